This design comes from an exercise in tuning for small area, a short achievable clock period and few clock cycles on the open sky130 flow, not from production work. At most, simulation tests tie the RTL to the original design; equivalence was not proved. Order is by start time. A run may have started before the one above it ended, and the first run may already hold edits. Not every run is shown, and edits may drop behaviour that the tests do not exercise. For runs 2 to 5, only the layout was checked, not whether the RTL still works.

## design/flow/config.mk

```make
export PLATFORM = sky130hd
export DESIGN_NAME = LASER
export DESIGN_NICKNAME = LASER
export VERILOG_FILES = /design/flow/design.v
export SDC_FILE = /design/flow/constraint.sdc
export NUM_CORES = 4
export LEC_CHECK = 0
export CAP_MARGIN = 20
export CORE_MARGIN = 2
export CORE_UTILIZATION = 40
export SLEW_MARGIN = 20
```

## design/flow/constraint.sdc

```tcl
create_clock -name core_clock -period 6.5 [get_ports {CLK}]
set_input_delay 1.3000 -clock core_clock [delete_from_list [all_inputs] [get_ports {CLK}]]
set_output_delay 1.3000 -clock core_clock [all_outputs]
set_load 0.01 [all_outputs]
```

## design/flow/design.v

```verilog
module LASER (
    input CLK,
    input RST,
    input [3:0] X,
    input [3:0] Y,
    output reg [3:0] C1X,
    output reg [3:0] C1Y,
    output reg [3:0] C2X,
    output reg [3:0] C2Y,
    output reg DONE);
  parameter DATA_WIDTH      = 4;
  parameter VALID_POINT_NUM = 40;
  parameter VALID_POINT_NUM_BY_FOUR = 10;
  parameter ITER_NUM        = 4;
  parameter VALID_PTS_WIDTH       = 6;
  parameter RADIUS = 4;
  integer idx,depth;
  reg[6:0] currentState, nextState;
  localparam IDLE         = 7'b0000001;
  localparam RD_DATA      = 7'b0000010;
  localparam FIRST_TRY_C1 = 7'b0000100;
  localparam FIND_C2      = 7'b0001000;
  localparam FIND_C1      = 7'b0010000;
  localparam EVAL         = 7'b0100000;
  localparam FINISH         = 7'b1000000;
  wire state_IDLE         = currentState[0];
  wire state_RD_DATA      = currentState[1];
  wire state_FIRST_TRY_C1 = currentState[2];
  wire state_FIND_C2      = currentState[3];
  wire state_FIND_C1      = currentState[4];
  wire state_EVAL         = currentState[5];
  wire state_DONE         = currentState[6];
  reg[5:0] valid_pts_cnt;
  reg[DATA_WIDTH-1:0] row_ptr,col_ptr;
  reg[2:0] iters_cnt ;
  wire[1:0] rd_data_in_switch = valid_pts_cnt[1:0];
  reg[VALID_PTS_WIDTH-1:0] curr_valid_Num_acc_ff;
  reg[VALID_PTS_WIDTH-1:0] best_Num_ff;
  reg[DATA_WIDTH-1:0] bestC1X_ff,bestC1Y_ff,bestC2X_ff,bestC2Y_ff;
  reg[DATA_WIDTH-1:0] valid_pts_X_cir_buf[0:VALID_POINT_NUM_BY_FOUR-1][0:3];
  reg[DATA_WIDTH-1:0] valid_pts_Y_cir_buf[0:VALID_POINT_NUM_BY_FOUR-1][0:3];
  reg [VALID_PTS_WIDTH-1:0] det_inside_C1;
  reg [VALID_PTS_WIDTH-1:0] det_inside_C2;
  reg [VALID_PTS_WIDTH-1:0] curr_valid_Num_acc_wr;
  wire[3:0] pt_is_in;
  wire[DATA_WIDTH-1:0] current_validX1 = valid_pts_X_cir_buf[VALID_POINT_NUM_BY_FOUR-1][0];
  wire[DATA_WIDTH-1:0] current_validY1 = valid_pts_Y_cir_buf[VALID_POINT_NUM_BY_FOUR-1][0];
  wire[DATA_WIDTH-1:0] current_validX2 = valid_pts_X_cir_buf[VALID_POINT_NUM_BY_FOUR-1][1];
  wire[DATA_WIDTH-1:0] current_validY2 = valid_pts_Y_cir_buf[VALID_POINT_NUM_BY_FOUR-1][1];
  wire[DATA_WIDTH-1:0] current_validX3 = valid_pts_X_cir_buf[VALID_POINT_NUM_BY_FOUR-1][2];
  wire[DATA_WIDTH-1:0] current_validY3 = valid_pts_Y_cir_buf[VALID_POINT_NUM_BY_FOUR-1][2];
  wire[DATA_WIDTH-1:0] current_validX4 = valid_pts_X_cir_buf[VALID_POINT_NUM_BY_FOUR-1][3];
  wire[DATA_WIDTH-1:0] current_validY4 = valid_pts_Y_cir_buf[VALID_POINT_NUM_BY_FOUR-1][3];
  wire rd_data_done_f        = valid_pts_cnt == (VALID_POINT_NUM-1) && state_RD_DATA;
  wire valid_pts_traversed_f = valid_pts_cnt == (VALID_POINT_NUM_BY_FOUR-1) &&
       (state_FIND_C1 || state_FIND_C2 || state_FIRST_TRY_C1) ;
  wire first_try_done_f      = row_ptr == 15 && col_ptr == 15
       && state_FIRST_TRY_C1 && valid_pts_traversed_f;
  wire find_C2_done_f      = row_ptr == 15 && col_ptr == 15 && state_FIND_C2;
  wire find_C1_done_f      = row_ptr == 15 && col_ptr == 15 && state_FIND_C1;
  wire value_converged_f   = curr_valid_Num_acc_ff == best_Num_ff && state_EVAL;
  wire iters_done_f        = iters_cnt == ITER_NUM-1;
  always @(posedge CLK)
  begin
    if(RST)
    begin
      currentState <= RD_DATA;
    end
    else
    begin
      currentState <= nextState;
    end
  end
  always @(*)
  begin
    case (currentState)
      IDLE    :
      begin
        nextState            = RD_DATA;
      end
      RD_DATA :
      begin
        nextState            = rd_data_done_f   ? FIRST_TRY_C1 : RD_DATA;
      end
      FIRST_TRY_C1 :
      begin
        nextState            = first_try_done_f ? FIND_C2 : FIRST_TRY_C1;
      end
      FIND_C2 :
      begin
        nextState            = find_C2_done_f ? FIND_C1 : FIND_C2;
      end
      FIND_C1 :
      begin
        nextState            =  find_C1_done_f ? EVAL : FIND_C1;
      end
      EVAL    :
      begin
        nextState            = (iters_done_f || value_converged_f) ? FINISH:FIND_C2;
      end
      FINISH    :
      begin
        nextState            = IDLE;
      end
      default :
      begin
        nextState            = IDLE;
      end
    endcase
  end
  always @(posedge CLK)
  begin
    if(RST)
    begin
      row_ptr <= 0;
      col_ptr <= 0;
    end
    else if(state_IDLE || currentState != nextState)
    begin
      row_ptr <= 0;
      col_ptr <= 0;
    end
    else
    begin
      if(first_try_done_f || find_C1_done_f || find_C2_done_f)
      begin
        row_ptr  <= 0;
        col_ptr  <= 0;
      end
      else
      begin
        row_ptr  <= (col_ptr == 15) && valid_pts_traversed_f ?
                 row_ptr+1 : row_ptr ;
        col_ptr  <= valid_pts_traversed_f ?
                 ((col_ptr==15) ? 0 :col_ptr+1) : col_ptr;
      end
    end
  end
  always @(posedge CLK)
  begin
    if(RST)
    begin
      valid_pts_cnt <= 0;
    end
    else if(state_IDLE || currentState != nextState || valid_pts_traversed_f)
    begin
      valid_pts_cnt <= 0;
    end
    else if(state_RD_DATA)
    begin
      valid_pts_cnt <= valid_pts_cnt + 1;
    end
    else if(state_FIND_C1 || state_FIND_C2 || state_FIRST_TRY_C1)
    begin
      valid_pts_cnt <= valid_pts_cnt + 1;
    end
    else
    begin
      valid_pts_cnt <= valid_pts_cnt;
    end
  end
  always @(posedge CLK)
  begin
    if(RST)
    begin
      iters_cnt <= 0;
    end
    else if(state_IDLE)
    begin
      iters_cnt <= 0;
    end
    else if(find_C1_done_f)
    begin
      iters_cnt <= iters_cnt + 1;
    end
    else
    begin
      ;
    end
  end
  always @(posedge CLK)
  begin
    if(state_RD_DATA)
    begin
      for ( depth = 0 ; depth < 4 ; depth = depth + 1)
        for(idx = 1 ; idx < VALID_POINT_NUM_BY_FOUR ; idx = idx+1)
        begin
          if(rd_data_in_switch==2'b00)
          begin
            valid_pts_X_cir_buf[idx][depth] <= valid_pts_X_cir_buf[idx-1][depth];
            valid_pts_Y_cir_buf[idx][depth] <= valid_pts_Y_cir_buf[idx-1][depth];
          end
        end
      case(rd_data_in_switch)
        2'b00:
        begin
          valid_pts_X_cir_buf[0][0] <= X;
          valid_pts_Y_cir_buf[0][0] <= Y;
        end
        2'b01:
        begin
          valid_pts_X_cir_buf[0][1] <= X;
          valid_pts_Y_cir_buf[0][1] <= Y;
        end
        2'b10:
        begin
          valid_pts_X_cir_buf[0][2] <= X;
          valid_pts_Y_cir_buf[0][2] <= Y;
        end
        2'b11:
        begin
          valid_pts_X_cir_buf[0][3] <= X;
          valid_pts_Y_cir_buf[0][3] <= Y;
        end
        default:
        begin
          valid_pts_X_cir_buf[0][0] <= 0;
          valid_pts_Y_cir_buf[0][0] <= 0;
        end
      endcase
    end
    else if((state_FIND_C1 || state_FIRST_TRY_C1 || state_FIND_C2))
    begin
      for(depth = 0 ;depth < 4 ; depth= depth + 1)
        for(idx = 1 ; idx < VALID_POINT_NUM_BY_FOUR ; idx = idx+1)
        begin
          valid_pts_X_cir_buf[idx][depth] <= valid_pts_X_cir_buf[idx-1][depth];
          valid_pts_Y_cir_buf[idx][depth] <= valid_pts_Y_cir_buf[idx-1][depth];
          valid_pts_X_cir_buf[0][depth] <= valid_pts_X_cir_buf[VALID_POINT_NUM_BY_FOUR-1][depth];
          valid_pts_Y_cir_buf[0][depth] <= valid_pts_Y_cir_buf[VALID_POINT_NUM_BY_FOUR-1][depth];
        end
    end
    else
    begin
      ;
    end
  end
  always @(posedge CLK)
  begin
    if(RST)
    begin
      bestC1X_ff <= 0;
      bestC1Y_ff <= 0;
      bestC2X_ff <= 0;
      bestC2Y_ff <= 0;
      best_Num_ff <= 0;
    end
    else if(state_IDLE)
    begin
      bestC1X_ff <= 0;
      bestC1Y_ff <= 0;
      bestC2X_ff <= 0;
      bestC2Y_ff <= 0;
      best_Num_ff <= 0;
    end
    else if(state_FIRST_TRY_C1 || state_FIND_C1)
    begin
      if(curr_valid_Num_acc_wr >= best_Num_ff)
      begin
        bestC1X_ff <= col_ptr;
        bestC1Y_ff <= row_ptr;
        best_Num_ff <= curr_valid_Num_acc_wr;
      end
      else
      begin
        ;
      end
    end
    else if(state_FIND_C2)
    begin
      if(curr_valid_Num_acc_wr >= best_Num_ff)
      begin
        bestC2X_ff <= col_ptr;
        bestC2Y_ff <= row_ptr;
        best_Num_ff <= curr_valid_Num_acc_wr;
      end
      else
      begin
        ;
      end
    end
    else
    begin
      bestC1X_ff <= bestC1X_ff;
      bestC1Y_ff <= bestC1Y_ff;
      bestC2X_ff <= bestC2X_ff;
      bestC2Y_ff <= bestC2Y_ff;
      best_Num_ff <= best_Num_ff;
    end
  end
  always @(posedge CLK)
  begin
    if(RST)
    begin
      C1X <= 0;
      C1Y <= 0;
      C2X <= 0;
      C2Y <= 0;
      DONE <= 0;
    end
    else if(state_IDLE)
    begin
      C1X <= 0;
      C1Y <= 0;
      C2X <= 0;
      C2Y <= 0;
      DONE <= 0;
    end
    else if(state_DONE)
    begin
      C1X <= bestC1X_ff;
      C1Y <= bestC1Y_ff;
      C2X <= bestC2X_ff;
      C2Y <= bestC2Y_ff;
      DONE <= 1;
    end
    else
    begin
      ;
    end
  end
  reg[DATA_WIDTH-1:0] C1_Xin;
  reg[DATA_WIDTH-1:0] C1_Yin;
  wire[DATA_WIDTH-1:0] C1_Xin_feed = C1_Xin;
  wire[DATA_WIDTH-1:0] C1_Yin_feed = C1_Yin;
  reg[DATA_WIDTH-1:0] C2_Xin;
  reg[DATA_WIDTH-1:0] C2_Yin;
  wire[DATA_WIDTH-1:0] C2_Xin_feed = C2_Xin;
  wire[DATA_WIDTH-1:0] C2_Yin_feed = C2_Yin;
  always @(*)
  begin:DET_IN_INPUTS
    if(state_FIRST_TRY_C1)
    begin
      C1_Xin = col_ptr;
      C1_Yin = row_ptr;
      C2_Xin = col_ptr;
      C2_Yin = row_ptr;
    end
    else if(state_FIND_C1)
    begin
      C1_Xin = col_ptr;
      C1_Yin = row_ptr;
      C2_Xin = bestC2X_ff;
      C2_Yin = bestC2Y_ff;
    end
    else if(state_FIND_C2)
    begin
      C1_Xin = bestC1X_ff;
      C1_Yin = bestC1Y_ff;
      C2_Xin = col_ptr;
      C2_Yin = row_ptr;
    end
    else
    begin
      C1_Xin = 0;
      C1_Yin = 0;
      C2_Xin = 0;
      C2_Yin = 0;
    end
  end
  always @(posedge CLK )
  begin
    if(RST)
    begin
      curr_valid_Num_acc_ff <= 0;
    end
    else if(state_IDLE || valid_pts_traversed_f||currentState!=nextState)
    begin
      curr_valid_Num_acc_ff <= 0;
    end
    else if(state_FIND_C1 || state_FIND_C2 || state_FIRST_TRY_C1)
    begin
      curr_valid_Num_acc_ff <= curr_valid_Num_acc_wr;
    end
    else
    begin
      curr_valid_Num_acc_ff <= curr_valid_Num_acc_ff;
    end
  end
  always @(*)
  begin
    curr_valid_Num_acc_wr = (pt_is_in[0] + pt_is_in[1]) + (pt_is_in[2] +pt_is_in[3])
                          + curr_valid_Num_acc_ff;
  end
  det_inside
    #(
      .RADIUS (RADIUS )
    )
    u_det_inside0(
      .circle1X (C1_Xin_feed ),
      .circle1Y (C1_Yin_feed ),
      .circle2X (C2_Xin_feed ),
      .circle2Y (C2_Yin_feed ),
      .validX   (current_validX1),
      .validY   (current_validY1),
      .pt_is_in (pt_is_in[0] )
    );
  det_inside
    #(
      .RADIUS (RADIUS )
    )
    u_det_inside1(
      .circle1X (C1_Xin_feed ),
      .circle1Y (C1_Yin_feed ),
      .circle2X (C2_Xin_feed ),
      .circle2Y (C2_Yin_feed ),
      .validX   (current_validX2),
      .validY   (current_validY2),
      .pt_is_in (pt_is_in[1] )
    );
  det_inside
    #(
      .RADIUS (RADIUS )
    )
    u_det_inside2(
      .circle1X (C1_Xin_feed ),
      .circle1Y (C1_Yin_feed ),
      .circle2X (C2_Xin_feed ),
      .circle2Y (C2_Yin_feed ),
      .validX   (current_validX3   ),
      .validY   (current_validY3  ),
      .pt_is_in (pt_is_in[2] )
    );
  det_inside
    #(
      .RADIUS (RADIUS )
    )
    u_det_inside3(
      .circle1X (C1_Xin_feed ),
      .circle1Y (C1_Yin_feed ),
      .circle2X (C2_Xin_feed ),
      .circle2Y (C2_Yin_feed ),
      .validX   (current_validX4   ),
      .validY   (current_validY4   ),
      .pt_is_in (pt_is_in[3] )
    );
endmodule
module det_inside(input[3:0] circle1X,
                    input[3:0] circle1Y,
                    input[3:0] circle2X,
                    input[3:0] circle2Y,
                    input[3:0] validX,
                    input[3:0] validY,
                    output pt_is_in);
  parameter RADIUS = 4;
  reg det_inside_C1,det_inside_C2;
  wire signed[4:0] dispC1X = validX - circle1X;
  reg[3:0] absDispC1X;
  wire signed[4:0] dispC1Y = validY - circle1Y;
  reg[3:0] absDispC1Y;
  wire signed[4:0] dispC2X = validX - circle2X;
  reg[3:0] absDispC2X;
  wire signed[4:0] dispC2Y = validY - circle2Y;
  reg[3:0] absDispC2Y;
  always @(*)
  begin: absoulute
    if(dispC1X > 0)
    begin
      absDispC1X = dispC1X;
    end
    else
    begin
      absDispC1X = ~dispC1X+1;
    end
    if(dispC1Y > 0)
    begin
      absDispC1Y = dispC1Y;
    end
    else
    begin
      absDispC1Y = ~dispC1Y+1;
    end
    if(dispC2X > 0)
    begin
      absDispC2X = dispC2X;
    end
    else
    begin
      absDispC2X = ~dispC2X+1;
    end
    if(dispC2Y > 0)
    begin
      absDispC2Y = dispC2Y;
    end
    else
    begin
      absDispC2Y = ~dispC2Y+1;
    end
  end
  always@(*)
  begin: DET_INSIDE
    det_inside_C1 = ((absDispC1X == RADIUS) && (absDispC1Y == 0))
                  || ((absDispC1X == 0) && (absDispC1Y == RADIUS))
                  || (((absDispC1X <= RADIUS - 1) && (absDispC1Y <= RADIUS - 1))
                      && ~((absDispC1X == RADIUS - 1) && (absDispC1Y == RADIUS - 1)));
    det_inside_C2 = ((absDispC2X == RADIUS) && (absDispC2Y == 0))
                  || ((absDispC2X == 0) && (absDispC2Y == RADIUS))
                  || (((absDispC2X <= RADIUS - 1) && (absDispC2Y <= RADIUS - 1))
                      && ~((absDispC2X == RADIUS - 1) && (absDispC2Y == RADIUS - 1)));
  end
  assign pt_is_in = det_inside_C1 || det_inside_C2;
endmodule
```

## design/flow/run.sh

```bash
#!/bin/bash
# synth_recipe.tcl (not shown) runs the flow's synth.tcl, then flattens the netlist and writes it again
# the make line also repeats each setting of config.mk as NAME=value (left out here)
make -C /OpenROAD-flow-scripts/flow DESIGN_CONFIG=/design/flow/config.mk WORK_HOME=/design/flow/orfs CLKGATE_MAP_FILE= SYNTH_SCRIPT=/design/flow/synth_recipe.tcl finish
```

==> out/qor.csv, run 1 <==
metric;value;unit
clock_latency;0.53;ns
fill_cells;3903;
maxSlewViolCount;0;
drv_cap;0;
final_common_cell;edfxtp_1;
drc;0;
n_antenna_cell;0;
clk_pin_slew;0.06;ns
via_count;11068;
track_usage;0.1640;
via_per_inst;5.103;
hold_violations;0;
path_common_cell;fa_1;
grt_pass1_vias;10756;
globalRouteOverflowTotal;0;
endpoint_kind;flop;
drtIter0Drc;832;
ant_nets;0;
finalCriticalPeriod;6.251;ns
multiInputGateArea;6621;um^2
syn_nets;1492;
yosysUniqueCellTypes;78;
grt_pass1_wl;59460;um
clkSinkCount;389;
synthArstFlopShare;0;
initial_core_util;0.4039;
crit_family;adder cells;
wl_per_cell;17.60;um
clock.fmax;0.1600;GHz
final_cell_mix;edfxtp_1, buf_4, nor2_1;
cts_buffers;40;
clk_path_buf_depth;3;
path_class;flop to flop;
syn_inst;1380;
setup_viol;0;
cp_slowest_cell;fa_1;
synth_ff_type;edfxtp_1;
synth_edf_count;320;
dpl-instance-area;19650;um^2
port_buffers;26;
first_pass_iters;5;
num_io_pins;27;
fin_crit_sh;0.9617;
syn_area;17780;um^2
maxSlewHeadroom;0.2948;
yosysWarnings;4;
crit_required;6.88;ns
design.core.area;44030;um^2
hpwl;27040;um
clock_skew;0.02120;ns
critical_path.max_stage_delay;0.51;ns
avgSynthCellArea;12.89;um^2
die_h;214.8;um
area_growth;20.26;%
die_w;214.8;um
cts_tree;done;
totalWireLength;38180;um
hold_path.class;flop to flop;
fin_area;21380;um^2
antenna_found_initial;0;
status;timing/DRC/antenna clean;
nets;1659;
critPathBufInv;3;
worst_pin_slew;1.058;ns
drive_above_1_share;0.1845;
synth_seq_cells;389;
cp-start-kind;flop;
gp_congestion;0.8823;
grt_max_degree;128;
num_rows;77;
seqCellArea;11000;um^2
root_buffer;clkbuf_16;
design.die.area;46160;um^2
htreeDepth;2;
cp.arrival;6.63;ns
crit_fanout;8;
synth.yosys.seq_area_share;0.6181;
worst reg2reg max path: cells and delay by family, from the launching register on:
family	cells	cell delay [ns]
flops	1	0.32
xor+xnor	1	0.18
mux	2	0.54
fa+ha+maj	7	2.55
compound gates	7	1.29
buf+inv	3	0.38
simple gates	7	0.81
worst paths after layout:
path	cells after the start	from	endpoint	slack [ns]
worst max register to register	27	currentState[3]	bestC2Y_ff[0]	0.25
worst min-delay path	0	valid_pts_Y_cir_buf[35][3]	valid_pts_Y_cir_buf[39][3]	0.41
worst max-delay path	27	currentState[3]	bestC2Y_ff[0]	0.25
worst min register to register	0	valid_pts_Y_cir_buf[35][3]	valid_pts_Y_cir_buf[39][3]	0.41
Yosys cell counts (7+ instances only):
cell / count / share of area
xnor2_1: 72 / 0.035
xor2_1: 23 / 0.011
a31oi_1: 21 / 0.0074
nand2_1: 70 / 0.015
nand3_1: 24 / 0.0068
o211ai_1: 16 / 0.0068
a21oi_1: 55 / 0.015
nor2_1: 110 / 0.023
o22ai_1: 7 / 0.0025
nor3_1: 20 / 0.0056
and3_1: 8 / 0.0028
a22oi_1: 10 / 0.0042
maj3_1: 27 / 0.015
o21ai_0: 69 / 0.019
nand4_1: 10 / 0.0035
ha_1: 99 / 0.070
nor2b_1: 14 / 0.0049
clkbuf_1: 26 / 0.0055
a211oi_1: 7 / 0.0030
mux2i_1: 52 / 0.029
nor4_1: 12 / 0.0042
edfxtp_1: 320 / 0.54
buf_2: 11 / 0.0031
inv_1: 88 / 0.019
dfxtp_1: 69 / 0.078
and2_1: 11 / 0.0039
o21a_1: 9 / 0.0038
area by class of cell:
type | count | area share
repair buffers | 167 | 0.06313
inverters | 89 | 0.01562
clock inverters | 26 | 0.01369
multi-input cells | 860 | 0.3096
flip-flops and latches | 389 | 0.5144
clock buffers | 46 | 0.04886
well taps | 592 | 0.03464
timing repair:
item / in CTS / in global routing
pin swaps: 9 / 28
endpoints found under the setup margin: 22 / 22
hold buffers: 0 / 0
gates resized for setup: 15 / 71
setup buffers: 1 / 2
cloned: 0 / 0
per-stage QoR:
stage                     setup slack, ns  hold WS, ns  std cells    util  setup TNS (ns)
after global routing             -0.03779       0.4171       2169  0.4857        -0.07372
after CTS                        0.005832       0.4134       2167  0.4783               0
after global placement            -0.3327       0.4012       2094  0.4464          -6.061
after detailed placement          -0.4929       0.4045       2094  0.4464          -9.457
final                              0.2492       0.4113       2169  0.4857               0
after floorplan                    0.1066       0.4003       1380       -               0
layer usage:
metal  global-route usage  up-vias  share of wire
li1                     -     5416              -
met1               0.2401     5373           0.50
met2               0.2494      213           0.44
met3              0.02350       66          0.036
met4              0.05671        0          0.028
met5                    0        -              0
cells by family (layout without fill, tap and decap cells):
kind of cell	count (synthesis)	after routing	share of synthesized area
compound gates	250	250	0.08993
xor+xnor	100	100	0.05172
fa+ha+maj	134	134	0.09140
buf+inv	131	328	0.02927
flops	389	389	0.6181
mux	60	60	0.03434
simple gates	316	316	0.08528
registers in the layout (all words and copies together) (netlist names), 6 cells and up:
signal,count
valid_pts_X_cir_buf,160
valid_pts_Y_cir_buf,160
currentState,7
best_Num_ff,6
curr_valid_Num_acc_ff,6
valid_pts_cnt,6
Testbench counts, summed over its fixed seeds: cycles 2,292,608.
Power of run 1 is not shown: the default activity estimate is doubtful for this run.
==> run 2: changes to the inputs <==
==> design/flow/design.v (replaced) <==
module LASER (
    input CLK,
    input RST,
    input [3:0] X,
    input [3:0] Y,
    output reg [3:0] C1X,
    output reg [3:0] C1Y,
    output reg [3:0] C2X,
    output reg [3:0] C2Y,
    output reg DONE);
  integer i, s;
  reg       inph;         
  reg [5:0] incnt;
  reg       fmode;        
  reg [2:0] fpass;
  reg [4:0] fk;           
  reg       smode;        
  reg [2:0] spass;
  reg [3:0] scx, scy;
  reg [4:0] ssub;
  reg [5:0] sacc;
  reg [5:0] best;
  reg [7:0] pa [0:19];
  reg [7:0] pb [0:19];
  reg [4:0] hix;
  always @(posedge CLK) begin
    for (i = 1; i < 20; i = i + 1) begin
      pa[i] <= pa[i-1];
      pb[i] <= pb[i-1];
    end
    pa[0] <= (inph && incnt < 6'd20) ? {X, Y} : pa[19];
    pb[0] <= (inph && incnt >= 6'd20) ? {X, Y} : pb[19];
    hix <= (inph || hix == 5'd19) ? 5'd0 : hix + 5'd1;
  end
  reg [15:0] bm [0:15];
  reg [3:0]  ro;
  wire [3:0] setpos = Y - ro + 4'd1;
  wire       bclr = inph && incnt == 6'd0;
  always @(posedge CLK) begin
    ro <= ro - 4'd1;
    for (i = 0; i < 16; i = i + 1)
      bm[i] <= (bm[(i + 15) % 16] & {16{!bclr}}) |
               ((inph && setpos == i) ? (16'd1 << X) : 16'd0);
  end
  function automatic [16:0] therm(input [3:0] q);
    therm[0]  = 1'b1;
    therm[1]  = q[3] | q[2] | q[1] | q[0];
    therm[2]  = q[3] | q[2] | q[1];
    therm[3]  = q[3] | q[2] | (q[1] & q[0]);
    therm[4]  = q[3] | q[2];
    therm[5]  = q[3] | (q[2] & (q[1] | q[0]));
    therm[6]  = q[3] | (q[2] & q[1]);
    therm[7]  = q[3] | (q[2] & q[1] & q[0]);
    therm[8]  = q[3];
    therm[9]  = q[3] & (q[2] | q[1] | q[0]);
    therm[10] = q[3] & (q[2] | q[1]);
    therm[11] = q[3] & (q[2] | (q[1] & q[0]));
    therm[12] = q[3] & q[2];
    therm[13] = q[3] & q[2] & (q[1] | q[0]);
    therm[14] = q[3] & q[2] & q[1];
    therm[15] = q[3] & q[2] & q[1] & q[0];
    therm[16] = 1'b0;
  endfunction
  function automatic incirc(input [3:0] cx, input [3:0] cy, input [3:0] px, input [3:0] py);
    reg [3:0] adx, ady;
    begin
      adx = (px >= cx) ? px - cx : cx - px;
      ady = (py >= cy) ? py - cy : cy - py;
      case (ady)
        4'd0: incirc = adx <= 4'd4;
        4'd1, 4'd2: incirc = adx <= 4'd3;
        4'd3: incirc = adx <= 4'd2;
        4'd4: incirc = adx == 4'd0;
        default: incirc = 1'b0;
      endcase
    end
  endfunction
  wire [3:0] cy  = ro + 4'd4;                  
  wire [3:0] cyn = ro + 4'd3;                  
  wire       fen = fpass != 3'd0;              
  wire [3:0] ffx = fpass[0] ? C1X : C2X;       
  wire [3:0] ffy = fpass[0] ? C1Y : C2Y;
  wire [16:0] fg = therm(ffx);
  wire [15:0] m0, m2, m3, m4;                  
  assign m0[0] = 1'b1 & !fg[1];
  assign m2[0] = 1'b1 & !fg[3];
  assign m3[0] = 1'b1 & !fg[4];
  assign m4[0] = 1'b1 & !fg[5];
  assign m0[1] = fg[1] & !fg[2];
  assign m2[1] = 1'b1 & !fg[4];
  assign m3[1] = 1'b1 & !fg[5];
  assign m4[1] = 1'b1 & !fg[6];
  assign m0[2] = fg[2] & !fg[3];
  assign m2[2] = 1'b1 & !fg[5];
  assign m3[2] = 1'b1 & !fg[6];
  assign m4[2] = 1'b1 & !fg[7];
  assign m0[3] = fg[3] & !fg[4];
  assign m2[3] = fg[1] & !fg[6];
  assign m3[3] = 1'b1 & !fg[7];
  assign m4[3] = 1'b1 & !fg[8];
  assign m0[4] = fg[4] & !fg[5];
  assign m2[4] = fg[2] & !fg[7];
  assign m3[4] = fg[1] & !fg[8];
  assign m4[4] = 1'b1 & !fg[9];
  assign m0[5] = fg[5] & !fg[6];
  assign m2[5] = fg[3] & !fg[8];
  assign m3[5] = fg[2] & !fg[9];
  assign m4[5] = fg[1] & !fg[10];
  assign m0[6] = fg[6] & !fg[7];
  assign m2[6] = fg[4] & !fg[9];
  assign m3[6] = fg[3] & !fg[10];
  assign m4[6] = fg[2] & !fg[11];
  assign m0[7] = fg[7] & !fg[8];
  assign m2[7] = fg[5] & !fg[10];
  assign m3[7] = fg[4] & !fg[11];
  assign m4[7] = fg[3] & !fg[12];
  assign m0[8] = fg[8] & !fg[9];
  assign m2[8] = fg[6] & !fg[11];
  assign m3[8] = fg[5] & !fg[12];
  assign m4[8] = fg[4] & !fg[13];
  assign m0[9] = fg[9] & !fg[10];
  assign m2[9] = fg[7] & !fg[12];
  assign m3[9] = fg[6] & !fg[13];
  assign m4[9] = fg[5] & !fg[14];
  assign m0[10] = fg[10] & !fg[11];
  assign m2[10] = fg[8] & !fg[13];
  assign m3[10] = fg[7] & !fg[14];
  assign m4[10] = fg[6] & !fg[15];
  assign m0[11] = fg[11] & !fg[12];
  assign m2[11] = fg[9] & !fg[14];
  assign m3[11] = fg[8] & !fg[15];
  assign m4[11] = fg[7] & !1'b0;
  assign m0[12] = fg[12] & !fg[13];
  assign m2[12] = fg[10] & !fg[15];
  assign m3[12] = fg[9] & !1'b0;
  assign m4[12] = fg[8] & !1'b0;
  assign m0[13] = fg[13] & !fg[14];
  assign m2[13] = fg[11] & !1'b0;
  assign m3[13] = fg[10] & !1'b0;
  assign m4[13] = fg[9] & !1'b0;
  assign m0[14] = fg[14] & !fg[15];
  assign m2[14] = fg[12] & !1'b0;
  assign m3[14] = fg[11] & !1'b0;
  assign m4[14] = fg[10] & !1'b0;
  assign m0[15] = fg[15] & !1'b0;
  assign m2[15] = fg[13] & !1'b0;
  assign m3[15] = fg[12] & !1'b0;
  assign m4[15] = fg[11] & !1'b0;
  wire signed [5:0] fq = $signed({2'b00, cyn}) - $signed({2'b00, ffy});
  reg [8:0] pe0, pe12, pe3, pe4, pvr;
  reg       pfen;
  always @(posedge CLK) begin
    pfen <= fen;
    pe0[0] <= fen && fq == (4);
    pe12[0] <= fen && (fq == (5) || fq == (6) || fq == (3) || fq == (2));
    pe3[0] <= fen && (fq == (7) || fq == (1));
    pe4[0] <= fen && (fq == (8) || fq == (0));
    pvr[0] <= cyn >= 4'd4;
    pe0[1] <= fen && fq == (3);
    pe12[1] <= fen && (fq == (4) || fq == (5) || fq == (2) || fq == (1));
    pe3[1] <= fen && (fq == (6) || fq == (0));
    pe4[1] <= fen && (fq == (7) || fq == (-1));
    pvr[1] <= cyn >= 4'd3;
    pe0[2] <= fen && fq == (2);
    pe12[2] <= fen && (fq == (3) || fq == (4) || fq == (1) || fq == (0));
    pe3[2] <= fen && (fq == (5) || fq == (-1));
    pe4[2] <= fen && (fq == (6) || fq == (-2));
    pvr[2] <= cyn >= 4'd2;
    pe0[3] <= fen && fq == (1);
    pe12[3] <= fen && (fq == (2) || fq == (3) || fq == (0) || fq == (-1));
    pe3[3] <= fen && (fq == (4) || fq == (-2));
    pe4[3] <= fen && (fq == (5) || fq == (-3));
    pvr[3] <= cyn >= 4'd1;
    pe0[4] <= fen && fq == (0);
    pe12[4] <= fen && (fq == (1) || fq == (2) || fq == (-1) || fq == (-2));
    pe3[4] <= fen && (fq == (3) || fq == (-3));
    pe4[4] <= fen && (fq == (4) || fq == (-4));
    pvr[4] <= 1'b1;
    pe0[5] <= fen && fq == (-1);
    pe12[5] <= fen && (fq == (0) || fq == (1) || fq == (-2) || fq == (-3));
    pe3[5] <= fen && (fq == (2) || fq == (-4));
    pe4[5] <= fen && (fq == (3) || fq == (-5));
    pvr[5] <= cyn <= 4'd14;
    pe0[6] <= fen && fq == (-2);
    pe12[6] <= fen && (fq == (-1) || fq == (0) || fq == (-3) || fq == (-4));
    pe3[6] <= fen && (fq == (1) || fq == (-5));
    pe4[6] <= fen && (fq == (2) || fq == (-6));
    pvr[6] <= cyn <= 4'd13;
    pe0[7] <= fen && fq == (-3);
    pe12[7] <= fen && (fq == (-2) || fq == (-1) || fq == (-4) || fq == (-5));
    pe3[7] <= fen && (fq == (0) || fq == (-6));
    pe4[7] <= fen && (fq == (1) || fq == (-7));
    pvr[7] <= cyn <= 4'd12;
    pe0[8] <= fen && fq == (-4);
    pe12[8] <= fen && (fq == (-3) || fq == (-2) || fq == (-5) || fq == (-6));
    pe3[8] <= fen && (fq == (-1) || fq == (-7));
    pe4[8] <= fen && (fq == (0) || fq == (-8));
    pvr[8] <= cyn <= 4'd11;
  end
  wire [15:0] ex0 = ({16{pe0[0]}} & m4) | ({16{pe12[0]}} & m3) | ({16{pe3[0]}} & m2) | ({16{pe4[0]}} & m0);
  wire [15:0] bb0 = bm[0] & {16{pvr[0]}} & ~ex0;
  wire [15:0] ex1 = ({16{pe0[1]}} & m4) | ({16{pe12[1]}} & m3) | ({16{pe3[1]}} & m2) | ({16{pe4[1]}} & m0);
  wire [15:0] bb1 = bm[1] & {16{pvr[1]}} & ~ex1;
  wire [15:0] ex2 = ({16{pe0[2]}} & m4) | ({16{pe12[2]}} & m3) | ({16{pe3[2]}} & m2) | ({16{pe4[2]}} & m0);
  wire [15:0] bb2 = bm[2] & {16{pvr[2]}} & ~ex2;
  wire [15:0] ex3 = ({16{pe0[3]}} & m4) | ({16{pe12[3]}} & m3) | ({16{pe3[3]}} & m2) | ({16{pe4[3]}} & m0);
  wire [15:0] bb3 = bm[3] & {16{pvr[3]}} & ~ex3;
  wire [15:0] ex4 = ({16{pe0[4]}} & m4) | ({16{pe12[4]}} & m3) | ({16{pe3[4]}} & m2) | ({16{pe4[4]}} & m0);
  wire [15:0] bb4 = bm[4] & {16{pvr[4]}} & ~ex4;
  wire [15:0] ex5 = ({16{pe0[5]}} & m4) | ({16{pe12[5]}} & m3) | ({16{pe3[5]}} & m2) | ({16{pe4[5]}} & m0);
  wire [15:0] bb5 = bm[5] & {16{pvr[5]}} & ~ex5;
  wire [15:0] ex6 = ({16{pe0[6]}} & m4) | ({16{pe12[6]}} & m3) | ({16{pe3[6]}} & m2) | ({16{pe4[6]}} & m0);
  wire [15:0] bb6 = bm[6] & {16{pvr[6]}} & ~ex6;
  wire [15:0] ex7 = ({16{pe0[7]}} & m4) | ({16{pe12[7]}} & m3) | ({16{pe3[7]}} & m2) | ({16{pe4[7]}} & m0);
  wire [15:0] bb7 = bm[7] & {16{pvr[7]}} & ~ex7;
  wire [15:0] ex8 = ({16{pe0[8]}} & m4) | ({16{pe12[8]}} & m3) | ({16{pe3[8]}} & m2) | ({16{pe4[8]}} & m0);
  wire [15:0] bb8 = bm[8] & {16{pvr[8]}} & ~ex8;
  wire [2:0] v5_0, v7_0;
  wire [3:0] v9_0;
  wire [2:0] v5_1, v7_1;
  wire [3:0] v9_1;
  wire [2:0] v5_2, v7_2;
  wire [3:0] v9_2;
  wire [2:0] v5_3, v7_3;
  wire [3:0] v9_3;
  wire [2:0] v5_4, v7_4;
  wire [3:0] v9_4;
  wire [2:0] v5_5, v7_5;
  wire [3:0] v9_5;
  wire [2:0] v5_6, v7_6;
  wire [3:0] v9_6;
  wire [2:0] v5_7, v7_7;
  wire [3:0] v9_7;
  wire [2:0] v5_8, v7_8;
  wire [3:0] v9_8;
  wire [2:0] v5_9, v7_9;
  wire [3:0] v9_9;
  wire [2:0] v5_10, v7_10;
  wire [3:0] v9_10;
  wire [2:0] v5_11, v7_11;
  wire [3:0] v9_11;
  wire [2:0] v5_12, v7_12;
  wire [3:0] v9_12;
  wire [2:0] v5_13, v7_13;
  wire [3:0] v9_13;
  wire [2:0] v5_14, v7_14;
  wire [3:0] v9_14;
  wire [2:0] v5_15, v7_15;
  wire [3:0] v9_15;
  wire [15:0] cdisc = bm[4] & (pfen ? ex4 : 16'hffff);
  wire [4:0] cpc;
  wire cw1, cw2, cw3, cw4, cw5, cw6, cw7, cw8, cw9, cw10, cw11, cw12, cw13, cw14, cw15, cw16;
  wire cw17, cw18, cw19, cw20, cw21, cw22, cw23, cw24, cw25, cw26, cw27, cw28, cw29, cw30, cw31, cw32;
  wire cw33, cw34, cw35, cw36, cw37, cw38, cw39, cw40, cw41, cw42, cw43, cw44, cw45, cw46, cw47, cw48;
  wire cw49, cw50, cw51, cw52, cw53, cw54, cw55, cw56, cw57, cw58, cw59, cw60, cw61, cw62, cw63, cw64;
  wire cw65, cw66, cw67, cw68, cw69, cw70, cw71, cw72, cw73, cw74, cw75, cw76, cw77, cw78, cw79, cw80;
  wire cw81, cw82, cw83, cw84, cw85, cw86, cw87, cw88, cw89, cw90, cw91, cw92, cw93, cw94, cw95, cw96;
  wire cw97, cw98, cw99, cw100, cw101, cw102, cw103, cw104, cw105, cw106, cw107, cw108, cw109, cw110, cw111, cw112;
  wire cw113, cw114, cw115, cw116, cw117, cw118, cw119, cw120, cw121, cw122, cw123, cw124, cw125, cw126, cw127, cw128;
  wire cw129, cw130, cw131, cw132, cw133, cw134, cw135, cw136, cw137, cw138, cw139, cw140, cw141, cw142, cw143, cw144;
  wire cw145, cw146, cw147, cw148, cw149, cw150, cw151, cw152, cw153, cw154, cw155, cw156, cw157, cw158, cw159, cw160;
  wire cw161, cw162, cw163, cw164, cw165, cw166, cw167, cw168, cw169, cw170, cw171, cw172, cw173, cw174, cw175, cw176;
  wire cw177, cw178, cw179, cw180, cw181, cw182, cw183, cw184, cw185, cw186, cw187, cw188, cw189, cw190, cw191, cw192;
  wire cw193, cw194, cw195, cw196, cw197, cw198, cw199, cw200, cw201, cw202, cw203, cw204, cw205, cw206, cw207, cw208;
  wire cw209, cw210, cw211, cw212, cw213, cw214, cw215, cw216, cw217, cw218, cw219, cw220, cw221, cw222, cw223, cw224;
  wire cw225, cw226, cw227, cw228, cw229, cw230, cw231, cw232, cw233, cw234, cw235, cw236, cw237, cw238, cw239, cw240;
  wire cw241, cw242, cw243, cw244, cw245, cw246, cw247, cw248, cw249, cw250, cw251, cw252, cw253, cw254, cw255, cw256;
  wire cw257, cw258, cw259, cw260, cw261, cw262, cw263, cw264, cw265, cw266, cw267, cw268, cw269, cw270, cw271, cw272;
  wire cw273, cw274, cw275, cw276, cw277, cw278, cw279, cw280, cw281, cw282, cw283, cw284, cw285, cw286, cw287, cw288;
  wire cw289, cw290, cw291, cw292, cw293, cw294, cw295, cw296, cw297, cw298, cw299, cw300, cw301, cw302, cw303, cw304;
  wire cw305, cw306, cw307, cw308, cw309, cw310, cw311, cw312, cw313, cw314, cw315, cw316, cw317, cw318;
  assign cw1 = bb2[0] ^ bb3[0] ^ bb4[0];
  assign cw2 = (bb2[0] & bb3[0]) | (bb2[0] & bb4[0]) | (bb3[0] & bb4[0]);
  assign cw3 = cw1 ^ bb5[0] ^ bb6[0];
  assign cw4 = (cw1 & bb5[0]) | (cw1 & bb6[0]) | (bb5[0] & bb6[0]);
  assign cw5 = cw4 ^ cw2;
  assign cw6 = cw4 & cw2;
  assign v5_0 = {cw6, cw5, cw3};
  assign cw7 = v5_0[0] ^ bb1[0] ^ bb7[0];
  assign cw8 = (v5_0[0] & bb1[0]) | (v5_0[0] & bb7[0]) | (bb1[0] & bb7[0]);
  assign cw9 = cw8 ^ v5_0[1];
  assign cw10 = cw8 & v5_0[1];
  assign cw11 = v5_0[2] ^ cw10;
  assign cw12 = v5_0[2] & cw10;
  assign v7_0 = {cw11, cw9, cw7};
  assign cw13 = v7_0[0] ^ bb0[0] ^ bb8[0];
  assign cw14 = (v7_0[0] & bb0[0]) | (v7_0[0] & bb8[0]) | (bb0[0] & bb8[0]);
  assign cw15 = cw14 ^ v7_0[1];
  assign cw16 = cw14 & v7_0[1];
  assign cw17 = v7_0[2] ^ cw16;
  assign cw18 = v7_0[2] & cw16;
  assign v9_0 = {cw18, cw17, cw15, cw13};
  assign cw19 = bb2[1] ^ bb3[1] ^ bb4[1];
  assign cw20 = (bb2[1] & bb3[1]) | (bb2[1] & bb4[1]) | (bb3[1] & bb4[1]);
  assign cw21 = cw19 ^ bb5[1] ^ bb6[1];
  assign cw22 = (cw19 & bb5[1]) | (cw19 & bb6[1]) | (bb5[1] & bb6[1]);
  assign cw23 = cw22 ^ cw20;
  assign cw24 = cw22 & cw20;
  assign v5_1 = {cw24, cw23, cw21};
  assign cw25 = v5_1[0] ^ bb1[1] ^ bb7[1];
  assign cw26 = (v5_1[0] & bb1[1]) | (v5_1[0] & bb7[1]) | (bb1[1] & bb7[1]);
  assign cw27 = cw26 ^ v5_1[1];
  assign cw28 = cw26 & v5_1[1];
  assign cw29 = v5_1[2] ^ cw28;
  assign cw30 = v5_1[2] & cw28;
  assign v7_1 = {cw29, cw27, cw25};
  assign cw31 = v7_1[0] ^ bb0[1] ^ bb8[1];
  assign cw32 = (v7_1[0] & bb0[1]) | (v7_1[0] & bb8[1]) | (bb0[1] & bb8[1]);
  assign cw33 = cw32 ^ v7_1[1];
  assign cw34 = cw32 & v7_1[1];
  assign cw35 = v7_1[2] ^ cw34;
  assign cw36 = v7_1[2] & cw34;
  assign v9_1 = {cw36, cw35, cw33, cw31};
  assign cw37 = bb2[2] ^ bb3[2] ^ bb4[2];
  assign cw38 = (bb2[2] & bb3[2]) | (bb2[2] & bb4[2]) | (bb3[2] & bb4[2]);
  assign cw39 = cw37 ^ bb5[2] ^ bb6[2];
  assign cw40 = (cw37 & bb5[2]) | (cw37 & bb6[2]) | (bb5[2] & bb6[2]);
  assign cw41 = cw40 ^ cw38;
  assign cw42 = cw40 & cw38;
  assign v5_2 = {cw42, cw41, cw39};
  assign cw43 = v5_2[0] ^ bb1[2] ^ bb7[2];
  assign cw44 = (v5_2[0] & bb1[2]) | (v5_2[0] & bb7[2]) | (bb1[2] & bb7[2]);
  assign cw45 = cw44 ^ v5_2[1];
  assign cw46 = cw44 & v5_2[1];
  assign cw47 = v5_2[2] ^ cw46;
  assign cw48 = v5_2[2] & cw46;
  assign v7_2 = {cw47, cw45, cw43};
  assign cw49 = v7_2[0] ^ bb0[2] ^ bb8[2];
  assign cw50 = (v7_2[0] & bb0[2]) | (v7_2[0] & bb8[2]) | (bb0[2] & bb8[2]);
  assign cw51 = cw50 ^ v7_2[1];
  assign cw52 = cw50 & v7_2[1];
  assign cw53 = v7_2[2] ^ cw52;
  assign cw54 = v7_2[2] & cw52;
  assign v9_2 = {cw54, cw53, cw51, cw49};
  assign cw55 = bb2[3] ^ bb3[3] ^ bb4[3];
  assign cw56 = (bb2[3] & bb3[3]) | (bb2[3] & bb4[3]) | (bb3[3] & bb4[3]);
  assign cw57 = cw55 ^ bb5[3] ^ bb6[3];
  assign cw58 = (cw55 & bb5[3]) | (cw55 & bb6[3]) | (bb5[3] & bb6[3]);
  assign cw59 = cw58 ^ cw56;
  assign cw60 = cw58 & cw56;
  assign v5_3 = {cw60, cw59, cw57};
  assign cw61 = v5_3[0] ^ bb1[3] ^ bb7[3];
  assign cw62 = (v5_3[0] & bb1[3]) | (v5_3[0] & bb7[3]) | (bb1[3] & bb7[3]);
  assign cw63 = cw62 ^ v5_3[1];
  assign cw64 = cw62 & v5_3[1];
  assign cw65 = v5_3[2] ^ cw64;
  assign cw66 = v5_3[2] & cw64;
  assign v7_3 = {cw65, cw63, cw61};
  assign cw67 = v7_3[0] ^ bb0[3] ^ bb8[3];
  assign cw68 = (v7_3[0] & bb0[3]) | (v7_3[0] & bb8[3]) | (bb0[3] & bb8[3]);
  assign cw69 = cw68 ^ v7_3[1];
  assign cw70 = cw68 & v7_3[1];
  assign cw71 = v7_3[2] ^ cw70;
  assign cw72 = v7_3[2] & cw70;
  assign v9_3 = {cw72, cw71, cw69, cw67};
  assign cw73 = bb2[4] ^ bb3[4] ^ bb4[4];
  assign cw74 = (bb2[4] & bb3[4]) | (bb2[4] & bb4[4]) | (bb3[4] & bb4[4]);
  assign cw75 = cw73 ^ bb5[4] ^ bb6[4];
  assign cw76 = (cw73 & bb5[4]) | (cw73 & bb6[4]) | (bb5[4] & bb6[4]);
  assign cw77 = cw76 ^ cw74;
  assign cw78 = cw76 & cw74;
  assign v5_4 = {cw78, cw77, cw75};
  assign cw79 = v5_4[0] ^ bb1[4] ^ bb7[4];
  assign cw80 = (v5_4[0] & bb1[4]) | (v5_4[0] & bb7[4]) | (bb1[4] & bb7[4]);
  assign cw81 = cw80 ^ v5_4[1];
  assign cw82 = cw80 & v5_4[1];
  assign cw83 = v5_4[2] ^ cw82;
  assign cw84 = v5_4[2] & cw82;
  assign v7_4 = {cw83, cw81, cw79};
  assign cw85 = v7_4[0] ^ bb0[4] ^ bb8[4];
  assign cw86 = (v7_4[0] & bb0[4]) | (v7_4[0] & bb8[4]) | (bb0[4] & bb8[4]);
  assign cw87 = cw86 ^ v7_4[1];
  assign cw88 = cw86 & v7_4[1];
  assign cw89 = v7_4[2] ^ cw88;
  assign cw90 = v7_4[2] & cw88;
  assign v9_4 = {cw90, cw89, cw87, cw85};
  assign cw91 = bb2[5] ^ bb3[5] ^ bb4[5];
  assign cw92 = (bb2[5] & bb3[5]) | (bb2[5] & bb4[5]) | (bb3[5] & bb4[5]);
  assign cw93 = cw91 ^ bb5[5] ^ bb6[5];
  assign cw94 = (cw91 & bb5[5]) | (cw91 & bb6[5]) | (bb5[5] & bb6[5]);
  assign cw95 = cw94 ^ cw92;
  assign cw96 = cw94 & cw92;
  assign v5_5 = {cw96, cw95, cw93};
  assign cw97 = v5_5[0] ^ bb1[5] ^ bb7[5];
  assign cw98 = (v5_5[0] & bb1[5]) | (v5_5[0] & bb7[5]) | (bb1[5] & bb7[5]);
  assign cw99 = cw98 ^ v5_5[1];
  assign cw100 = cw98 & v5_5[1];
  assign cw101 = v5_5[2] ^ cw100;
  assign cw102 = v5_5[2] & cw100;
  assign v7_5 = {cw101, cw99, cw97};
  assign cw103 = v7_5[0] ^ bb0[5] ^ bb8[5];
  assign cw104 = (v7_5[0] & bb0[5]) | (v7_5[0] & bb8[5]) | (bb0[5] & bb8[5]);
  assign cw105 = cw104 ^ v7_5[1];
  assign cw106 = cw104 & v7_5[1];
  assign cw107 = v7_5[2] ^ cw106;
  assign cw108 = v7_5[2] & cw106;
  assign v9_5 = {cw108, cw107, cw105, cw103};
  assign cw109 = bb2[6] ^ bb3[6] ^ bb4[6];
  assign cw110 = (bb2[6] & bb3[6]) | (bb2[6] & bb4[6]) | (bb3[6] & bb4[6]);
  assign cw111 = cw109 ^ bb5[6] ^ bb6[6];
  assign cw112 = (cw109 & bb5[6]) | (cw109 & bb6[6]) | (bb5[6] & bb6[6]);
  assign cw113 = cw112 ^ cw110;
  assign cw114 = cw112 & cw110;
  assign v5_6 = {cw114, cw113, cw111};
  assign cw115 = v5_6[0] ^ bb1[6] ^ bb7[6];
  assign cw116 = (v5_6[0] & bb1[6]) | (v5_6[0] & bb7[6]) | (bb1[6] & bb7[6]);
  assign cw117 = cw116 ^ v5_6[1];
  assign cw118 = cw116 & v5_6[1];
  assign cw119 = v5_6[2] ^ cw118;
  assign cw120 = v5_6[2] & cw118;
  assign v7_6 = {cw119, cw117, cw115};
  assign cw121 = v7_6[0] ^ bb0[6] ^ bb8[6];
  assign cw122 = (v7_6[0] & bb0[6]) | (v7_6[0] & bb8[6]) | (bb0[6] & bb8[6]);
  assign cw123 = cw122 ^ v7_6[1];
  assign cw124 = cw122 & v7_6[1];
  assign cw125 = v7_6[2] ^ cw124;
  assign cw126 = v7_6[2] & cw124;
  assign v9_6 = {cw126, cw125, cw123, cw121};
  assign cw127 = bb2[7] ^ bb3[7] ^ bb4[7];
  assign cw128 = (bb2[7] & bb3[7]) | (bb2[7] & bb4[7]) | (bb3[7] & bb4[7]);
  assign cw129 = cw127 ^ bb5[7] ^ bb6[7];
  assign cw130 = (cw127 & bb5[7]) | (cw127 & bb6[7]) | (bb5[7] & bb6[7]);
  assign cw131 = cw130 ^ cw128;
  assign cw132 = cw130 & cw128;
  assign v5_7 = {cw132, cw131, cw129};
  assign cw133 = v5_7[0] ^ bb1[7] ^ bb7[7];
  assign cw134 = (v5_7[0] & bb1[7]) | (v5_7[0] & bb7[7]) | (bb1[7] & bb7[7]);
  assign cw135 = cw134 ^ v5_7[1];
  assign cw136 = cw134 & v5_7[1];
  assign cw137 = v5_7[2] ^ cw136;
  assign cw138 = v5_7[2] & cw136;
  assign v7_7 = {cw137, cw135, cw133};
  assign cw139 = v7_7[0] ^ bb0[7] ^ bb8[7];
  assign cw140 = (v7_7[0] & bb0[7]) | (v7_7[0] & bb8[7]) | (bb0[7] & bb8[7]);
  assign cw141 = cw140 ^ v7_7[1];
  assign cw142 = cw140 & v7_7[1];
  assign cw143 = v7_7[2] ^ cw142;
  assign cw144 = v7_7[2] & cw142;
  assign v9_7 = {cw144, cw143, cw141, cw139};
  assign cw145 = bb2[8] ^ bb3[8] ^ bb4[8];
  assign cw146 = (bb2[8] & bb3[8]) | (bb2[8] & bb4[8]) | (bb3[8] & bb4[8]);
  assign cw147 = cw145 ^ bb5[8] ^ bb6[8];
  assign cw148 = (cw145 & bb5[8]) | (cw145 & bb6[8]) | (bb5[8] & bb6[8]);
  assign cw149 = cw148 ^ cw146;
  assign cw150 = cw148 & cw146;
  assign v5_8 = {cw150, cw149, cw147};
  assign cw151 = v5_8[0] ^ bb1[8] ^ bb7[8];
  assign cw152 = (v5_8[0] & bb1[8]) | (v5_8[0] & bb7[8]) | (bb1[8] & bb7[8]);
  assign cw153 = cw152 ^ v5_8[1];
  assign cw154 = cw152 & v5_8[1];
  assign cw155 = v5_8[2] ^ cw154;
  assign cw156 = v5_8[2] & cw154;
  assign v7_8 = {cw155, cw153, cw151};
  assign cw157 = v7_8[0] ^ bb0[8] ^ bb8[8];
  assign cw158 = (v7_8[0] & bb0[8]) | (v7_8[0] & bb8[8]) | (bb0[8] & bb8[8]);
  assign cw159 = cw158 ^ v7_8[1];
  assign cw160 = cw158 & v7_8[1];
  assign cw161 = v7_8[2] ^ cw160;
  assign cw162 = v7_8[2] & cw160;
  assign v9_8 = {cw162, cw161, cw159, cw157};
  assign cw163 = bb2[9] ^ bb3[9] ^ bb4[9];
  assign cw164 = (bb2[9] & bb3[9]) | (bb2[9] & bb4[9]) | (bb3[9] & bb4[9]);
  assign cw165 = cw163 ^ bb5[9] ^ bb6[9];
  assign cw166 = (cw163 & bb5[9]) | (cw163 & bb6[9]) | (bb5[9] & bb6[9]);
  assign cw167 = cw166 ^ cw164;
  assign cw168 = cw166 & cw164;
  assign v5_9 = {cw168, cw167, cw165};
  assign cw169 = v5_9[0] ^ bb1[9] ^ bb7[9];
  assign cw170 = (v5_9[0] & bb1[9]) | (v5_9[0] & bb7[9]) | (bb1[9] & bb7[9]);
  assign cw171 = cw170 ^ v5_9[1];
  assign cw172 = cw170 & v5_9[1];
  assign cw173 = v5_9[2] ^ cw172;
  assign cw174 = v5_9[2] & cw172;
  assign v7_9 = {cw173, cw171, cw169};
  assign cw175 = v7_9[0] ^ bb0[9] ^ bb8[9];
  assign cw176 = (v7_9[0] & bb0[9]) | (v7_9[0] & bb8[9]) | (bb0[9] & bb8[9]);
  assign cw177 = cw176 ^ v7_9[1];
  assign cw178 = cw176 & v7_9[1];
  assign cw179 = v7_9[2] ^ cw178;
  assign cw180 = v7_9[2] & cw178;
  assign v9_9 = {cw180, cw179, cw177, cw175};
  assign cw181 = bb2[10] ^ bb3[10] ^ bb4[10];
  assign cw182 = (bb2[10] & bb3[10]) | (bb2[10] & bb4[10]) | (bb3[10] & bb4[10]);
  assign cw183 = cw181 ^ bb5[10] ^ bb6[10];
  assign cw184 = (cw181 & bb5[10]) | (cw181 & bb6[10]) | (bb5[10] & bb6[10]);
  assign cw185 = cw184 ^ cw182;
  assign cw186 = cw184 & cw182;
  assign v5_10 = {cw186, cw185, cw183};
  assign cw187 = v5_10[0] ^ bb1[10] ^ bb7[10];
  assign cw188 = (v5_10[0] & bb1[10]) | (v5_10[0] & bb7[10]) | (bb1[10] & bb7[10]);
  assign cw189 = cw188 ^ v5_10[1];
  assign cw190 = cw188 & v5_10[1];
  assign cw191 = v5_10[2] ^ cw190;
  assign cw192 = v5_10[2] & cw190;
  assign v7_10 = {cw191, cw189, cw187};
  assign cw193 = v7_10[0] ^ bb0[10] ^ bb8[10];
  assign cw194 = (v7_10[0] & bb0[10]) | (v7_10[0] & bb8[10]) | (bb0[10] & bb8[10]);
  assign cw195 = cw194 ^ v7_10[1];
  assign cw196 = cw194 & v7_10[1];
  assign cw197 = v7_10[2] ^ cw196;
  assign cw198 = v7_10[2] & cw196;
  assign v9_10 = {cw198, cw197, cw195, cw193};
  assign cw199 = bb2[11] ^ bb3[11] ^ bb4[11];
  assign cw200 = (bb2[11] & bb3[11]) | (bb2[11] & bb4[11]) | (bb3[11] & bb4[11]);
  assign cw201 = cw199 ^ bb5[11] ^ bb6[11];
  assign cw202 = (cw199 & bb5[11]) | (cw199 & bb6[11]) | (bb5[11] & bb6[11]);
  assign cw203 = cw202 ^ cw200;
  assign cw204 = cw202 & cw200;
  assign v5_11 = {cw204, cw203, cw201};
  assign cw205 = v5_11[0] ^ bb1[11] ^ bb7[11];
  assign cw206 = (v5_11[0] & bb1[11]) | (v5_11[0] & bb7[11]) | (bb1[11] & bb7[11]);
  assign cw207 = cw206 ^ v5_11[1];
  assign cw208 = cw206 & v5_11[1];
  assign cw209 = v5_11[2] ^ cw208;
  assign cw210 = v5_11[2] & cw208;
  assign v7_11 = {cw209, cw207, cw205};
  assign cw211 = v7_11[0] ^ bb0[11] ^ bb8[11];
  assign cw212 = (v7_11[0] & bb0[11]) | (v7_11[0] & bb8[11]) | (bb0[11] & bb8[11]);
  assign cw213 = cw212 ^ v7_11[1];
  assign cw214 = cw212 & v7_11[1];
  assign cw215 = v7_11[2] ^ cw214;
  assign cw216 = v7_11[2] & cw214;
  assign v9_11 = {cw216, cw215, cw213, cw211};
  assign cw217 = bb2[12] ^ bb3[12] ^ bb4[12];
  assign cw218 = (bb2[12] & bb3[12]) | (bb2[12] & bb4[12]) | (bb3[12] & bb4[12]);
  assign cw219 = cw217 ^ bb5[12] ^ bb6[12];
  assign cw220 = (cw217 & bb5[12]) | (cw217 & bb6[12]) | (bb5[12] & bb6[12]);
  assign cw221 = cw220 ^ cw218;
  assign cw222 = cw220 & cw218;
  assign v5_12 = {cw222, cw221, cw219};
  assign cw223 = v5_12[0] ^ bb1[12] ^ bb7[12];
  assign cw224 = (v5_12[0] & bb1[12]) | (v5_12[0] & bb7[12]) | (bb1[12] & bb7[12]);
  assign cw225 = cw224 ^ v5_12[1];
  assign cw226 = cw224 & v5_12[1];
  assign cw227 = v5_12[2] ^ cw226;
  assign cw228 = v5_12[2] & cw226;
  assign v7_12 = {cw227, cw225, cw223};
  assign cw229 = v7_12[0] ^ bb0[12] ^ bb8[12];
  assign cw230 = (v7_12[0] & bb0[12]) | (v7_12[0] & bb8[12]) | (bb0[12] & bb8[12]);
  assign cw231 = cw230 ^ v7_12[1];
  assign cw232 = cw230 & v7_12[1];
  assign cw233 = v7_12[2] ^ cw232;
  assign cw234 = v7_12[2] & cw232;
  assign v9_12 = {cw234, cw233, cw231, cw229};
  assign cw235 = bb2[13] ^ bb3[13] ^ bb4[13];
  assign cw236 = (bb2[13] & bb3[13]) | (bb2[13] & bb4[13]) | (bb3[13] & bb4[13]);
  assign cw237 = cw235 ^ bb5[13] ^ bb6[13];
  assign cw238 = (cw235 & bb5[13]) | (cw235 & bb6[13]) | (bb5[13] & bb6[13]);
  assign cw239 = cw238 ^ cw236;
  assign cw240 = cw238 & cw236;
  assign v5_13 = {cw240, cw239, cw237};
  assign cw241 = v5_13[0] ^ bb1[13] ^ bb7[13];
  assign cw242 = (v5_13[0] & bb1[13]) | (v5_13[0] & bb7[13]) | (bb1[13] & bb7[13]);
  assign cw243 = cw242 ^ v5_13[1];
  assign cw244 = cw242 & v5_13[1];
  assign cw245 = v5_13[2] ^ cw244;
  assign cw246 = v5_13[2] & cw244;
  assign v7_13 = {cw245, cw243, cw241};
  assign cw247 = v7_13[0] ^ bb0[13] ^ bb8[13];
  assign cw248 = (v7_13[0] & bb0[13]) | (v7_13[0] & bb8[13]) | (bb0[13] & bb8[13]);
  assign cw249 = cw248 ^ v7_13[1];
  assign cw250 = cw248 & v7_13[1];
  assign cw251 = v7_13[2] ^ cw250;
  assign cw252 = v7_13[2] & cw250;
  assign v9_13 = {cw252, cw251, cw249, cw247};
  assign cw253 = bb2[14] ^ bb3[14] ^ bb4[14];
  assign cw254 = (bb2[14] & bb3[14]) | (bb2[14] & bb4[14]) | (bb3[14] & bb4[14]);
  assign cw255 = cw253 ^ bb5[14] ^ bb6[14];
  assign cw256 = (cw253 & bb5[14]) | (cw253 & bb6[14]) | (bb5[14] & bb6[14]);
  assign cw257 = cw256 ^ cw254;
  assign cw258 = cw256 & cw254;
  assign v5_14 = {cw258, cw257, cw255};
  assign cw259 = v5_14[0] ^ bb1[14] ^ bb7[14];
  assign cw260 = (v5_14[0] & bb1[14]) | (v5_14[0] & bb7[14]) | (bb1[14] & bb7[14]);
  assign cw261 = cw260 ^ v5_14[1];
  assign cw262 = cw260 & v5_14[1];
  assign cw263 = v5_14[2] ^ cw262;
  assign cw264 = v5_14[2] & cw262;
  assign v7_14 = {cw263, cw261, cw259};
  assign cw265 = v7_14[0] ^ bb0[14] ^ bb8[14];
  assign cw266 = (v7_14[0] & bb0[14]) | (v7_14[0] & bb8[14]) | (bb0[14] & bb8[14]);
  assign cw267 = cw266 ^ v7_14[1];
  assign cw268 = cw266 & v7_14[1];
  assign cw269 = v7_14[2] ^ cw268;
  assign cw270 = v7_14[2] & cw268;
  assign v9_14 = {cw270, cw269, cw267, cw265};
  assign cw271 = bb2[15] ^ bb3[15] ^ bb4[15];
  assign cw272 = (bb2[15] & bb3[15]) | (bb2[15] & bb4[15]) | (bb3[15] & bb4[15]);
  assign cw273 = cw271 ^ bb5[15] ^ bb6[15];
  assign cw274 = (cw271 & bb5[15]) | (cw271 & bb6[15]) | (bb5[15] & bb6[15]);
  assign cw275 = cw274 ^ cw272;
  assign cw276 = cw274 & cw272;
  assign v5_15 = {cw276, cw275, cw273};
  assign cw277 = v5_15[0] ^ bb1[15] ^ bb7[15];
  assign cw278 = (v5_15[0] & bb1[15]) | (v5_15[0] & bb7[15]) | (bb1[15] & bb7[15]);
  assign cw279 = cw278 ^ v5_15[1];
  assign cw280 = cw278 & v5_15[1];
  assign cw281 = v5_15[2] ^ cw280;
  assign cw282 = v5_15[2] & cw280;
  assign v7_15 = {cw281, cw279, cw277};
  assign cw283 = v7_15[0] ^ bb0[15] ^ bb8[15];
  assign cw284 = (v7_15[0] & bb0[15]) | (v7_15[0] & bb8[15]) | (bb0[15] & bb8[15]);
  assign cw285 = cw284 ^ v7_15[1];
  assign cw286 = cw284 & v7_15[1];
  assign cw287 = v7_15[2] ^ cw286;
  assign cw288 = v7_15[2] & cw286;
  assign v9_15 = {cw288, cw287, cw285, cw283};
  assign cw289 = cdisc[0] ^ cdisc[1] ^ cdisc[2];
  assign cw290 = (cdisc[0] & cdisc[1]) | (cdisc[0] & cdisc[2]) | (cdisc[1] & cdisc[2]);
  assign cw291 = cdisc[3] ^ cdisc[4] ^ cdisc[5];
  assign cw292 = (cdisc[3] & cdisc[4]) | (cdisc[3] & cdisc[5]) | (cdisc[4] & cdisc[5]);
  assign cw293 = cdisc[6] ^ cdisc[7] ^ cdisc[8];
  assign cw294 = (cdisc[6] & cdisc[7]) | (cdisc[6] & cdisc[8]) | (cdisc[7] & cdisc[8]);
  assign cw295 = cdisc[9] ^ cdisc[10] ^ cdisc[11];
  assign cw296 = (cdisc[9] & cdisc[10]) | (cdisc[9] & cdisc[11]) | (cdisc[10] & cdisc[11]);
  assign cw297 = cdisc[12] ^ cdisc[13] ^ cdisc[14];
  assign cw298 = (cdisc[12] & cdisc[13]) | (cdisc[12] & cdisc[14]) | (cdisc[13] & cdisc[14]);
  assign cw299 = cw289 ^ cw291 ^ cw293;
  assign cw300 = (cw289 & cw291) | (cw289 & cw293) | (cw291 & cw293);
  assign cw301 = cw295 ^ cw297 ^ cdisc[15];
  assign cw302 = (cw295 & cw297) | (cw295 & cdisc[15]) | (cw297 & cdisc[15]);
  assign cw303 = cw290 ^ cw292 ^ cw294;
  assign cw304 = (cw290 & cw292) | (cw290 & cw294) | (cw292 & cw294);
  assign cw305 = cw300 ^ cw302 ^ cw303;
  assign cw306 = (cw300 & cw302) | (cw300 & cw303) | (cw302 & cw303);
  assign cw307 = cw305 ^ cw296 ^ cw298;
  assign cw308 = (cw305 & cw296) | (cw305 & cw298) | (cw296 & cw298);
  assign cw309 = cw308 ^ cw306 ^ cw304;
  assign cw310 = (cw308 & cw306) | (cw308 & cw304) | (cw306 & cw304);
  assign cw311 = cw299 ^ cw301;
  assign cw312 = cw299 & cw301;
  assign cw313 = cw307 ^ cw312;
  assign cw314 = cw307 & cw312;
  assign cw315 = cw309 ^ cw314;
  assign cw316 = cw309 & cw314;
  assign cw317 = cw310 ^ cw316;
  assign cw318 = cw310 & cw316;
  assign cpc = {cw318, cw317, cw315, cw313, cw311};
  reg [2:0] v5R [0:15];
  reg [2:0] v7R [0:15];
  reg [3:0] v9R [0:15];
  reg [15:0] v1R;
  always @(posedge CLK) begin
    v5R[0] <= v5_0; v7R[0] <= v7_0; v9R[0] <= v9_0;
    v5R[1] <= v5_1; v7R[1] <= v7_1; v9R[1] <= v9_1;
    v5R[2] <= v5_2; v7R[2] <= v7_2; v9R[2] <= v9_2;
    v5R[3] <= v5_3; v7R[3] <= v7_3; v9R[3] <= v9_3;
    v5R[4] <= v5_4; v7R[4] <= v7_4; v9R[4] <= v9_4;
    v5R[5] <= v5_5; v7R[5] <= v7_5; v9R[5] <= v9_5;
    v5R[6] <= v5_6; v7R[6] <= v7_6; v9R[6] <= v9_6;
    v5R[7] <= v5_7; v7R[7] <= v7_7; v9R[7] <= v9_7;
    v5R[8] <= v5_8; v7R[8] <= v7_8; v9R[8] <= v9_8;
    v5R[9] <= v5_9; v7R[9] <= v7_9; v9R[9] <= v9_9;
    v5R[10] <= v5_10; v7R[10] <= v7_10; v9R[10] <= v9_10;
    v5R[11] <= v5_11; v7R[11] <= v7_11; v9R[11] <= v9_11;
    v5R[12] <= v5_12; v7R[12] <= v7_12; v9R[12] <= v9_12;
    v5R[13] <= v5_13; v7R[13] <= v7_13; v9R[13] <= v9_13;
    v5R[14] <= v5_14; v7R[14] <= v7_14; v9R[14] <= v9_14;
    v5R[15] <= v5_15; v7R[15] <= v7_15; v9R[15] <= v9_15;
    v1R <= bb4;
  end
  wire [5:0] cnt0;
  wire [2:0] v5r0 = v5R[0];
  wire [2:0] v7r0 = v7R[0];
  wire [3:0] v9r0 = v9R[0];
  wire [5:0] cnt1;
  wire [2:0] v5r1 = v5R[1];
  wire [2:0] v7r1 = v7R[1];
  wire [3:0] v9r1 = v9R[1];
  wire [5:0] cnt2;
  wire [2:0] v5r2 = v5R[2];
  wire [2:0] v7r2 = v7R[2];
  wire [3:0] v9r2 = v9R[2];
  wire [5:0] cnt3;
  wire [2:0] v5r3 = v5R[3];
  wire [2:0] v7r3 = v7R[3];
  wire [3:0] v9r3 = v9R[3];
  wire [5:0] cnt4;
  wire [2:0] v5r4 = v5R[4];
  wire [2:0] v7r4 = v7R[4];
  wire [3:0] v9r4 = v9R[4];
  wire [5:0] cnt5;
  wire [2:0] v5r5 = v5R[5];
  wire [2:0] v7r5 = v7R[5];
  wire [3:0] v9r5 = v9R[5];
  wire [5:0] cnt6;
  wire [2:0] v5r6 = v5R[6];
  wire [2:0] v7r6 = v7R[6];
  wire [3:0] v9r6 = v9R[6];
  wire [5:0] cnt7;
  wire [2:0] v5r7 = v5R[7];
  wire [2:0] v7r7 = v7R[7];
  wire [3:0] v9r7 = v9R[7];
  wire [5:0] cnt8;
  wire [2:0] v5r8 = v5R[8];
  wire [2:0] v7r8 = v7R[8];
  wire [3:0] v9r8 = v9R[8];
  wire [5:0] cnt9;
  wire [2:0] v5r9 = v5R[9];
  wire [2:0] v7r9 = v7R[9];
  wire [3:0] v9r9 = v9R[9];
  wire [5:0] cnt10;
  wire [2:0] v5r10 = v5R[10];
  wire [2:0] v7r10 = v7R[10];
  wire [3:0] v9r10 = v9R[10];
  wire [5:0] cnt11;
  wire [2:0] v5r11 = v5R[11];
  wire [2:0] v7r11 = v7R[11];
  wire [3:0] v9r11 = v9R[11];
  wire [5:0] cnt12;
  wire [2:0] v5r12 = v5R[12];
  wire [2:0] v7r12 = v7R[12];
  wire [3:0] v9r12 = v9R[12];
  wire [5:0] cnt13;
  wire [2:0] v5r13 = v5R[13];
  wire [2:0] v7r13 = v7R[13];
  wire [3:0] v9r13 = v9R[13];
  wire [5:0] cnt14;
  wire [2:0] v5r14 = v5R[14];
  wire [2:0] v7r14 = v7R[14];
  wire [3:0] v9r14 = v9R[14];
  wire [5:0] cnt15;
  wire [2:0] v5r15 = v5R[15];
  wire [2:0] v7r15 = v7R[15];
  wire [3:0] v9r15 = v9R[15];
  wire cx1, cx2, cx3, cx4, cx5, cx6, cx7, cx8, cx9, cx10, cx11, cx12, cx13, cx14, cx15, cx16;
  wire cx17, cx18, cx19, cx20, cx21, cx22, cx23, cx24, cx25, cx26, cx27, cx28, cx29, cx30, cx31, cx32;
  wire cx33, cx34, cx35, cx36, cx37, cx38, cx39, cx40, cx41, cx42, cx43, cx44, cx45, cx46, cx47, cx48;
  wire cx49, cx50, cx51, cx52, cx53, cx54, cx55, cx56, cx57, cx58, cx59, cx60, cx61, cx62, cx63, cx64;
  wire cx65, cx66, cx67, cx68, cx69, cx70, cx71, cx72, cx73, cx74, cx75, cx76, cx77, cx78, cx79, cx80;
  wire cx81, cx82, cx83, cx84, cx85, cx86, cx87, cx88, cx89, cx90, cx91, cx92, cx93, cx94, cx95, cx96;
  wire cx97, cx98, cx99, cx100, cx101, cx102, cx103, cx104, cx105, cx106, cx107, cx108, cx109, cx110, cx111, cx112;
  wire cx113, cx114, cx115, cx116, cx117, cx118, cx119, cx120, cx121, cx122, cx123, cx124, cx125, cx126, cx127, cx128;
  wire cx129, cx130, cx131, cx132, cx133, cx134, cx135, cx136, cx137, cx138, cx139, cx140, cx141, cx142, cx143, cx144;
  wire cx145, cx146, cx147, cx148, cx149, cx150, cx151, cx152, cx153, cx154, cx155, cx156, cx157, cx158, cx159, cx160;
  wire cx161, cx162, cx163, cx164, cx165, cx166, cx167, cx168, cx169, cx170, cx171, cx172, cx173, cx174, cx175, cx176;
  wire cx177, cx178, cx179, cx180, cx181, cx182, cx183, cx184, cx185, cx186, cx187, cx188, cx189, cx190, cx191, cx192;
  wire cx193, cx194, cx195, cx196, cx197, cx198, cx199, cx200, cx201, cx202, cx203, cx204, cx205, cx206, cx207, cx208;
  wire cx209, cx210, cx211, cx212, cx213, cx214, cx215, cx216, cx217, cx218, cx219, cx220, cx221, cx222, cx223, cx224;
  wire cx225, cx226, cx227, cx228, cx229, cx230, cx231, cx232, cx233, cx234, cx235, cx236, cx237, cx238, cx239, cx240;
  wire cx241, cx242, cx243, cx244, cx245, cx246, cx247, cx248, cx249, cx250, cx251, cx252, cx253, cx254, cx255, cx256;
  wire cx257, cx258, cx259, cx260, cx261, cx262, cx263, cx264, cx265, cx266, cx267, cx268, cx269, cx270, cx271, cx272;
  wire cx273, cx274, cx275, cx276, cx277, cx278, cx279, cx280, cx281, cx282, cx283, cx284, cx285, cx286, cx287, cx288;
  wire cx289, cx290, cx291, cx292, cx293, cx294, cx295, cx296, cx297, cx298, cx299, cx300, cx301, cx302, cx303, cx304;
  wire cx305, cx306, cx307, cx308, cx309, cx310, cx311, cx312, cx313, cx314, cx315, cx316, cx317, cx318, cx319, cx320;
  wire cx321, cx322, cx323, cx324, cx325, cx326, cx327, cx328, cx329, cx330, cx331, cx332, cx333, cx334, cx335, cx336;
  wire cx337, cx338, cx339, cx340, cx341, cx342, cx343, cx344, cx345, cx346, cx347, cx348, cx349, cx350, cx351, cx352;
  wire cx353, cx354, cx355, cx356, cx357, cx358, cx359, cx360, cx361, cx362, cx363, cx364, cx365, cx366, cx367, cx368;
  wire cx369, cx370, cx371, cx372, cx373, cx374, cx375, cx376, cx377, cx378, cx379, cx380, cx381, cx382, cx383, cx384;
  wire cx385, cx386, cx387, cx388, cx389, cx390, cx391, cx392, cx393, cx394, cx395, cx396, cx397, cx398, cx399, cx400;
  wire cx401, cx402, cx403, cx404, cx405, cx406, cx407, cx408, cx409, cx410, cx411, cx412, cx413, cx414, cx415, cx416;
  wire cx417, cx418, cx419, cx420, cx421, cx422, cx423, cx424, cx425, cx426, cx427, cx428, cx429, cx430, cx431, cx432;
  wire cx433, cx434, cx435, cx436, cx437, cx438, cx439, cx440, cx441, cx442, cx443, cx444, cx445, cx446, cx447, cx448;
  wire cx449, cx450, cx451, cx452, cx453, cx454, cx455, cx456, cx457, cx458, cx459, cx460, cx461, cx462, cx463, cx464;
  wire cx465, cx466, cx467, cx468, cx469, cx470, cx471, cx472, cx473, cx474, cx475, cx476, cx477, cx478, cx479, cx480;
  wire cx481, cx482, cx483, cx484, cx485, cx486, cx487, cx488, cx489, cx490, cx491, cx492, cx493, cx494, cx495, cx496;
  wire cx497, cx498, cx499, cx500, cx501, cx502, cx503, cx504, cx505, cx506, cx507, cx508, cx509, cx510, cx511, cx512;
  wire cx513, cx514, cx515, cx516, cx517, cx518, cx519, cx520, cx521, cx522, cx523, cx524, cx525, cx526, cx527, cx528;
  wire cx529, cx530, cx531, cx532, cx533, cx534, cx535, cx536, cx537, cx538, cx539, cx540, cx541, cx542, cx543, cx544;
  assign cx1 = v9r0[0] ^ v7r1[0] ^ v7r2[0];
  assign cx2 = (v9r0[0] & v7r1[0]) | (v9r0[0] & v7r2[0]) | (v7r1[0] & v7r2[0]);
  assign cx3 = v9r0[1] ^ v7r1[1] ^ v7r2[1];
  assign cx4 = (v9r0[1] & v7r1[1]) | (v9r0[1] & v7r2[1]) | (v7r1[1] & v7r2[1]);
  assign cx5 = v9r0[2] ^ v7r1[2] ^ v7r2[2];
  assign cx6 = (v9r0[2] & v7r1[2]) | (v9r0[2] & v7r2[2]) | (v7r1[2] & v7r2[2]);
  assign cx7 = cx1 ^ v5r3[0] ^ v1R[4];
  assign cx8 = (cx1 & v5r3[0]) | (cx1 & v1R[4]) | (v5r3[0] & v1R[4]);
  assign cx9 = cx2 ^ cx3 ^ v5r3[1];
  assign cx10 = (cx2 & cx3) | (cx2 & v5r3[1]) | (cx3 & v5r3[1]);
  assign cx11 = cx4 ^ cx5 ^ v5r3[2];
  assign cx12 = (cx4 & cx5) | (cx4 & v5r3[2]) | (cx5 & v5r3[2]);
  assign cx13 = cx12 ^ cx6 ^ v9r0[3];
  assign cx14 = (cx12 & cx6) | (cx12 & v9r0[3]) | (cx6 & v9r0[3]);
  assign cx15 = cx8 ^ cx9;
  assign cx16 = cx8 & cx9;
  assign cx17 = cx10 ^ cx11 ^ cx16;
  assign cx18 = (cx10 & cx11) | (cx10 & cx16) | (cx11 & cx16);
  assign cx19 = cx13 ^ cx18;
  assign cx20 = cx13 & cx18;
  assign cx21 = cx14 ^ cx20;
  assign cx22 = cx14 & cx20;
  assign cnt0 = {cx22, cx21, cx19, cx17, cx15, cx7};
  assign cx23 = v9r1[0] ^ v7r0[0] ^ v7r2[0];
  assign cx24 = (v9r1[0] & v7r0[0]) | (v9r1[0] & v7r2[0]) | (v7r0[0] & v7r2[0]);
  assign cx25 = v7r3[0] ^ v5r4[0] ^ v1R[5];
  assign cx26 = (v7r3[0] & v5r4[0]) | (v7r3[0] & v1R[5]) | (v5r4[0] & v1R[5]);
  assign cx27 = v9r1[1] ^ v7r0[1] ^ v7r2[1];
  assign cx28 = (v9r1[1] & v7r0[1]) | (v9r1[1] & v7r2[1]) | (v7r0[1] & v7r2[1]);
  assign cx29 = v9r1[2] ^ v7r0[2] ^ v7r2[2];
  assign cx30 = (v9r1[2] & v7r0[2]) | (v9r1[2] & v7r2[2]) | (v7r0[2] & v7r2[2]);
  assign cx31 = cx24 ^ cx26 ^ cx27;
  assign cx32 = (cx24 & cx26) | (cx24 & cx27) | (cx26 & cx27);
  assign cx33 = cx28 ^ cx29 ^ v7r3[2];
  assign cx34 = (cx28 & cx29) | (cx28 & v7r3[2]) | (cx29 & v7r3[2]);
  assign cx35 = cx31 ^ v7r3[1] ^ v5r4[1];
  assign cx36 = (cx31 & v7r3[1]) | (cx31 & v5r4[1]) | (v7r3[1] & v5r4[1]);
  assign cx37 = cx32 ^ cx33 ^ v5r4[2];
  assign cx38 = (cx32 & cx33) | (cx32 & v5r4[2]) | (cx33 & v5r4[2]);
  assign cx39 = cx34 ^ cx30 ^ v9r1[3];
  assign cx40 = (cx34 & cx30) | (cx34 & v9r1[3]) | (cx30 & v9r1[3]);
  assign cx41 = cx23 ^ cx25;
  assign cx42 = cx23 & cx25;
  assign cx43 = cx35 ^ cx42;
  assign cx44 = cx35 & cx42;
  assign cx45 = cx36 ^ cx37 ^ cx44;
  assign cx46 = (cx36 & cx37) | (cx36 & cx44) | (cx37 & cx44);
  assign cx47 = cx38 ^ cx39 ^ cx46;
  assign cx48 = (cx38 & cx39) | (cx38 & cx46) | (cx39 & cx46);
  assign cx49 = cx40 ^ cx48;
  assign cx50 = cx40 & cx48;
  assign cnt1 = {cx50, cx49, cx47, cx45, cx43, cx41};
  assign cx51 = v9r2[0] ^ v7r0[0] ^ v7r1[0];
  assign cx52 = (v9r2[0] & v7r0[0]) | (v9r2[0] & v7r1[0]) | (v7r0[0] & v7r1[0]);
  assign cx53 = v7r3[0] ^ v7r4[0] ^ v5r5[0];
  assign cx54 = (v7r3[0] & v7r4[0]) | (v7r3[0] & v5r5[0]) | (v7r4[0] & v5r5[0]);
  assign cx55 = v9r2[1] ^ v7r0[1] ^ v7r1[1];
  assign cx56 = (v9r2[1] & v7r0[1]) | (v9r2[1] & v7r1[1]) | (v7r0[1] & v7r1[1]);
  assign cx57 = v7r3[1] ^ v7r4[1] ^ v5r5[1];
  assign cx58 = (v7r3[1] & v7r4[1]) | (v7r3[1] & v5r5[1]) | (v7r4[1] & v5r5[1]);
  assign cx59 = v9r2[2] ^ v7r0[2] ^ v7r1[2];
  assign cx60 = (v9r2[2] & v7r0[2]) | (v9r2[2] & v7r1[2]) | (v7r0[2] & v7r1[2]);
  assign cx61 = v7r3[2] ^ v7r4[2] ^ v5r5[2];
  assign cx62 = (v7r3[2] & v7r4[2]) | (v7r3[2] & v5r5[2]) | (v7r4[2] & v5r5[2]);
  assign cx63 = cx51 ^ cx53 ^ v1R[6];
  assign cx64 = (cx51 & cx53) | (cx51 & v1R[6]) | (cx53 & v1R[6]);
  assign cx65 = cx52 ^ cx54 ^ cx55;
  assign cx66 = (cx52 & cx54) | (cx52 & cx55) | (cx54 & cx55);
  assign cx67 = cx56 ^ cx58 ^ cx59;
  assign cx68 = (cx56 & cx58) | (cx56 & cx59) | (cx58 & cx59);
  assign cx69 = cx60 ^ cx62 ^ v9r2[3];
  assign cx70 = (cx60 & cx62) | (cx60 & v9r2[3]) | (cx62 & v9r2[3]);
  assign cx71 = cx64 ^ cx65 ^ cx57;
  assign cx72 = (cx64 & cx65) | (cx64 & cx57) | (cx65 & cx57);
  assign cx73 = cx66 ^ cx67 ^ cx61;
  assign cx74 = (cx66 & cx67) | (cx66 & cx61) | (cx67 & cx61);
  assign cx75 = cx74 ^ cx68 ^ cx69;
  assign cx76 = (cx74 & cx68) | (cx74 & cx69) | (cx68 & cx69);
  assign cx77 = cx72 ^ cx73;
  assign cx78 = cx72 & cx73;
  assign cx79 = cx75 ^ cx78;
  assign cx80 = cx75 & cx78;
  assign cx81 = cx76 ^ cx70 ^ cx80;
  assign cx82 = (cx76 & cx70) | (cx76 & cx80) | (cx70 & cx80);
  assign cnt2 = {cx82, cx81, cx79, cx77, cx71, cx63};
  assign cx83 = v9r3[0] ^ v7r1[0] ^ v7r2[0];
  assign cx84 = (v9r3[0] & v7r1[0]) | (v9r3[0] & v7r2[0]) | (v7r1[0] & v7r2[0]);
  assign cx85 = v7r4[0] ^ v7r5[0] ^ v5r0[0];
  assign cx86 = (v7r4[0] & v7r5[0]) | (v7r4[0] & v5r0[0]) | (v7r5[0] & v5r0[0]);
  assign cx87 = v9r3[1] ^ v7r1[1] ^ v7r2[1];
  assign cx88 = (v9r3[1] & v7r1[1]) | (v9r3[1] & v7r2[1]) | (v7r1[1] & v7r2[1]);
  assign cx89 = v7r4[1] ^ v7r5[1] ^ v5r0[1];
  assign cx90 = (v7r4[1] & v7r5[1]) | (v7r4[1] & v5r0[1]) | (v7r5[1] & v5r0[1]);
  assign cx91 = v9r3[2] ^ v7r1[2] ^ v7r2[2];
  assign cx92 = (v9r3[2] & v7r1[2]) | (v9r3[2] & v7r2[2]) | (v7r1[2] & v7r2[2]);
  assign cx93 = v7r4[2] ^ v7r5[2] ^ v5r0[2];
  assign cx94 = (v7r4[2] & v7r5[2]) | (v7r4[2] & v5r0[2]) | (v7r5[2] & v5r0[2]);
  assign cx95 = cx83 ^ cx85 ^ v5r6[0];
  assign cx96 = (cx83 & cx85) | (cx83 & v5r6[0]) | (cx85 & v5r6[0]);
  assign cx97 = cx84 ^ cx86 ^ cx87;
  assign cx98 = (cx84 & cx86) | (cx84 & cx87) | (cx86 & cx87);
  assign cx99 = cx88 ^ cx90 ^ cx91;
  assign cx100 = (cx88 & cx90) | (cx88 & cx91) | (cx90 & cx91);
  assign cx101 = cx92 ^ cx94 ^ v9r3[3];
  assign cx102 = (cx92 & cx94) | (cx92 & v9r3[3]) | (cx94 & v9r3[3]);
  assign cx103 = cx96 ^ cx97 ^ cx89;
  assign cx104 = (cx96 & cx97) | (cx96 & cx89) | (cx97 & cx89);
  assign cx105 = cx98 ^ cx99 ^ cx93;
  assign cx106 = (cx98 & cx99) | (cx98 & cx93) | (cx99 & cx93);
  assign cx107 = cx104 ^ cx105 ^ v5r6[2];
  assign cx108 = (cx104 & cx105) | (cx104 & v5r6[2]) | (cx105 & v5r6[2]);
  assign cx109 = cx106 ^ cx100 ^ cx101;
  assign cx110 = (cx106 & cx100) | (cx106 & cx101) | (cx100 & cx101);
  assign cx111 = cx95 ^ v1R[7];
  assign cx112 = cx95 & v1R[7];
  assign cx113 = cx103 ^ v5r6[1] ^ cx112;
  assign cx114 = (cx103 & v5r6[1]) | (cx103 & cx112) | (v5r6[1] & cx112);
  assign cx115 = cx107 ^ cx114;
  assign cx116 = cx107 & cx114;
  assign cx117 = cx108 ^ cx109 ^ cx116;
  assign cx118 = (cx108 & cx109) | (cx108 & cx116) | (cx109 & cx116);
  assign cx119 = cx110 ^ cx102 ^ cx118;
  assign cx120 = (cx110 & cx102) | (cx110 & cx118) | (cx102 & cx118);
  assign cnt3 = {cx120, cx119, cx117, cx115, cx113, cx111};
  assign cx121 = v9r4[0] ^ v7r2[0] ^ v7r3[0];
  assign cx122 = (v9r4[0] & v7r2[0]) | (v9r4[0] & v7r3[0]) | (v7r2[0] & v7r3[0]);
  assign cx123 = v7r5[0] ^ v7r6[0] ^ v5r1[0];
  assign cx124 = (v7r5[0] & v7r6[0]) | (v7r5[0] & v5r1[0]) | (v7r6[0] & v5r1[0]);
  assign cx125 = v5r7[0] ^ v1R[0] ^ v1R[8];
  assign cx126 = (v5r7[0] & v1R[0]) | (v5r7[0] & v1R[8]) | (v1R[0] & v1R[8]);
  assign cx127 = v9r4[1] ^ v7r2[1] ^ v7r3[1];
  assign cx128 = (v9r4[1] & v7r2[1]) | (v9r4[1] & v7r3[1]) | (v7r2[1] & v7r3[1]);
  assign cx129 = v7r5[1] ^ v7r6[1] ^ v5r1[1];
  assign cx130 = (v7r5[1] & v7r6[1]) | (v7r5[1] & v5r1[1]) | (v7r6[1] & v5r1[1]);
  assign cx131 = v9r4[2] ^ v7r2[2] ^ v7r3[2];
  assign cx132 = (v9r4[2] & v7r2[2]) | (v9r4[2] & v7r3[2]) | (v7r2[2] & v7r3[2]);
  assign cx133 = v7r5[2] ^ v7r6[2] ^ v5r1[2];
  assign cx134 = (v7r5[2] & v7r6[2]) | (v7r5[2] & v5r1[2]) | (v7r6[2] & v5r1[2]);
  assign cx135 = cx121 ^ cx123 ^ cx125;
  assign cx136 = (cx121 & cx123) | (cx121 & cx125) | (cx123 & cx125);
  assign cx137 = cx122 ^ cx124 ^ cx126;
  assign cx138 = (cx122 & cx124) | (cx122 & cx126) | (cx124 & cx126);
  assign cx139 = cx127 ^ cx129 ^ v5r7[1];
  assign cx140 = (cx127 & cx129) | (cx127 & v5r7[1]) | (cx129 & v5r7[1]);
  assign cx141 = cx128 ^ cx130 ^ cx131;
  assign cx142 = (cx128 & cx130) | (cx128 & cx131) | (cx130 & cx131);
  assign cx143 = cx132 ^ cx134 ^ v9r4[3];
  assign cx144 = (cx132 & cx134) | (cx132 & v9r4[3]) | (cx134 & v9r4[3]);
  assign cx145 = cx136 ^ cx137 ^ cx139;
  assign cx146 = (cx136 & cx137) | (cx136 & cx139) | (cx137 & cx139);
  assign cx147 = cx138 ^ cx140 ^ cx141;
  assign cx148 = (cx138 & cx140) | (cx138 & cx141) | (cx140 & cx141);
  assign cx149 = cx146 ^ cx147 ^ cx133;
  assign cx150 = (cx146 & cx147) | (cx146 & cx133) | (cx147 & cx133);
  assign cx151 = cx148 ^ cx142 ^ cx143;
  assign cx152 = (cx148 & cx142) | (cx148 & cx143) | (cx142 & cx143);
  assign cx153 = cx149 ^ v5r7[2];
  assign cx154 = cx149 & v5r7[2];
  assign cx155 = cx150 ^ cx151 ^ cx154;
  assign cx156 = (cx150 & cx151) | (cx150 & cx154) | (cx151 & cx154);
  assign cx157 = cx152 ^ cx144 ^ cx156;
  assign cx158 = (cx152 & cx144) | (cx152 & cx156) | (cx144 & cx156);
  assign cnt4 = {cx158, cx157, cx155, cx153, cx145, cx135};
  assign cx159 = v9r5[0] ^ v7r3[0] ^ v7r4[0];
  assign cx160 = (v9r5[0] & v7r3[0]) | (v9r5[0] & v7r4[0]) | (v7r3[0] & v7r4[0]);
  assign cx161 = v7r6[0] ^ v7r7[0] ^ v5r2[0];
  assign cx162 = (v7r6[0] & v7r7[0]) | (v7r6[0] & v5r2[0]) | (v7r7[0] & v5r2[0]);
  assign cx163 = v5r8[0] ^ v1R[1] ^ v1R[9];
  assign cx164 = (v5r8[0] & v1R[1]) | (v5r8[0] & v1R[9]) | (v1R[1] & v1R[9]);
  assign cx165 = v9r5[1] ^ v7r3[1] ^ v7r4[1];
  assign cx166 = (v9r5[1] & v7r3[1]) | (v9r5[1] & v7r4[1]) | (v7r3[1] & v7r4[1]);
  assign cx167 = v7r6[1] ^ v7r7[1] ^ v5r2[1];
  assign cx168 = (v7r6[1] & v7r7[1]) | (v7r6[1] & v5r2[1]) | (v7r7[1] & v5r2[1]);
  assign cx169 = v9r5[2] ^ v7r3[2] ^ v7r4[2];
  assign cx170 = (v9r5[2] & v7r3[2]) | (v9r5[2] & v7r4[2]) | (v7r3[2] & v7r4[2]);
  assign cx171 = v7r6[2] ^ v7r7[2] ^ v5r2[2];
  assign cx172 = (v7r6[2] & v7r7[2]) | (v7r6[2] & v5r2[2]) | (v7r7[2] & v5r2[2]);
  assign cx173 = cx159 ^ cx161 ^ cx163;
  assign cx174 = (cx159 & cx161) | (cx159 & cx163) | (cx161 & cx163);
  assign cx175 = cx160 ^ cx162 ^ cx164;
  assign cx176 = (cx160 & cx162) | (cx160 & cx164) | (cx162 & cx164);
  assign cx177 = cx165 ^ cx167 ^ v5r8[1];
  assign cx178 = (cx165 & cx167) | (cx165 & v5r8[1]) | (cx167 & v5r8[1]);
  assign cx179 = cx166 ^ cx168 ^ cx169;
  assign cx180 = (cx166 & cx168) | (cx166 & cx169) | (cx168 & cx169);
  assign cx181 = cx170 ^ cx172 ^ v9r5[3];
  assign cx182 = (cx170 & cx172) | (cx170 & v9r5[3]) | (cx172 & v9r5[3]);
  assign cx183 = cx174 ^ cx175 ^ cx177;
  assign cx184 = (cx174 & cx175) | (cx174 & cx177) | (cx175 & cx177);
  assign cx185 = cx176 ^ cx178 ^ cx179;
  assign cx186 = (cx176 & cx178) | (cx176 & cx179) | (cx178 & cx179);
  assign cx187 = cx184 ^ cx185 ^ cx171;
  assign cx188 = (cx184 & cx185) | (cx184 & cx171) | (cx185 & cx171);
  assign cx189 = cx186 ^ cx180 ^ cx181;
  assign cx190 = (cx186 & cx180) | (cx186 & cx181) | (cx180 & cx181);
  assign cx191 = cx187 ^ v5r8[2];
  assign cx192 = cx187 & v5r8[2];
  assign cx193 = cx188 ^ cx189 ^ cx192;
  assign cx194 = (cx188 & cx189) | (cx188 & cx192) | (cx189 & cx192);
  assign cx195 = cx190 ^ cx182 ^ cx194;
  assign cx196 = (cx190 & cx182) | (cx190 & cx194) | (cx182 & cx194);
  assign cnt5 = {cx196, cx195, cx193, cx191, cx183, cx173};
  assign cx197 = v9r6[0] ^ v7r4[0] ^ v7r5[0];
  assign cx198 = (v9r6[0] & v7r4[0]) | (v9r6[0] & v7r5[0]) | (v7r4[0] & v7r5[0]);
  assign cx199 = v7r7[0] ^ v7r8[0] ^ v5r3[0];
  assign cx200 = (v7r7[0] & v7r8[0]) | (v7r7[0] & v5r3[0]) | (v7r8[0] & v5r3[0]);
  assign cx201 = v5r9[0] ^ v1R[2] ^ v1R[10];
  assign cx202 = (v5r9[0] & v1R[2]) | (v5r9[0] & v1R[10]) | (v1R[2] & v1R[10]);
  assign cx203 = v9r6[1] ^ v7r4[1] ^ v7r5[1];
  assign cx204 = (v9r6[1] & v7r4[1]) | (v9r6[1] & v7r5[1]) | (v7r4[1] & v7r5[1]);
  assign cx205 = v7r7[1] ^ v7r8[1] ^ v5r3[1];
  assign cx206 = (v7r7[1] & v7r8[1]) | (v7r7[1] & v5r3[1]) | (v7r8[1] & v5r3[1]);
  assign cx207 = v9r6[2] ^ v7r4[2] ^ v7r5[2];
  assign cx208 = (v9r6[2] & v7r4[2]) | (v9r6[2] & v7r5[2]) | (v7r4[2] & v7r5[2]);
  assign cx209 = v7r7[2] ^ v7r8[2] ^ v5r3[2];
  assign cx210 = (v7r7[2] & v7r8[2]) | (v7r7[2] & v5r3[2]) | (v7r8[2] & v5r3[2]);
  assign cx211 = cx197 ^ cx199 ^ cx201;
  assign cx212 = (cx197 & cx199) | (cx197 & cx201) | (cx199 & cx201);
  assign cx213 = cx198 ^ cx200 ^ cx202;
  assign cx214 = (cx198 & cx200) | (cx198 & cx202) | (cx200 & cx202);
  assign cx215 = cx203 ^ cx205 ^ v5r9[1];
  assign cx216 = (cx203 & cx205) | (cx203 & v5r9[1]) | (cx205 & v5r9[1]);
  assign cx217 = cx204 ^ cx206 ^ cx207;
  assign cx218 = (cx204 & cx206) | (cx204 & cx207) | (cx206 & cx207);
  assign cx219 = cx208 ^ cx210 ^ v9r6[3];
  assign cx220 = (cx208 & cx210) | (cx208 & v9r6[3]) | (cx210 & v9r6[3]);
  assign cx221 = cx212 ^ cx213 ^ cx215;
  assign cx222 = (cx212 & cx213) | (cx212 & cx215) | (cx213 & cx215);
  assign cx223 = cx214 ^ cx216 ^ cx217;
  assign cx224 = (cx214 & cx216) | (cx214 & cx217) | (cx216 & cx217);
  assign cx225 = cx222 ^ cx223 ^ cx209;
  assign cx226 = (cx222 & cx223) | (cx222 & cx209) | (cx223 & cx209);
  assign cx227 = cx224 ^ cx218 ^ cx219;
  assign cx228 = (cx224 & cx218) | (cx224 & cx219) | (cx218 & cx219);
  assign cx229 = cx225 ^ v5r9[2];
  assign cx230 = cx225 & v5r9[2];
  assign cx231 = cx226 ^ cx227 ^ cx230;
  assign cx232 = (cx226 & cx227) | (cx226 & cx230) | (cx227 & cx230);
  assign cx233 = cx228 ^ cx220 ^ cx232;
  assign cx234 = (cx228 & cx220) | (cx228 & cx232) | (cx220 & cx232);
  assign cnt6 = {cx234, cx233, cx231, cx229, cx221, cx211};
  assign cx235 = v9r7[0] ^ v7r5[0] ^ v7r6[0];
  assign cx236 = (v9r7[0] & v7r5[0]) | (v9r7[0] & v7r6[0]) | (v7r5[0] & v7r6[0]);
  assign cx237 = v7r8[0] ^ v7r9[0] ^ v5r4[0];
  assign cx238 = (v7r8[0] & v7r9[0]) | (v7r8[0] & v5r4[0]) | (v7r9[0] & v5r4[0]);
  assign cx239 = v5r10[0] ^ v1R[3] ^ v1R[11];
  assign cx240 = (v5r10[0] & v1R[3]) | (v5r10[0] & v1R[11]) | (v1R[3] & v1R[11]);
  assign cx241 = v9r7[1] ^ v7r5[1] ^ v7r6[1];
  assign cx242 = (v9r7[1] & v7r5[1]) | (v9r7[1] & v7r6[1]) | (v7r5[1] & v7r6[1]);
  assign cx243 = v7r8[1] ^ v7r9[1] ^ v5r4[1];
  assign cx244 = (v7r8[1] & v7r9[1]) | (v7r8[1] & v5r4[1]) | (v7r9[1] & v5r4[1]);
  assign cx245 = v9r7[2] ^ v7r5[2] ^ v7r6[2];
  assign cx246 = (v9r7[2] & v7r5[2]) | (v9r7[2] & v7r6[2]) | (v7r5[2] & v7r6[2]);
  assign cx247 = v7r8[2] ^ v7r9[2] ^ v5r4[2];
  assign cx248 = (v7r8[2] & v7r9[2]) | (v7r8[2] & v5r4[2]) | (v7r9[2] & v5r4[2]);
  assign cx249 = cx235 ^ cx237 ^ cx239;
  assign cx250 = (cx235 & cx237) | (cx235 & cx239) | (cx237 & cx239);
  assign cx251 = cx236 ^ cx238 ^ cx240;
  assign cx252 = (cx236 & cx238) | (cx236 & cx240) | (cx238 & cx240);
  assign cx253 = cx241 ^ cx243 ^ v5r10[1];
  assign cx254 = (cx241 & cx243) | (cx241 & v5r10[1]) | (cx243 & v5r10[1]);
  assign cx255 = cx242 ^ cx244 ^ cx245;
  assign cx256 = (cx242 & cx244) | (cx242 & cx245) | (cx244 & cx245);
  assign cx257 = cx246 ^ cx248 ^ v9r7[3];
  assign cx258 = (cx246 & cx248) | (cx246 & v9r7[3]) | (cx248 & v9r7[3]);
  assign cx259 = cx250 ^ cx251 ^ cx253;
  assign cx260 = (cx250 & cx251) | (cx250 & cx253) | (cx251 & cx253);
  assign cx261 = cx252 ^ cx254 ^ cx255;
  assign cx262 = (cx252 & cx254) | (cx252 & cx255) | (cx254 & cx255);
  assign cx263 = cx260 ^ cx261 ^ cx247;
  assign cx264 = (cx260 & cx261) | (cx260 & cx247) | (cx261 & cx247);
  assign cx265 = cx262 ^ cx256 ^ cx257;
  assign cx266 = (cx262 & cx256) | (cx262 & cx257) | (cx256 & cx257);
  assign cx267 = cx263 ^ v5r10[2];
  assign cx268 = cx263 & v5r10[2];
  assign cx269 = cx264 ^ cx265 ^ cx268;
  assign cx270 = (cx264 & cx265) | (cx264 & cx268) | (cx265 & cx268);
  assign cx271 = cx266 ^ cx258 ^ cx270;
  assign cx272 = (cx266 & cx258) | (cx266 & cx270) | (cx258 & cx270);
  assign cnt7 = {cx272, cx271, cx269, cx267, cx259, cx249};
  assign cx273 = v9r8[0] ^ v7r6[0] ^ v7r7[0];
  assign cx274 = (v9r8[0] & v7r6[0]) | (v9r8[0] & v7r7[0]) | (v7r6[0] & v7r7[0]);
  assign cx275 = v7r9[0] ^ v7r10[0] ^ v5r5[0];
  assign cx276 = (v7r9[0] & v7r10[0]) | (v7r9[0] & v5r5[0]) | (v7r10[0] & v5r5[0]);
  assign cx277 = v5r11[0] ^ v1R[4] ^ v1R[12];
  assign cx278 = (v5r11[0] & v1R[4]) | (v5r11[0] & v1R[12]) | (v1R[4] & v1R[12]);
  assign cx279 = v9r8[1] ^ v7r6[1] ^ v7r7[1];
  assign cx280 = (v9r8[1] & v7r6[1]) | (v9r8[1] & v7r7[1]) | (v7r6[1] & v7r7[1]);
  assign cx281 = v7r9[1] ^ v7r10[1] ^ v5r5[1];
  assign cx282 = (v7r9[1] & v7r10[1]) | (v7r9[1] & v5r5[1]) | (v7r10[1] & v5r5[1]);
  assign cx283 = v9r8[2] ^ v7r6[2] ^ v7r7[2];
  assign cx284 = (v9r8[2] & v7r6[2]) | (v9r8[2] & v7r7[2]) | (v7r6[2] & v7r7[2]);
  assign cx285 = v7r9[2] ^ v7r10[2] ^ v5r5[2];
  assign cx286 = (v7r9[2] & v7r10[2]) | (v7r9[2] & v5r5[2]) | (v7r10[2] & v5r5[2]);
  assign cx287 = cx273 ^ cx275 ^ cx277;
  assign cx288 = (cx273 & cx275) | (cx273 & cx277) | (cx275 & cx277);
  assign cx289 = cx274 ^ cx276 ^ cx278;
  assign cx290 = (cx274 & cx276) | (cx274 & cx278) | (cx276 & cx278);
  assign cx291 = cx279 ^ cx281 ^ v5r11[1];
  assign cx292 = (cx279 & cx281) | (cx279 & v5r11[1]) | (cx281 & v5r11[1]);
  assign cx293 = cx280 ^ cx282 ^ cx283;
  assign cx294 = (cx280 & cx282) | (cx280 & cx283) | (cx282 & cx283);
  assign cx295 = cx284 ^ cx286 ^ v9r8[3];
  assign cx296 = (cx284 & cx286) | (cx284 & v9r8[3]) | (cx286 & v9r8[3]);
  assign cx297 = cx288 ^ cx289 ^ cx291;
  assign cx298 = (cx288 & cx289) | (cx288 & cx291) | (cx289 & cx291);
  assign cx299 = cx290 ^ cx292 ^ cx293;
  assign cx300 = (cx290 & cx292) | (cx290 & cx293) | (cx292 & cx293);
  assign cx301 = cx298 ^ cx299 ^ cx285;
  assign cx302 = (cx298 & cx299) | (cx298 & cx285) | (cx299 & cx285);
  assign cx303 = cx300 ^ cx294 ^ cx295;
  assign cx304 = (cx300 & cx294) | (cx300 & cx295) | (cx294 & cx295);
  assign cx305 = cx301 ^ v5r11[2];
  assign cx306 = cx301 & v5r11[2];
  assign cx307 = cx302 ^ cx303 ^ cx306;
  assign cx308 = (cx302 & cx303) | (cx302 & cx306) | (cx303 & cx306);
  assign cx309 = cx304 ^ cx296 ^ cx308;
  assign cx310 = (cx304 & cx296) | (cx304 & cx308) | (cx296 & cx308);
  assign cnt8 = {cx310, cx309, cx307, cx305, cx297, cx287};
  assign cx311 = v9r9[0] ^ v7r7[0] ^ v7r8[0];
  assign cx312 = (v9r9[0] & v7r7[0]) | (v9r9[0] & v7r8[0]) | (v7r7[0] & v7r8[0]);
  assign cx313 = v7r10[0] ^ v7r11[0] ^ v5r6[0];
  assign cx314 = (v7r10[0] & v7r11[0]) | (v7r10[0] & v5r6[0]) | (v7r11[0] & v5r6[0]);
  assign cx315 = v5r12[0] ^ v1R[5] ^ v1R[13];
  assign cx316 = (v5r12[0] & v1R[5]) | (v5r12[0] & v1R[13]) | (v1R[5] & v1R[13]);
  assign cx317 = v9r9[1] ^ v7r7[1] ^ v7r8[1];
  assign cx318 = (v9r9[1] & v7r7[1]) | (v9r9[1] & v7r8[1]) | (v7r7[1] & v7r8[1]);
  assign cx319 = v7r10[1] ^ v7r11[1] ^ v5r6[1];
  assign cx320 = (v7r10[1] & v7r11[1]) | (v7r10[1] & v5r6[1]) | (v7r11[1] & v5r6[1]);
  assign cx321 = v9r9[2] ^ v7r7[2] ^ v7r8[2];
  assign cx322 = (v9r9[2] & v7r7[2]) | (v9r9[2] & v7r8[2]) | (v7r7[2] & v7r8[2]);
  assign cx323 = v7r10[2] ^ v7r11[2] ^ v5r6[2];
  assign cx324 = (v7r10[2] & v7r11[2]) | (v7r10[2] & v5r6[2]) | (v7r11[2] & v5r6[2]);
  assign cx325 = cx311 ^ cx313 ^ cx315;
  assign cx326 = (cx311 & cx313) | (cx311 & cx315) | (cx313 & cx315);
  assign cx327 = cx312 ^ cx314 ^ cx316;
  assign cx328 = (cx312 & cx314) | (cx312 & cx316) | (cx314 & cx316);
  assign cx329 = cx317 ^ cx319 ^ v5r12[1];
  assign cx330 = (cx317 & cx319) | (cx317 & v5r12[1]) | (cx319 & v5r12[1]);
  assign cx331 = cx318 ^ cx320 ^ cx321;
  assign cx332 = (cx318 & cx320) | (cx318 & cx321) | (cx320 & cx321);
  assign cx333 = cx322 ^ cx324 ^ v9r9[3];
  assign cx334 = (cx322 & cx324) | (cx322 & v9r9[3]) | (cx324 & v9r9[3]);
  assign cx335 = cx326 ^ cx327 ^ cx329;
  assign cx336 = (cx326 & cx327) | (cx326 & cx329) | (cx327 & cx329);
  assign cx337 = cx328 ^ cx330 ^ cx331;
  assign cx338 = (cx328 & cx330) | (cx328 & cx331) | (cx330 & cx331);
  assign cx339 = cx336 ^ cx337 ^ cx323;
  assign cx340 = (cx336 & cx337) | (cx336 & cx323) | (cx337 & cx323);
  assign cx341 = cx338 ^ cx332 ^ cx333;
  assign cx342 = (cx338 & cx332) | (cx338 & cx333) | (cx332 & cx333);
  assign cx343 = cx339 ^ v5r12[2];
  assign cx344 = cx339 & v5r12[2];
  assign cx345 = cx340 ^ cx341 ^ cx344;
  assign cx346 = (cx340 & cx341) | (cx340 & cx344) | (cx341 & cx344);
  assign cx347 = cx342 ^ cx334 ^ cx346;
  assign cx348 = (cx342 & cx334) | (cx342 & cx346) | (cx334 & cx346);
  assign cnt9 = {cx348, cx347, cx345, cx343, cx335, cx325};
  assign cx349 = v9r10[0] ^ v7r8[0] ^ v7r9[0];
  assign cx350 = (v9r10[0] & v7r8[0]) | (v9r10[0] & v7r9[0]) | (v7r8[0] & v7r9[0]);
  assign cx351 = v7r11[0] ^ v7r12[0] ^ v5r7[0];
  assign cx352 = (v7r11[0] & v7r12[0]) | (v7r11[0] & v5r7[0]) | (v7r12[0] & v5r7[0]);
  assign cx353 = v5r13[0] ^ v1R[6] ^ v1R[14];
  assign cx354 = (v5r13[0] & v1R[6]) | (v5r13[0] & v1R[14]) | (v1R[6] & v1R[14]);
  assign cx355 = v9r10[1] ^ v7r8[1] ^ v7r9[1];
  assign cx356 = (v9r10[1] & v7r8[1]) | (v9r10[1] & v7r9[1]) | (v7r8[1] & v7r9[1]);
  assign cx357 = v7r11[1] ^ v7r12[1] ^ v5r7[1];
  assign cx358 = (v7r11[1] & v7r12[1]) | (v7r11[1] & v5r7[1]) | (v7r12[1] & v5r7[1]);
  assign cx359 = v9r10[2] ^ v7r8[2] ^ v7r9[2];
  assign cx360 = (v9r10[2] & v7r8[2]) | (v9r10[2] & v7r9[2]) | (v7r8[2] & v7r9[2]);
  assign cx361 = v7r11[2] ^ v7r12[2] ^ v5r7[2];
  assign cx362 = (v7r11[2] & v7r12[2]) | (v7r11[2] & v5r7[2]) | (v7r12[2] & v5r7[2]);
  assign cx363 = cx349 ^ cx351 ^ cx353;
  assign cx364 = (cx349 & cx351) | (cx349 & cx353) | (cx351 & cx353);
  assign cx365 = cx350 ^ cx352 ^ cx354;
  assign cx366 = (cx350 & cx352) | (cx350 & cx354) | (cx352 & cx354);
  assign cx367 = cx355 ^ cx357 ^ v5r13[1];
  assign cx368 = (cx355 & cx357) | (cx355 & v5r13[1]) | (cx357 & v5r13[1]);
  assign cx369 = cx356 ^ cx358 ^ cx359;
  assign cx370 = (cx356 & cx358) | (cx356 & cx359) | (cx358 & cx359);
  assign cx371 = cx360 ^ cx362 ^ v9r10[3];
  assign cx372 = (cx360 & cx362) | (cx360 & v9r10[3]) | (cx362 & v9r10[3]);
  assign cx373 = cx364 ^ cx365 ^ cx367;
  assign cx374 = (cx364 & cx365) | (cx364 & cx367) | (cx365 & cx367);
  assign cx375 = cx366 ^ cx368 ^ cx369;
  assign cx376 = (cx366 & cx368) | (cx366 & cx369) | (cx368 & cx369);
  assign cx377 = cx374 ^ cx375 ^ cx361;
  assign cx378 = (cx374 & cx375) | (cx374 & cx361) | (cx375 & cx361);
  assign cx379 = cx376 ^ cx370 ^ cx371;
  assign cx380 = (cx376 & cx370) | (cx376 & cx371) | (cx370 & cx371);
  assign cx381 = cx377 ^ v5r13[2];
  assign cx382 = cx377 & v5r13[2];
  assign cx383 = cx378 ^ cx379 ^ cx382;
  assign cx384 = (cx378 & cx379) | (cx378 & cx382) | (cx379 & cx382);
  assign cx385 = cx380 ^ cx372 ^ cx384;
  assign cx386 = (cx380 & cx372) | (cx380 & cx384) | (cx372 & cx384);
  assign cnt10 = {cx386, cx385, cx383, cx381, cx373, cx363};
  assign cx387 = v9r11[0] ^ v7r9[0] ^ v7r10[0];
  assign cx388 = (v9r11[0] & v7r9[0]) | (v9r11[0] & v7r10[0]) | (v7r9[0] & v7r10[0]);
  assign cx389 = v7r12[0] ^ v7r13[0] ^ v5r8[0];
  assign cx390 = (v7r12[0] & v7r13[0]) | (v7r12[0] & v5r8[0]) | (v7r13[0] & v5r8[0]);
  assign cx391 = v5r14[0] ^ v1R[7] ^ v1R[15];
  assign cx392 = (v5r14[0] & v1R[7]) | (v5r14[0] & v1R[15]) | (v1R[7] & v1R[15]);
  assign cx393 = v9r11[1] ^ v7r9[1] ^ v7r10[1];
  assign cx394 = (v9r11[1] & v7r9[1]) | (v9r11[1] & v7r10[1]) | (v7r9[1] & v7r10[1]);
  assign cx395 = v7r12[1] ^ v7r13[1] ^ v5r8[1];
  assign cx396 = (v7r12[1] & v7r13[1]) | (v7r12[1] & v5r8[1]) | (v7r13[1] & v5r8[1]);
  assign cx397 = v9r11[2] ^ v7r9[2] ^ v7r10[2];
  assign cx398 = (v9r11[2] & v7r9[2]) | (v9r11[2] & v7r10[2]) | (v7r9[2] & v7r10[2]);
  assign cx399 = v7r12[2] ^ v7r13[2] ^ v5r8[2];
  assign cx400 = (v7r12[2] & v7r13[2]) | (v7r12[2] & v5r8[2]) | (v7r13[2] & v5r8[2]);
  assign cx401 = cx387 ^ cx389 ^ cx391;
  assign cx402 = (cx387 & cx389) | (cx387 & cx391) | (cx389 & cx391);
  assign cx403 = cx388 ^ cx390 ^ cx392;
  assign cx404 = (cx388 & cx390) | (cx388 & cx392) | (cx390 & cx392);
  assign cx405 = cx393 ^ cx395 ^ v5r14[1];
  assign cx406 = (cx393 & cx395) | (cx393 & v5r14[1]) | (cx395 & v5r14[1]);
  assign cx407 = cx394 ^ cx396 ^ cx397;
  assign cx408 = (cx394 & cx396) | (cx394 & cx397) | (cx396 & cx397);
  assign cx409 = cx398 ^ cx400 ^ v9r11[3];
  assign cx410 = (cx398 & cx400) | (cx398 & v9r11[3]) | (cx400 & v9r11[3]);
  assign cx411 = cx402 ^ cx403 ^ cx405;
  assign cx412 = (cx402 & cx403) | (cx402 & cx405) | (cx403 & cx405);
  assign cx413 = cx404 ^ cx406 ^ cx407;
  assign cx414 = (cx404 & cx406) | (cx404 & cx407) | (cx406 & cx407);
  assign cx415 = cx412 ^ cx413 ^ cx399;
  assign cx416 = (cx412 & cx413) | (cx412 & cx399) | (cx413 & cx399);
  assign cx417 = cx414 ^ cx408 ^ cx409;
  assign cx418 = (cx414 & cx408) | (cx414 & cx409) | (cx408 & cx409);
  assign cx419 = cx415 ^ v5r14[2];
  assign cx420 = cx415 & v5r14[2];
  assign cx421 = cx416 ^ cx417 ^ cx420;
  assign cx422 = (cx416 & cx417) | (cx416 & cx420) | (cx417 & cx420);
  assign cx423 = cx418 ^ cx410 ^ cx422;
  assign cx424 = (cx418 & cx410) | (cx418 & cx422) | (cx410 & cx422);
  assign cnt11 = {cx424, cx423, cx421, cx419, cx411, cx401};
  assign cx425 = v9r12[0] ^ v7r10[0] ^ v7r11[0];
  assign cx426 = (v9r12[0] & v7r10[0]) | (v9r12[0] & v7r11[0]) | (v7r10[0] & v7r11[0]);
  assign cx427 = v7r13[0] ^ v7r14[0] ^ v5r9[0];
  assign cx428 = (v7r13[0] & v7r14[0]) | (v7r13[0] & v5r9[0]) | (v7r14[0] & v5r9[0]);
  assign cx429 = v9r12[1] ^ v7r10[1] ^ v7r11[1];
  assign cx430 = (v9r12[1] & v7r10[1]) | (v9r12[1] & v7r11[1]) | (v7r10[1] & v7r11[1]);
  assign cx431 = v7r13[1] ^ v7r14[1] ^ v5r9[1];
  assign cx432 = (v7r13[1] & v7r14[1]) | (v7r13[1] & v5r9[1]) | (v7r14[1] & v5r9[1]);
  assign cx433 = v9r12[2] ^ v7r10[2] ^ v7r11[2];
  assign cx434 = (v9r12[2] & v7r10[2]) | (v9r12[2] & v7r11[2]) | (v7r10[2] & v7r11[2]);
  assign cx435 = v7r13[2] ^ v7r14[2] ^ v5r9[2];
  assign cx436 = (v7r13[2] & v7r14[2]) | (v7r13[2] & v5r9[2]) | (v7r14[2] & v5r9[2]);
  assign cx437 = cx425 ^ cx427 ^ v5r15[0];
  assign cx438 = (cx425 & cx427) | (cx425 & v5r15[0]) | (cx427 & v5r15[0]);
  assign cx439 = cx426 ^ cx428 ^ cx429;
  assign cx440 = (cx426 & cx428) | (cx426 & cx429) | (cx428 & cx429);
  assign cx441 = cx430 ^ cx432 ^ cx433;
  assign cx442 = (cx430 & cx432) | (cx430 & cx433) | (cx432 & cx433);
  assign cx443 = cx434 ^ cx436 ^ v9r12[3];
  assign cx444 = (cx434 & cx436) | (cx434 & v9r12[3]) | (cx436 & v9r12[3]);
  assign cx445 = cx438 ^ cx439 ^ cx431;
  assign cx446 = (cx438 & cx439) | (cx438 & cx431) | (cx439 & cx431);
  assign cx447 = cx440 ^ cx441 ^ cx435;
  assign cx448 = (cx440 & cx441) | (cx440 & cx435) | (cx441 & cx435);
  assign cx449 = cx446 ^ cx447 ^ v5r15[2];
  assign cx450 = (cx446 & cx447) | (cx446 & v5r15[2]) | (cx447 & v5r15[2]);
  assign cx451 = cx448 ^ cx442 ^ cx443;
  assign cx452 = (cx448 & cx442) | (cx448 & cx443) | (cx442 & cx443);
  assign cx453 = cx437 ^ v1R[8];
  assign cx454 = cx437 & v1R[8];
  assign cx455 = cx445 ^ v5r15[1] ^ cx454;
  assign cx456 = (cx445 & v5r15[1]) | (cx445 & cx454) | (v5r15[1] & cx454);
  assign cx457 = cx449 ^ cx456;
  assign cx458 = cx449 & cx456;
  assign cx459 = cx450 ^ cx451 ^ cx458;
  assign cx460 = (cx450 & cx451) | (cx450 & cx458) | (cx451 & cx458);
  assign cx461 = cx452 ^ cx444 ^ cx460;
  assign cx462 = (cx452 & cx444) | (cx452 & cx460) | (cx444 & cx460);
  assign cnt12 = {cx462, cx461, cx459, cx457, cx455, cx453};
  assign cx463 = v9r13[0] ^ v7r11[0] ^ v7r12[0];
  assign cx464 = (v9r13[0] & v7r11[0]) | (v9r13[0] & v7r12[0]) | (v7r11[0] & v7r12[0]);
  assign cx465 = v7r14[0] ^ v7r15[0] ^ v5r10[0];
  assign cx466 = (v7r14[0] & v7r15[0]) | (v7r14[0] & v5r10[0]) | (v7r15[0] & v5r10[0]);
  assign cx467 = v9r13[1] ^ v7r11[1] ^ v7r12[1];
  assign cx468 = (v9r13[1] & v7r11[1]) | (v9r13[1] & v7r12[1]) | (v7r11[1] & v7r12[1]);
  assign cx469 = v7r14[1] ^ v7r15[1] ^ v5r10[1];
  assign cx470 = (v7r14[1] & v7r15[1]) | (v7r14[1] & v5r10[1]) | (v7r15[1] & v5r10[1]);
  assign cx471 = v9r13[2] ^ v7r11[2] ^ v7r12[2];
  assign cx472 = (v9r13[2] & v7r11[2]) | (v9r13[2] & v7r12[2]) | (v7r11[2] & v7r12[2]);
  assign cx473 = v7r14[2] ^ v7r15[2] ^ v5r10[2];
  assign cx474 = (v7r14[2] & v7r15[2]) | (v7r14[2] & v5r10[2]) | (v7r15[2] & v5r10[2]);
  assign cx475 = cx463 ^ cx465 ^ v1R[9];
  assign cx476 = (cx463 & cx465) | (cx463 & v1R[9]) | (cx465 & v1R[9]);
  assign cx477 = cx464 ^ cx466 ^ cx467;
  assign cx478 = (cx464 & cx466) | (cx464 & cx467) | (cx466 & cx467);
  assign cx479 = cx468 ^ cx470 ^ cx471;
  assign cx480 = (cx468 & cx470) | (cx468 & cx471) | (cx470 & cx471);
  assign cx481 = cx472 ^ cx474 ^ v9r13[3];
  assign cx482 = (cx472 & cx474) | (cx472 & v9r13[3]) | (cx474 & v9r13[3]);
  assign cx483 = cx476 ^ cx477 ^ cx469;
  assign cx484 = (cx476 & cx477) | (cx476 & cx469) | (cx477 & cx469);
  assign cx485 = cx478 ^ cx479 ^ cx473;
  assign cx486 = (cx478 & cx479) | (cx478 & cx473) | (cx479 & cx473);
  assign cx487 = cx486 ^ cx480 ^ cx481;
  assign cx488 = (cx486 & cx480) | (cx486 & cx481) | (cx480 & cx481);
  assign cx489 = cx484 ^ cx485;
  assign cx490 = cx484 & cx485;
  assign cx491 = cx487 ^ cx490;
  assign cx492 = cx487 & cx490;
  assign cx493 = cx488 ^ cx482 ^ cx492;
  assign cx494 = (cx488 & cx482) | (cx488 & cx492) | (cx482 & cx492);
  assign cnt13 = {cx494, cx493, cx491, cx489, cx483, cx475};
  assign cx495 = v9r14[0] ^ v7r12[0] ^ v7r13[0];
  assign cx496 = (v9r14[0] & v7r12[0]) | (v9r14[0] & v7r13[0]) | (v7r12[0] & v7r13[0]);
  assign cx497 = v7r15[0] ^ v5r11[0] ^ v1R[10];
  assign cx498 = (v7r15[0] & v5r11[0]) | (v7r15[0] & v1R[10]) | (v5r11[0] & v1R[10]);
  assign cx499 = v9r14[1] ^ v7r12[1] ^ v7r13[1];
  assign cx500 = (v9r14[1] & v7r12[1]) | (v9r14[1] & v7r13[1]) | (v7r12[1] & v7r13[1]);
  assign cx501 = v9r14[2] ^ v7r12[2] ^ v7r13[2];
  assign cx502 = (v9r14[2] & v7r12[2]) | (v9r14[2] & v7r13[2]) | (v7r12[2] & v7r13[2]);
  assign cx503 = cx496 ^ cx498 ^ cx499;
  assign cx504 = (cx496 & cx498) | (cx496 & cx499) | (cx498 & cx499);
  assign cx505 = cx500 ^ cx501 ^ v7r15[2];
  assign cx506 = (cx500 & cx501) | (cx500 & v7r15[2]) | (cx501 & v7r15[2]);
  assign cx507 = cx503 ^ v7r15[1] ^ v5r11[1];
  assign cx508 = (cx503 & v7r15[1]) | (cx503 & v5r11[1]) | (v7r15[1] & v5r11[1]);
  assign cx509 = cx504 ^ cx505 ^ v5r11[2];
  assign cx510 = (cx504 & cx505) | (cx504 & v5r11[2]) | (cx505 & v5r11[2]);
  assign cx511 = cx506 ^ cx502 ^ v9r14[3];
  assign cx512 = (cx506 & cx502) | (cx506 & v9r14[3]) | (cx502 & v9r14[3]);
  assign cx513 = cx495 ^ cx497;
  assign cx514 = cx495 & cx497;
  assign cx515 = cx507 ^ cx514;
  assign cx516 = cx507 & cx514;
  assign cx517 = cx508 ^ cx509 ^ cx516;
  assign cx518 = (cx508 & cx509) | (cx508 & cx516) | (cx509 & cx516);
  assign cx519 = cx510 ^ cx511 ^ cx518;
  assign cx520 = (cx510 & cx511) | (cx510 & cx518) | (cx511 & cx518);
  assign cx521 = cx512 ^ cx520;
  assign cx522 = cx512 & cx520;
  assign cnt14 = {cx522, cx521, cx519, cx517, cx515, cx513};
  assign cx523 = v9r15[0] ^ v7r13[0] ^ v7r14[0];
  assign cx524 = (v9r15[0] & v7r13[0]) | (v9r15[0] & v7r14[0]) | (v7r13[0] & v7r14[0]);
  assign cx525 = v9r15[1] ^ v7r13[1] ^ v7r14[1];
  assign cx526 = (v9r15[1] & v7r13[1]) | (v9r15[1] & v7r14[1]) | (v7r13[1] & v7r14[1]);
  assign cx527 = v9r15[2] ^ v7r13[2] ^ v7r14[2];
  assign cx528 = (v9r15[2] & v7r13[2]) | (v9r15[2] & v7r14[2]) | (v7r13[2] & v7r14[2]);
  assign cx529 = cx523 ^ v5r12[0] ^ v1R[11];
  assign cx530 = (cx523 & v5r12[0]) | (cx523 & v1R[11]) | (v5r12[0] & v1R[11]);
  assign cx531 = cx524 ^ cx525 ^ v5r12[1];
  assign cx532 = (cx524 & cx525) | (cx524 & v5r12[1]) | (cx525 & v5r12[1]);
  assign cx533 = cx526 ^ cx527 ^ v5r12[2];
  assign cx534 = (cx526 & cx527) | (cx526 & v5r12[2]) | (cx527 & v5r12[2]);
  assign cx535 = cx534 ^ cx528 ^ v9r15[3];
  assign cx536 = (cx534 & cx528) | (cx534 & v9r15[3]) | (cx528 & v9r15[3]);
  assign cx537 = cx530 ^ cx531;
  assign cx538 = cx530 & cx531;
  assign cx539 = cx532 ^ cx533 ^ cx538;
  assign cx540 = (cx532 & cx533) | (cx532 & cx538) | (cx533 & cx538);
  assign cx541 = cx535 ^ cx540;
  assign cx542 = cx535 & cx540;
  assign cx543 = cx536 ^ cx542;
  assign cx544 = cx536 & cx542;
  assign cnt15 = {cx544, cx543, cx541, cx539, cx537, cx529};
  wire evalid = fmode && fk != 5'd0 && fk <= 5'd16;     
  reg [5:0] nR [0:15];
  reg       v2, vR, kR, vM, k2;
  reg [3:0] ry2, ryR, ryM, rxM;
  reg [5:0] rmM;
  reg [5:0] acc;         
  always @(posedge CLK) begin
    nR[0] <= cnt0;
    nR[1] <= cnt1;
    nR[2] <= cnt2;
    nR[3] <= cnt3;
    nR[4] <= cnt4;
    nR[5] <= cnt5;
    nR[6] <= cnt6;
    nR[7] <= cnt7;
    nR[8] <= cnt8;
    nR[9] <= cnt9;
    nR[10] <= cnt10;
    nR[11] <= cnt11;
    nR[12] <= cnt12;
    nR[13] <= cnt13;
    nR[14] <= cnt14;
    nR[15] <= cnt15;
    ry2 <= cy;
    k2 <= pfen && cy == 4'd15;
    ryR <= ry2;
    kR <= k2;
  end
  reg [5:0] m1v [0:7];  reg [3:0] m1i [0:7];
  reg [5:0] m2v [0:3];  reg [3:0] m2i [0:3];
  reg [5:0] m3v [0:1];  reg [3:0] m3i [0:1];
  reg [5:0] m4v;        reg [3:0] m4i;
  always @(*) begin
    for (i = 0; i < 7; i = i + 1)
      if (nR[2*i+1] >= nR[2*i]) begin m1v[i] = nR[2*i+1]; m1i[i] = 2*i+1; end
      else begin m1v[i] = nR[2*i]; m1i[i] = 2*i; end
    if (!kR && nR[15] >= nR[14]) begin m1v[7] = nR[15]; m1i[7] = 4'd15; end
    else begin m1v[7] = nR[14]; m1i[7] = 4'd14; end
    for (i = 0; i < 4; i = i + 1)
      if (m1v[2*i+1] >= m1v[2*i]) begin m2v[i] = m1v[2*i+1]; m2i[i] = m1i[2*i+1]; end
      else begin m2v[i] = m1v[2*i]; m2i[i] = m1i[2*i]; end
    for (i = 0; i < 2; i = i + 1)
      if (m2v[2*i+1] >= m2v[2*i]) begin m3v[i] = m2v[2*i+1]; m3i[i] = m2i[2*i+1]; end
      else begin m3v[i] = m2v[2*i]; m3i[i] = m2i[2*i]; end
    if (m3v[1] >= m3v[0]) begin m4v = m3v[1]; m4i = m3i[1]; end
    else begin m4v = m3v[0]; m4i = m3i[0]; end
  end
  always @(posedge CLK) begin
    rmM <= m4v;
    rxM <= m4i;
    ryM <= ryR;
  end
  reg       found;
  reg [5:0] maxE;
  reg [3:0] bx, by;
  wire tupd = vM && (!found || rmM > maxE || (rmM == maxE && ryM > by));
  wire [5:0] fmax = tupd ? rmM : maxE;
  wire [3:0] fbx  = tupd ? rxM : bx;
  wire [3:0] fby  = tupd ? ryM : by;
  wire [6:0] nstar = {1'b0, fmax} + (fen ? {1'b0, acc} : 7'd0);
  wire       fupd = nstar >= {1'b0, best};
  wire [3:0] gxo = fpass[0] ? C2X : C1X;    
  wire [3:0] gyo = fpass[0] ? C2Y : C1Y;
  wire       fconv = !fupd || (fbx == gxo && fby == gyo && nstar[5:0] == best);
  wire [3:0] sfx = spass[0] ? C1X : C2X;
  wire [3:0] sfy = spass[0] ? C1Y : C2Y;
  wire       sfen = spass != 3'd0;
  wire       s1515 = scx == 4'd15 && scy == 4'd15 && sfen;
  wire [4:0] slo = {spass - 3'd1, 2'b00};
  wire       sa_in = hix >= slo && hix <= slo + 5'd3;
  wire       sb_in = spass == 3'd6 && hix <= 5'd3;
  wire covA = (incirc(scx, scy, pa[0][7:4], pa[0][3:0]) ||
               (sfen && incirc(sfx, sfy, pa[0][7:4], pa[0][3:0]))) && (!s1515 || sa_in);
  wire covB = (incirc(scx, scy, pb[0][7:4], pb[0][3:0]) ||
               (sfen && incirc(sfx, sfy, pb[0][7:4], pb[0][3:0]))) && (!s1515 || sb_in);
  wire [5:0] stot = sacc + covA + covB;
  wire fend = fmode && fk == 5'd19;
  wire goslow = fend && fpass == 3'd0 && (acc != 6'd40 || fmax < 6'd5);
  wire sstep = smode && ssub == 5'd19;
  always @(posedge CLK) begin
    if (RST) begin
      inph <= 1'b1;
      incnt <= 6'd0;
      fmode <= 1'b0;
      smode <= 1'b0;
      DONE <= 1'b0;
      v2 <= 1'b0;
      vR <= 1'b0;
      vM <= 1'b0;
    end else begin
      v2 <= evalid;
      vR <= v2;
      vM <= vR;
      DONE <= 1'b0;
      if (DONE) begin
        inph <= 1'b1;
        incnt <= 6'd0;
      end
      if (inph) begin
        incnt <= incnt + 6'd1;
        if (incnt == 6'd39) begin
          inph <= 1'b0;
          fmode <= 1'b1;
        end
      end
      if (fmode) begin
        if (fend) begin
          fk <= 5'd0;
          fpass <= fpass + 3'd1;
          if (goslow) fmode <= 1'b0;
          if (fpass == 3'd6 || (fpass >= 3'd2 && fconv)) begin
            fmode <= 1'b0;
            DONE <= 1'b1;
          end
        end else begin
          fk <= fk + 5'd1;
        end
      end else begin
        fk <= 5'd0;
        fpass <= 3'd0;
      end
      if (goslow) smode <= 1'b1;
      if (smode) begin
        ssub <= sstep ? 5'd0 : ssub + 5'd1;
        if (sstep) begin
          {scy, scx} <= {scy, scx} + 8'd1;
          if (scx == 4'd15 && scy == 4'd15) begin
            spass <= spass + 3'd1;
            if (spass == 3'd6) begin
              smode <= 1'b0;
              DONE <= 1'b1;
            end
          end
        end
      end else begin
        ssub <= 5'd0;
        spass <= 3'd0;
        scx <= 4'd0;
        scy <= 4'd0;
      end
    end
    if (evalid)
      acc <= (fk == 5'd1 ? 6'd0 : acc) + {1'b0, cpc};
    if (fk == 5'd0)
      found <= 1'b0;
    else if (tupd) begin
      found <= 1'b1;
      maxE <= rmM;
      bx <= rxM;
      by <= ryM;
    end
    sacc <= sstep || !smode ? 6'd0 : stot;
    if (inph || goslow) begin
      best <= 6'd0;
      C1X <= 4'd0; C1Y <= 4'd0; C2X <= 4'd0; C2Y <= 4'd0;
    end else if (fend && fupd) begin
      best <= nstar[5:0];
      if (!fpass[0]) begin C1X <= fbx; C1Y <= fby; end
      else begin C2X <= fbx; C2Y <= fby; end
    end else if (sstep && stot >= best) begin
      best <= stot;
      if (!spass[0]) begin C1X <= scx; C1Y <= scy; end
      else begin C2X <= scx; C2Y <= scy; end
    end
  end
endmodule
==> run 2 against run 1 <==
Still clean on timing, DRC and antenna. Non-clock buffer count is 87 higher. Register-to-register slack got worse by 0.16 ns. Sequential share of layout area shrank 13 points. Routed wire length grew to 3.5 times the previous value. Worst hold slack worse by 0.16 ns.
==> out/qor.csv, run 2 <==
metric;value;unit
nets;5140;
grt_max_degree;162;
hpwl;103300;um
crit_fanout;7;
track_usage;0.2240;
ant_nets;0;
synth_ff_type;dfxtp_1;
maxSlewViolCount;0;
cp_slowest_cell;dfxtp_2;
avgSynthCellArea;10.83;um^2
hold_path.class;flop to flop;
synth_area_leaders;dfxtp_1, fa_1, ha_1;
fin_hold_ws;0.2532;ns
totalWireLength;134900;um
syn_nets;4961;
largest_reg_flops;256;
first_pass_iters;6;
reg2reg_depth;39;
port_buffers;26;
largest_register;bm;
clock.fmax;0.1560;GHz
drtIter0Drc;2839;
holdPathStages;0;
post-synth-top-count-cell;dfxtp_1;
reg_top3;bm (256), pa (160), pb (160);
via_per_inst;5.227;
gp_congestion;1.053;
synth_edf_count;44;
r2r-end;rxM[0];
num_io_pins;27;
status;timing/DRC/antenna clean;
initial_core_util;0.4020;
num_rows;125;
die_h;345.3;um
globalRouteOverflowTotal;0;
clkSinkCount;1012;
cts_buffers;101;
area_growth;15.63;%
root_buffer;clkbuf_16;
syn_inst;4302;
final_cell_mix;dfxtp_1, inv_1, fa_1;
synth_seq_cells;1012;
path_class;flop to flop;
synth_top_area_cell;dfxtp_1;
clk_path_buf_depth;3;
critPathCapture;rxM[0];
finalCriticalPeriod;6.409;ns
ys_top_cells_by_count;dfxtp_1, inv_1, fa_1;
hold_violations;0;
drc;0;
reg2reg_slack;0.09;ns
htreeDepth;3;
antenna_found_initial;1;
synth.top_cell.area_share;0.4160;
yosysWarnings;14;
crit_start;nR[1][0];
wl_per_cell;22.17;um
synthArstFlopShare;0;
design.die.area;119200;um^2
clk_pin_slew;0.06;ns
die_w;345.3;um
cts_tree;done;
setup_viol;0;
yosysUniqueCellTypes;80;
crit-reg2reg-launch;nR[1][0];
final_common_cell;dfxtp_1;
grt_pass1_wl;201900;um
cp-start-kind;flop;
maxSlewHeadroom;0.1994;
fin_crit_sh;0.9860;
synth.yosys.seq_area_share;0.4443;
endpoint_kind;flop;
critical_path.max_stage_delay;0.33;ns
path_common_cell;a21o_1;
clock_skew;0.08763;ns
worst_pin_slew;1.199;ns
rsz0062_at_grt;true;
drv_cap;0;
timing.final.ws_setup;0.09125;ns
cp.arrival;6.97;ns
grt_pass1_vias;31652;
clock_latency;0.75;ns
via_count;31818;
crit_required;7.06;ns
drive_above_1_share;0.1166;
design.core.area;115900;um^2
syn_area;46590;um^2
place_ws;-0.1867;ns
-- run 2: cell count changes in the layout (fill, tap and decap cells not counted), moves of 63 or more --
cell | before | now
a221o_1 | 1 | 64
a221oi_1 | 1 | 64
a22o_1 | 2 | 137
buf_4 | 135 | 214
dfxtp_1 | 65 | 957
edfxtp_1 | 320 | 44
fa_1 | 2 | 356
ha_1 | 93 | 290
inv_1 | 84 | 569
mux2i_1 | 52 | 133
nand2_1 | 67 | 345
o21ai_0 | 62 | 168
-- run 2: worst max-delay path: cells and delay by family (launching register included) --
kind | cells | cell delay, ns
buf+inv | 5 | 0.47
mux | 4 | 0.95
compound gates | 17 | 2.64
fa+ha+maj | 4 | 1.01
simple gates | 9 | 0.87
flops | 1 | 0.33
-- run 2: per-stage QoR --
stage | area (um^2) | std cells | setup TNS (ns) | util
after global routing | 53870 | 6086 | -2.953 | 0.4648
final | 53870 | 6087 | 0 | 0.4648
after CTS | 53600 | 6076 | 0 | 0.4625
after global placement | 49790 | 5878 | 0 | 0.4296
after detailed placement | 49790 | 5878 | -1.226 | 0.4296
after floorplan | 46680 | 4302 | 0 | -
-- run 2: worst min path at each step --
stage	to	start
3_3_place_gp	pb[14][0]	pb[13][0]
4_1_cts	pb[17][6]	pb[16][6]
6_report	pb[17][6]	pb[16][6]
5_1_grt	pb[17][6]	pb[16][6]
3_5_place_dp	pa[4][0]	pa[3][0]
2_1_floorplan	kR	k2
-- run 2: area by class of cell --
type / instances / area, um^2
antenna: 1 / 2.502
clock buffer: 147 / 2932
clock inverter: 37 / 560.5
fill: 10673 / 62020
inverter: 575 / 2166
multi-input combinational: 2537 / 23510
sequential: 1012 / 20710
tap: 1524 / 1907
timing repair buffer: 254 / 2077
-- run 2: cells by family (layout without fill, tap and decap cells) --
group                    after synthesis  in the layout  synth area share
buffers and inverters                753           1013           0.06096
AO/OA/AOI/OAI                        808            808            0.1249
multiplexers                         201            201           0.04474
AND/OR/NAND/NOR                      816            816           0.08148
adder cells (fa/ha/maj)              651            651            0.2321
flip-flops                          1012           1012            0.4443
XOR/XNOR                              61             61           0.01147
other                                  0              1                 0
-- run 2: layer usage --
layer | vias up | global-route usage | routed length [um]
met1 | 15550 | 0.3068 | 60390
met2 | 1089 | 0.3550 | 60810
met4 | 2 | 0.08333 | 5324
met5 | - | 0 | 7
met3 | 317 | 0.03900 | 8389
li1 | 14860 | - | -
-- run 2: what timing repair did --
action                     4_1_cts  5_1_grt
buffers inserted                15       10
resized for setup               47       43
setup endpoints to repair       10       35
pin swaps                       49       24
hold buffers                     0        0
Power of run 2 is not shown: the default activity estimate is doubtful for this run.
==> run 3: changes to the inputs <==
--- a/design/flow/design.v
+++ b/design/flow/design.v
@@ -83,68 +83,72 @@
   wire [16:0] fg = therm(ffx);
-  wire [15:0] m0, m2, m3, m4;                  
-  assign m0[0] = 1'b1 & !fg[1];
-  assign m2[0] = 1'b1 & !fg[3];
-  assign m3[0] = 1'b1 & !fg[4];
-  assign m4[0] = 1'b1 & !fg[5];
-  assign m0[1] = fg[1] & !fg[2];
-  assign m2[1] = 1'b1 & !fg[4];
-  assign m3[1] = 1'b1 & !fg[5];
-  assign m4[1] = 1'b1 & !fg[6];
-  assign m0[2] = fg[2] & !fg[3];
-  assign m2[2] = 1'b1 & !fg[5];
-  assign m3[2] = 1'b1 & !fg[6];
-  assign m4[2] = 1'b1 & !fg[7];
-  assign m0[3] = fg[3] & !fg[4];
-  assign m2[3] = fg[1] & !fg[6];
-  assign m3[3] = 1'b1 & !fg[7];
-  assign m4[3] = 1'b1 & !fg[8];
-  assign m0[4] = fg[4] & !fg[5];
-  assign m2[4] = fg[2] & !fg[7];
-  assign m3[4] = fg[1] & !fg[8];
-  assign m4[4] = 1'b1 & !fg[9];
-  assign m0[5] = fg[5] & !fg[6];
-  assign m2[5] = fg[3] & !fg[8];
-  assign m3[5] = fg[2] & !fg[9];
-  assign m4[5] = fg[1] & !fg[10];
-  assign m0[6] = fg[6] & !fg[7];
-  assign m2[6] = fg[4] & !fg[9];
-  assign m3[6] = fg[3] & !fg[10];
-  assign m4[6] = fg[2] & !fg[11];
-  assign m0[7] = fg[7] & !fg[8];
-  assign m2[7] = fg[5] & !fg[10];
-  assign m3[7] = fg[4] & !fg[11];
-  assign m4[7] = fg[3] & !fg[12];
-  assign m0[8] = fg[8] & !fg[9];
-  assign m2[8] = fg[6] & !fg[11];
-  assign m3[8] = fg[5] & !fg[12];
-  assign m4[8] = fg[4] & !fg[13];
-  assign m0[9] = fg[9] & !fg[10];
-  assign m2[9] = fg[7] & !fg[12];
-  assign m3[9] = fg[6] & !fg[13];
-  assign m4[9] = fg[5] & !fg[14];
-  assign m0[10] = fg[10] & !fg[11];
-  assign m2[10] = fg[8] & !fg[13];
-  assign m3[10] = fg[7] & !fg[14];
-  assign m4[10] = fg[6] & !fg[15];
-  assign m0[11] = fg[11] & !fg[12];
-  assign m2[11] = fg[9] & !fg[14];
-  assign m3[11] = fg[8] & !fg[15];
-  assign m4[11] = fg[7] & !1'b0;
-  assign m0[12] = fg[12] & !fg[13];
-  assign m2[12] = fg[10] & !fg[15];
-  assign m3[12] = fg[9] & !1'b0;
-  assign m4[12] = fg[8] & !1'b0;
-  assign m0[13] = fg[13] & !fg[14];
-  assign m2[13] = fg[11] & !1'b0;
-  assign m3[13] = fg[10] & !1'b0;
-  assign m4[13] = fg[9] & !1'b0;
-  assign m0[14] = fg[14] & !fg[15];
-  assign m2[14] = fg[12] & !1'b0;
-  assign m3[14] = fg[11] & !1'b0;
-  assign m4[14] = fg[10] & !1'b0;
-  assign m0[15] = fg[15] & !1'b0;
-  assign m2[15] = fg[13] & !1'b0;
-  assign m3[15] = fg[12] & !1'b0;
-  assign m4[15] = fg[11] & !1'b0;
-  wire signed [5:0] fq = $signed({2'b00, cyn}) - $signed({2'b00, ffy});
+  wire [15:0] mc0, mc2, mc3, mc4;              
+  reg  [15:0] m0, m2, m3, m4;
+  always @(posedge CLK) begin
+    m0 <= mc0; m2 <= mc2; m3 <= mc3; m4 <= mc4;
+  end
+  assign mc0[0] = 1'b1 & !fg[1];
+  assign mc2[0] = 1'b1 & !fg[3];
+  assign mc3[0] = 1'b1 & !fg[4];
+  assign mc4[0] = 1'b1 & !fg[5];
+  assign mc0[1] = fg[1] & !fg[2];
+  assign mc2[1] = 1'b1 & !fg[4];
+  assign mc3[1] = 1'b1 & !fg[5];
+  assign mc4[1] = 1'b1 & !fg[6];
+  assign mc0[2] = fg[2] & !fg[3];
+  assign mc2[2] = 1'b1 & !fg[5];
+  assign mc3[2] = 1'b1 & !fg[6];
+  assign mc4[2] = 1'b1 & !fg[7];
+  assign mc0[3] = fg[3] & !fg[4];
+  assign mc2[3] = fg[1] & !fg[6];
+  assign mc3[3] = 1'b1 & !fg[7];
+  assign mc4[3] = 1'b1 & !fg[8];
+  assign mc0[4] = fg[4] & !fg[5];
+  assign mc2[4] = fg[2] & !fg[7];
+  assign mc3[4] = fg[1] & !fg[8];
+  assign mc4[4] = 1'b1 & !fg[9];
+  assign mc0[5] = fg[5] & !fg[6];
+  assign mc2[5] = fg[3] & !fg[8];
+  assign mc3[5] = fg[2] & !fg[9];
+  assign mc4[5] = fg[1] & !fg[10];
+  assign mc0[6] = fg[6] & !fg[7];
+  assign mc2[6] = fg[4] & !fg[9];
+  assign mc3[6] = fg[3] & !fg[10];
+  assign mc4[6] = fg[2] & !fg[11];
+  assign mc0[7] = fg[7] & !fg[8];
+  assign mc2[7] = fg[5] & !fg[10];
+  assign mc3[7] = fg[4] & !fg[11];
+  assign mc4[7] = fg[3] & !fg[12];
+  assign mc0[8] = fg[8] & !fg[9];
+  assign mc2[8] = fg[6] & !fg[11];
+  assign mc3[8] = fg[5] & !fg[12];
+  assign mc4[8] = fg[4] & !fg[13];
+  assign mc0[9] = fg[9] & !fg[10];
+  assign mc2[9] = fg[7] & !fg[12];
+  assign mc3[9] = fg[6] & !fg[13];
+  assign mc4[9] = fg[5] & !fg[14];
+  assign mc0[10] = fg[10] & !fg[11];
+  assign mc2[10] = fg[8] & !fg[13];
+  assign mc3[10] = fg[7] & !fg[14];
+  assign mc4[10] = fg[6] & !fg[15];
+  assign mc0[11] = fg[11] & !fg[12];
+  assign mc2[11] = fg[9] & !fg[14];
+  assign mc3[11] = fg[8] & !fg[15];
+  assign mc4[11] = fg[7] & !1'b0;
+  assign mc0[12] = fg[12] & !fg[13];
+  assign mc2[12] = fg[10] & !fg[15];
+  assign mc3[12] = fg[9] & !1'b0;
+  assign mc4[12] = fg[8] & !1'b0;
+  assign mc0[13] = fg[13] & !fg[14];
+  assign mc2[13] = fg[11] & !1'b0;
+  assign mc3[13] = fg[10] & !1'b0;
+  assign mc4[13] = fg[9] & !1'b0;
+  assign mc0[14] = fg[14] & !fg[15];
+  assign mc2[14] = fg[12] & !1'b0;
+  assign mc3[14] = fg[11] & !1'b0;
+  assign mc4[14] = fg[10] & !1'b0;
+  assign mc0[15] = fg[15] & !1'b0;
+  assign mc2[15] = fg[13] & !1'b0;
+  assign mc3[15] = fg[12] & !1'b0;
+  assign mc4[15] = fg[11] & !1'b0;
+  wire [5:0] fq = {2'b00, cyn} - {2'b00, ffy};    
   reg [8:0] pe0, pe12, pe3, pe4, pvr;
@@ -153,46 +157,46 @@
     pfen <= fen;
-    pe0[0] <= fen && fq == (4);
-    pe12[0] <= fen && (fq == (5) || fq == (6) || fq == (3) || fq == (2));
-    pe3[0] <= fen && (fq == (7) || fq == (1));
-    pe4[0] <= fen && (fq == (8) || fq == (0));
+    pe0[0] <= fen && fq == 6'd4;
+    pe12[0] <= fen && (fq == 6'd5 || fq == 6'd6 || fq == 6'd3 || fq == 6'd2);
+    pe3[0] <= fen && (fq == 6'd7 || fq == 6'd1);
+    pe4[0] <= fen && (fq == 6'd8 || fq == 6'd0);
     pvr[0] <= cyn >= 4'd4;
-    pe0[1] <= fen && fq == (3);
-    pe12[1] <= fen && (fq == (4) || fq == (5) || fq == (2) || fq == (1));
-    pe3[1] <= fen && (fq == (6) || fq == (0));
-    pe4[1] <= fen && (fq == (7) || fq == (-1));
+    pe0[1] <= fen && fq == 6'd3;
+    pe12[1] <= fen && (fq == 6'd4 || fq == 6'd5 || fq == 6'd2 || fq == 6'd1);
+    pe3[1] <= fen && (fq == 6'd6 || fq == 6'd0);
+    pe4[1] <= fen && (fq == 6'd7 || fq == 6'd63);
     pvr[1] <= cyn >= 4'd3;
-    pe0[2] <= fen && fq == (2);
-    pe12[2] <= fen && (fq == (3) || fq == (4) || fq == (1) || fq == (0));
-    pe3[2] <= fen && (fq == (5) || fq == (-1));
-    pe4[2] <= fen && (fq == (6) || fq == (-2));
+    pe0[2] <= fen && fq == 6'd2;
+    pe12[2] <= fen && (fq == 6'd3 || fq == 6'd4 || fq == 6'd1 || fq == 6'd0);
+    pe3[2] <= fen && (fq == 6'd5 || fq == 6'd63);
+    pe4[2] <= fen && (fq == 6'd6 || fq == 6'd62);
     pvr[2] <= cyn >= 4'd2;
-    pe0[3] <= fen && fq == (1);
-    pe12[3] <= fen && (fq == (2) || fq == (3) || fq == (0) || fq == (-1));
-    pe3[3] <= fen && (fq == (4) || fq == (-2));
-    pe4[3] <= fen && (fq == (5) || fq == (-3));
+    pe0[3] <= fen && fq == 6'd1;
+    pe12[3] <= fen && (fq == 6'd2 || fq == 6'd3 || fq == 6'd0 || fq == 6'd63);
+    pe3[3] <= fen && (fq == 6'd4 || fq == 6'd62);
+    pe4[3] <= fen && (fq == 6'd5 || fq == 6'd61);
     pvr[3] <= cyn >= 4'd1;
-    pe0[4] <= fen && fq == (0);
-    pe12[4] <= fen && (fq == (1) || fq == (2) || fq == (-1) || fq == (-2));
-    pe3[4] <= fen && (fq == (3) || fq == (-3));
-    pe4[4] <= fen && (fq == (4) || fq == (-4));
+    pe0[4] <= fen && fq == 6'd0;
+    pe12[4] <= fen && (fq == 6'd1 || fq == 6'd2 || fq == 6'd63 || fq == 6'd62);
+    pe3[4] <= fen && (fq == 6'd3 || fq == 6'd61);
+    pe4[4] <= fen && (fq == 6'd4 || fq == 6'd60);
     pvr[4] <= 1'b1;
-    pe0[5] <= fen && fq == (-1);
-    pe12[5] <= fen && (fq == (0) || fq == (1) || fq == (-2) || fq == (-3));
-    pe3[5] <= fen && (fq == (2) || fq == (-4));
-    pe4[5] <= fen && (fq == (3) || fq == (-5));
+    pe0[5] <= fen && fq == 6'd63;
+    pe12[5] <= fen && (fq == 6'd0 || fq == 6'd1 || fq == 6'd62 || fq == 6'd61);
+    pe3[5] <= fen && (fq == 6'd2 || fq == 6'd60);
+    pe4[5] <= fen && (fq == 6'd3 || fq == 6'd59);
     pvr[5] <= cyn <= 4'd14;
-    pe0[6] <= fen && fq == (-2);
-    pe12[6] <= fen && (fq == (-1) || fq == (0) || fq == (-3) || fq == (-4));
-    pe3[6] <= fen && (fq == (1) || fq == (-5));
-    pe4[6] <= fen && (fq == (2) || fq == (-6));
+    pe0[6] <= fen && fq == 6'd62;
+    pe12[6] <= fen && (fq == 6'd63 || fq == 6'd0 || fq == 6'd61 || fq == 6'd60);
+    pe3[6] <= fen && (fq == 6'd1 || fq == 6'd59);
+    pe4[6] <= fen && (fq == 6'd2 || fq == 6'd58);
     pvr[6] <= cyn <= 4'd13;
-    pe0[7] <= fen && fq == (-3);
-    pe12[7] <= fen && (fq == (-2) || fq == (-1) || fq == (-4) || fq == (-5));
-    pe3[7] <= fen && (fq == (0) || fq == (-6));
-    pe4[7] <= fen && (fq == (1) || fq == (-7));
+    pe0[7] <= fen && fq == 6'd61;
+    pe12[7] <= fen && (fq == 6'd62 || fq == 6'd63 || fq == 6'd60 || fq == 6'd59);
+    pe3[7] <= fen && (fq == 6'd0 || fq == 6'd58);
+    pe4[7] <= fen && (fq == 6'd1 || fq == 6'd57);
     pvr[7] <= cyn <= 4'd12;
-    pe0[8] <= fen && fq == (-4);
-    pe12[8] <= fen && (fq == (-3) || fq == (-2) || fq == (-5) || fq == (-6));
-    pe3[8] <= fen && (fq == (-1) || fq == (-7));
-    pe4[8] <= fen && (fq == (0) || fq == (-8));
+    pe0[8] <= fen && fq == 6'd60;
+    pe12[8] <= fen && (fq == 6'd61 || fq == 6'd62 || fq == 6'd59 || fq == 6'd58);
+    pe3[8] <= fen && (fq == 6'd63 || fq == 6'd57);
+    pe4[8] <= fen && (fq == 6'd0 || fq == 6'd56);
     pvr[8] <= cyn <= 4'd11;
@@ -1347,20 +1351,16 @@
   end
-  reg [5:0] m1v [0:7];  reg [3:0] m1i [0:7];
-  reg [5:0] m2v [0:3];  reg [3:0] m2i [0:3];
-  reg [5:0] m3v [0:1];  reg [3:0] m3i [0:1];
-  reg [5:0] m4v;        reg [3:0] m4i;
+  reg [15:0] am [0:6];
+  reg [5:0]  m4v;
+  reg [3:0]  m4i;
+  reg [15:0] tb;
   always @(*) begin
-    for (i = 0; i < 7; i = i + 1)
-      if (nR[2*i+1] >= nR[2*i]) begin m1v[i] = nR[2*i+1]; m1i[i] = 2*i+1; end
-      else begin m1v[i] = nR[2*i]; m1i[i] = 2*i; end
-    if (!kR && nR[15] >= nR[14]) begin m1v[7] = nR[15]; m1i[7] = 4'd15; end
-    else begin m1v[7] = nR[14]; m1i[7] = 4'd14; end
-    for (i = 0; i < 4; i = i + 1)
-      if (m1v[2*i+1] >= m1v[2*i]) begin m2v[i] = m1v[2*i+1]; m2i[i] = m1i[2*i+1]; end
-      else begin m2v[i] = m1v[2*i]; m2i[i] = m1i[2*i]; end
-    for (i = 0; i < 2; i = i + 1)
-      if (m2v[2*i+1] >= m2v[2*i]) begin m3v[i] = m2v[2*i+1]; m3i[i] = m2i[2*i+1]; end
-      else begin m3v[i] = m2v[2*i]; m3i[i] = m2i[2*i]; end
-    if (m3v[1] >= m3v[0]) begin m4v = m3v[1]; m4i = m3i[1]; end
-    else begin m4v = m3v[0]; m4i = m3i[0]; end
+    am[6] = {!kR, 15'h7fff};
+    for (s = 5; s >= 0; s = s - 1) begin
+      for (i = 0; i < 16; i = i + 1) tb[i] = am[s+1][i] & nR[i][s];
+      m4v[s] = |tb;
+      am[s] = m4v[s] ? tb : am[s+1];
+    end
+    m4i = 4'd0;
+    for (i = 0; i < 16; i = i + 1)
+      if (am[0][i]) m4i = i;
   end
@@ -1378,4 +1378,7 @@
   wire [3:0] fby  = tupd ? ryM : by;
-  wire [6:0] nstar = {1'b0, fmax} + (fen ? {1'b0, acc} : 7'd0);
-  wire       fupd = nstar >= {1'b0, best};
+  wire [5:0] acce = fen ? acc : 6'd0;
+  wire [6:0] nstar = {1'b0, fmax} + {1'b0, acce};
+  reg  [6:0] thr;
+  always @(posedge CLK) thr <= {1'b0, best} - {1'b0, acce};
+  wire       fupd = thr[6] || fmax >= thr[5:0];
   wire [3:0] gxo = fpass[0] ? C2X : C1X;    
@@ -1394,6 +1397,10 @@
                (sfen && incirc(sfx, sfy, pb[0][7:4], pb[0][3:0]))) && (!s1515 || sb_in);
-  wire [5:0] stot = sacc + covA + covB;
+  reg        sgap;        
+  wire       stest = smode && !sgap;
+  reg        tA, tB, tlast, tfin, tpar;
+  reg  [3:0] tcx, tcy;
+  wire [5:0] stot = sacc + tA + tB;
   wire fend = fmode && fk == 5'd19;
   wire goslow = fend && fpass == 3'd0 && (acc != 6'd40 || fmax < 6'd5);
-  wire sstep = smode && ssub == 5'd19;
+  wire sstep = stest && ssub == 5'd19;
   always @(posedge CLK) begin
@@ -1404,2 +1411,5 @@
       smode <= 1'b0;
+      sgap <= 1'b0;
+      tlast <= 1'b0;
+      tfin <= 1'b0;
       DONE <= 1'b0;
@@ -1441,3 +1451,5 @@
       if (goslow) smode <= 1'b1;
-      if (smode) begin
+      sgap <= 1'b0;
+      if (tfin) DONE <= 1'b1;
+      if (stest) begin
         ssub <= sstep ? 5'd0 : ssub + 5'd1;
@@ -1447,9 +1459,7 @@
             spass <= spass + 3'd1;
-            if (spass == 3'd6) begin
-              smode <= 1'b0;
-              DONE <= 1'b1;
-            end
+            sgap <= 1'b1;
+            if (spass == 3'd6) smode <= 1'b0;
           end
         end
-      end else begin
+      end else if (!smode) begin
         ssub <= 5'd0;
@@ -1470,3 +1480,12 @@
     end
-    sacc <= sstep || !smode ? 6'd0 : stot;
+    tA <= stest && covA;
+    tB <= stest && covB;
+    tcx <= scx;
+    tcy <= scy;
+    tpar <= spass[0];
+    if (!RST) begin
+      tlast <= sstep;
+      tfin <= sstep && scx == 4'd15 && scy == 4'd15 && spass == 3'd6;
+    end
+    sacc <= tlast || !smode ? 6'd0 : stot;
     if (inph || goslow) begin
@@ -1478,6 +1497,6 @@
       else begin C2X <= fbx; C2Y <= fby; end
-    end else if (sstep && stot >= best) begin
+    end else if (tlast && stot >= best) begin
       best <= stot;
-      if (!spass[0]) begin C1X <= scx; C1Y <= scy; end
-      else begin C2X <= scx; C2Y <= scy; end
+      if (!tpar) begin C1X <= tcx; C1Y <= tcy; end
+      else begin C2X <= tcx; C2Y <= tcy; end
     end
--- a/design/flow/config.mk
+++ b/design/flow/config.mk
@@ -7,2 +7,3 @@
 export LEC_CHECK = 0
+export ABC_CLOCK_PERIOD_IN_PS = 4000
 export CAP_MARGIN = 20
@@ -10,2 +11,3 @@
 export CORE_UTILIZATION = 40
+export SETUP_SLACK_MARGIN = 2.0
 export SLEW_MARGIN = 20
==> run 3 against run 2 <==
Critical path depth shrank 15. Worst hold slack gained 0.062 ns. Routed wire length shrank 1.2%. Critical endpoint is now rxM[1]. Via count shrank 0.12%. Maximum frequency grew 18%. Setup slack gained 0.97 ns. Utilization is essentially flat. Still clean on timing, DRC and antenna. Die area grew 0.32%. Register-to-register slack gained 0.97 ns.
==> out/qor.csv, run 3 <==
metric;value;unit
setup_tns;0;ns
cts_hold_buf;0;
multiInputGateArea;22480;um^2
root_buffer;clkbuf_16;
synth_seq_cells;1087;
die_w;345.8;um
maxSlewViolCount;0;
hold_end;pa[7][7];
status;timing/DRC/antenna clean;
path_class;flop to flop;
synth_area_leaders;dfxtp_1, fa_1, ha_1;
clock.fmax;0.1838;GHz
synth.top_cell.area_share;0.4467;
cts_tree;done;
synth.yosys.seq_area_share;0.4750;
drv_cap;0;
finalCriticalPeriod;5.441;ns
clk_pin_slew;0.07;ns
largest_reg_flops;256;
reg2reg_depth;24;
clkSinkCount;1087;
syn_inst;4264;
nets;4881;
grt_pass1_vias;31162;
drive_above_1_share;0.1146;
gp_congestion;0.9429;
antenna_found_initial;1;
cp.arrival;6.06;ns
clock_skew;0.08813;ns
first_pass_iters;12;
crit_required;7.12;ns
holdPathStages;0;
globalRouteOverflowTotal;0;
hold_path.class;flop to flop;
drtIter0Drc;3897;
via_count;31780;
syn_nets;4839;
worstHoldStart;pa[6][7];
crit_fanout;7;
clock_latency;0.77;ns
crit-reg2reg-launch;nR[13][5];
fill_cells;10691;
ant_nets;0;
synth_ff_type;dfxtp_1;
yosysWarnings;9;
design.core.area;116000;um^2
synth_top_area_cell;dfxtp_1;
cp-start-kind;flop;
grt_pass1_wl;198900;um
rsz0062_at_grt;true;
worst_pin_slew;1.105;ns
synthArstFlopShare;0;
syn_area;46740;um^2
yosysUniqueCellTypes;76;
totalWireLength;133400;um
track_usage;0.2187;
hpwl;102600;um
r2r-end;rxM[1];
num_io_pins;27;
grt_max_degree;240;
reg2reg_slack;1.06;ns
via_per_inst;5.367;
num_rows;125;
initial_core_util;0.4028;
seqCellArea;22240;um^2
hold_violations;0;
final_cell_mix;dfxtp_1, inv_1, nand2_1;
endpoint_kind;flop;
htreeDepth;3;
cts_buffers;110;
final_common_cell;dfxtp_1;
fin_crit_sh;0.8371;
wl_per_cell;22.52;um
avgSynthCellArea;10.96;um^2
post-synth-top-count-cell;dfxtp_1;
die_h;345.8;um
setup_viol;0;
drc;0;
maxSlewHeadroom;0.2634;
synth_edf_count;44;
ys_top_cells_by_count;dfxtp_1, inv_1, nand2_1;
clk_path_buf_depth;3;
design.die.area;119600;um^2
port_buffers;26;
area_growth;15.40;%
largest_register;bm;
reg_top3;bm (256), pa (160), pb (160);
-- run 3: metal layers --
| metal | global-route usage | vias to the layer above | part of all wire |
|---|---|---|---|
| li1 | - | 14657 | - |
| met1 | 0.2991 | 15719 | 0.44 |
| met2 | 0.3550 | 1157 | 0.46 |
| met3 | 0.03077 | 247 | 0.061 |
| met4 | 0.07522 | 0 | 0.033 |
| met5 | 0 | - | 0 |
-- run 3: cell type report --
type | count | share of cell area
sequential | 1087 | 0.4123
clock inverter | 59 | 0.01503
clock buffer | 143 | 0.05728
tap | 1524 | 0.03535
multi-input combinational | 2426 | 0.4168
antenna | 1 | 0.00004640
inverter | 537 | 0.03746
timing repair buffer | 144 | 0.02563
-- run 3: logic make-up (layout without fill, tap and decap cells) --
| logic type | after synthesis | after routing | share of synthesized area |
|---|---|---|---|
| compound gates | 777 | 777 | 0.1258 |
| buf+inv | 752 | 883 | 0.06125 |
| flops | 1087 | 1087 | 0.4750 |
| mux | 81 | 81 | 0.01804 |
| other cells | 0 | 1 | 0 |
| simple gates | 924 | 925 | 0.09661 |
| xor+xnor | 75 | 75 | 0.01405 |
| fa+ha+maj | 568 | 568 | 0.2092 |
-- run 3: through the flow --
stage / utilization / setup WS [ns] / hold WS, ns / cell area [um^2] / cells
after global routing: 0.4647 / 0.9017 / 0.3157 / 53930 / 5920
after global placement: 0.4182 / 0.3996 / 0.3099 / 48530 / 5634
final: 0.4648 / 1.059 / 0.3153 / 53940 / 5921
after floorplan: - / 1.397 / 0.3096 / 46940 / 4264
after detailed placement: 0.4183 / 0.4608 / 0.3121 / 48540 / 5635
after CTS: 0.4596 / 1.137 / 0.3204 / 53340 / 5891
-- run 3: repair_timing --
action	CTS	global route
pin swaps	53	53
setup endpoints to repair	36	38
resized for setup	124	84
cloned	4	2
setup buffers	50	27
-- run 3: worst max path at each step --
stage                     endpoint  cells after the start      start  slack (ns)
after floorplan             rxM[1]                     23  nR[13][5]        1.40
after global placement      rxM[0]                     24  nR[12][5]        0.40
after detailed placement    rxM[0]                     24  nR[12][5]        0.46
after CTS                   rxM[0]                     26  nR[12][5]        1.14
after global routing        rxM[1]                     27  nR[13][5]        0.90
final                       rxM[1]                     24  nR[13][5]        1.06
-- run 3: critical path, stage by stage (launching register included) --
cell	delay (ns)
dfxtp_4	0.35
or4_4	0.55
a21oi_4	0.15
and2_4	0.18
inv_4	0.04
o21a_4	0.25
buf_6	0.15
o221a_4	0.26
a21o_1	0.17
a211oi_2	0.28
a31oi_4	0.13
a211oi_4	0.26
buf_6	0.15
o221a_4	0.21
a22o_1	0.19
nor3_4	0.07
buf_12	0.13
o211a_1	0.21
a2111o_1	0.44
nor4_4	0.28
buf_6	0.18
buf_6	0.10
o221ai_4	0.09
a311o_1	0.37
a31o_1	0.18
Power of run 3 is not shown: the default activity estimate is doubtful for this run.
==> run 4: changes to the inputs <==
--- a/design/flow/design.v
+++ b/design/flow/design.v
@@ -1329,2 +1329,3 @@
   reg [5:0] acc;         
+  reg [4:0] cpcR;
   always @(posedge CLK) begin
@@ -1351,16 +1352,26 @@
   end
-  reg [15:0] am [0:6];
-  reg [5:0]  m4v;
-  reg [3:0]  m4i;
-  reg [15:0] tb;
+  function automatic [5:0] sel4(input [5:0] a, input [5:0] b, input [5:0] c,
+                                input [5:0] d, input va, input vb, input vc, input vd);
+    reg pd, pc, pb;
+    begin
+      pd = vd && (!vc || d >= c) && (!vb || d >= b) && (!va || d >= a);
+      pc = !pd && vc && (!vb || c >= b) && (!va || c >= a);
+      pb = !pd && !pc && vb && (!va || b >= a);
+      sel4 = {pd, pc, pb, 3'b000};
+    end
+  endfunction
+  reg [5:0] gv [0:3];
+  reg [3:0] gi [0:3];
+  reg [5:0] ps;
+  reg [5:0] m4v;
+  reg [3:0] m4i;
   always @(*) begin
-    am[6] = {!kR, 15'h7fff};
-    for (s = 5; s >= 0; s = s - 1) begin
-      for (i = 0; i < 16; i = i + 1) tb[i] = am[s+1][i] & nR[i][s];
-      m4v[s] = |tb;
-      am[s] = m4v[s] ? tb : am[s+1];
+    for (i = 0; i < 4; i = i + 1) begin
+      ps = sel4(nR[4*i], nR[4*i+1], nR[4*i+2], nR[4*i+3], 1'b1, 1'b1, 1'b1, !(i == 3 && kR));
+      gv[i] = ps[5] ? nR[4*i+3] : ps[4] ? nR[4*i+2] : ps[3] ? nR[4*i+1] : nR[4*i];
+      gi[i] = 4*i + (ps[5] ? 3 : ps[4] ? 2 : ps[3] ? 1 : 0);
     end
-    m4i = 4'd0;
-    for (i = 0; i < 16; i = i + 1)
-      if (am[0][i]) m4i = i;
+    ps = sel4(gv[0], gv[1], gv[2], gv[3], 1'b1, 1'b1, 1'b1, 1'b1);
+    m4v = ps[5] ? gv[3] : ps[4] ? gv[2] : ps[3] ? gv[1] : gv[0];
+    m4i = ps[5] ? gi[3] : ps[4] ? gi[2] : ps[3] ? gi[1] : gi[0];
   end
@@ -1470,4 +1481,5 @@
     end
-    if (evalid)
-      acc <= (fk == 5'd1 ? 6'd0 : acc) + {1'b0, cpc};
+    cpcR <= cpc;
+    if (v2)
+      acc <= (fk == 5'd2 ? 6'd0 : acc) + {1'b0, cpcR};
     if (fk == 5'd0)
--- a/design/flow/config.mk
+++ b/design/flow/config.mk
@@ -7,3 +7,3 @@
 export LEC_CHECK = 0
-export ABC_CLOCK_PERIOD_IN_PS = 4000
+export ABC_CLOCK_PERIOD_IN_PS = 3500
 export CAP_MARGIN = 20
@@ -11,3 +11,3 @@
 export CORE_UTILIZATION = 40
-export SETUP_SLACK_MARGIN = 2.0
+export SETUP_SLACK_MARGIN = 2.5
 export SLEW_MARGIN = 20
==> run 4 against run 3 <==
Sequential share of layout area shrank 3.3 points. Critical path depth shrank 5. Cell count is 10% higher. Design area up 9.2%. Clock skew decreased by 0.015 ns. Non-clock buffer count increased by 73. Critical endpoint is now fmode.
==> out/qor.csv, run 4 <==
metric;value;unit
synth.top_cell.area_share;0.4173;
hold_path.class;flop to flop;
clock.fmax;0.2306;GHz
drc;0;
num_rows;130;
hpwl;101100;um
largest_register;bm;
crit_chain;inv_2 > ha_1 > and4_1 > a221o_1 > a311oi_4 > buf_4 > mux2i_4 > inv_2 > ha_4 > fa_2 > a21o_1 > a21oi_2 > xnor3_1 > nor3_2 > nand2_1 > mux2i_2 > inv_2 > o31ai_4 > a211oi_1;
globalRouteOverflowTotal;0;
synth.yosys.seq_area_share;0.4436;
via_per_inst;5.277;
path_class;flop to flop;
post-synth-top-count-cell;dfxtp_1;
gp_congestion;0.9510;
critical_path.max_stage_delay;0.43;ns
endpoint_kind;flop;
antenna_found_initial;4;
htreeDepth;3;
grt_max_degree;205;
design.core.area;125200;um^2
setup_viol;0;
drive_above_1_share;0.1405;
ys_top_cells_by_count;dfxtp_1, inv_1, ha_1;
rsz0062_at_grt;true;
setup_tns;0;ns
root_buffer;clkbuf_16;
synthArstFlopShare;0;
synth_area_leaders;dfxtp_1, fa_1, ha_1;
port_buffers;26;
clkSinkCount;1092;
critPathBufInv;4;
cp_slowest_cell;edfxtp_1;
synth_seq_cells;1092;
reg_top3;bm (256), pa (160), pb (160);
clk_path_buf_depth;3;
ant_nets;0;
syn_area;50270;um^2
area_growth;17.20;%
cts_buffers;110;
crit_fanout;3;
die_w;358.5;um
drv_cap;0;
avgSynthCellArea;10.84;um^2
synth_edf_count;44;
yosysWarnings;10;
yosysUniqueCellTypes;78;
clock_skew;0.07282;ns
use_met2;0.3437;
met3_usage;0.02802;
num_io_pins;27;
maxSlewViolCount;0;
initial_core_util;0.4014;
worst_pin_slew;0.9478;ns
syn_nets;5393;
cts_hold_buf;0;
totalWireLength;133700;um
syn_inst;4638;
final_cell_mix;dfxtp_1, inv_1, nand2_1;
finalCriticalPeriod;4.336;ns
nets;5523;
cts_tree;done;
status;timing/DRC/antenna clean;
fin_crit_sh;0.6671;
drtIter0Drc;3536;
path_common_cell;inv_2;
grt_pass1_wl;205600;um
cp.arrival;4.94;ns
cp-start-kind;flop;
wl_per_cell;20.54;um
busiest_layer;met2;
die_h;358.5;um
synth_ff_type;dfxtp_1;
final_common_cell;dfxtp_1;
crit_required;7.11;ns
clock_latency;0.73;ns
grt_util_met1;0.2798;
hold_violations;0;
largest_reg_flops;256;
design.die.area;128500;um^2
track_usage;0.2078;
first_pass_iters;15;
maxSlewHeadroom;0.3673;
grt_pass1_vias;34325;
via_count;34367;
crit_family;compound AO/OA/AOI/OAI gates;
synth_top_area_cell;dfxtp_1;
clk_pin_slew;0.06;ns
==> run 4: final cells by class <==
| type | instances | area [um^2] |
|---|---|---|
| Antenna cell | 1 | 2.502 |
| Clock inverter | 61 | 900.9 |
| Clock buffer | 145 | 3075 |
| Sequential cell | 1092 | 22360 |
| Inverter | 614 | 2318 |
| Fill cell | 11393 | 66330 |
| Timing Repair Buffer | 217 | 2021 |
| Multi-Input combinational cell | 2733 | 26170 |
| Tap cell | 1650 | 2064 |
==> run 4: cell families after synthesis <==
family,after synthesis,synth area share
flip-flops,1092,0.4436
AND/OR/NAND/NOR,937,0.09112
AO/OA/AOI/OAI,803,0.1161
adder cells (fa/ha/maj),747,0.2391
XOR/XNOR,68,0.01267
multiplexers,176,0.03636
buffers and inverters,815,0.06098
==> run 4: per-layer routing <==
| metal | vias up | wire, um |
|---|---|---|
| met5 | - | 40 |
| met4 | 6 | 5129 |
| met3 | 364 | 7361 |
| met2 | 1214 | 62380 |
| met1 | 16691 | 58840 |
| li1 | 16092 | - |
==> run 4: repair_timing <==
| item | in CTS | in global routing |
|---|---|---|
| gates resized for setup | 159 | 167 |
| setup endpoints to repair | 52 | 102 |
| buffers inserted | 113 | 51 |
| gates cloned | 2 | 1 |
| pin swaps | 65 | 91 |
==> run 4: worst paths after layout <==
kind	startpoint	endpoint	slack (ns)	depth (start not counted)
max	maxE[5]	fmode	2.16	19
min	pa[7][6]	pa[8][6]	0.32	0
min reg2reg	pa[7][6]	pa[8][6]	0.32	0
max reg2reg	maxE[5]	fmode	2.16	19
==> run 4: through the flow <==
stage	utilization	area [um^2]	hold WS (ns)	instances	setup slack [ns]
2_1_floorplan	-	50520	0.3096	4638	2.206
3_3_place_gp	0.4171	52240	0.3101	6139	1.391
3_5_place_dp	0.4171	52240	0.3121	6139	1.345
4_1_cts	0.4616	57810	0.3199	6460	2.129
5_1_grt	0.4704	58920	0.3166	6512	1.947
6_report	0.4704	58920	0.3193	6513	2.164
Power of run 4 is not shown: the default activity estimate is doubtful for this run.
==> run 5: changes to the inputs <==
--- a/design/flow/design.v
+++ b/design/flow/design.v
@@ -82,72 +82,70 @@
   wire [3:0] ffy = fpass[0] ? C1Y : C2Y;
-  wire [16:0] fg = therm(ffx);
-  wire [15:0] mc0, mc2, mc3, mc4;              
-  reg  [15:0] m0, m2, m3, m4;
-  always @(posedge CLK) begin
-    m0 <= mc0; m2 <= mc2; m3 <= mc3; m4 <= mc4;
-  end
-  assign mc0[0] = 1'b1 & !fg[1];
-  assign mc2[0] = 1'b1 & !fg[3];
-  assign mc3[0] = 1'b1 & !fg[4];
-  assign mc4[0] = 1'b1 & !fg[5];
-  assign mc0[1] = fg[1] & !fg[2];
-  assign mc2[1] = 1'b1 & !fg[4];
-  assign mc3[1] = 1'b1 & !fg[5];
-  assign mc4[1] = 1'b1 & !fg[6];
-  assign mc0[2] = fg[2] & !fg[3];
-  assign mc2[2] = 1'b1 & !fg[5];
-  assign mc3[2] = 1'b1 & !fg[6];
-  assign mc4[2] = 1'b1 & !fg[7];
-  assign mc0[3] = fg[3] & !fg[4];
-  assign mc2[3] = fg[1] & !fg[6];
-  assign mc3[3] = 1'b1 & !fg[7];
-  assign mc4[3] = 1'b1 & !fg[8];
-  assign mc0[4] = fg[4] & !fg[5];
-  assign mc2[4] = fg[2] & !fg[7];
-  assign mc3[4] = fg[1] & !fg[8];
-  assign mc4[4] = 1'b1 & !fg[9];
-  assign mc0[5] = fg[5] & !fg[6];
-  assign mc2[5] = fg[3] & !fg[8];
-  assign mc3[5] = fg[2] & !fg[9];
-  assign mc4[5] = fg[1] & !fg[10];
-  assign mc0[6] = fg[6] & !fg[7];
-  assign mc2[6] = fg[4] & !fg[9];
-  assign mc3[6] = fg[3] & !fg[10];
-  assign mc4[6] = fg[2] & !fg[11];
-  assign mc0[7] = fg[7] & !fg[8];
-  assign mc2[7] = fg[5] & !fg[10];
-  assign mc3[7] = fg[4] & !fg[11];
-  assign mc4[7] = fg[3] & !fg[12];
-  assign mc0[8] = fg[8] & !fg[9];
-  assign mc2[8] = fg[6] & !fg[11];
-  assign mc3[8] = fg[5] & !fg[12];
-  assign mc4[8] = fg[4] & !fg[13];
-  assign mc0[9] = fg[9] & !fg[10];
-  assign mc2[9] = fg[7] & !fg[12];
-  assign mc3[9] = fg[6] & !fg[13];
-  assign mc4[9] = fg[5] & !fg[14];
-  assign mc0[10] = fg[10] & !fg[11];
-  assign mc2[10] = fg[8] & !fg[13];
-  assign mc3[10] = fg[7] & !fg[14];
-  assign mc4[10] = fg[6] & !fg[15];
-  assign mc0[11] = fg[11] & !fg[12];
-  assign mc2[11] = fg[9] & !fg[14];
-  assign mc3[11] = fg[8] & !fg[15];
-  assign mc4[11] = fg[7] & !1'b0;
-  assign mc0[12] = fg[12] & !fg[13];
-  assign mc2[12] = fg[10] & !fg[15];
-  assign mc3[12] = fg[9] & !1'b0;
-  assign mc4[12] = fg[8] & !1'b0;
-  assign mc0[13] = fg[13] & !fg[14];
-  assign mc2[13] = fg[11] & !1'b0;
-  assign mc3[13] = fg[10] & !1'b0;
-  assign mc4[13] = fg[9] & !1'b0;
-  assign mc0[14] = fg[14] & !fg[15];
-  assign mc2[14] = fg[12] & !1'b0;
-  assign mc3[14] = fg[11] & !1'b0;
-  assign mc4[14] = fg[10] & !1'b0;
-  assign mc0[15] = fg[15] & !1'b0;
-  assign mc2[15] = fg[13] & !1'b0;
-  assign mc3[15] = fg[12] & !1'b0;
-  assign mc4[15] = fg[11] & !1'b0;
+  wire [16:0] fgc = therm(ffx);
+  reg  [15:1] fg;                              
+  always @(posedge CLK) fg <= fgc[15:1];
+  wire [15:0] m0, m2, m3, m4;                  
+  assign m0[0] = 1'b1 & !fg[1];
+  assign m2[0] = 1'b1 & !fg[3];
+  assign m3[0] = 1'b1 & !fg[4];
+  assign m4[0] = 1'b1 & !fg[5];
+  assign m0[1] = fg[1] & !fg[2];
+  assign m2[1] = 1'b1 & !fg[4];
+  assign m3[1] = 1'b1 & !fg[5];
+  assign m4[1] = 1'b1 & !fg[6];
+  assign m0[2] = fg[2] & !fg[3];
+  assign m2[2] = 1'b1 & !fg[5];
+  assign m3[2] = 1'b1 & !fg[6];
+  assign m4[2] = 1'b1 & !fg[7];
+  assign m0[3] = fg[3] & !fg[4];
+  assign m2[3] = fg[1] & !fg[6];
+  assign m3[3] = 1'b1 & !fg[7];
+  assign m4[3] = 1'b1 & !fg[8];
+  assign m0[4] = fg[4] & !fg[5];
+  assign m2[4] = fg[2] & !fg[7];
+  assign m3[4] = fg[1] & !fg[8];
+  assign m4[4] = 1'b1 & !fg[9];
+  assign m0[5] = fg[5] & !fg[6];
+  assign m2[5] = fg[3] & !fg[8];
+  assign m3[5] = fg[2] & !fg[9];
+  assign m4[5] = fg[1] & !fg[10];
+  assign m0[6] = fg[6] & !fg[7];
+  assign m2[6] = fg[4] & !fg[9];
+  assign m3[6] = fg[3] & !fg[10];
+  assign m4[6] = fg[2] & !fg[11];
+  assign m0[7] = fg[7] & !fg[8];
+  assign m2[7] = fg[5] & !fg[10];
+  assign m3[7] = fg[4] & !fg[11];
+  assign m4[7] = fg[3] & !fg[12];
+  assign m0[8] = fg[8] & !fg[9];
+  assign m2[8] = fg[6] & !fg[11];
+  assign m3[8] = fg[5] & !fg[12];
+  assign m4[8] = fg[4] & !fg[13];
+  assign m0[9] = fg[9] & !fg[10];
+  assign m2[9] = fg[7] & !fg[12];
+  assign m3[9] = fg[6] & !fg[13];
+  assign m4[9] = fg[5] & !fg[14];
+  assign m0[10] = fg[10] & !fg[11];
+  assign m2[10] = fg[8] & !fg[13];
+  assign m3[10] = fg[7] & !fg[14];
+  assign m4[10] = fg[6] & !fg[15];
+  assign m0[11] = fg[11] & !fg[12];
+  assign m2[11] = fg[9] & !fg[14];
+  assign m3[11] = fg[8] & !fg[15];
+  assign m4[11] = fg[7] & !1'b0;
+  assign m0[12] = fg[12] & !fg[13];
+  assign m2[12] = fg[10] & !fg[15];
+  assign m3[12] = fg[9] & !1'b0;
+  assign m4[12] = fg[8] & !1'b0;
+  assign m0[13] = fg[13] & !fg[14];
+  assign m2[13] = fg[11] & !1'b0;
+  assign m3[13] = fg[10] & !1'b0;
+  assign m4[13] = fg[9] & !1'b0;
+  assign m0[14] = fg[14] & !fg[15];
+  assign m2[14] = fg[12] & !1'b0;
+  assign m3[14] = fg[11] & !1'b0;
+  assign m4[14] = fg[10] & !1'b0;
+  assign m0[15] = fg[15] & !1'b0;
+  assign m2[15] = fg[13] & !1'b0;
+  assign m3[15] = fg[12] & !1'b0;
+  assign m4[15] = fg[11] & !1'b0;
   wire [5:0] fq = {2'b00, cyn} - {2'b00, ffy};    
@@ -274,3 +272,5 @@
   wire cw289, cw290, cw291, cw292, cw293, cw294, cw295, cw296, cw297, cw298, cw299, cw300, cw301, cw302, cw303, cw304;
-  wire cw305, cw306, cw307, cw308, cw309, cw310, cw311, cw312, cw313, cw314, cw315, cw316, cw317, cw318;
+  wire cw305, cw306, cw307, cw308, cw309, cw310, cw311, cw312, cw313, cw314, cw315, cw316, cw317, cw318, cw319, cw320;
+  wire cw321, cw322, cw323, cw324, cw325, cw326, cw327, cw328, cw329, cw330, cw331, cw332, cw333, cw334, cw335, cw336;
+  wire cw337, cw338, cw339, cw340, cw341, cw342, cw343, cw344, cw345, cw346, cw347, cw348, cw349, cw350;
   assign cw1 = bb2[0] ^ bb3[0] ^ bb4[0];
@@ -289,355 +289,387 @@
   assign v7_0 = {cw11, cw9, cw7};
-  assign cw13 = v7_0[0] ^ bb0[0] ^ bb8[0];
-  assign cw14 = (v7_0[0] & bb0[0]) | (v7_0[0] & bb8[0]) | (bb0[0] & bb8[0]);
-  assign cw15 = cw14 ^ v7_0[1];
-  assign cw16 = cw14 & v7_0[1];
-  assign cw17 = v7_0[2] ^ cw16;
-  assign cw18 = v7_0[2] & cw16;
-  assign v9_0 = {cw18, cw17, cw15, cw13};
-  assign cw19 = bb2[1] ^ bb3[1] ^ bb4[1];
-  assign cw20 = (bb2[1] & bb3[1]) | (bb2[1] & bb4[1]) | (bb3[1] & bb4[1]);
-  assign cw21 = cw19 ^ bb5[1] ^ bb6[1];
-  assign cw22 = (cw19 & bb5[1]) | (cw19 & bb6[1]) | (bb5[1] & bb6[1]);
-  assign cw23 = cw22 ^ cw20;
-  assign cw24 = cw22 & cw20;
-  assign v5_1 = {cw24, cw23, cw21};
-  assign cw25 = v5_1[0] ^ bb1[1] ^ bb7[1];
-  assign cw26 = (v5_1[0] & bb1[1]) | (v5_1[0] & bb7[1]) | (bb1[1] & bb7[1]);
-  assign cw27 = cw26 ^ v5_1[1];
-  assign cw28 = cw26 & v5_1[1];
-  assign cw29 = v5_1[2] ^ cw28;
-  assign cw30 = v5_1[2] & cw28;
-  assign v7_1 = {cw29, cw27, cw25};
-  assign cw31 = v7_1[0] ^ bb0[1] ^ bb8[1];
-  assign cw32 = (v7_1[0] & bb0[1]) | (v7_1[0] & bb8[1]) | (bb0[1] & bb8[1]);
-  assign cw33 = cw32 ^ v7_1[1];
-  assign cw34 = cw32 & v7_1[1];
-  assign cw35 = v7_1[2] ^ cw34;
-  assign cw36 = v7_1[2] & cw34;
-  assign v9_1 = {cw36, cw35, cw33, cw31};
-  assign cw37 = bb2[2] ^ bb3[2] ^ bb4[2];
-  assign cw38 = (bb2[2] & bb3[2]) | (bb2[2] & bb4[2]) | (bb3[2] & bb4[2]);
-  assign cw39 = cw37 ^ bb5[2] ^ bb6[2];
-  assign cw40 = (cw37 & bb5[2]) | (cw37 & bb6[2]) | (bb5[2] & bb6[2]);
-  assign cw41 = cw40 ^ cw38;
-  assign cw42 = cw40 & cw38;
-  assign v5_2 = {cw42, cw41, cw39};
-  assign cw43 = v5_2[0] ^ bb1[2] ^ bb7[2];
-  assign cw44 = (v5_2[0] & bb1[2]) | (v5_2[0] & bb7[2]) | (bb1[2] & bb7[2]);
-  assign cw45 = cw44 ^ v5_2[1];
-  assign cw46 = cw44 & v5_2[1];
-  assign cw47 = v5_2[2] ^ cw46;
-  assign cw48 = v5_2[2] & cw46;
-  assign v7_2 = {cw47, cw45, cw43};
-  assign cw49 = v7_2[0] ^ bb0[2] ^ bb8[2];
-  assign cw50 = (v7_2[0] & bb0[2]) | (v7_2[0] & bb8[2]) | (bb0[2] & bb8[2]);
-  assign cw51 = cw50 ^ v7_2[1];
-  assign cw52 = cw50 & v7_2[1];
-  assign cw53 = v7_2[2] ^ cw52;
-  assign cw54 = v7_2[2] & cw52;
-  assign v9_2 = {cw54, cw53, cw51, cw49};
-  assign cw55 = bb2[3] ^ bb3[3] ^ bb4[3];
-  assign cw56 = (bb2[3] & bb3[3]) | (bb2[3] & bb4[3]) | (bb3[3] & bb4[3]);
-  assign cw57 = cw55 ^ bb5[3] ^ bb6[3];
-  assign cw58 = (cw55 & bb5[3]) | (cw55 & bb6[3]) | (bb5[3] & bb6[3]);
-  assign cw59 = cw58 ^ cw56;
-  assign cw60 = cw58 & cw56;
-  assign v5_3 = {cw60, cw59, cw57};
-  assign cw61 = v5_3[0] ^ bb1[3] ^ bb7[3];
-  assign cw62 = (v5_3[0] & bb1[3]) | (v5_3[0] & bb7[3]) | (bb1[3] & bb7[3]);
-  assign cw63 = cw62 ^ v5_3[1];
-  assign cw64 = cw62 & v5_3[1];
-  assign cw65 = v5_3[2] ^ cw64;
-  assign cw66 = v5_3[2] & cw64;
-  assign v7_3 = {cw65, cw63, cw61};
-  assign cw67 = v7_3[0] ^ bb0[3] ^ bb8[3];
-  assign cw68 = (v7_3[0] & bb0[3]) | (v7_3[0] & bb8[3]) | (bb0[3] & bb8[3]);
-  assign cw69 = cw68 ^ v7_3[1];
-  assign cw70 = cw68 & v7_3[1];
-  assign cw71 = v7_3[2] ^ cw70;
-  assign cw72 = v7_3[2] & cw70;
-  assign v9_3 = {cw72, cw71, cw69, cw67};
-  assign cw73 = bb2[4] ^ bb3[4] ^ bb4[4];
-  assign cw74 = (bb2[4] & bb3[4]) | (bb2[4] & bb4[4]) | (bb3[4] & bb4[4]);
-  assign cw75 = cw73 ^ bb5[4] ^ bb6[4];
-  assign cw76 = (cw73 & bb5[4]) | (cw73 & bb6[4]) | (bb5[4] & bb6[4]);
-  assign cw77 = cw76 ^ cw74;
-  assign cw78 = cw76 & cw74;
-  assign v5_4 = {cw78, cw77, cw75};
-  assign cw79 = v5_4[0] ^ bb1[4] ^ bb7[4];
-  assign cw80 = (v5_4[0] & bb1[4]) | (v5_4[0] & bb7[4]) | (bb1[4] & bb7[4]);
-  assign cw81 = cw80 ^ v5_4[1];
-  assign cw82 = cw80 & v5_4[1];
-  assign cw83 = v5_4[2] ^ cw82;
-  assign cw84 = v5_4[2] & cw82;
-  assign v7_4 = {cw83, cw81, cw79};
-  assign cw85 = v7_4[0] ^ bb0[4] ^ bb8[4];
-  assign cw86 = (v7_4[0] & bb0[4]) | (v7_4[0] & bb8[4]) | (bb0[4] & bb8[4]);
-  assign cw87 = cw86 ^ v7_4[1];
-  assign cw88 = cw86 & v7_4[1];
-  assign cw89 = v7_4[2] ^ cw88;
-  assign cw90 = v7_4[2] & cw88;
-  assign v9_4 = {cw90, cw89, cw87, cw85};
-  assign cw91 = bb2[5] ^ bb3[5] ^ bb4[5];
-  assign cw92 = (bb2[5] & bb3[5]) | (bb2[5] & bb4[5]) | (bb3[5] & bb4[5]);
-  assign cw93 = cw91 ^ bb5[5] ^ bb6[5];
-  assign cw94 = (cw91 & bb5[5]) | (cw91 & bb6[5]) | (bb5[5] & bb6[5]);
-  assign cw95 = cw94 ^ cw92;
-  assign cw96 = cw94 & cw92;
-  assign v5_5 = {cw96, cw95, cw93};
-  assign cw97 = v5_5[0] ^ bb1[5] ^ bb7[5];
-  assign cw98 = (v5_5[0] & bb1[5]) | (v5_5[0] & bb7[5]) | (bb1[5] & bb7[5]);
-  assign cw99 = cw98 ^ v5_5[1];
-  assign cw100 = cw98 & v5_5[1];
-  assign cw101 = v5_5[2] ^ cw100;
-  assign cw102 = v5_5[2] & cw100;
-  assign v7_5 = {cw101, cw99, cw97};
-  assign cw103 = v7_5[0] ^ bb0[5] ^ bb8[5];
-  assign cw104 = (v7_5[0] & bb0[5]) | (v7_5[0] & bb8[5]) | (bb0[5] & bb8[5]);
-  assign cw105 = cw104 ^ v7_5[1];
-  assign cw106 = cw104 & v7_5[1];
-  assign cw107 = v7_5[2] ^ cw106;
-  assign cw108 = v7_5[2] & cw106;
-  assign v9_5 = {cw108, cw107, cw105, cw103};
-  assign cw109 = bb2[6] ^ bb3[6] ^ bb4[6];
-  assign cw110 = (bb2[6] & bb3[6]) | (bb2[6] & bb4[6]) | (bb3[6] & bb4[6]);
-  assign cw111 = cw109 ^ bb5[6] ^ bb6[6];
-  assign cw112 = (cw109 & bb5[6]) | (cw109 & bb6[6]) | (bb5[6] & bb6[6]);
-  assign cw113 = cw112 ^ cw110;
-  assign cw114 = cw112 & cw110;
-  assign v5_6 = {cw114, cw113, cw111};
-  assign cw115 = v5_6[0] ^ bb1[6] ^ bb7[6];
-  assign cw116 = (v5_6[0] & bb1[6]) | (v5_6[0] & bb7[6]) | (bb1[6] & bb7[6]);
-  assign cw117 = cw116 ^ v5_6[1];
-  assign cw118 = cw116 & v5_6[1];
-  assign cw119 = v5_6[2] ^ cw118;
-  assign cw120 = v5_6[2] & cw118;
-  assign v7_6 = {cw119, cw117, cw115};
-  assign cw121 = v7_6[0] ^ bb0[6] ^ bb8[6];
-  assign cw122 = (v7_6[0] & bb0[6]) | (v7_6[0] & bb8[6]) | (bb0[6] & bb8[6]);
-  assign cw123 = cw122 ^ v7_6[1];
-  assign cw124 = cw122 & v7_6[1];
-  assign cw125 = v7_6[2] ^ cw124;
-  assign cw126 = v7_6[2] & cw124;
-  assign v9_6 = {cw126, cw125, cw123, cw121};
-  assign cw127 = bb2[7] ^ bb3[7] ^ bb4[7];
-  assign cw128 = (bb2[7] & bb3[7]) | (bb2[7] & bb4[7]) | (bb3[7] & bb4[7]);
-  assign cw129 = cw127 ^ bb5[7] ^ bb6[7];
-  assign cw130 = (cw127 & bb5[7]) | (cw127 & bb6[7]) | (bb5[7] & bb6[7]);
-  assign cw131 = cw130 ^ cw128;
-  assign cw132 = cw130 & cw128;
-  assign v5_7 = {cw132, cw131, cw129};
-  assign cw133 = v5_7[0] ^ bb1[7] ^ bb7[7];
-  assign cw134 = (v5_7[0] & bb1[7]) | (v5_7[0] & bb7[7]) | (bb1[7] & bb7[7]);
-  assign cw135 = cw134 ^ v5_7[1];
-  assign cw136 = cw134 & v5_7[1];
-  assign cw137 = v5_7[2] ^ cw136;
-  assign cw138 = v5_7[2] & cw136;
-  assign v7_7 = {cw137, cw135, cw133};
-  assign cw139 = v7_7[0] ^ bb0[7] ^ bb8[7];
-  assign cw140 = (v7_7[0] & bb0[7]) | (v7_7[0] & bb8[7]) | (bb0[7] & bb8[7]);
-  assign cw141 = cw140 ^ v7_7[1];
-  assign cw142 = cw140 & v7_7[1];
-  assign cw143 = v7_7[2] ^ cw142;
-  assign cw144 = v7_7[2] & cw142;
-  assign v9_7 = {cw144, cw143, cw141, cw139};
-  assign cw145 = bb2[8] ^ bb3[8] ^ bb4[8];
-  assign cw146 = (bb2[8] & bb3[8]) | (bb2[8] & bb4[8]) | (bb3[8] & bb4[8]);
-  assign cw147 = cw145 ^ bb5[8] ^ bb6[8];
-  assign cw148 = (cw145 & bb5[8]) | (cw145 & bb6[8]) | (bb5[8] & bb6[8]);
-  assign cw149 = cw148 ^ cw146;
-  assign cw150 = cw148 & cw146;
-  assign v5_8 = {cw150, cw149, cw147};
-  assign cw151 = v5_8[0] ^ bb1[8] ^ bb7[8];
-  assign cw152 = (v5_8[0] & bb1[8]) | (v5_8[0] & bb7[8]) | (bb1[8] & bb7[8]);
-  assign cw153 = cw152 ^ v5_8[1];
-  assign cw154 = cw152 & v5_8[1];
-  assign cw155 = v5_8[2] ^ cw154;
-  assign cw156 = v5_8[2] & cw154;
-  assign v7_8 = {cw155, cw153, cw151};
-  assign cw157 = v7_8[0] ^ bb0[8] ^ bb8[8];
-  assign cw158 = (v7_8[0] & bb0[8]) | (v7_8[0] & bb8[8]) | (bb0[8] & bb8[8]);
-  assign cw159 = cw158 ^ v7_8[1];
-  assign cw160 = cw158 & v7_8[1];
-  assign cw161 = v7_8[2] ^ cw160;
-  assign cw162 = v7_8[2] & cw160;
-  assign v9_8 = {cw162, cw161, cw159, cw157};
-  assign cw163 = bb2[9] ^ bb3[9] ^ bb4[9];
-  assign cw164 = (bb2[9] & bb3[9]) | (bb2[9] & bb4[9]) | (bb3[9] & bb4[9]);
-  assign cw165 = cw163 ^ bb5[9] ^ bb6[9];
-  assign cw166 = (cw163 & bb5[9]) | (cw163 & bb6[9]) | (bb5[9] & bb6[9]);
-  assign cw167 = cw166 ^ cw164;
-  assign cw168 = cw166 & cw164;
-  assign v5_9 = {cw168, cw167, cw165};
-  assign cw169 = v5_9[0] ^ bb1[9] ^ bb7[9];
-  assign cw170 = (v5_9[0] & bb1[9]) | (v5_9[0] & bb7[9]) | (bb1[9] & bb7[9]);
-  assign cw171 = cw170 ^ v5_9[1];
-  assign cw172 = cw170 & v5_9[1];
-  assign cw173 = v5_9[2] ^ cw172;
-  assign cw174 = v5_9[2] & cw172;
-  assign v7_9 = {cw173, cw171, cw169};
-  assign cw175 = v7_9[0] ^ bb0[9] ^ bb8[9];
-  assign cw176 = (v7_9[0] & bb0[9]) | (v7_9[0] & bb8[9]) | (bb0[9] & bb8[9]);
-  assign cw177 = cw176 ^ v7_9[1];
-  assign cw178 = cw176 & v7_9[1];
-  assign cw179 = v7_9[2] ^ cw178;
-  assign cw180 = v7_9[2] & cw178;
-  assign v9_9 = {cw180, cw179, cw177, cw175};
-  assign cw181 = bb2[10] ^ bb3[10] ^ bb4[10];
-  assign cw182 = (bb2[10] & bb3[10]) | (bb2[10] & bb4[10]) | (bb3[10] & bb4[10]);
-  assign cw183 = cw181 ^ bb5[10] ^ bb6[10];
-  assign cw184 = (cw181 & bb5[10]) | (cw181 & bb6[10]) | (bb5[10] & bb6[10]);
+  assign cw13 = v5_0[0] ^ bb1[0] ^ bb7[0];
+  assign cw14 = (v5_0[0] & bb1[0]) | (v5_0[0] & bb7[0]) | (bb1[0] & bb7[0]);
+  assign cw15 = cw13 ^ bb0[0] ^ bb8[0];
+  assign cw16 = (cw13 & bb0[0]) | (cw13 & bb8[0]) | (bb0[0] & bb8[0]);
+  assign cw17 = cw16 ^ cw14 ^ v5_0[1];
+  assign cw18 = (cw16 & cw14) | (cw16 & v5_0[1]) | (cw14 & v5_0[1]);
+  assign cw19 = cw18 ^ v5_0[2];
+  assign cw20 = cw18 & v5_0[2];
+  assign v9_0 = {cw20, cw19, cw17, cw15};
+  assign cw21 = bb2[1] ^ bb3[1] ^ bb4[1];
+  assign cw22 = (bb2[1] & bb3[1]) | (bb2[1] & bb4[1]) | (bb3[1] & bb4[1]);
+  assign cw23 = cw21 ^ bb5[1] ^ bb6[1];
+  assign cw24 = (cw21 & bb5[1]) | (cw21 & bb6[1]) | (bb5[1] & bb6[1]);
+  assign cw25 = cw24 ^ cw22;
+  assign cw26 = cw24 & cw22;
+  assign v5_1 = {cw26, cw25, cw23};
+  assign cw27 = v5_1[0] ^ bb1[1] ^ bb7[1];
+  assign cw28 = (v5_1[0] & bb1[1]) | (v5_1[0] & bb7[1]) | (bb1[1] & bb7[1]);
+  assign cw29 = cw28 ^ v5_1[1];
+  assign cw30 = cw28 & v5_1[1];
+  assign cw31 = v5_1[2] ^ cw30;
+  assign cw32 = v5_1[2] & cw30;
+  assign v7_1 = {cw31, cw29, cw27};
+  assign cw33 = v5_1[0] ^ bb1[1] ^ bb7[1];
+  assign cw34 = (v5_1[0] & bb1[1]) | (v5_1[0] & bb7[1]) | (bb1[1] & bb7[1]);
+  assign cw35 = cw33 ^ bb0[1] ^ bb8[1];
+  assign cw36 = (cw33 & bb0[1]) | (cw33 & bb8[1]) | (bb0[1] & bb8[1]);
+  assign cw37 = cw36 ^ cw34 ^ v5_1[1];
+  assign cw38 = (cw36 & cw34) | (cw36 & v5_1[1]) | (cw34 & v5_1[1]);
+  assign cw39 = cw38 ^ v5_1[2];
+  assign cw40 = cw38 & v5_1[2];
+  assign v9_1 = {cw40, cw39, cw37, cw35};
+  assign cw41 = bb2[2] ^ bb3[2] ^ bb4[2];
+  assign cw42 = (bb2[2] & bb3[2]) | (bb2[2] & bb4[2]) | (bb3[2] & bb4[2]);
+  assign cw43 = cw41 ^ bb5[2] ^ bb6[2];
+  assign cw44 = (cw41 & bb5[2]) | (cw41 & bb6[2]) | (bb5[2] & bb6[2]);
+  assign cw45 = cw44 ^ cw42;
+  assign cw46 = cw44 & cw42;
+  assign v5_2 = {cw46, cw45, cw43};
+  assign cw47 = v5_2[0] ^ bb1[2] ^ bb7[2];
+  assign cw48 = (v5_2[0] & bb1[2]) | (v5_2[0] & bb7[2]) | (bb1[2] & bb7[2]);
+  assign cw49 = cw48 ^ v5_2[1];
+  assign cw50 = cw48 & v5_2[1];
+  assign cw51 = v5_2[2] ^ cw50;
+  assign cw52 = v5_2[2] & cw50;
+  assign v7_2 = {cw51, cw49, cw47};
+  assign cw53 = v5_2[0] ^ bb1[2] ^ bb7[2];
+  assign cw54 = (v5_2[0] & bb1[2]) | (v5_2[0] & bb7[2]) | (bb1[2] & bb7[2]);
+  assign cw55 = cw53 ^ bb0[2] ^ bb8[2];
+  assign cw56 = (cw53 & bb0[2]) | (cw53 & bb8[2]) | (bb0[2] & bb8[2]);
+  assign cw57 = cw56 ^ cw54 ^ v5_2[1];
+  assign cw58 = (cw56 & cw54) | (cw56 & v5_2[1]) | (cw54 & v5_2[1]);
+  assign cw59 = cw58 ^ v5_2[2];
+  assign cw60 = cw58 & v5_2[2];
+  assign v9_2 = {cw60, cw59, cw57, cw55};
+  assign cw61 = bb2[3] ^ bb3[3] ^ bb4[3];
+  assign cw62 = (bb2[3] & bb3[3]) | (bb2[3] & bb4[3]) | (bb3[3] & bb4[3]);
+  assign cw63 = cw61 ^ bb5[3] ^ bb6[3];
+  assign cw64 = (cw61 & bb5[3]) | (cw61 & bb6[3]) | (bb5[3] & bb6[3]);
+  assign cw65 = cw64 ^ cw62;
+  assign cw66 = cw64 & cw62;
+  assign v5_3 = {cw66, cw65, cw63};
+  assign cw67 = v5_3[0] ^ bb1[3] ^ bb7[3];
+  assign cw68 = (v5_3[0] & bb1[3]) | (v5_3[0] & bb7[3]) | (bb1[3] & bb7[3]);
+  assign cw69 = cw68 ^ v5_3[1];
+  assign cw70 = cw68 & v5_3[1];
+  assign cw71 = v5_3[2] ^ cw70;
+  assign cw72 = v5_3[2] & cw70;
+  assign v7_3 = {cw71, cw69, cw67};
+  assign cw73 = v5_3[0] ^ bb1[3] ^ bb7[3];
+  assign cw74 = (v5_3[0] & bb1[3]) | (v5_3[0] & bb7[3]) | (bb1[3] & bb7[3]);
+  assign cw75 = cw73 ^ bb0[3] ^ bb8[3];
+  assign cw76 = (cw73 & bb0[3]) | (cw73 & bb8[3]) | (bb0[3] & bb8[3]);
+  assign cw77 = cw76 ^ cw74 ^ v5_3[1];
+  assign cw78 = (cw76 & cw74) | (cw76 & v5_3[1]) | (cw74 & v5_3[1]);
+  assign cw79 = cw78 ^ v5_3[2];
+  assign cw80 = cw78 & v5_3[2];
+  assign v9_3 = {cw80, cw79, cw77, cw75};
+  assign cw81 = bb2[4] ^ bb3[4] ^ bb4[4];
+  assign cw82 = (bb2[4] & bb3[4]) | (bb2[4] & bb4[4]) | (bb3[4] & bb4[4]);
+  assign cw83 = cw81 ^ bb5[4] ^ bb6[4];
+  assign cw84 = (cw81 & bb5[4]) | (cw81 & bb6[4]) | (bb5[4] & bb6[4]);
+  assign cw85 = cw84 ^ cw82;
+  assign cw86 = cw84 & cw82;
+  assign v5_4 = {cw86, cw85, cw83};
+  assign cw87 = v5_4[0] ^ bb1[4] ^ bb7[4];
+  assign cw88 = (v5_4[0] & bb1[4]) | (v5_4[0] & bb7[4]) | (bb1[4] & bb7[4]);
+  assign cw89 = cw88 ^ v5_4[1];
+  assign cw90 = cw88 & v5_4[1];
+  assign cw91 = v5_4[2] ^ cw90;
+  assign cw92 = v5_4[2] & cw90;
+  assign v7_4 = {cw91, cw89, cw87};
+  assign cw93 = v5_4[0] ^ bb1[4] ^ bb7[4];
+  assign cw94 = (v5_4[0] & bb1[4]) | (v5_4[0] & bb7[4]) | (bb1[4] & bb7[4]);
+  assign cw95 = cw93 ^ bb0[4] ^ bb8[4];
+  assign cw96 = (cw93 & bb0[4]) | (cw93 & bb8[4]) | (bb0[4] & bb8[4]);
+  assign cw97 = cw96 ^ cw94 ^ v5_4[1];
+  assign cw98 = (cw96 & cw94) | (cw96 & v5_4[1]) | (cw94 & v5_4[1]);
+  assign cw99 = cw98 ^ v5_4[2];
+  assign cw100 = cw98 & v5_4[2];
+  assign v9_4 = {cw100, cw99, cw97, cw95};
+  assign cw101 = bb2[5] ^ bb3[5] ^ bb4[5];
+  assign cw102 = (bb2[5] & bb3[5]) | (bb2[5] & bb4[5]) | (bb3[5] & bb4[5]);
+  assign cw103 = cw101 ^ bb5[5] ^ bb6[5];
+  assign cw104 = (cw101 & bb5[5]) | (cw101 & bb6[5]) | (bb5[5] & bb6[5]);
+  assign cw105 = cw104 ^ cw102;
+  assign cw106 = cw104 & cw102;
+  assign v5_5 = {cw106, cw105, cw103};
+  assign cw107 = v5_5[0] ^ bb1[5] ^ bb7[5];
+  assign cw108 = (v5_5[0] & bb1[5]) | (v5_5[0] & bb7[5]) | (bb1[5] & bb7[5]);
+  assign cw109 = cw108 ^ v5_5[1];
+  assign cw110 = cw108 & v5_5[1];
+  assign cw111 = v5_5[2] ^ cw110;
+  assign cw112 = v5_5[2] & cw110;
+  assign v7_5 = {cw111, cw109, cw107};
+  assign cw113 = v5_5[0] ^ bb1[5] ^ bb7[5];
+  assign cw114 = (v5_5[0] & bb1[5]) | (v5_5[0] & bb7[5]) | (bb1[5] & bb7[5]);
+  assign cw115 = cw113 ^ bb0[5] ^ bb8[5];
+  assign cw116 = (cw113 & bb0[5]) | (cw113 & bb8[5]) | (bb0[5] & bb8[5]);
+  assign cw117 = cw116 ^ cw114 ^ v5_5[1];
+  assign cw118 = (cw116 & cw114) | (cw116 & v5_5[1]) | (cw114 & v5_5[1]);
+  assign cw119 = cw118 ^ v5_5[2];
+  assign cw120 = cw118 & v5_5[2];
+  assign v9_5 = {cw120, cw119, cw117, cw115};
+  assign cw121 = bb2[6] ^ bb3[6] ^ bb4[6];
+  assign cw122 = (bb2[6] & bb3[6]) | (bb2[6] & bb4[6]) | (bb3[6] & bb4[6]);
+  assign cw123 = cw121 ^ bb5[6] ^ bb6[6];
+  assign cw124 = (cw121 & bb5[6]) | (cw121 & bb6[6]) | (bb5[6] & bb6[6]);
+  assign cw125 = cw124 ^ cw122;
+  assign cw126 = cw124 & cw122;
+  assign v5_6 = {cw126, cw125, cw123};
+  assign cw127 = v5_6[0] ^ bb1[6] ^ bb7[6];
+  assign cw128 = (v5_6[0] & bb1[6]) | (v5_6[0] & bb7[6]) | (bb1[6] & bb7[6]);
+  assign cw129 = cw128 ^ v5_6[1];
+  assign cw130 = cw128 & v5_6[1];
+  assign cw131 = v5_6[2] ^ cw130;
+  assign cw132 = v5_6[2] & cw130;
+  assign v7_6 = {cw131, cw129, cw127};
+  assign cw133 = v5_6[0] ^ bb1[6] ^ bb7[6];
+  assign cw134 = (v5_6[0] & bb1[6]) | (v5_6[0] & bb7[6]) | (bb1[6] & bb7[6]);
+  assign cw135 = cw133 ^ bb0[6] ^ bb8[6];
+  assign cw136 = (cw133 & bb0[6]) | (cw133 & bb8[6]) | (bb0[6] & bb8[6]);
+  assign cw137 = cw136 ^ cw134 ^ v5_6[1];
+  assign cw138 = (cw136 & cw134) | (cw136 & v5_6[1]) | (cw134 & v5_6[1]);
+  assign cw139 = cw138 ^ v5_6[2];
+  assign cw140 = cw138 & v5_6[2];
+  assign v9_6 = {cw140, cw139, cw137, cw135};
+  assign cw141 = bb2[7] ^ bb3[7] ^ bb4[7];
+  assign cw142 = (bb2[7] & bb3[7]) | (bb2[7] & bb4[7]) | (bb3[7] & bb4[7]);
+  assign cw143 = cw141 ^ bb5[7] ^ bb6[7];
+  assign cw144 = (cw141 & bb5[7]) | (cw141 & bb6[7]) | (bb5[7] & bb6[7]);
+  assign cw145 = cw144 ^ cw142;
+  assign cw146 = cw144 & cw142;
+  assign v5_7 = {cw146, cw145, cw143};
+  assign cw147 = v5_7[0] ^ bb1[7] ^ bb7[7];
+  assign cw148 = (v5_7[0] & bb1[7]) | (v5_7[0] & bb7[7]) | (bb1[7] & bb7[7]);
+  assign cw149 = cw148 ^ v5_7[1];
+  assign cw150 = cw148 & v5_7[1];
+  assign cw151 = v5_7[2] ^ cw150;
+  assign cw152 = v5_7[2] & cw150;
+  assign v7_7 = {cw151, cw149, cw147};
+  assign cw153 = v5_7[0] ^ bb1[7] ^ bb7[7];
+  assign cw154 = (v5_7[0] & bb1[7]) | (v5_7[0] & bb7[7]) | (bb1[7] & bb7[7]);
+  assign cw155 = cw153 ^ bb0[7] ^ bb8[7];
+  assign cw156 = (cw153 & bb0[7]) | (cw153 & bb8[7]) | (bb0[7] & bb8[7]);
+  assign cw157 = cw156 ^ cw154 ^ v5_7[1];
+  assign cw158 = (cw156 & cw154) | (cw156 & v5_7[1]) | (cw154 & v5_7[1]);
+  assign cw159 = cw158 ^ v5_7[2];
+  assign cw160 = cw158 & v5_7[2];
+  assign v9_7 = {cw160, cw159, cw157, cw155};
+  assign cw161 = bb2[8] ^ bb3[8] ^ bb4[8];
+  assign cw162 = (bb2[8] & bb3[8]) | (bb2[8] & bb4[8]) | (bb3[8] & bb4[8]);
+  assign cw163 = cw161 ^ bb5[8] ^ bb6[8];
+  assign cw164 = (cw161 & bb5[8]) | (cw161 & bb6[8]) | (bb5[8] & bb6[8]);
+  assign cw165 = cw164 ^ cw162;
+  assign cw166 = cw164 & cw162;
+  assign v5_8 = {cw166, cw165, cw163};
+  assign cw167 = v5_8[0] ^ bb1[8] ^ bb7[8];
+  assign cw168 = (v5_8[0] & bb1[8]) | (v5_8[0] & bb7[8]) | (bb1[8] & bb7[8]);
+  assign cw169 = cw168 ^ v5_8[1];
+  assign cw170 = cw168 & v5_8[1];
+  assign cw171 = v5_8[2] ^ cw170;
+  assign cw172 = v5_8[2] & cw170;
+  assign v7_8 = {cw171, cw169, cw167};
+  assign cw173 = v5_8[0] ^ bb1[8] ^ bb7[8];
+  assign cw174 = (v5_8[0] & bb1[8]) | (v5_8[0] & bb7[8]) | (bb1[8] & bb7[8]);
+  assign cw175 = cw173 ^ bb0[8] ^ bb8[8];
+  assign cw176 = (cw173 & bb0[8]) | (cw173 & bb8[8]) | (bb0[8] & bb8[8]);
+  assign cw177 = cw176 ^ cw174 ^ v5_8[1];
+  assign cw178 = (cw176 & cw174) | (cw176 & v5_8[1]) | (cw174 & v5_8[1]);
+  assign cw179 = cw178 ^ v5_8[2];
+  assign cw180 = cw178 & v5_8[2];
+  assign v9_8 = {cw180, cw179, cw177, cw175};
+  assign cw181 = bb2[9] ^ bb3[9] ^ bb4[9];
+  assign cw182 = (bb2[9] & bb3[9]) | (bb2[9] & bb4[9]) | (bb3[9] & bb4[9]);
+  assign cw183 = cw181 ^ bb5[9] ^ bb6[9];
+  assign cw184 = (cw181 & bb5[9]) | (cw181 & bb6[9]) | (bb5[9] & bb6[9]);
   assign cw185 = cw184 ^ cw182;
   assign cw186 = cw184 & cw182;
-  assign v5_10 = {cw186, cw185, cw183};
-  assign cw187 = v5_10[0] ^ bb1[10] ^ bb7[10];
-  assign cw188 = (v5_10[0] & bb1[10]) | (v5_10[0] & bb7[10]) | (bb1[10] & bb7[10]);
-  assign cw189 = cw188 ^ v5_10[1];
-  assign cw190 = cw188 & v5_10[1];
-  assign cw191 = v5_10[2] ^ cw190;
-  assign cw192 = v5_10[2] & cw190;
-  assign v7_10 = {cw191, cw189, cw187};
-  assign cw193 = v7_10[0] ^ bb0[10] ^ bb8[10];
-  assign cw194 = (v7_10[0] & bb0[10]) | (v7_10[0] & bb8[10]) | (bb0[10] & bb8[10]);
-  assign cw195 = cw194 ^ v7_10[1];
-  assign cw196 = cw194 & v7_10[1];
-  assign cw197 = v7_10[2] ^ cw196;
-  assign cw198 = v7_10[2] & cw196;
-  assign v9_10 = {cw198, cw197, cw195, cw193};
-  assign cw199 = bb2[11] ^ bb3[11] ^ bb4[11];
-  assign cw200 = (bb2[11] & bb3[11]) | (bb2[11] & bb4[11]) | (bb3[11] & bb4[11]);
-  assign cw201 = cw199 ^ bb5[11] ^ bb6[11];
-  assign cw202 = (cw199 & bb5[11]) | (cw199 & bb6[11]) | (bb5[11] & bb6[11]);
-  assign cw203 = cw202 ^ cw200;
-  assign cw204 = cw202 & cw200;
-  assign v5_11 = {cw204, cw203, cw201};
-  assign cw205 = v5_11[0] ^ bb1[11] ^ bb7[11];
-  assign cw206 = (v5_11[0] & bb1[11]) | (v5_11[0] & bb7[11]) | (bb1[11] & bb7[11]);
-  assign cw207 = cw206 ^ v5_11[1];
-  assign cw208 = cw206 & v5_11[1];
-  assign cw209 = v5_11[2] ^ cw208;
-  assign cw210 = v5_11[2] & cw208;
-  assign v7_11 = {cw209, cw207, cw205};
-  assign cw211 = v7_11[0] ^ bb0[11] ^ bb8[11];
-  assign cw212 = (v7_11[0] & bb0[11]) | (v7_11[0] & bb8[11]) | (bb0[11] & bb8[11]);
-  assign cw213 = cw212 ^ v7_11[1];
-  assign cw214 = cw212 & v7_11[1];
-  assign cw215 = v7_11[2] ^ cw214;
-  assign cw216 = v7_11[2] & cw214;
-  assign v9_11 = {cw216, cw215, cw213, cw211};
-  assign cw217 = bb2[12] ^ bb3[12] ^ bb4[12];
-  assign cw218 = (bb2[12] & bb3[12]) | (bb2[12] & bb4[12]) | (bb3[12] & bb4[12]);
-  assign cw219 = cw217 ^ bb5[12] ^ bb6[12];
-  assign cw220 = (cw217 & bb5[12]) | (cw217 & bb6[12]) | (bb5[12] & bb6[12]);
-  assign cw221 = cw220 ^ cw218;
-  assign cw222 = cw220 & cw218;
-  assign v5_12 = {cw222, cw221, cw219};
-  assign cw223 = v5_12[0] ^ bb1[12] ^ bb7[12];
-  assign cw224 = (v5_12[0] & bb1[12]) | (v5_12[0] & bb7[12]) | (bb1[12] & bb7[12]);
-  assign cw225 = cw224 ^ v5_12[1];
-  assign cw226 = cw224 & v5_12[1];
-  assign cw227 = v5_12[2] ^ cw226;
-  assign cw228 = v5_12[2] & cw226;
-  assign v7_12 = {cw227, cw225, cw223};
-  assign cw229 = v7_12[0] ^ bb0[12] ^ bb8[12];
-  assign cw230 = (v7_12[0] & bb0[12]) | (v7_12[0] & bb8[12]) | (bb0[12] & bb8[12]);
-  assign cw231 = cw230 ^ v7_12[1];
-  assign cw232 = cw230 & v7_12[1];
-  assign cw233 = v7_12[2] ^ cw232;
-  assign cw234 = v7_12[2] & cw232;
-  assign v9_12 = {cw234, cw233, cw231, cw229};
-  assign cw235 = bb2[13] ^ bb3[13] ^ bb4[13];
-  assign cw236 = (bb2[13] & bb3[13]) | (bb2[13] & bb4[13]) | (bb3[13] & bb4[13]);
-  assign cw237 = cw235 ^ bb5[13] ^ bb6[13];
-  assign cw238 = (cw235 & bb5[13]) | (cw235 & bb6[13]) | (bb5[13] & bb6[13]);
-  assign cw239 = cw238 ^ cw236;
-  assign cw240 = cw238 & cw236;
-  assign v5_13 = {cw240, cw239, cw237};
-  assign cw241 = v5_13[0] ^ bb1[13] ^ bb7[13];
-  assign cw242 = (v5_13[0] & bb1[13]) | (v5_13[0] & bb7[13]) | (bb1[13] & bb7[13]);
-  assign cw243 = cw242 ^ v5_13[1];
-  assign cw244 = cw242 & v5_13[1];
-  assign cw245 = v5_13[2] ^ cw244;
-  assign cw246 = v5_13[2] & cw244;
-  assign v7_13 = {cw245, cw243, cw241};
-  assign cw247 = v7_13[0] ^ bb0[13] ^ bb8[13];
-  assign cw248 = (v7_13[0] & bb0[13]) | (v7_13[0] & bb8[13]) | (bb0[13] & bb8[13]);
-  assign cw249 = cw248 ^ v7_13[1];
-  assign cw250 = cw248 & v7_13[1];
-  assign cw251 = v7_13[2] ^ cw250;
-  assign cw252 = v7_13[2] & cw250;
-  assign v9_13 = {cw252, cw251, cw249, cw247};
-  assign cw253 = bb2[14] ^ bb3[14] ^ bb4[14];
-  assign cw254 = (bb2[14] & bb3[14]) | (bb2[14] & bb4[14]) | (bb3[14] & bb4[14]);
-  assign cw255 = cw253 ^ bb5[14] ^ bb6[14];
-  assign cw256 = (cw253 & bb5[14]) | (cw253 & bb6[14]) | (bb5[14] & bb6[14]);
-  assign cw257 = cw256 ^ cw254;
-  assign cw258 = cw256 & cw254;
-  assign v5_14 = {cw258, cw257, cw255};
-  assign cw259 = v5_14[0] ^ bb1[14] ^ bb7[14];
-  assign cw260 = (v5_14[0] & bb1[14]) | (v5_14[0] & bb7[14]) | (bb1[14] & bb7[14]);
-  assign cw261 = cw260 ^ v5_14[1];
-  assign cw262 = cw260 & v5_14[1];
-  assign cw263 = v5_14[2] ^ cw262;
-  assign cw264 = v5_14[2] & cw262;
-  assign v7_14 = {cw263, cw261, cw259};
-  assign cw265 = v7_14[0] ^ bb0[14] ^ bb8[14];
-  assign cw266 = (v7_14[0] & bb0[14]) | (v7_14[0] & bb8[14]) | (bb0[14] & bb8[14]);
-  assign cw267 = cw266 ^ v7_14[1];
-  assign cw268 = cw266 & v7_14[1];
-  assign cw269 = v7_14[2] ^ cw268;
-  assign cw270 = v7_14[2] & cw268;
-  assign v9_14 = {cw270, cw269, cw267, cw265};
-  assign cw271 = bb2[15] ^ bb3[15] ^ bb4[15];
-  assign cw272 = (bb2[15] & bb3[15]) | (bb2[15] & bb4[15]) | (bb3[15] & bb4[15]);
-  assign cw273 = cw271 ^ bb5[15] ^ bb6[15];
-  assign cw274 = (cw271 & bb5[15]) | (cw271 & bb6[15]) | (bb5[15] & bb6[15]);
-  assign cw275 = cw274 ^ cw272;
-  assign cw276 = cw274 & cw272;
-  assign v5_15 = {cw276, cw275, cw273};
-  assign cw277 = v5_15[0] ^ bb1[15] ^ bb7[15];
-  assign cw278 = (v5_15[0] & bb1[15]) | (v5_15[0] & bb7[15]) | (bb1[15] & bb7[15]);
-  assign cw279 = cw278 ^ v5_15[1];
-  assign cw280 = cw278 & v5_15[1];
-  assign cw281 = v5_15[2] ^ cw280;
-  assign cw282 = v5_15[2] & cw280;
-  assign v7_15 = {cw281, cw279, cw277};
-  assign cw283 = v7_15[0] ^ bb0[15] ^ bb8[15];
-  assign cw284 = (v7_15[0] & bb0[15]) | (v7_15[0] & bb8[15]) | (bb0[15] & bb8[15]);
-  assign cw285 = cw284 ^ v7_15[1];
-  assign cw286 = cw284 & v7_15[1];
-  assign cw287 = v7_15[2] ^ cw286;
-  assign cw288 = v7_15[2] & cw286;
-  assign v9_15 = {cw288, cw287, cw285, cw283};
-  assign cw289 = cdisc[0] ^ cdisc[1] ^ cdisc[2];
-  assign cw290 = (cdisc[0] & cdisc[1]) | (cdisc[0] & cdisc[2]) | (cdisc[1] & cdisc[2]);
-  assign cw291 = cdisc[3] ^ cdisc[4] ^ cdisc[5];
-  assign cw292 = (cdisc[3] & cdisc[4]) | (cdisc[3] & cdisc[5]) | (cdisc[4] & cdisc[5]);
-  assign cw293 = cdisc[6] ^ cdisc[7] ^ cdisc[8];
-  assign cw294 = (cdisc[6] & cdisc[7]) | (cdisc[6] & cdisc[8]) | (cdisc[7] & cdisc[8]);
-  assign cw295 = cdisc[9] ^ cdisc[10] ^ cdisc[11];
-  assign cw296 = (cdisc[9] & cdisc[10]) | (cdisc[9] & cdisc[11]) | (cdisc[10] & cdisc[11]);
-  assign cw297 = cdisc[12] ^ cdisc[13] ^ cdisc[14];
-  assign cw298 = (cdisc[12] & cdisc[13]) | (cdisc[12] & cdisc[14]) | (cdisc[13] & cdisc[14]);
-  assign cw299 = cw289 ^ cw291 ^ cw293;
-  assign cw300 = (cw289 & cw291) | (cw289 & cw293) | (cw291 & cw293);
-  assign cw301 = cw295 ^ cw297 ^ cdisc[15];
-  assign cw302 = (cw295 & cw297) | (cw295 & cdisc[15]) | (cw297 & cdisc[15]);
-  assign cw303 = cw290 ^ cw292 ^ cw294;
-  assign cw304 = (cw290 & cw292) | (cw290 & cw294) | (cw292 & cw294);
-  assign cw305 = cw300 ^ cw302 ^ cw303;
-  assign cw306 = (cw300 & cw302) | (cw300 & cw303) | (cw302 & cw303);
-  assign cw307 = cw305 ^ cw296 ^ cw298;
-  assign cw308 = (cw305 & cw296) | (cw305 & cw298) | (cw296 & cw298);
-  assign cw309 = cw308 ^ cw306 ^ cw304;
-  assign cw310 = (cw308 & cw306) | (cw308 & cw304) | (cw306 & cw304);
-  assign cw311 = cw299 ^ cw301;
-  assign cw312 = cw299 & cw301;
-  assign cw313 = cw307 ^ cw312;
-  assign cw314 = cw307 & cw312;
-  assign cw315 = cw309 ^ cw314;
-  assign cw316 = cw309 & cw314;
-  assign cw317 = cw310 ^ cw316;
-  assign cw318 = cw310 & cw316;
-  assign cpc = {cw318, cw317, cw315, cw313, cw311};
+  assign v5_9 = {cw186, cw185, cw183};
+  assign cw187 = v5_9[0] ^ bb1[9] ^ bb7[9];
+  assign cw188 = (v5_9[0] & bb1[9]) | (v5_9[0] & bb7[9]) | (bb1[9] & bb7[9]);
+  assign cw189 = cw188 ^ v5_9[1];
+  assign cw190 = cw188 & v5_9[1];
+  assign cw191 = v5_9[2] ^ cw190;
+  assign cw192 = v5_9[2] & cw190;
+  assign v7_9 = {cw191, cw189, cw187};
+  assign cw193 = v5_9[0] ^ bb1[9] ^ bb7[9];
+  assign cw194 = (v5_9[0] & bb1[9]) | (v5_9[0] & bb7[9]) | (bb1[9] & bb7[9]);
+  assign cw195 = cw193 ^ bb0[9] ^ bb8[9];
+  assign cw196 = (cw193 & bb0[9]) | (cw193 & bb8[9]) | (bb0[9] & bb8[9]);
+  assign cw197 = cw196 ^ cw194 ^ v5_9[1];
+  assign cw198 = (cw196 & cw194) | (cw196 & v5_9[1]) | (cw194 & v5_9[1]);
+  assign cw199 = cw198 ^ v5_9[2];
+  assign cw200 = cw198 & v5_9[2];
+  assign v9_9 = {cw200, cw199, cw197, cw195};
+  assign cw201 = bb2[10] ^ bb3[10] ^ bb4[10];
+  assign cw202 = (bb2[10] & bb3[10]) | (bb2[10] & bb4[10]) | (bb3[10] & bb4[10]);
+  assign cw203 = cw201 ^ bb5[10] ^ bb6[10];
+  assign cw204 = (cw201 & bb5[10]) | (cw201 & bb6[10]) | (bb5[10] & bb6[10]);
+  assign cw205 = cw204 ^ cw202;
+  assign cw206 = cw204 & cw202;
+  assign v5_10 = {cw206, cw205, cw203};
+  assign cw207 = v5_10[0] ^ bb1[10] ^ bb7[10];
+  assign cw208 = (v5_10[0] & bb1[10]) | (v5_10[0] & bb7[10]) | (bb1[10] & bb7[10]);
+  assign cw209 = cw208 ^ v5_10[1];
+  assign cw210 = cw208 & v5_10[1];
+  assign cw211 = v5_10[2] ^ cw210;
+  assign cw212 = v5_10[2] & cw210;
+  assign v7_10 = {cw211, cw209, cw207};
+  assign cw213 = v5_10[0] ^ bb1[10] ^ bb7[10];
+  assign cw214 = (v5_10[0] & bb1[10]) | (v5_10[0] & bb7[10]) | (bb1[10] & bb7[10]);
+  assign cw215 = cw213 ^ bb0[10] ^ bb8[10];
+  assign cw216 = (cw213 & bb0[10]) | (cw213 & bb8[10]) | (bb0[10] & bb8[10]);
+  assign cw217 = cw216 ^ cw214 ^ v5_10[1];
+  assign cw218 = (cw216 & cw214) | (cw216 & v5_10[1]) | (cw214 & v5_10[1]);
+  assign cw219 = cw218 ^ v5_10[2];
+  assign cw220 = cw218 & v5_10[2];
+  assign v9_10 = {cw220, cw219, cw217, cw215};
+  assign cw221 = bb2[11] ^ bb3[11] ^ bb4[11];
+  assign cw222 = (bb2[11] & bb3[11]) | (bb2[11] & bb4[11]) | (bb3[11] & bb4[11]);
+  assign cw223 = cw221 ^ bb5[11] ^ bb6[11];
+  assign cw224 = (cw221 & bb5[11]) | (cw221 & bb6[11]) | (bb5[11] & bb6[11]);
+  assign cw225 = cw224 ^ cw222;
+  assign cw226 = cw224 & cw222;
+  assign v5_11 = {cw226, cw225, cw223};
+  assign cw227 = v5_11[0] ^ bb1[11] ^ bb7[11];
+  assign cw228 = (v5_11[0] & bb1[11]) | (v5_11[0] & bb7[11]) | (bb1[11] & bb7[11]);
+  assign cw229 = cw228 ^ v5_11[1];
+  assign cw230 = cw228 & v5_11[1];
+  assign cw231 = v5_11[2] ^ cw230;
+  assign cw232 = v5_11[2] & cw230;
+  assign v7_11 = {cw231, cw229, cw227};
+  assign cw233 = v5_11[0] ^ bb1[11] ^ bb7[11];
+  assign cw234 = (v5_11[0] & bb1[11]) | (v5_11[0] & bb7[11]) | (bb1[11] & bb7[11]);
+  assign cw235 = cw233 ^ bb0[11] ^ bb8[11];
+  assign cw236 = (cw233 & bb0[11]) | (cw233 & bb8[11]) | (bb0[11] & bb8[11]);
+  assign cw237 = cw236 ^ cw234 ^ v5_11[1];
+  assign cw238 = (cw236 & cw234) | (cw236 & v5_11[1]) | (cw234 & v5_11[1]);
+  assign cw239 = cw238 ^ v5_11[2];
+  assign cw240 = cw238 & v5_11[2];
+  assign v9_11 = {cw240, cw239, cw237, cw235};
+  assign cw241 = bb2[12] ^ bb3[12] ^ bb4[12];
+  assign cw242 = (bb2[12] & bb3[12]) | (bb2[12] & bb4[12]) | (bb3[12] & bb4[12]);
+  assign cw243 = cw241 ^ bb5[12] ^ bb6[12];
+  assign cw244 = (cw241 & bb5[12]) | (cw241 & bb6[12]) | (bb5[12] & bb6[12]);
+  assign cw245 = cw244 ^ cw242;
+  assign cw246 = cw244 & cw242;
+  assign v5_12 = {cw246, cw245, cw243};
+  assign cw247 = v5_12[0] ^ bb1[12] ^ bb7[12];
+  assign cw248 = (v5_12[0] & bb1[12]) | (v5_12[0] & bb7[12]) | (bb1[12] & bb7[12]);
+  assign cw249 = cw248 ^ v5_12[1];
+  assign cw250 = cw248 & v5_12[1];
+  assign cw251 = v5_12[2] ^ cw250;
+  assign cw252 = v5_12[2] & cw250;
+  assign v7_12 = {cw251, cw249, cw247};
+  assign cw253 = v5_12[0] ^ bb1[12] ^ bb7[12];
+  assign cw254 = (v5_12[0] & bb1[12]) | (v5_12[0] & bb7[12]) | (bb1[12] & bb7[12]);
+  assign cw255 = cw253 ^ bb0[12] ^ bb8[12];
+  assign cw256 = (cw253 & bb0[12]) | (cw253 & bb8[12]) | (bb0[12] & bb8[12]);
+  assign cw257 = cw256 ^ cw254 ^ v5_12[1];
+  assign cw258 = (cw256 & cw254) | (cw256 & v5_12[1]) | (cw254 & v5_12[1]);
+  assign cw259 = cw258 ^ v5_12[2];
+  assign cw260 = cw258 & v5_12[2];
+  assign v9_12 = {cw260, cw259, cw257, cw255};
+  assign cw261 = bb2[13] ^ bb3[13] ^ bb4[13];
+  assign cw262 = (bb2[13] & bb3[13]) | (bb2[13] & bb4[13]) | (bb3[13] & bb4[13]);
+  assign cw263 = cw261 ^ bb5[13] ^ bb6[13];
+  assign cw264 = (cw261 & bb5[13]) | (cw261 & bb6[13]) | (bb5[13] & bb6[13]);
+  assign cw265 = cw264 ^ cw262;
+  assign cw266 = cw264 & cw262;
+  assign v5_13 = {cw266, cw265, cw263};
+  assign cw267 = v5_13[0] ^ bb1[13] ^ bb7[13];
+  assign cw268 = (v5_13[0] & bb1[13]) | (v5_13[0] & bb7[13]) | (bb1[13] & bb7[13]);
+  assign cw269 = cw268 ^ v5_13[1];
+  assign cw270 = cw268 & v5_13[1];
+  assign cw271 = v5_13[2] ^ cw270;
+  assign cw272 = v5_13[2] & cw270;
+  assign v7_13 = {cw271, cw269, cw267};
+  assign cw273 = v5_13[0] ^ bb1[13] ^ bb7[13];
+  assign cw274 = (v5_13[0] & bb1[13]) | (v5_13[0] & bb7[13]) | (bb1[13] & bb7[13]);
+  assign cw275 = cw273 ^ bb0[13] ^ bb8[13];
+  assign cw276 = (cw273 & bb0[13]) | (cw273 & bb8[13]) | (bb0[13] & bb8[13]);
+  assign cw277 = cw276 ^ cw274 ^ v5_13[1];
+  assign cw278 = (cw276 & cw274) | (cw276 & v5_13[1]) | (cw274 & v5_13[1]);
+  assign cw279 = cw278 ^ v5_13[2];
+  assign cw280 = cw278 & v5_13[2];
+  assign v9_13 = {cw280, cw279, cw277, cw275};
+  assign cw281 = bb2[14] ^ bb3[14] ^ bb4[14];
+  assign cw282 = (bb2[14] & bb3[14]) | (bb2[14] & bb4[14]) | (bb3[14] & bb4[14]);
+  assign cw283 = cw281 ^ bb5[14] ^ bb6[14];
+  assign cw284 = (cw281 & bb5[14]) | (cw281 & bb6[14]) | (bb5[14] & bb6[14]);
+  assign cw285 = cw284 ^ cw282;
+  assign cw286 = cw284 & cw282;
+  assign v5_14 = {cw286, cw285, cw283};
+  assign cw287 = v5_14[0] ^ bb1[14] ^ bb7[14];
+  assign cw288 = (v5_14[0] & bb1[14]) | (v5_14[0] & bb7[14]) | (bb1[14] & bb7[14]);
+  assign cw289 = cw288 ^ v5_14[1];
+  assign cw290 = cw288 & v5_14[1];
+  assign cw291 = v5_14[2] ^ cw290;
+  assign cw292 = v5_14[2] & cw290;
+  assign v7_14 = {cw291, cw289, cw287};
+  assign cw293 = v5_14[0] ^ bb1[14] ^ bb7[14];
+  assign cw294 = (v5_14[0] & bb1[14]) | (v5_14[0] & bb7[14]) | (bb1[14] & bb7[14]);
+  assign cw295 = cw293 ^ bb0[14] ^ bb8[14];
+  assign cw296 = (cw293 & bb0[14]) | (cw293 & bb8[14]) | (bb0[14] & bb8[14]);
+  assign cw297 = cw296 ^ cw294 ^ v5_14[1];
+  assign cw298 = (cw296 & cw294) | (cw296 & v5_14[1]) | (cw294 & v5_14[1]);
+  assign cw299 = cw298 ^ v5_14[2];
+  assign cw300 = cw298 & v5_14[2];
+  assign v9_14 = {cw300, cw299, cw297, cw295};
+  assign cw301 = bb2[15] ^ bb3[15] ^ bb4[15];
+  assign cw302 = (bb2[15] & bb3[15]) | (bb2[15] & bb4[15]) | (bb3[15] & bb4[15]);
+  assign cw303 = cw301 ^ bb5[15] ^ bb6[15];
+  assign cw304 = (cw301 & bb5[15]) | (cw301 & bb6[15]) | (bb5[15] & bb6[15]);
+  assign cw305 = cw304 ^ cw302;
+  assign cw306 = cw304 & cw302;
+  assign v5_15 = {cw306, cw305, cw303};
+  assign cw307 = v5_15[0] ^ bb1[15] ^ bb7[15];
+  assign cw308 = (v5_15[0] & bb1[15]) | (v5_15[0] & bb7[15]) | (bb1[15] & bb7[15]);
+  assign cw309 = cw308 ^ v5_15[1];
+  assign cw310 = cw308 & v5_15[1];
+  assign cw311 = v5_15[2] ^ cw310;
+  assign cw312 = v5_15[2] & cw310;
+  assign v7_15 = {cw311, cw309, cw307};
+  assign cw313 = v5_15[0] ^ bb1[15] ^ bb7[15];
+  assign cw314 = (v5_15[0] & bb1[15]) | (v5_15[0] & bb7[15]) | (bb1[15] & bb7[15]);
+  assign cw315 = cw313 ^ bb0[15] ^ bb8[15];
+  assign cw316 = (cw313 & bb0[15]) | (cw313 & bb8[15]) | (bb0[15] & bb8[15]);
+  assign cw317 = cw316 ^ cw314 ^ v5_15[1];
+  assign cw318 = (cw316 & cw314) | (cw316 & v5_15[1]) | (cw314 & v5_15[1]);
+  assign cw319 = cw318 ^ v5_15[2];
+  assign cw320 = cw318 & v5_15[2];
+  assign v9_15 = {cw320, cw319, cw317, cw315};
+  assign cw321 = cdisc[0] ^ cdisc[1] ^ cdisc[2];
+  assign cw322 = (cdisc[0] & cdisc[1]) | (cdisc[0] & cdisc[2]) | (cdisc[1] & cdisc[2]);
+  assign cw323 = cdisc[3] ^ cdisc[4] ^ cdisc[5];
+  assign cw324 = (cdisc[3] & cdisc[4]) | (cdisc[3] & cdisc[5]) | (cdisc[4] & cdisc[5]);
+  assign cw325 = cdisc[6] ^ cdisc[7] ^ cdisc[8];
+  assign cw326 = (cdisc[6] & cdisc[7]) | (cdisc[6] & cdisc[8]) | (cdisc[7] & cdisc[8]);
+  assign cw327 = cdisc[9] ^ cdisc[10] ^ cdisc[11];
+  assign cw328 = (cdisc[9] & cdisc[10]) | (cdisc[9] & cdisc[11]) | (cdisc[10] & cdisc[11]);
+  assign cw329 = cdisc[12] ^ cdisc[13] ^ cdisc[14];
+  assign cw330 = (cdisc[12] & cdisc[13]) | (cdisc[12] & cdisc[14]) | (cdisc[13] & cdisc[14]);
+  assign cw331 = cw321 ^ cw323 ^ cw325;
+  assign cw332 = (cw321 & cw323) | (cw321 & cw325) | (cw323 & cw325);
+  assign cw333 = cw327 ^ cw329 ^ cdisc[15];
+  assign cw334 = (cw327 & cw329) | (cw327 & cdisc[15]) | (cw329 & cdisc[15]);
+  assign cw335 = cw322 ^ cw324 ^ cw326;
+  assign cw336 = (cw322 & cw324) | (cw322 & cw326) | (cw324 & cw326);
+  assign cw337 = cw332 ^ cw334 ^ cw335;
+  assign cw338 = (cw332 & cw334) | (cw332 & cw335) | (cw334 & cw335);
+  assign cw339 = cw337 ^ cw328 ^ cw330;
+  assign cw340 = (cw337 & cw328) | (cw337 & cw330) | (cw328 & cw330);
+  assign cw341 = cw340 ^ cw338 ^ cw336;
+  assign cw342 = (cw340 & cw338) | (cw340 & cw336) | (cw338 & cw336);
+  assign cw343 = cw331 ^ cw333;
+  assign cw344 = cw331 & cw333;
+  assign cw345 = cw339 ^ cw344;
+  assign cw346 = cw339 & cw344;
+  assign cw347 = cw341 ^ cw346;
+  assign cw348 = cw341 & cw346;
+  assign cw349 = cw342 ^ cw348;
+  assign cw350 = cw342 & cw348;
+  assign cpc = {cw350, cw349, cw347, cw345, cw343};
   reg [2:0] v5R [0:15];
@@ -1325,3 +1357,3 @@
   reg [5:0] nR [0:15];
-  reg       v2, vR, kR, vM, k2;
+  reg       v2, vR, kR, vM, k2, vM1;
   reg [3:0] ry2, ryR, ryM, rxM;
@@ -1363,6 +1395,7 @@
   reg [5:0] gv [0:3];
-  reg [3:0] gi [0:3];
-  reg [5:0] ps;
-  reg [5:0] m4v;
-  reg [3:0] m4i;
+  reg [1:0] gi [0:3];
+  reg [5:0] ps, qs;
+  reg [5:0] gvR [0:3];
+  reg [1:0] giR [0:3];
+  reg [3:0] ryM1;
   always @(*) begin
@@ -1371,7 +1404,18 @@
       gv[i] = ps[5] ? nR[4*i+3] : ps[4] ? nR[4*i+2] : ps[3] ? nR[4*i+1] : nR[4*i];
-      gi[i] = 4*i + (ps[5] ? 3 : ps[4] ? 2 : ps[3] ? 1 : 0);
+      gi[i] = ps[5] ? 2'd3 : ps[4] ? 2'd2 : ps[3] ? 2'd1 : 2'd0;
+    end
+  end
+  always @(posedge CLK) begin
+    for (i = 0; i < 4; i = i + 1) begin
+      gvR[i] <= gv[i];
+      giR[i] <= gi[i];
     end
-    ps = sel4(gv[0], gv[1], gv[2], gv[3], 1'b1, 1'b1, 1'b1, 1'b1);
-    m4v = ps[5] ? gv[3] : ps[4] ? gv[2] : ps[3] ? gv[1] : gv[0];
-    m4i = ps[5] ? gi[3] : ps[4] ? gi[2] : ps[3] ? gi[1] : gi[0];
+    ryM1 <= ryR;
+  end
+  reg [5:0] m4v;
+  reg [3:0] m4i;
+  always @(*) begin
+    qs = sel4(gvR[0], gvR[1], gvR[2], gvR[3], 1'b1, 1'b1, 1'b1, 1'b1);
+    m4v = qs[5] ? gvR[3] : qs[4] ? gvR[2] : qs[3] ? gvR[1] : gvR[0];
+    m4i = qs[5] ? {2'd3, giR[3]} : qs[4] ? {2'd2, giR[2]} : qs[3] ? {2'd1, giR[1]} : {2'd0, giR[0]};
   end
@@ -1380,3 +1424,3 @@
     rxM <= m4i;
-    ryM <= ryR;
+    ryM <= ryM1;
   end
@@ -1393,3 +1437,3 @@
   always @(posedge CLK) thr <= {1'b0, best} - {1'b0, acce};
-  wire       fupd = thr[6] || fmax >= thr[5:0];
+  wire       fupd = thr[6] || (tupd ? rmM >= thr[5:0] : maxE >= thr[5:0]);
   wire [3:0] gxo = fpass[0] ? C2X : C1X;    
@@ -1413,3 +1457,3 @@
   wire [5:0] stot = sacc + tA + tB;
-  wire fend = fmode && fk == 5'd19;
+  wire fend = fmode && fk == 5'd20;
   wire goslow = fend && fpass == 3'd0 && (acc != 6'd40 || fmax < 6'd5);
@@ -1428,2 +1472,3 @@
       vR <= 1'b0;
+      vM1 <= 1'b0;
       vM <= 1'b0;
@@ -1432,3 +1477,4 @@
       vR <= v2;
-      vM <= vR;
+      vM1 <= vR;
+      vM <= vM1;
       DONE <= 1'b0;
--- a/design/flow/config.mk
+++ b/design/flow/config.mk
@@ -7,3 +7,2 @@
 export LEC_CHECK = 0
-export ABC_CLOCK_PERIOD_IN_PS = 3500
 export CAP_MARGIN = 20
@@ -11,3 +10,3 @@
 export CORE_UTILIZATION = 40
-export SETUP_SLACK_MARGIN = 2.5
+export SETUP_SLACK_MARGIN = 3.0
 export SLEW_MARGIN = 20
==> run 5 against run 4 <==
Synthesized area increased by 0.27%. Routed wire length increased by 7.4%. Synthesized cell count rose by 1.2%. Worst hold slack worse by 0.0099 ns.
==> out/qor.csv, run 5 <==
metric;value;unit
status;timing/DRC/antenna clean;
crit_chain;buf_12 > a222oi_1 > a21boi_2 > a21boi_0 > fa_1 > fa_2 > inv_2 > fa_1 > fa_2 > fa_1 > inv_2 > ha_4 > ha_4;
synth_top_family_by_area;adder cells;
synth-simple-area-share;0.08755;
worst_pin_slew;1.323;ns
synth.yosys.seq_area_share;0.4417;
post-synth-top-count-cell;dfxtp_1;
syn_area;50400;um^2
via_count;34887;
design.core.area;125400;um^2
synth_seq_cells;1090;
busiest_layer;met2;
final_common_cell;dfxtp_1;
via_per_inst;5.254;
endpoint_kind;flop;
avgSynthCellArea;10.74;um^2
grt_pass1_vias;35018;
clock_skew;0.09510;ns
largest_reg_flops;256;
n_antenna_cell;0;
synth_top_area_cell;dfxtp_1;
synth.area.mux_share;0.03011;
hold_violations;0;
fin_crit_sh;0.6082;
finalCriticalPeriod;3.954;ns
num_rows;130;
synth_compound_area_frac;0.1227;
clk_path_buf_depth;3;
reg_top3;bm (256), pa (160), pb (160);
rsz0062_at_grt;true;
first_pass_iters;14;
path_common_cell;fa_1;
met3_usage;0.04623;
area_growth;19.08;%
setup_tns;0;ns
clkSinkCount;1090;
use_met2;0.3489;
num_io_pins;27;
seqCellArea;22470;um^2
ant_nets;0;
clk_pin_slew;0.06;ns
cp_slowest_cell;fa_1;
clock_latency;0.77;ns
cts_buffers;112;
synthArstFlopShare;0;
clock.fmax;0.2529;GHz
syn_nets;5452;
syn_inst;4692;
hold_path.class;flop to flop;
fin_hold_ws;0.3094;ns
wl_per_cell;21.63;um
setup_viol;0;
synth_edf_count;44;
drive_above_1_share;0.1858;
globalRouteOverflowTotal;0;
htreeDepth;3;
place_inst;6231;
multiInputGateArea;26470;um^2
port_buffers;26;
fill_cells;11263;
maxSlewHeadroom;0.1169;
synthAdderAreaFrac;0.2424;
crit_fanout;6;
cp.arrival;4.59;ns
synth.top_cell.area_share;0.4154;
yosysWarnings;12;
ys_top_cells_by_count;dfxtp_1, inv_1, ha_1;
critical_path.max_stage_delay;0.56;ns
grt_max_degree;257;
final_cell_mix;dfxtp_1, inv_1, nand2_1;
path_class;flop to flop;
die_w;359.0;um
drc;0;
cp-start-kind;flop;
initial_core_util;0.4019;
drv_cap;0;
antenna_found_initial;7;
grt_util_met1;0.2931;
stdcell_count;6640;
crit_required;7.14;ns
gp_congestion;0.9773;
largest_register;bm;
track_usage;0.2199;
hpwl;103900;um
totalWireLength;143600;um
synth_area_leaders;dfxtp_1, fa_1, ha_1;
root_buffer;clkbuf_16;
maxSlewViolCount;0;
fin_util;0.4786;
grt_pass1_wl;217100;um
critPathBufInv;3;
cts_tree;done;
yosysUniqueCellTypes;77;
drtIter0Drc;3760;
crit_family;adder cells;
die_h;359.0;um
synth_xor_area_frac;0.01338;
synth_ff_type;dfxtp_1;
design.die.area;128900;um^2
nets;5655;
## run 5: cell types whose count changed after synthesis, sizes merged, moves of 18 or more
cell    delta
nand2b    +27
a21oi     +29
nand3     +27
a22oi     +31
o22ai     +22
and4      -47
nor2      -18
a222oi    -62
inv       +36
nor2b     +44
o221ai    +19
## run 5: repair_timing
action,4_1_cts,5_1_grt
gates cloned,1,2
setup endpoints to repair,334,351
setup buffers,153,43
pin swaps,109,66
hold buffers,0,0
gates resized for setup,359,145
## run 5: cells by family (layout without fill, tap and decap cells)
family                   count (synthesis)  after routing
flip-flops                            1090           1090
AND/OR/NAND/NOR                        920            922
AO/OA/AOI/OAI                          874            874
buffers and inverters                  832           1128
adder cells (fa/ha/maj)                754            754
multiplexers                           145            145
XOR/XNOR                                77             77
## run 5: layout make-up
type / count / area share
Inverter: 651 / 0.04186
Sequential cell: 1090 / 0.3744
Timing Repair Buffer: 268 / 0.04192
Multi-Input combinational cell: 2772 / 0.4409
Clock buffer: 160 / 0.05530
Clock inverter: 49 / 0.01119
Tap cell: 1650 / 0.03440
## run 5: layer usage
metal | part of all wire | routed length [um] | vias to the layer above
met5 | 0.00032 | 46 | -
met4 | 0.045 | 6409 | 8
met3 | 0.077 | 11040 | 438
met2 | 0.45 | 64210 | 1370
met1 | 0.43 | 61890 | 16810
li1 | - | - | 16261
## run 5: per-stage QoR
step	area (um^2)	setup slack [ns]
floorplan	51030	2.584
global placement	52740	1.866
detailed placement	52760	1.764
CTS	59130	2.569
global route	60020	2.478
finish	60020	2.546
## run 5: path summary, 6_finish.rpt
| kind | startpoint | endpoint | slack, ns | cells past startpoint |
|---|---|---|---|---|
| worst max register to register | fg[9] | cpcR[3] | 2.55 | 13 |
| worst min register to register | pb[8][5] | pb[9][5] | 0.31 | 0 |
| worst max-delay path | fg[9] | cpcR[3] | 2.55 | 13 |
| worst min-delay path | pb[8][5] | pb[9][5] | 0.31 | 0 |
Power of run 5 is not shown: the default activity estimate is doubtful for this run.
==> run 6: changes to the inputs <==
--- a/design/flow/design.v
+++ b/design/flow/design.v
@@ -32,3 +32,3 @@
     pb[0] <= (inph && incnt >= 6'd20) ? {X, Y} : pb[19];
-    hix <= (inph || hix == 5'd19) ? 5'd0 : hix + 5'd1;
+    hix <= (inph || hix == 5'd19) ? (inph ? 5'd19 : 5'd0) : hix + 5'd1;
   end
@@ -1504,3 +1504,3 @@
       end else begin
-        fk <= 5'd0;
+        fk <= (inph && incnt == 6'd39) ? 5'd1 : 5'd0;
         fpass <= 3'd0;
@@ -1530,3 +1530,3 @@
       acc <= (fk == 5'd2 ? 6'd0 : acc) + {1'b0, cpcR};
-    if (fk == 5'd0)
+    if (fk == 5'd0 || !fmode)
       found <= 1'b0;
==> run 6 against run 5 <==
Clock skew rose by 0.0060 ns. Sequential share of layout area fell by 0.55 points. Maximum frequency fell by 8.9%. Die area fell by 0.26%. Non-clock buffer count rose by 95. Register-to-register slack got worse by 0.39 ns. Critical path depth rose by 5. Sequential cell count did not move. Synthesized area fell by 0.27%. Largest cell class unchanged. Highest routed layer unchanged.
==> out/qor.csv, run 6 <==
metric;value;unit
post-synth-top-count-cell;dfxtp_1;
clock_skew;0.1011;ns
holdPathStages;0;
synth_top_family_by_area;adder cells;
via_count;34753;
hold_path.class;flop to flop;
maxSlewHeadroom;0.1241;
clk_pin_slew;0.06;ns
nets;5714;
hold_violations;0;
largest_register;bm;
wl_met3;10010;um
worst_pin_slew;1.312;ns
htreeDepth;3;
via_per_inst;5.195;
totalWireLength;144000;um
r2r-end;fmode;
synth_area_leaders;dfxtp_1, fa_1, ha_1;
globalRouteOverflowTotal;0;
cp-start-kind;flop;
synthAdderAreaFrac;0.2434;
yosysWarnings;12;
crit_required;7.09;ns
maxSlewViolCount;0;
drtIter0Drc;2996;
fill_cells;11245;
reg_top3;bm (256), pa (160), pb (160);
cts_buffers;110;
path_class;flop to flop;
wl_per_cell;21.53;um
synthArstFlopShare;0;
synth.area.mux_share;0.03781;
routed-wl-met2;64780;um
ant_nets;0;
crit-reg2reg-launch;by[1];
ys_top_cells_by_count;dfxtp_1, inv_1, ha_1;
yosysUniqueCellTypes;65;
root_buffer;clkbuf_16;
synth_edf_count;44;
clkSinkCount;1090;
drc;0;
status;timing/DRC/antenna clean;
track_usage;0.2215;
drv_cap;0;
syn_inst;4653;
avgSynthCellArea;10.80;um^2
crit_start;by[1];
design.core.area;125200;um^2
port_buffers;26;
rsz0062_at_grt;true;
clock.fmax;0.2304;GHz
initial_core_util;0.4014;
clk_path_buf_depth;3;
gp_congestion;0.9674;
synth_ff_type;dfxtp_1;
drive_above_1_share;0.2082;
grt_max_degree;257;
synth_compound_area_frac;0.1168;
critPathCapture;fmode;
final_common_cell;dfxtp_1;
syn_area;50270;um^2
finalCriticalPeriod;4.341;ns
endpoint_kind;flop;
die_h;358.5;um
grt_pass1_vias;34755;
cp.arrival;4.93;ns
largest_reg_flops;256;
clock_latency;0.74;ns
hpwl;104400;um
routed.top_layer;met5;
synth_xor_area_frac;0.01307;
reg2reg_depth;18;
fin_crit_sh;0.6679;
synth_top_area_cell;dfxtp_1;
antenna_found_initial;5;
synth.yosys.seq_area_share;0.4428;
m1WireLength;63130;um
synth-simple-area-share;0.08480;
synth_seq_cells;1090;
final_cell_mix;dfxtp_1, inv_1, nand2_1;
die_w;358.5;um
reg2reg_slack;2.16;ns
grt_pass1_wl;214600;um
crit_fanout;6;
first_pass_iters;12;
num_rows;130;
synth.top_cell.area_share;0.4166;
design.die.area;128500;um^2
setup_tns;0;ns
syn_nets;5414;
area_growth;21.19;%
cts_hold_buf;0;
num_io_pins;27;
setup_viol;0;
cts_tree;done;
==> run 6: cells by family after synthesis <==
| group | after synthesis |
|---|---|
| DFF | 1090 |
| and+or+nand+nor | 898 |
| AOI/OAI and AO/OA | 836 |
| buffers and inverters | 817 |
| adders and majority gates | 755 |
| muxes | 182 |
| xor gates and xnor gates | 75 |
==> run 6: how the worst min path moves through the flow <==
stage | slack (ns) | from | endpoint
floorplan | 0.31 | k2 | kR
global placement | 0.31 | pb[16][2] | pb[17][2]
detailed placement | 0.31 | pa[9][0] | pa[10][0]
CTS | 0.22 | pa[14][7] | pa[15][7]
global route | 0.24 | pa[14][7] | pa[15][7]
finish | 0.23 | pa[10][7] | pa[11][7]
==> run 6: worst max-delay path, stage by stage (launching register included) <==
cell	delay, ns
edfxtp_1	0.39
inv_2	0.09
ha_4	0.20
nor2b_4	0.12
o211ai_1	0.21
a211oi_2	0.12
a311oi_4	0.38
mux2_4	0.38
ha_4	0.21
a21o_1	0.18
a21oi_4	0.20
xnor2_2	0.15
xnor2_1	0.08
nor4_1	0.24
o2111ai_1	0.20
or4_4	0.49
o41ai_4	0.23
o2111ai_2	0.17
nor3b_2	0.18
==> run 6: area by class of cell <==
| class | count | area, um^2 | share of cell area |
|---|---|---|---|
| repair buffers | 363 | 3487 | 0.05724 |
| well taps | 1650 | 2064 | 0.03389 |
| clock buffers | 140 | 3055 | 0.05015 |
| diodes | 1 | 2.502 | 0.00004108 |
| multi-input cells | 2746 | 26500 | 0.4350 |
| flip-flops and latches | 1090 | 22470 | 0.3689 |
| inverters | 642 | 2474 | 0.04060 |
| clock inverters | 58 | 867.1 | 0.01423 |
==> run 6: stage by stage <==
step / cells / util / hold slack, ns / setup slack [ns] / instance area [um^2]
floorplan: 4653 / - / 0.3096 / 2.240 / 50910
global placement: 6198 / 0.4206 / 0.3096 / 1.575 / 52680
detailed placement: 6200 / 0.4209 / 0.3121 / 1.514 / 52710
CTS: 6594 / 0.4724 / 0.2215 / 2.228 / 59160
global route: 6689 / 0.4864 / 0.2381 / 1.918 / 60920
finish: 6690 / 0.4864 / 0.2256 / 2.159 / 60920
==> run 6: what timing repair did <==
item	4_1_cts	5_1_grt
buffers inserted	195	94
setup endpoints to repair	319	348
gates resized for setup	321	272
cloned	1	1
hold endpoints to repair	0	0
pin swaps	83	107
==> run 6: layer usage <==
metal | GRT usage | vias to the layer above
li1 | - | 16264
met1 | 0.2961 | 16877
met2 | 0.3523 | 1214
met3 | 0.04437 | 394
met4 | 0.08758 | 4
met5 | 0.001852 | -
Testbench counts for the RTL of run 6, summed over its fixed seeds: cycles 16,565.
Power of run 6 is not shown: the default activity estimate is doubtful for this run.
==> run 7: changes to the inputs <==
--- a/design/flow/config.mk
+++ b/design/flow/config.mk
@@ -9,3 +9,3 @@
 export CORE_MARGIN = 2
-export CORE_UTILIZATION = 40
+export CORE_UTILIZATION = 60
 export SETUP_SLACK_MARGIN = 3.0
==> run 7 against run 6 <==
Routed wire length hardly changed. Synthesized cell count unchanged. Synthesized area did not move. Worst hold slack improved by 0.085 ns. Critical endpoint unchanged. Highest routed layer is now met4.
==> out/qor.csv, run 7 <==
metric;value;unit
hpwl;100400;um
reg2reg_slack;2.13;ns
antenna_found_initial;1;
crit_required;7.08;ns
die_h;293.5;um
critical_path.max_stage_delay;0.54;ns
grt_pass1_wl;211700;um
fill_cells;5978;
ant_nets;0;
area_growth;17.77;%
setup_viol;0;
reg_top3;bm (256), pa (160), pb (160);
drtIter0Drc;3914;
cp-start-kind;flop;
synth_top_area_cell;dfxtp_1;
clk_pin_slew;0.07;ns
num_io_pins;27;
track_usage;0.3263;
largest_reg_flops;256;
cp_slowest_cell;or4_4;
status;timing/DRC/antenna clean;
worstHoldStart;pb[16][7];
synth.yosys.seq_area_share;0.4428;
r2r-end;fmode;
crit_chain;inv_2 > ha_4 > nor2b_4 > o211ai_1 > a211oi_2 > a311oi_4 > buf_6 > mux2_4 > fa_2 > a21oi_2 > nor2_1 > nor2_1 > xnor2_1 > xnor2_1 > o2111ai_2 > or4_4 > o41ai_4 > o2111ai_2 > nor3b_2;
clock_skew;0.05705;ns
clkSinkCount;1090;
finalCriticalPeriod;4.369;ns
syn_inst;4653;
critPathBufInv;2;
drive_above_1_share;0.1942;
avgSynthCellArea;10.80;um^2
post-synth-top-count-cell;dfxtp_1;
final_cell_mix;dfxtp_1, inv_1, nand2_1;
setup_tns;0;ns
cts_buffers;105;
critPathCapture;fmode;
worst_pin_slew;1.393;ns
crit-reg2reg-launch;by[1];
via_per_inst;5.815;
die_w;293.5;um
fin_area;59200;um^2
multiInputGateArea;26440;um^2
initial_core_util;0.6035;
synth_seq_cells;1090;
wl_per_cell;23.73;um
clock_latency;0.70;ns
endpoint_kind;flop;
cts_tree;done;
synth_area_leaders;dfxtp_1, fa_1, ha_1;
hold_violations;0;
largest_register;bm;
design.core.area;83290;um^2
seqCellArea;22460;um^2
yosysUniqueCellTypes;65;
crit_fanout;5;
fin_crit_sh;0.6722;
maxSlewViolCount;0;
synthArstFlopShare;0;
totalWireLength;144100;um
globalRouteOverflowTotal;0;
reg2reg_depth;19;
grt_max_degree;166;
path_depth;19;
syn_nets;5414;
cts_hold_buf;0;
first_pass_iters;13;
fin_hold_ws;0.3102;ns
design.die.area;86110;um^2
root_buffer;clkbuf_16;
synth_ff_type;dfxtp_1;
ys_top_cells_by_count;dfxtp_1, inv_1, ha_1;
synth.top_cell.area_share;0.4166;
port_buffers;26;
maxSlewHeadroom;0.07037;
htreeDepth;3;
clk_path_buf_depth;3;
nets;5662;
via_count;35304;
cp.arrival;4.95;ns
yosysWarnings;12;
gp_congestion;0.9756;
place_inst;5618;
clock.fmax;0.2289;GHz
crit_start;by[1];
synth_edf_count;44;
hold_path.class;flop to flop;
num_rows;106;
rsz0062_at_grt;true;
path_class;flop to flop;
dpl-instance-area;51910;um^2
drv_cap;0;
grt_pass1_vias;34646;
crit_family;compound AO/OA/AOI/OAI gates;
drc;0;
syn_area;50270;um^2
stdcell_count;6071;
final_common_cell;dfxtp_1;
## run 7: per-layer routing
layer | share of wire | GRT usage | vias to the layer above | wire length [um]
met4 | 0.043 | 0.1200 | 0 | 6161
met5 | 0 | 0.002836 | - | 0
met2 | 0.43 | 0.4872 | 1614 | 62080
met3 | 0.090 | 0.07595 | 493 | 12970
met1 | 0.44 | 0.4641 | 17040 | 62850
li1 | - | - | 16157 | -
## run 7: per-stage QoR
step | utilization | worst slack, ns
after global routing | 0.7107 | 1.892
after floorplan | - | 2.240
after global placement | 0.6231 | 1.535
after CTS | 0.6919 | 2.058
after detailed placement | 0.6233 | 1.400
final | 0.7108 | 2.131
## run 7: cells by family after synthesis
group / after synthesis / synth area share
flip-flops: 1090 / 0.4428
AND/OR/NAND/NOR: 898 / 0.08480
AO/OA/AOI/OAI: 836 / 0.1168
buffers and inverters: 817 / 0.06123
adder cells (fa/ha/maj): 755 / 0.2434
multiplexers: 182 / 0.03781
XOR/XNOR: 75 / 0.01307
## run 7: worst min-delay path by stage
stage	endpoint	slack, ns	cells past startpoint
finish	pb[17][7]	0.31	0
global route	pb[17][7]	0.32	0
CTS	pb[17][7]	0.32	0
detailed placement	pa[8][5]	0.31	0
global placement	pa[14][5]	0.31	0
floorplan	kR	0.31	0
## run 7: cell type report
cell class                 instances  area share
clock inverter                    39    0.009870
tap                             1080     0.02283
timing repair buffer             315     0.04880
antenna                            1  0.00004227
sequential                      1090      0.3795
clock buffer                     157     0.05077
inverter                         642     0.04168
multi-input combinational       2747      0.4466
## run 7: worst reg2reg max path, cell delays in order, from the launching register on
cell	delay [ns]
edfxtp_1	0.40
inv_2	0.09
ha_4	0.19
nor2b_4	0.12
o211ai_1	0.20
a211oi_2	0.12
a311oi_4	0.33
buf_6	0.18
mux2_4	0.34
fa_2	0.40
a21oi_2	0.15
nor2_1	0.05
nor2_1	0.11
xnor2_1	0.18
xnor2_1	0.17
o2111ai_2	0.15
or4_4	0.54
o41ai_4	0.23
o2111ai_2	0.14
nor3b_2	0.18
## run 7: timing repair
action / in CTS / in global routing
setup buffers: 160 / 92
cloned: 2 / 2
pin swaps: 77 / 104
endpoints found under the setup margin: 314 / 378
resized for setup: 292 / 224
Power of run 7 is not shown: the default activity estimate is doubtful for this run.
==> run 8: too many edits to list; what changed since run 7 <==
design/flow/design.v: 1562 -> 1670 lines; modules unchanged: 0
  LASER: edited, 1562 -> 1670 lines, shown in part
==> module LASER, changes in run 8, first 51 of 1036 lines <==
@@ -82,70 +82,72 @@
   wire [3:0] ffy = fpass[0] ? C1Y : C2Y;
-  wire [16:0] fgc = therm(ffx);
-  reg  [15:1] fg;                              
-  always @(posedge CLK) fg <= fgc[15:1];
-  wire [15:0] m0, m2, m3, m4;                  
-  assign m0[0] = 1'b1 & !fg[1];
-  assign m2[0] = 1'b1 & !fg[3];
-  assign m3[0] = 1'b1 & !fg[4];
-  assign m4[0] = 1'b1 & !fg[5];
-  assign m0[1] = fg[1] & !fg[2];
-  assign m2[1] = 1'b1 & !fg[4];
-  assign m3[1] = 1'b1 & !fg[5];
-  assign m4[1] = 1'b1 & !fg[6];
-  assign m0[2] = fg[2] & !fg[3];
-  assign m2[2] = 1'b1 & !fg[5];
-  assign m3[2] = 1'b1 & !fg[6];
-  assign m4[2] = 1'b1 & !fg[7];
-  assign m0[3] = fg[3] & !fg[4];
-  assign m2[3] = fg[1] & !fg[6];
-  assign m3[3] = 1'b1 & !fg[7];
-  assign m4[3] = 1'b1 & !fg[8];
-  assign m0[4] = fg[4] & !fg[5];
-  assign m2[4] = fg[2] & !fg[7];
-  assign m3[4] = fg[1] & !fg[8];
-  assign m4[4] = 1'b1 & !fg[9];
-  assign m0[5] = fg[5] & !fg[6];
-  assign m2[5] = fg[3] & !fg[8];
-  assign m3[5] = fg[2] & !fg[9];
-  assign m4[5] = fg[1] & !fg[10];
-  assign m0[6] = fg[6] & !fg[7];
-  assign m2[6] = fg[4] & !fg[9];
-  assign m3[6] = fg[3] & !fg[10];
-  assign m4[6] = fg[2] & !fg[11];
-  assign m0[7] = fg[7] & !fg[8];
-  assign m2[7] = fg[5] & !fg[10];
-  assign m3[7] = fg[4] & !fg[11];
-  assign m4[7] = fg[3] & !fg[12];
-  assign m0[8] = fg[8] & !fg[9];
-  assign m2[8] = fg[6] & !fg[11];
-  assign m3[8] = fg[5] & !fg[12];
-  assign m4[8] = fg[4] & !fg[13];
-  assign m0[9] = fg[9] & !fg[10];
-  assign m2[9] = fg[7] & !fg[12];
-  assign m3[9] = fg[6] & !fg[13];
-  assign m4[9] = fg[5] & !fg[14];
-  assign m0[10] = fg[10] & !fg[11];
-  assign m2[10] = fg[8] & !fg[13];
-  assign m3[10] = fg[7] & !fg[14];
-  assign m4[10] = fg[6] & !fg[15];
-  assign m0[11] = fg[11] & !fg[12];
--- a/design/flow/config.mk
+++ b/design/flow/config.mk
@@ -9,4 +9,4 @@
 export CORE_MARGIN = 2
-export CORE_UTILIZATION = 60
-export SETUP_SLACK_MARGIN = 3.0
+export CORE_UTILIZATION = 40
+export SETUP_SLACK_MARGIN = 2.0
 export SLEW_MARGIN = 20
==> run 8 against run 7 <==
Count of clock-buffer cells in the layout decreased by 10. Design area increased by 0.77%. Cell count increased by 11%. Sequential share of layout area increased by 1.2 points. Synthesized area increased by 6.5%. Largest cell class unchanged. Non-clock buffer count decreased by 272. Utilization decreased by 26 points. Still clean on timing, DRC and antenna. Critical path depth decreased by 4. First-iteration DRC count decreased by 0.54%. Global-route usage decreased by 12 points. Critical endpoint is now best[5].
==> out/qor.csv, run 8 <==
metric;value;unit
status;timing/DRC/antenna clean;
cts_setup_buffers;0;
cts_tree;done;
wl_per_cell;20.47;um
grt_pass1_vias;35200;
via_per_inst;5.215;
synth_ff_type;dfxtp_1;
clock.fmax;0.2498;GHz
clkSinkCount;1145;
avgSynthCellArea;10.92;um^2
stdcell_count;6724;
clk_pin_slew;0.07;ns
synth_top_area_cell;dfxtp_1;
drc;0;
track_usage;0.2020;
clock_skew;0.1020;ns
synth_xor_area_frac;0.01112;
reg2reg_slack;2.50;ns
synth_compound_area_frac;0.1194;
crit_start;fpass[0];
via_count;35064;
path_common_cell;a21oi_1;
ant_nets;0;
root_buffer;clkbuf_16;
setup_viol;0;
port_buffers;26;
die_w;369.9;um
synth.top_cell.area_share;0.4115;
syn_nets;5727;
design.die.area;136800;um^2
cts_hold_buf;0;
path_class;flop to flop;
cp.arrival;4.73;ns
design.core.area;133100;um^2
num_io_pins;27;
timing.final.ws_setup;2.496;ns
drive_above_1_share;0.06338;
place_ws;1.765;ns
synth_top_family_by_area;adder cells;
drtIter0Drc;3893;
synth_edf_count;44;
synthArstFlopShare;0;
nets;5675;
final_cell_mix;dfxtp_1, inv_1, fa_1;
synth_seq_cells;1145;
largest_reg_flops;256;
cp_slowest_cell;clkinv_1;
hpwl;109000;um
crit-reg2reg-launch;fpass[0];
cp-start-kind;flop;
initial_core_util;0.4023;
grt_max_degree;99;
post_cts_resized;0;
yosysWarnings;12;
maxSlewViolCount;0;
setup_tns;0;ns
syn_inst;4903;
endpoint_kind;flop;
synth.yosys.seq_area_share;0.4362;
reg_top3;bm (256), pa (160), pb (160);
synth_area_leaders;dfxtp_1, fa_1, ha_1;
cts_buffers;115;
crit_required;7.23;ns
syn_area;53560;um^2
worst_pin_slew;1.061;ns
area_growth;11.38;%
globalRouteOverflowTotal;0;
hold_path.class;flop to flop;
synth.area.mux_share;0.03537;
place_inst;6501;
gp_congestion;0.9324;
ys_top_cells_by_count;dfxtp_1, inv_1, fa_1;
largest_register;bm;
totalWireLength;137700;um
rsz0062_at_grt;false;
r2r-end;best[5];
antenna_found_initial;3;
fin_crit_sh;0.6159;
reg2reg_depth;15;
grt_pass1_wl;213100;um
first_pass_iters;12;
critical_path.max_stage_delay;0.45;ns
final_common_cell;dfxtp_1;
crit_chain;buf_4 > clkinv_1 > ha_1 > nor2b_1 > inv_1 > nand2_1 > inv_1 > ha_1 > a211oi_1 > o21bai_1 > a21oi_1 > xnor2_1 > a21oi_1 > a311o_1 > a21oi_1;
synth-simple-area-share;0.08281;
finalCriticalPeriod;4.004;ns
maxSlewHeadroom;0.2788;
drv_cap;0;
synthAdderAreaFrac;0.2492;
hold_violations;0;
num_rows;134;
critPathCapture;best[5];
crit_fanout;31;
yosysUniqueCellTypes;84;
htreeDepth;3;
clk_path_buf_depth;3;
clock_latency;0.79;ns
post-synth-top-count-cell;dfxtp_1;
die_h;369.9;um
[run 8: worst max-delay path, delay by kind of cell (launching register included)]
family | cells | cell delay [ns]
buf+inv | 4 | 1.34
compound gates | 6 | 1.05
simple gates | 2 | 0.45
fa+ha+maj | 2 | 0.59
flops | 1 | 0.32
xor+xnor | 1 | 0.16
[run 8: area by class of cell]
type / instances / area, um^2
Fill cell: 12449 / 73470
Multi-Input combinational cell: 2824 / 26700
Sequential cell: 1145 / 23360
Clock buffer: 147 / 3192
Inverter: 722 / 2710
Tap cell: 1768 / 2212
Clock inverter: 73 / 1087
Timing Repair Buffer: 43 / 387.9
Antenna cell: 2 / 5.005
[run 8: cells by family after synthesis]
| kind of cell | count (synthesis) |
|---|---|
| flops | 1145 |
| fa+ha+maj | 814 |
| buf+inv | 934 |
| mux | 180 |
| xor+xnor | 68 |
| compound gates | 850 |
| simple gates | 912 |
[run 8: per-stage QoR]
stage                     hold slack, ns  utilization  cell area [um^2]
after floorplan                   0.3096            -             53560
after global placement            0.3099       0.4157             55330
after detailed placement          0.3121       0.4158             55350
after CTS                         0.2251       0.4479             59630
after global routing              0.2459       0.4481             59650
final                             0.2346       0.4481             59660
[run 8: worst min-delay path by stage]
stage / start / depth (start not counted) / endpoint / slack, ns
after global placement: pa[10][2] / 0 / pa[11][2] / 0.31
after CTS: ry2[0] / 0 / ryR[0] / 0.23
final: ry2[0] / 0 / ryR[0] / 0.23
after floorplan: k2 / 0 / kR / 0.31
after global routing: ry2[0] / 0 / ryR[0] / 0.25
after detailed placement: pa[3][3] / 0 / pa[4][3] / 0.31
[run 8: layer usage]
layer / vias up / track usage / share of wire
met5: - / 0 / 0.000094
met3: 268 / 0.03382 / 0.064
met4: 2 / 0.06129 / 0.028
li1: 16539 / - / -
met1: 17085 / 0.2809 / 0.45
met2: 1170 / 0.3218 / 0.45
Testbench counts for the RTL of run 8, summed over its fixed seeds: cycles 16,565.
Power of run 8 is not shown: the default activity estimate is doubtful for this run.
==> run 9: changes to the inputs <==
--- a/design/flow/config.mk
+++ b/design/flow/config.mk
@@ -10,3 +10,4 @@
 export CORE_UTILIZATION = 40
-export SETUP_SLACK_MARGIN = 2.0
+export CTS_BUF_LIST = sky130_fd_sc_hd__clkbuf_4 sky130_fd_sc_hd__clkbuf_8
+export SETUP_SLACK_MARGIN = 3.0
 export SLEW_MARGIN = 20
==> run 9 against run 8 <==
Global-route usage grew 0.28 points. Worst hold slack better by 0.046 ns. Maximum frequency increased by 13%. Sequential share of layout area fell by 0.13 points. Synthesized area unchanged. Die area stayed put. Count of clock-buffer cells in the layout increased by 121. Critical path depth down 6. Cell count grew 2.1%. Critical endpoint is now nR[3][4].
==> out/qor.csv, run 9 <==
metric;value;unit
status;timing/DRC/antenna clean;
final_cell_mix;dfxtp_1, inv_1, nand2_1;
antenna_found_initial;4;
crit-reg2reg-launch;v7R[2][2];
syn_inst;4903;
globalRouteOverflowTotal;0;
drc;0;
clkSinkCount;1145;
r2r-end;nR[3][4];
grt_pass1_vias;35986;
hold_path.class;flop to flop;
via_per_inst;5.204;
largest_register;bm;
reg2reg_slack;2.95;ns
yosysWarnings;12;
syn_nets;5727;
nets;5767;
fin_crit_sh;0.5461;
initial_core_util;0.4023;
die_w;369.9;um
clock.fmax;0.2817;GHz
reg2reg_depth;9;
holdPathStages;0;
num_io_pins;27;
ys_top_cells_by_count;dfxtp_1, inv_1, fa_1;
cts_buffers;184;
drive_above_1_share;0.1231;
syn_area;53560;um^2
synth_area_leaders;dfxtp_1, fa_1, ha_1;
hold_end;pb[12][4];
synth_top_area_cell;dfxtp_1;
wl_per_cell;20.37;um
post-synth-top-count-cell;dfxtp_1;
root_buffer;clkbuf_8;
track_usage;0.2048;
area_growth;12.49;%
endpoint_kind;flop;
gp_congestion;0.9268;
worstHoldStart;pb[11][4];
ant_nets;0;
clock_latency;0.92;ns
fill_cells;12351;
cp.arrival;4.37;ns
totalWireLength;139800;um
clock_skew;0.08100;ns
htreeDepth;4;
hold_violations;0;
critical_path.max_stage_delay;0.57;ns
maxSlewHeadroom;0.1751;
first_pass_iters;10;
cts_hold_buf;0;
cp-start-kind;flop;
synth.yosys.seq_area_share;0.4362;
drv_cap;0;
maxSlewViolCount;0;
final_common_cell;dfxtp_1;
path_common_cell;fa_1;
synth_edf_count;44;
hpwl;108700;um
via_count;35715;
setup_viol;0;
worst_pin_slew;1.237;ns
finalCriticalPeriod;3.550;ns
crit_chain;fa_1 > fa_1 > inv_2 > fa_1 > inv_1 > fa_1 > ha_2 > fa_2 > fa_2;
largest_reg_flops;256;
rsz0062_at_grt;true;
crit_fanout;3;
design.core.area;133100;um^2
cts_tree;done;
cp_slowest_cell;fa_2;
setup_tns;0;ns
port_buffers;26;
synthArstFlopShare;0;
drtIter0Drc;3986;
reg_top3;bm (256), pa (160), pb (160);
clk_path_buf_depth;3;
crit_required;7.32;ns
grt_max_degree;257;
synth.top_cell.area_share;0.4115;
design.die.area;136800;um^2
path_class;flop to flop;
num_rows;134;
synth_seq_cells;1145;
grt_pass1_wl;215500;um
yosysUniqueCellTypes;84;
avgSynthCellArea;10.92;um^2
synth_ff_type;dfxtp_1;
clk_pin_slew;0.06;ns
die_h;369.9;um
==> run 9: cell types whose count changed in the layout (fill, tap and decap cells not counted), moves of 24 or more <==
| cell | previous run | this run |
|---|---|---|
| dfxtp_2 | 0 | 38 |
| fa_1 | 421 | 377 |
| dfxtp_4 | 0 | 28 |
| clkbuf_8 | 13 | 216 |
| clkbuf_4 | 0 | 52 |
| clkbuf_16 | 118 | 0 |
| inv_2 | 0 | 24 |
| fa_2 | 0 | 44 |
| inv_1 | 721 | 696 |
| dfxtp_1 | 1101 | 1035 |
==> run 9: worst max path at each step <==
stage                    end  cells past startpoint  slack [ns]      start
CTS                 bm[8][7]                     11        2.76       Y[1]
global route        bm[5][8]                     11        2.83       Y[1]
finish              nR[3][4]                      9        2.95  v7R[2][2]
floorplan           nR[4][4]                      9        3.00  v7R[3][2]
detailed placement  bm[8][1]                     11        1.80       Y[1]
global placement    bm[1][1]                     11        1.77       Y[1]
==> run 9: stage by stage <==
step | area [um^2] | setup slack [ns] | std cells | hold WS [ns] | utilization
floorplan | 53580 | 3.001 | 4903 | 0.3096 | -
global placement | 55340 | 1.767 | 6498 | 0.3095 | 0.4157
detailed placement | 55350 | 1.799 | 6498 | 0.3121 | 0.4158
CTS | 59970 | 2.763 | 6849 | 0.2773 | 0.4505
global route | 60250 | 2.832 | 6862 | 0.2817 | 0.4526
finish | 60250 | 2.950 | 6863 | 0.2807 | 0.4526
==> run 9: logic make-up (layout without fill, tap and decap cells) <==
kind of cell	Yosys count	after routing	synth area share
compound gates	850	850	0.1194
flops	1145	1145	0.4362
buf+inv	934	1122	0.06592
simple gates	912	913	0.08281
other cells	0	3	0
fa+ha+maj	814	814	0.2492
xor+xnor	68	68	0.01112
mux	180	180	0.03537
==> run 9: repair_timing <==
action,4_1_cts,5_1_grt
cloned,0,1
buffers inserted,16,10
setup endpoints to repair,123,204
gates resized for setup,121,77
hold endpoints to repair,0,0
pin swaps,18,30
==> run 9: layer usage <==
metal  share of wire  global-route usage  wire length, um
met1            0.45              0.2782            62770
met2            0.45              0.3222            63070
met3           0.070             0.04424             9793
met4           0.030             0.07129             4152
met5        0.000093                   0               13
==> run 9: layout make-up <==
cell class              instances  area (um^2)  share of cell area
flip-flops and latches       1145        23520              0.3903
multi-input cells            2825        26950              0.4474
clock buffers                 268         3363             0.05582
well taps                    1768         2212             0.03672
diodes                          3        7.507           0.0001246
inverters                     722         2715             0.04506
clock inverters                67        902.1             0.01497
repair buffers                 65        581.8            0.009657
==> run 9: worst max-delay path, delay by kind of cell, from the launching register on <==
| kind | cells | cell delay [ns] |
|---|---|---|
| adders and majority gates | 7 | 3.04 |
| buffers and inverters | 2 | 0.09 |
| DFF | 1 | 0.36 |
Power of run 9 is not shown: the default activity estimate is doubtful for this run.
==> run 10: changes to the inputs <==
--- a/design/flow/config.mk
+++ b/design/flow/config.mk
@@ -10,3 +10,2 @@
 export CORE_UTILIZATION = 40
-export CTS_BUF_LIST = sky130_fd_sc_hd__clkbuf_4 sky130_fd_sc_hd__clkbuf_8
 export SETUP_SLACK_MARGIN = 3.0
==> run 10 against run 9 <==
Synthesized area unchanged. Clock skew decreased by 0.0049 ns. Count of clock-buffer cells in the layout decreased by 112. Still clean. Synthesized cell count unchanged. Register-to-register slack improved by 0.03 ns. Worst hold slack improved by 0.026 ns. Sequential share of layout area increased by 0.16 points. First-iteration DRC count decreased by 5.2%. Global-route usage decreased by 0.24 points. Highest routed layer unchanged. Routed wire length decreased by 0.37%. Largest cell class unchanged.
==> out/qor.csv, run 10 <==
metric;value;unit
status;timing/DRC/antenna clean;
area_growth;11.99;%
globalRouteOverflowTotal;0;
totalWireLength;139300;um
synth_edf_count;44;
nets;5705;
via_per_inst;5.221;
cp_slowest_cell;fa_1;
avgSynthCellArea;10.92;um^2
crit-reg2reg-launch;v7R[2][2];
synth.top_cell.area_share;0.4115;
reg_top3;bm (256), pa (160), pb (160);
fin_util;0.4506;
largest_register;bm;
drv_cap;0;
holdPathStages;0;
worst_pin_slew;1.222;ns
hold_end;pa[15][5];
syn_area;53560;um^2
hold_violations;0;
finalCriticalPeriod;3.523;ns
crit_chain;fa_1 > fa_1 > inv_2 > fa_1 > inv_1 > fa_1 > ha_2 > fa_2 > fa_2;
cp-start-kind;flop;
drive_above_1_share;0.09879;
die_h;369.9;um
path_common_cell;fa_1;
grt_max_degree;257;
rsz0062_at_grt;true;
clock_skew;0.07613;ns
clkSinkCount;1145;
clock_latency;0.76;ns
largest_reg_flops;256;
fill_cells;12326;
reg2reg_slack;2.98;ns
path_class;flop to flop;
drtIter0Drc;3777;
hpwl;108700;um
final_common_cell;dfxtp_1;
num_rows;134;
wl_per_cell;20.67;um
fin_crit_sh;0.5420;
drc;0;
synth_area_leaders;dfxtp_1, fa_1, ha_1;
grt_pass1_wl;213800;um
critPathBufInv;2;
gp_congestion;0.9268;
ant_nets;0;
hold_path.class;flop to flop;
maxSlewViolCount;0;
met3_usage;0.03875;
ys_top_cells_by_count;dfxtp_1, inv_1, fa_1;
via_count;35184;
die_w;369.9;um
synth_top_area_cell;dfxtp_1;
yosysUniqueCellTypes;84;
clk_path_buf_depth;3;
reg2reg_depth;9;
clk_pin_slew;0.07;ns
yosysWarnings;12;
crit_fanout;3;
design.core.area;133100;um^2
synth_seq_cells;1145;
root_buffer;clkbuf_16;
design.die.area;136800;um^2
use_met2;0.3233;
grt_util_met1;0.2797;
post-synth-top-count-cell;dfxtp_1;
busiest_layer;met2;
clock.fmax;0.2839;GHz
crit_start;v7R[2][2];
crit_required;7.17;ns
port_buffers;26;
synth.yosys.seq_area_share;0.4362;
num_io_pins;27;
grt_pass1_vias;35326;
cts_tree;done;
place_inst;6498;
track_usage;0.2024;
setup_tns;0;ns
initial_core_util;0.4023;
fin_area;59980;um^2
final_cell_mix;dfxtp_1, inv_1, ha_1;
maxSlewHeadroom;0.1856;
first_pass_iters;12;
worstHoldStart;pa[14][5];
dpl-instance-area;55350;um^2
setup_viol;0;
syn_inst;4903;
seqCellArea;23510;um^2
stdcell_count;6739;
synth_ff_type;dfxtp_1;
cp.arrival;4.19;ns
crit_family;adder cells;
endpoint_kind;flop;
syn_nets;5727;
critical_path.max_stage_delay;0.54;ns
r2r-end;nR[4][4];
multiInputGateArea;27000;um^2
htreeDepth;3;
cts_buffers;115;
antenna_found_initial;4;
synthArstFlopShare;0;
## run 10: cell type report
cell class,count,area share
well taps,1768,0.03688
clock inverters,50,0.01024
diodes,1,0.00004172
inverters,722,0.04522
flip-flops and latches,1145,0.3919
multi-input cells,2825,0.4501
repair buffers,72,0.01128
clock buffers,156,0.05426
## run 10: per-layer routing
layer	share of wire	wire, um	vias to the layer above
met1	0.45	63220	17210
met4	0.025	3531	2
met3	0.067	9380	248
li1	-	-	16593
met5	0.000093	13	-
met2	0.45	63140	1131
## run 10: stage by stage
step | setup slack, ns | hold slack (ns)
finish | 2.977 | 0.3069
global route | 2.892 | 0.3154
CTS | 2.830 | 0.2999
detailed placement | 1.799 | 0.3121
global placement | 1.767 | 0.3095
floorplan | 3.001 | 0.3096
## run 10: worst max-delay path by stage
stage                to  depth (start not counted)
3_3_place_gp   bm[1][1]                         11
6_report       nR[4][4]                          9
2_1_floorplan  nR[4][4]                          9
4_1_cts        bm[5][9]                         11
3_5_place_dp   bm[8][1]                         11
5_1_grt         best[5]                         16
## run 10: what timing repair did
| action | in CTS | in global routing |
|---|---|---|
| setup buffers | 20 | 12 |
| hold buffers | 0 | 0 |
| pin swaps | 18 | 30 |
| gates cloned | 0 | 2 |
| endpoints found under the setup margin | 239 | 305 |
| resized for setup | 130 | 87 |
## run 10: cells by family after synthesis
logic type	synth area share
AND/OR/NAND/NOR	0.08281
buffers and inverters	0.06592
adder cells (fa/ha/maj)	0.2492
flip-flops	0.4362
AO/OA/AOI/OAI	0.1194
multiplexers	0.03537
XOR/XNOR	0.01112
Power of run 10 is not shown: the default activity estimate is doubtful for this run.
==> run 11: changes to the inputs <==
--- a/design/flow/config.mk
+++ b/design/flow/config.mk
@@ -10,3 +10,3 @@
 export CORE_UTILIZATION = 40
-export SETUP_SLACK_MARGIN = 3.0
+export SETUP_SLACK_MARGIN = 4.0
 export SLEW_MARGIN = 20
==> run 11 against run 10 <==
Worst hold slack worse by 0.026 ns. Cell count rose by 3.7%. Critical path type unchanged. Sequential share of layout area is 3.0 points lower. Die area did not move. Setup slack worse by 0.0060 ns. Design area rose by 9.5%. Synthesized cell count stayed put. Maximum frequency down 0.17%. First-iteration DRC count up 11%. Routed wire length is 5.0% higher. Via count rose by 4.5%. Highest routed layer unchanged.
==> out/qor.csv, run 11 <==
metric;value;unit
synth-simple-area-share;0.08281;
setup_viol;0;
synth_area_leaders;dfxtp_1, fa_1, ha_1;
yosysWarnings;12;
avgSynthCellArea;10.92;um^2
totalWireLength;146300;um
grt_pass1_wl;219500;um
synth_ff_type;dfxtp_1;
worstHoldStart;ryM1[0];
via_count;36779;
design.core.area;133100;um^2
synthArstFlopShare;0;
hold_path.class;flop to flop;
clock_skew;0.09767;ns
final_common_cell;dfxtp_1;
synthAdderAreaFrac;0.2492;
ant_nets;0;
crit_required;7.16;ns
endpoint_kind;flop;
design.die.area;136800;um^2
nets;5946;
post-synth-top-count-cell;dfxtp_1;
largest_reg_flops;256;
num_io_pins;27;
port_buffers;26;
path_class;flop to flop;
wl_per_cell;20.93;um
busiest_layer;met2;
largest_register;bm;
root_buffer;clkbuf_16;
reg_top3;bm (256), pa (160), pb (160);
synth_compound_area_frac;0.1194;
clock_latency;0.77;ns
hold_end;ryM[0];
seqCellArea;23740;um^2
synth.area.mux_share;0.03537;
area_growth;22.65;%
synth.top_cell.area_share;0.4115;
crit_fanout;3;
grt_util_met1;0.2808;
first_pass_iters;9;
syn_area;53560;um^2
clk_path_buf_depth;3;
drc;0;
globalRouteOverflowTotal;0;
antenna_found_initial;7;
finalCriticalPeriod;3.529;ns
reg2reg_depth;9;
via_per_inst;5.263;
hold_violations;0;
crit_chain;fa_1 > fa_1 > inv_2 > fa_1 > inv_1 > fa_1 > ha_4 > fa_2 > fa_2;
rsz0062_at_grt;true;
multiInputGateArea;29940;um^2
holdPathStages;0;
maxSlewHeadroom;0.2042;
crit-reg2reg-launch;v7R[10][2];
maxSlewViolCount;0;
synth_seq_cells;1145;
track_usage;0.2084;
setup_tns;0;ns
grt_pass1_vias;36429;
initial_core_util;0.4023;
final_cell_mix;dfxtp_1, inv_1, nand2_1;
critical_path.max_stage_delay;0.52;ns
synth_xor_area_frac;0.01112;
reg2reg_slack;2.97;ns
synth_top_family_by_area;adder cells;
die_h;369.9;um
grt_max_degree;257;
worst_pin_slew;1.194;ns
hpwl;108500;um
die_w;369.9;um
htreeDepth;3;
clk_pin_slew;0.06;ns
drtIter0Drc;4185;
ys_top_cells_by_count;dfxtp_1, inv_1, fa_1;
cts_hold_buf;0;
r2r-end;nR[11][4];
clock.fmax;0.2834;GHz
syn_inst;4903;
yosysUniqueCellTypes;84;
path_common_cell;fa_1;
num_rows;134;
met3_usage;0.03515;
cp-start-kind;flop;
use_met2;0.3405;
syn_nets;5727;
cts_buffers;111;
gp_congestion;0.9857;
cp.arrival;4.19;ns
drive_above_1_share;0.2689;
drv_cap;0;
synth_top_area_cell;dfxtp_1;
status;timing/DRC/antenna clean;
synth.yosys.seq_area_share;0.4362;
fill_cells;11731;
fin_crit_sh;0.5429;
cts_tree;done;
synth_edf_count;44;
cp_slowest_cell;fa_2;
clkSinkCount;1145;
==> run 11: critical path: cells and delay by family (launching register included) <==
family,cells,cell delay (ns)
buffers and inverters,2,0.09
adders and majority gates,7,3.02
DFF,1,0.36
==> run 11: final cells by class <==
cell class | instances | area share
tap | 1768 | 0.03367
multi-input combinational | 2832 | 0.4557
inverter | 722 | 0.04209
sequential | 1145 | 0.3614
antenna | 2 | 0.00007618
clock inverter | 61 | 0.01295
timing repair buffer | 310 | 0.04657
clock buffer | 148 | 0.04748
==> run 11: cell families after synthesis <==
family                   count (synthesis)
flip-flops                            1145
buffers and inverters                  934
AND/OR/NAND/NOR                        912
AO/OA/AOI/OAI                          850
adder cells (fa/ha/maj)                814
multiplexers                           180
XOR/XNOR                                68
==> run 11: per-stage QoR <==
stage	utilization	hold WS, ns	instances	cell area [um^2]	setup slack [ns]
after global placement	0.4249	0.3095	6496	56560	1.936
after detailed placement	0.4249	0.3121	6496	56560	1.900
after floorplan	-	0.3096	4903	55360	3.138
final	0.4935	0.2814	6988	65690	2.971
after global routing	0.4934	0.2870	6986	65690	2.905
after CTS	0.4783	0.2714	6894	63670	3.008
==> run 11: routing by layer <==
| layer | vias to the layer above | part of all wire |
|---|---|---|
| met1 | 18116 | 0.44 |
| met3 | 304 | 0.060 |
| met5 | - | 0.00018 |
| li1 | 17153 | - |
| met4 | 4 | 0.032 |
| met2 | 1202 | 0.47 |
==> run 11: worst max-delay path by stage <==
stage                from    endpoint  slack [ns]
2_1_floorplan   v7R[2][2]    nR[4][4]        3.14
3_3_place_gp         Y[1]   bm[15][7]        1.94
3_5_place_dp         Y[1]  bm[15][13]        1.90
4_1_cts        v7R[10][2]   nR[11][4]        3.01
5_1_grt         v7R[2][2]    nR[3][4]        2.90
6_report       v7R[10][2]   nR[11][4]        2.97
==> run 11: timing repair <==
action	in CTS	in global routing
endpoints found under the setup margin	638	591
setup buffers	181	89
hold endpoints to repair	0	0
pin swaps	199	154
gates cloned	8	3
resized for setup	548	309
Power of run 11 is not shown: the default activity estimate is doubtful for this run.

==> re-timing with driven ports <==
The flow's constraints put no driver on any port. The routed layouts listed below were extracted and timed again, unchanged, in two steps. Step 1 sets driving cells, clkbuf_16 on the clock port and buf_2 on the other inputs (assumed; they add their load-dependent delay and slew). Step 2 times the ports against the registers' clock, not the clock port: input delays grow and output delays shrink by t, the midpoint of the rising clock arrivals with the driver on. a / b / c = no drivers / after step 1 / after step 2; a / b = the first two.
run	shift t [ns]	setup slack, ns	latest minus earliest clock arrival (ns)	slew at the worst register clock pin (ns)
run 1	0.573	0.249 / 0.249 / 0.249	0.022 / 0.021	0.06 / 0.06
run 2	0.781	0.091 / 0.091 / 0.091	0.098 / 0.098	0.07 / 0.07
run 3	0.792	1.059 / 1.059 / 1.059	0.093 / 0.093	0.07 / 0.07
run 4	0.762	2.164 / 2.164 / 2.043	0.073 / 0.073	0.07 / 0.07
run 5	0.794	2.546 / 2.546 / 2.285	0.096 / 0.096	0.07 / 0.07
run 6	0.761	2.159 / 2.159 / 2.159	0.108 / 0.107	0.08 / 0.08
run 7	0.745	2.131 / 2.131 / 2.131	0.061 / 0.060	0.07 / 0.07
run 8	0.806	2.496 / 2.496 / 1.852	0.102 / 0.102	0.07 / 0.07
run 9	0.953	2.950 / 2.950 / 2.054	0.083 / 0.083	0.07 / 0.07
run 10	0.801	2.977 / 2.977 / 2.408	0.083 / 0.083	0.07 / 0.07
run 11	0.788	2.971 / 2.971 / 2.768	0.100 / 0.101	0.07 / 0.07
After both steps setup and hold are still met in every run listed. For run 9, which loses most, drivers alone change the setup slack by 0.000 ns; drivers and shift together by -0.896 ns.
